This is an optimization exercise on Yosys and OpenROAD, whose aim is small area, not a production implementation.
Function was checked by simulation only, so behaviour that the tests miss may differ from the original.
The runs stand in the order in which they began. Some may have run side by side, so a run need not build on the results above it, and the first need not be the original design.
The series may have gaps, and a smaller design here may also do less where the tests do not look.

==> design/flow/design.v <==
module mux
(input[15:0] A, B, C, D,
 input[1:0] CHAVE,
 output reg[15:0] outMux);
always @(*)
begin
	case(CHAVE)
		2'b00 : outMux <= A;
		2'b01 : outMux <= B;
		2'b10 : outMux <= C;
		2'b11 : outMux <= D;
	endcase
end
endmodule
module somador
(input [15:0] IN1,IN2,
 input [0:0] H,
 output reg [15:0] outSum);
always @(*)
begin
	case(H)
		1'b0 : outSum <= IN1 + IN2;
		1'b1 : outSum <= IN1 * IN2;
	endcase
end
endmodule
module display 
(input [9:0] res, 
output reg[6:0] display0, display1, display2, display3);
wire[15:0] dif, dif2, dif3, dif4;
wire[15:0] div, div2, div3, div4;
assign div = res/10;  
assign dif = div*10;  
wire[3:0] numeroDisplay0 = res-dif;  
assign div2 = div/10;  
assign dif2 = div2*10;  
wire[3:0] numeroDisplay1 = div-dif2;  
assign div3 = div2/10;  
assign dif3 = div3*10;  
wire[3:0] numeroDisplay2 = div2-dif3;  
wire[3:0] numeroDisplay3 = div3;  
always @(*)
begin
	case(numeroDisplay0) 
		4'b0000 : display0 <= 7'b1000000; 
		4'b0001 : display0 <= 7'b1111001; 
		4'b0010 : display0 <= 7'b0100100; 
		4'b0011 : display0 <= 7'b0110000; 
		4'b0100 : display0 <= 7'b0011001; 
		4'b0101 : display0 <= 7'b0010010; 
		4'b0110 : display0 <= 7'b0000010; 
		4'b0111 : display0 <= 7'b1011000; 
		4'b1000 : display0 <= 7'b0000000;
		4'b1001 : display0 <= 7'b0010000; 
		default : display0 <= 7'b0111111;
	endcase
	case(numeroDisplay1) 
		4'b0000 : display1 <= 7'b1000000; 
		4'b0001 : display1 <= 7'b1111001; 
		4'b0010 : display1 <= 7'b0100100; 
		4'b0011 : display1 <= 7'b0110000; 
		4'b0100 : display1 <= 7'b0011001; 
		4'b0101 : display1 <= 7'b0010010; 
		4'b0110 : display1 <= 7'b0000010; 
		4'b0111 : display1 <= 7'b1011000; 
		4'b1000 : display1 <= 7'b0000000;
		4'b1001 : display1 <= 7'b0010000; 
		default : display1 <= 7'b0111111;
	endcase
	case(numeroDisplay2) 
		4'b0000 : display2 <= 7'b1000000; 
		4'b0001 : display2 <= 7'b1111001; 
		4'b0010 : display2 <= 7'b0100100; 
		4'b0011 : display2 <= 7'b0110000; 
		4'b0100 : display2 <= 7'b0011001; 
		4'b0101 : display2 <= 7'b0010010; 
		4'b0110 : display2 <= 7'b0000010; 
		4'b0111 : display2 <= 7'b1011000; 
		4'b1000 : display2 <= 7'b0000000;
		4'b1001 : display2 <= 7'b0010000; 
		default : display2 <= 7'b0111111;
	endcase
	case(numeroDisplay3) 
		4'b0000 : display3 <= 7'b1000000; 
		4'b0001 : display3 <= 7'b1111001; 
		4'b0010 : display3 <= 7'b0100100; 
		4'b0011 : display3 <= 7'b0110000; 
		4'b0100 : display3 <= 7'b0011001; 
		4'b0101 : display3 <= 7'b0010010; 
		4'b0110 : display3 <= 7'b0000010; 
		4'b0111 : display3 <= 7'b1011000; 
		4'b1000 : display3 <= 7'b0000000;
		4'b1001 : display3 <= 7'b0010000; 
		default : display3 <= 7'b0111111;
	endcase
end
endmodule
module bo
(output [6:0] d0, d1, d2, d3,
input flag,
input LX, LS, LH, _H,
input[1:0] _M0, _M1, _M2,
input clock,
input[9:0] X);
parameter A = 2;
parameter B = 2;
parameter C = 1;
wire[15:0] resultado;
wire[15:0] outM0, outM1, outM2;
reg[15:0] regX, regS, regH;
always @(posedge clock)
begin
	if(LX == 1)
		regX <= {6'b000000, X};
	if(LS == 1)
		regS[15:0] <= resultado;
	if(LH == 1)
		regH[15:0] <= resultado;
	if(flag == 1)
		regS <= 0;
end
mux M0(.A(0), .B(A) , .C(B), .D(C), .CHAVE(_M0), .outMux(outM0));  
mux M1(.A(outM0), .B(regX) , .C(regS), .D(regH), .CHAVE(_M1), .outMux(outM2));  
mux M2(.A(regX), .B(outM0) , .C(regS), .D(regH), .CHAVE(_M2), .outMux(outM1));  
somador sum(.IN1(outM2), .IN2(outM1), .H(_H), .outSum(resultado));
display dis(.res(regS), .display0(d0), .display1(d1), .display2(d2), .display3(d3));
endmodule
module bc
(input clock, start,  
 output reg flag,
 output reg LX, LS, LH, H,
 output reg[1:0] M0, M1, M2);
reg[3:0] state;
always @(posedge clock)
	begin
		if(start == 1) 
			begin
				state <= 1;
				flag <= 0;
			end
		if(start == 0) 
			begin
				state <= 0;
				flag <= 1;
				LX <= 0;
				LS <= 0;
				LH <= 0;
				H <= 0;
				M0 <= 2'b00;
				M1 <= 2'b00;
				M2 <= 2'b00;
			end
		else
		begin 
			case(state)
				3'd1 : begin
							LX <= 1;
							LS <= 0;
							LH <= 0;
							H <= 0;
							M0 <= 2'b00;
							M1 <= 2'b00;
							M2 <= 2'b00;
							flag <= 3'd0;
							state <= 2;
						end
				3'd2 : begin
							LX <= 0;
							LS <= 1;
							LH <= 0;
							H <= 1;
							M0 <= 2'b00;
							M1 <= 2'b01;
							M2 <= 2'b00;
							state <= 3;
						end
				3'd3 : begin
							LX <= 0;
							LS <= 0;
							LH <= 1;
							H <= 1;
							M0 <= 2'b01;
							M1 <= 2'b00;
							M2 <= 2'b10;
							state <= 4;
						end
				3'd4 : begin
							LX <= 0;
							LS <= 1;
							LH <= 0;
							H <= 1;
							M0 <= 2'b10;
							M1 <= 2'b00;
							M2 <= 2'b00;
							state <= 5;
						end
				3'd5 : begin
							LX <= 0;
							LS <= 1;
							LH <= 0;
							H <= 0;
							M0 <= 2'b10;
							M1 <= 2'b11;
							M2 <= 2'b10;
							state <= 6;
						end
				3'd6 : begin
							LX <= 0;
							LS <= 1;
							LH <= 0;
							H <= 0;
							M0 <= 2'b11;
							M1 <= 2'b00;
							M2 <= 2'b10;
							state <= 7;
						end		
				3'd7 : begin
							LX <= 0;
							LS <= 1;
							LH <= 0;
							H <= 0;
							M0 <= 2'b11;
							M1 <= 2'b00;
							M2 <= 2'b10;
							flag <= 3'd1;
							state <= 1;
						end
			endcase
		end
	end
endmodule
module main
(input clk,
input start,
input[9:0] x,
output flag,
output [6:0] hex0, hex1, hex2, hex3);
wire[1:0] m0, m1, m2;
wire lx, ls, lh, h, f;
assign flag = f;
bc comandBlock(.clock(clk), .start(start), .LX(lx), .LS(ls), .LH(lh), .H(h), .flag(f), .M0(m0), .M1(m1), .M2(m2));
bo operatorBlock(.d0(hex0), .d1(hex1), .d2(hex2),  .d3(hex3), .flag(f), .LX(lx), .LS(ls), .LH(lh), ._H(h), ._M0(m0), ._M1(m1), ._M2(m2),  .clock(clk), .X(x));
endmodule
==> design/flow/run.sh <==
#!/bin/bash
# synth_recipe.tcl (not shown) runs the flow's synth.tcl, then flattens the netlist and writes it again
# the make line also repeats each setting of config.mk as NAME=value (left out here)
make -C /OpenROAD-flow-scripts/flow DESIGN_CONFIG=/design/flow/config.mk WORK_HOME=/design/flow/orfs CLKGATE_MAP_FILE= SYNTH_SCRIPT=/design/flow/synth_recipe.tcl finish
==> design/flow/config.mk <==
export PLATFORM = sky130hd
export DESIGN_NAME = main
export DESIGN_NICKNAME = main
export VERILOG_FILES = /design/flow/design.v
export SDC_FILE = /design/flow/constraint.sdc
export NUM_CORES = 4
export LEC_CHECK = 0
export CAP_MARGIN = 20
export CORE_MARGIN = 2
export CORE_UTILIZATION = 40
export SLEW_MARGIN = 20
==> design/flow/constraint.sdc <==
create_clock -name core_clock -period 16.0 [get_ports {clk}]
set_input_delay 3.2000 -clock core_clock [delete_from_list [all_inputs] [get_ports {clk}]]
set_output_delay 3.2000 -clock core_clock [all_outputs]
set_load 0.01 [all_outputs]
==> impl_metrics.tcl, run 1 <==
set metrics [dict create \
    tns_ps 0 \
    hold_buffers 0 \
    maxCapViolations 0 \
    synth.avg_cell_area_sq_um 8.05 \
    num_io_pins 41 \
    holdPathStages 2 \
    busiest_layer "met2" \
    multiInputGateArea_sq_um 5090 \
    cp-startpoint "operatorBlock.regS[9]$_SDFFE_PP0P_" \
    worst_slew_pin_slew_ps 906 \
    min_period_ps 14970 \
    hpwl_um 12900 \
    grt_pass1_vias 5398 \
    core_area_sq_um 16600 \
    cp-endpoint "hex1[2]" \
    clkTransAtPathRegs_ps 60 \
    clock-sinks 43 \
    slew_violations 0 \
    yosys_register_bits 43 \
    critPathMaxStageDelay_ps 790 \
    grt_overflow 0 \
    yosys.cell_types.count 100 \
    ant_nets 0 \
    slew_headroom_pct 37.9 \
    outcome "timing/DRC/antenna clean" \
    place.gp.congestion 0.904 \
    clock_skew_ps 3.06 \
    dieArea_sq_um 18000 \
    gr-usage-met3_pct 1.74 \
    rr_endpoint "operatorBlock.regS[9]$_SDFFE_PP0P_" \
    io_buffers 37 \
    num_rows 47 \
    die_h_um 134 \
    cts_buffers 5 \
    synth_edf_count 20 \
    grtUsageMet1_pct 24.5 \
    vias 5882 \
    cp_max_fo 24 \
    start_kind "register" \
    timing.final.crit_share_pct 93.6 \
    rr_worst_depth 24 \
    crit_top_cell "ha_1" \
    grt_max_degree 26 \
    syn-cell-area_sq_um 6770 \
    hold_viol_final 0 \
    clock_path_buffers 2 \
    final_cell_mix "inv_1 (90), nor2_1 (83), nand2_1 (71), ha_1 (71), a21oi_1 (47)" \
    diodes 0 \
    grt_pass1_wl_um 27000 \
    clock_latency_ps 280 \
    cts_tree "yes" \
    arrival_ps 11770 \
    rsz0062_at_grt "no" \
    timing.rr.start "comandBlock.M1[1]$_SDFFE_PN0P_" \
    place_area_sq_um 7180 \
    final_common_cell "inv_1" \
    drive_gt1_share_pct 7.83 \
    ys_seq_area_share_pct 15.7 \
    fillers 1681 \
    route.detailed.drc 0 \
    ys.flop_type "dfxtp_1" \
    endpoint_kind "output pin" \
    area_growth_syn_to_layout_pct 8.44 \
    cts_max_level 2 \
    synth_cells 841 \
    viasPerCell 5.53 \
    root_buffer "clkbuf_16" \
    fmax_mhz 66.8 \
    crit_required_ps 12800 \
    dieWidth_um 134 \
    rrSetupSlack_ps 9550 \
    start_util_pct 40.8 \
    track_usage_pct 18.0 \
    critPathKind "reg -> out" \
    async_flop_share_pct 0 \
    routedWlPerCell_um 15.4 \
    drtIter0Drc 322 \
    ys_warn_count 10 \
    antenna_found_initial 0 \
    use_met2_pct 31.7 \
    seq_area_sq_um 1060 \
    finalSetupViolations 0 \
    nets 950 \
    hp-class "reg -> reg" \
    drtPass1Iterations 8 \
    drt-total-wl_um 16300 \
    design_area_sq_um 7350 \
    cpMaxStageDelayCell "dfxtp_1" \
]
Yosys cell counts (all sizes together) (23+ instances only):
master  count  area [sq um]
ha         71           888
xnor2      36           353
o21ai      55           275
a21oi      48           244
dfxtp      23           460
fa         25           500
inv        94           353
nand2      73           293
buf        31           203
nor2       86           340
mux2i      24           240
per-layer routing:
| metal | wire length, um | share of wire [%] | vias up |
|---|---|---|---|
| li1 | - | - | 2951 |
| met5 | 0 | 0 | - |
| met1 | 7650 | 47 | 2760 |
| met3 | 657 | 4.0 | 15 |
| met4 | 142 | 0.87 | 0 |
| met2 | 7890 | 48 | 156 |
flip-flops by register name (all words and copies together) (netlist names), 2 cells and up:
| register | count |
|---|---|
| operatorBlock.regS | 10 |
| comandBlock.M1 | 2 |
| operatorBlock.regH | 10 |
| comandBlock.state | 3 |
| operatorBlock.regX | 10 |
| comandBlock.M0 | 2 |
critical path, delay by kind of cell (launching register included):
family          cells  cell delay [ps]
flops               1              790
fa+ha+maj           6             2090
buf+inv             6             1050
simple gates       12             3510
compound gates     17             4070
final cells by class:
type / instances / area share (%)
multi-input combinational: 658 / 69.3
sequential: 43 / 14.5
timing repair buffer: 39 / 5.25
inverter: 95 / 5.02
tap: 220 / 3.75
clock buffer: 5 / 1.70
clock inverter: 3 / 0.528
what timing repair did:
| action | 4_1_cts | 5_1_grt |
|---|---|---|
| setup buffers | 0 | 0 |
| gates resized for setup | 0 | 2 |
| endpoints found under the setup margin | 0 | 5 |
how the worst min path moves through the flow:
stage	from	endpoint	slack (ps)
2_1_floorplan	comandBlock.M0[1]$_SDFFE_PN0P_	comandBlock.M0[1]$_SDFFE_PN0P_	470
3_3_place_gp	comandBlock.M0[1]$_SDFFE_PN0P_	comandBlock.M0[1]$_SDFFE_PN0P_	510
3_5_place_dp	comandBlock.M0[1]$_SDFFE_PN0P_	comandBlock.M0[1]$_SDFFE_PN0P_	520
4_1_cts	comandBlock.M0[1]$_SDFFE_PN0P_	comandBlock.M0[1]$_SDFFE_PN0P_	530
5_1_grt	comandBlock.M0[1]$_SDFFE_PN0P_	comandBlock.M0[1]$_SDFFE_PN0P_	580
6_report	comandBlock.M0[1]$_SDFFE_PN0P_	comandBlock.M0[1]$_SDFFE_PN0P_	520
through the flow:
stage               hold slack [ps]  utilization [%]  std cells  worst slack, ps
finish                          522             44.3       1063             1030
global route                    579             44.3       1063             79.3
CTS                             530             44.3       1063              994
detailed placement              520             43.3       1055             1320
global placement                514             43.3       1055             1620
floorplan                       473                -        842             3400
kinds of logic (layout without fill, tap and decap cells):
family	count (synthesis)	after routing	synth area share (%)
and+or+nand+nor	247	247	17.7
xor gates and xnor gates	43	43	6.22
buffers and inverters	141	142	9.27
adders and majority gates	99	99	21.0
AOI/OAI and AO/OA	228	228	24.2
muxes	38	38	5.87
DFF	43	43	15.7
other	2	3	0.111
Power of run 1 is not shown: default switching activity piles up to over one toggle a cycle in this logic, so the estimate is an artifact.
==> run 2, diff against run 1 <==
==> design/flow/design.v (replaced) <==
module mux
(input [9:0] q,
 input sh, b,
 output [9:0] out);
assign out = sh ? {q[8:0], b} : q;
endmodule
module somador
(input [8:0] X,
 input s, a,
 output [9:0] q);
wire w1 = (s & X[0]) ^ (a & X[0]);
wire w2 = (s & X[0]) & (a & X[0]);
wire w3 = (a & X[1]) ^ (w2);
wire w4 = (a & X[1]) & (w2);
wire w5 = (s & X[1] & ~X[0]) ^ (a & X[2]) ^ (w4);
wire w6 = ((s & X[1] & ~X[0]) & (a & X[2])) | ((w4) & ((s & X[1] & ~X[0]) ^ (a & X[2])));
wire w7 = (s & X[0] & X[1]) ^ (s & X[0] & X[2]) ^ (a & X[3]);
wire w8 = ((s & X[0] & X[1]) & (s & X[0] & X[2])) | ((a & X[3]) & ((s & X[0] & X[1]) ^ (s & X[0] & X[2])));
wire w9 = (w6) ^ (w7);
wire w10 = (w6) & (w7);
wire w11 = (s & X[2] & ~X[1]) ^ (s & X[0] & X[3]) ^ (a & X[4]);
wire w12 = ((s & X[2] & ~X[1]) & (s & X[0] & X[3])) | ((a & X[4]) & ((s & X[2] & ~X[1]) ^ (s & X[0] & X[3])));
wire w13 = (w8) ^ (w10) ^ (w11);
wire w14 = ((w8) & (w10)) | ((w11) & ((w8) ^ (w10)));
wire w15 = (s & X[1] & X[2]) ^ (s & X[0] & X[4]) ^ (s & X[1] & X[3]);
wire w16 = ((s & X[1] & X[2]) & (s & X[0] & X[4])) | ((s & X[1] & X[3]) & ((s & X[1] & X[2]) ^ (s & X[0] & X[4])));
wire w17 = (a & X[5]) ^ (w12) ^ (w14);
wire w18 = ((a & X[5]) & (w12)) | ((w14) & ((a & X[5]) ^ (w12)));
wire w19 = (w15) ^ (w17);
wire w20 = (w15) & (w17);
wire w21 = (s & X[3] & ~X[2]) ^ (s & X[0] & X[5]) ^ (s & X[1] & X[4]);
wire w22 = ((s & X[3] & ~X[2]) & (s & X[0] & X[5])) | ((s & X[1] & X[4]) & ((s & X[3] & ~X[2]) ^ (s & X[0] & X[5])));
wire w23 = (a & X[6]) ^ (w16) ^ (w18);
wire w24 = ((a & X[6]) & (w16)) | ((w18) & ((a & X[6]) ^ (w16)));
wire w25 = (w20) ^ (w21) ^ (w23);
wire w26 = ((w20) & (w21)) | ((w23) & ((w20) ^ (w21)));
wire w27 = (s & X[2] & X[3]) ^ (s & X[0] & X[6]) ^ (s & X[1] & X[5]);
wire w28 = ((s & X[2] & X[3]) & (s & X[0] & X[6])) | ((s & X[1] & X[5]) & ((s & X[2] & X[3]) ^ (s & X[0] & X[6])));
wire w29 = (s & X[2] & X[4]) ^ (a & X[7]) ^ (w22);
wire w30 = ((s & X[2] & X[4]) & (a & X[7])) | ((w22) & ((s & X[2] & X[4]) ^ (a & X[7])));
wire w31 = (w24) ^ (w26) ^ (w27);
wire w32 = ((w24) & (w26)) | ((w27) & ((w24) ^ (w26)));
wire w33 = (w29) ^ (w31);
wire w34 = (w29) & (w31);
wire w35 = (s & X[4] & ~X[3]) ^ (s & X[0] & X[7]) ^ (s & X[1] & X[6]);
wire w36 = ((s & X[4] & ~X[3]) & (s & X[0] & X[7])) | ((s & X[1] & X[6]) & ((s & X[4] & ~X[3]) ^ (s & X[0] & X[7])));
wire w37 = (s & X[2] & X[5]) ^ (a & X[8]) ^ (w28);
wire w38 = ((s & X[2] & X[5]) & (a & X[8])) | ((w28) & ((s & X[2] & X[5]) ^ (a & X[8])));
wire w39 = (w30) ^ (w32) ^ (w34);
wire w40 = ((w30) & (w32)) | ((w34) & ((w30) ^ (w32)));
wire w41 = (w35) ^ (w37) ^ (w39);
wire w42 = ((w35) & (w37)) | ((w39) & ((w35) ^ (w37)));
wire w43 = (s & X[3] & X[4]) ^ (s & X[0] & X[8]) ^ (s & X[1] & X[7]);
wire w44 = (s & X[2] & X[6]) ^ (s & X[3] & X[5]) ^ (w36);
wire w45 = (w38) ^ (w40) ^ (w42);
wire w46 = (w43) ^ (w44) ^ (w45);
assign q[0] = w1;
assign q[1] = w3;
assign q[2] = w5;
assign q[3] = w9;
assign q[4] = w13;
assign q[5] = w19;
assign q[6] = w25;
assign q[7] = w33;
assign q[8] = w41;
assign q[9] = w46;
endmodule
module display
(input [9:0] res,
output [6:0] display0, display1, display2, display3);
function [3:0] a3(input [3:0] d);
	case (d)
		4'd0: a3=4'd0; 4'd1: a3=4'd1; 4'd2: a3=4'd2; 4'd3: a3=4'd3; 4'd4: a3=4'd4;
		4'd5: a3=4'd8; 4'd6: a3=4'd9; 4'd7: a3=4'd10; 4'd8: a3=4'd11; 4'd9: a3=4'd12;
		default: a3=4'bxxxx;
	endcase
endfunction
wire [3:0] c1 = a3({1'b0,res[9:7]});
wire [3:0] c2 = a3({c1[2:0],res[6]});
wire [3:0] c3 = a3({c2[2:0],res[5]});
wire [3:0] c4 = a3({c3[2:0],res[4]});
wire [3:0] d1 = a3({1'b0,c1[3],c2[3],c3[3]});
wire [3:0] c5 = a3({c4[2:0],res[3]});
wire [3:0] d2 = a3({d1[2:0],c4[3]});
wire [3:0] c6 = a3({c5[2:0],res[2]});
wire [3:0] d3 = a3({d2[2:0],c5[3]});
wire [3:0] e1 = a3({1'b0,d1[3],d2[3],d3[3]});
wire [3:0] c7 = a3({c6[2:0],res[1]});
wire [3:0] d4 = a3({d3[2:0],c6[3]});
wire [3:0] ones = {c7[2:0],res[0]};
wire [3:0] tens = {d4[2:0],c7[3]};
wire [3:0] hund = {e1[2:0],d4[3]};
wire th = e1[3];
seg7 s0(ones, display0); seg7 s1(tens, display1); seg7 s2(hund, display2);
assign display3 = {1'b1, th, th, th, 2'b00, th};
endmodule
module seg7(input [3:0] d, output reg [6:0] s);
always @(*)
	case (d)
		4'd0: s = 7'b1000000;
		4'd1: s = 7'b1111001;
		4'd2: s = 7'b0100100;
		4'd3: s = 7'b0110000;
		4'd4: s = 7'b0011001;
		4'd5: s = 7'b0010010;
		4'd6: s = 7'b0000010;
		4'd7: s = 7'b1011000;
		4'd8: s = 7'b0000000;
		4'd9: s = 7'b0010000;
		default: s = 7'bxxxxxxx;
	endcase
endmodule
module bo
(output [6:0] d0, d1, d2, d3,
 input ldx,
 input s, a, sh, b,
 input clock,
 input [9:0] X);
reg [8:0] regX;
always @(posedge clock)
	if (ldx)
		regX <= X[8:0];
wire [9:0] q, v;
somador sum(.X(regX), .s(s), .a(a), .q(q));
mux m(.q(q), .sh(sh), .b(b), .out(v));
display dis(.res(v), .display0(d0), .display1(d1), .display2(d2), .display3(d3));
endmodule
module bc
(input clock, start,
 output flag,
 output ldx,             
 output s, a, sh, b);    
localparam R0  = 4'd0,  RX2 = 4'd1,  R2X = 4'd2,  RP  = 4'd3,
           RP1 = 4'd4,  A   = 4'd5,  B   = 4'd6,  S2  = 4'd7,
           S3  = 4'd8,  S4  = 4'd9,  S5  = 4'd10, S6  = 4'd11,
           S7  = 4'd12;
reg [3:0] state;
always @(posedge clock)
	if (start)
		case (state)
			A, B:    state <= S2;
			S2:      state <= S3;
			S3:      state <= S4;
			S4:      state <= S5;
			S5:      state <= S6;
			S6:      state <= S7;
			S7:      state <= B;
			default: state <= A;
		endcase
	else
		case (state)
			S3, S4:  state <= RX2;
			S5:      state <= R2X;
			S6:      state <= RP;
			S7:      state <= RP1;
			default: state <= R0;
		endcase
reg [3:0] c;
always @(*)
	case (state)
		RX2, S4, S5: c = 4'b1000;    
		R2X, S6:     c = 4'b0110;    
		RP, S7:      c = 4'b1110;    
		RP1, B:      c = 4'b1111;    
		default:     c = 4'b0000;    
	endcase
assign {s, a, sh, b} = c;
assign flag = (state == R0) | (state == RX2) | (state == R2X) |
              (state == RP) | (state == RP1) | (state == B);
assign ldx = !(state == S3 || state == S4 || state == S5 ||
               state == S6 || state == S7);
endmodule
module main
(input clk,
input start,
input[9:0] x,
output flag,
output [6:0] hex0, hex1, hex2, hex3);
wire ldx, s, a, sh, b;
bc comandBlock(.clock(clk), .start(start), .flag(flag), .ldx(ldx), .s(s), .a(a), .sh(sh), .b(b));
bo operatorBlock(.d0(hex0), .d1(hex1), .d2(hex2), .d3(hex3), .ldx(ldx), .s(s), .a(a), .sh(sh), .b(b), .clock(clk), .X(x));
endmodule
--- a/design/flow/config.mk
+++ b/design/flow/config.mk
@@ -7,2 +7,3 @@
 export LEC_CHECK = 0
+export ABC_AREA = 1
 export CAP_MARGIN = 20
==> run 2 against run 1 <==
Effect of this change:
- global-route usage decreased by 3.5 points
- utilization increased by 3.4 points
- count of clock-buffer cells in the layout decreased by 2
- setup slack improved by 2100 ps
- fmax is 16% higher
- highest routed layer unchanged
==> impl_metrics.tcl, run 2 <==
set metrics [dict create \
    timing.final.crit_share_pct 80.7 \
    outcome "timing/DRC/antenna clean" \
    ys_seq_area_share_pct 11.9 \
    route.detailed.drc 0 \
    root_buffer "clkbuf_8" \
    critPathMaxStageDelay_ps 540 \
    synth_area_leaders "nand2_1 (13%), fa_1 (11%), edfxtp_1 (9.9%), ha_1 (9.9%), inv_1 (9.8%)" \
    cp_max_fo 12 \
    diodes 0 \
    hold_viol_final 0 \
    worst_slew_pin_slew_ps 713 \
    antenna_found_initial 0 \
    clock-sinks 13 \
    routedWlPerCell_um 9.33 \
    ys.flop_type "edfxtp_1" \
    endpoint_kind "output pin" \
    final_common_cell "nand2_1" \
    core_area_sq_um 7290 \
    cpMaxStageDelayCell "fa_1" \
    fillers 789 \
    top_regs "operatorBlock.regX (9), comandBlock.state (4)" \
    drive_gt1_share_pct 16.3 \
    fmax_mhz 77.5 \
    start_util_pct 41.4 \
    dieWidth_um 90.9 \
    slew_violations 0 \
    holdPathStages 2 \
    grt_overflow 0 \
    synth.avg_cell_area_sq_um 6.45 \
    ys_warn_count 4 \
    finalNonFillerCells 597 \
    synth_most_common_cell "nand2_1" \
    drtPass1Iterations 4 \
    grt_max_degree 20 \
    arrival_ps 9710 \
    postCtsResizedCells 0 \
    drtIter0Drc 55 \
    rsz0062_at_grt "no" \
    hold_buffers 0 \
    num_io_pins 41 \
    crit_required_ps 12800 \
    synth_common_cells "nand2_1 (106), inv_1 (79), nor2_1 (56), nand3_1 (31), ha_1 (24)" \
    clock_path_buffers 2 \
    viasPerCell 4.62 \
    synth_edf_count 10 \
    setup_ws_ps 3090 \
    ant_nets 0 \
    yosys.cell_types.count 38 \
    cts_buffers 3 \
    largest_reg_flops 9 \
    holdPathEnd "comandBlock.state[2]$_DFF_P_" \
    nets 551 \
    start_kind "register" \
    cts_tree "yes" \
    regMostFlops "operatorBlock.regX" \
    final_cell_mix "nand2_1 (106), inv_1 (79), nor2_1 (56)" \
    clock_latency_ps 240 \
    yosys.area.top_type "nand2_1" \
    timing.rr.start "comandBlock.state[0]$_DFFE_PP_" \
    post-place-cells 593 \
    hpwl_um 4860 \
    cts_max_level 1 \
    maxCapViolations 0 \
    area_growth_syn_to_layout_pct 15.0 \
    hp-class "reg -> reg" \
    design_area_sq_um 3470 \
    clock_skew_ps 1.28 \
    synth_cells 468 \
    num_rows 31 \
    postCtsSetupRepairBufs 0 \
    async_flop_share_pct 0 \
    drt-total-wl_um 5570 \
    place.gp.congestion 0.828 \
    synth_top_area_share_pct 13.2 \
    vias 2758 \
    rrSetupSlack_ps 14260 \
    rr_endpoint "operatorBlock.regX[4]$_DFFE_PN_" \
    yosys_register_bits 13 \
    rr_worst_depth 3 \
    io_buffers 36 \
    tns_ps 0 \
    slew_headroom_pct 52.1 \
    hold_start "comandBlock.state[3]$_SDFF_PN0_" \
    min_period_ps 12910 \
    grt_pass1_vias 2705 \
    track_usage_pct 14.5 \
    finalSetupViolations 0 \
    dp_worst_setup_slack_ps 3320 \
    place_area_sq_um 3430 \
    clkTransAtPathRegs_ps 50 \
    syn-cell-area_sq_um 3020 \
    die_h_um 90.9 \
    dieArea_sq_um 8260 \
    critPathKind "reg -> out" \
    grt_pass1_wl_um 10700 \
]
[run 2: worst max-delay path, delay by kind of cell, from the launching register on]
family / cells / cell delay, ps
compound gates: 2 / 370
xor+xnor: 2 / 410
fa+ha+maj: 12 / 4310
buf+inv: 11 / 1290
flops: 1 / 430
simple gates: 23 / 2640
[run 2: per-stage QoR]
| step | utilization [%] | hold slack [ps] |
|---|---|---|
| floorplan | - | 570 |
| global placement | 47.0 | 619 |
| detailed placement | 47.0 | 630 |
| CTS | 47.6 | 645 |
| global route | 47.6 | 684 |
| finish | 47.6 | 642 |
[run 2: worst max-delay path by stage]
stage / cells past startpoint / from / to
final: 50 / comandBlock.state[0]$_DFFE_PP_ / hex2[4]
after global routing: 51 / comandBlock.state[0]$_DFFE_PP_ / hex2[3]
after CTS: 50 / comandBlock.state[0]$_DFFE_PP_ / hex2[4]
after detailed placement: 50 / comandBlock.state[0]$_DFFE_PP_ / hex2[4]
after global placement: 50 / comandBlock.state[0]$_DFFE_PP_ / hex2[4]
after floorplan: 50 / comandBlock.state[0]$_DFFE_PP_ / hex2[4]
[run 2: cells by family after synthesis]
family	after synthesis	synth area share [%]
adder cells (fa/ha/maj)	40	20.5
AND/OR/NAND/NOR	252	40.9
AO/OA/AOI/OAI	51	11.1
flip-flops	13	11.9
buffers and inverters	108	14.7
other	2	0.249
XOR/XNOR	2	0.580
[run 2: layer usage]
| metal | GRT usage, % | part of all wire [%] | vias to the layer above |
|---|---|---|---|
| li1 | - | - | 1492 |
| met1 | 17.6 | 47 | 1228 |
| met2 | 27.6 | 50 | 33 |
| met3 | 0.751 | 2.1 | 5 |
| met4 | 4.17 | 0.95 | 0 |
| met5 | 0 | 0 | - |
[run 2: final cells by class]
class	count	area (sq um)	area share (%)
clock buffers	3	41.3	1.19
clock inverters	1	5.00	0.144
inverters	97	364	10.5
multi-input cells	348	2220	63.9
flip-flops and latches	13	360	10.4
well taps	99	124	3.57
repair buffers	36	360	10.4
Power of run 2 is left out for the same reason.
==> run 3, diff against run 2 <==
==> design/flow/flow/run.sh (new file) <==
#!/bin/bash
# Standard layout with two changes: after the standard synthesis every
# combinational cell is set to its smallest drive strength (the flow's own
# repair steps size up whatever needs it), and the port buffers are buf_1.
set -euo pipefail
R=orfs/results/$FLOW_PLATFORM/main/base
bash standard.sh synth > synth.log 2>&1
cp $R/1_2_yosys.v 1_2_yosys.std.v
python3 flow/downsize.py $FLOW_HOME/platforms/$FLOW_PLATFORM/lib/sky130_fd_sc_hd__tt_025C_1v80.lib \
    1_2_yosys.std.v $R/1_2_yosys.v > downsize.log 2>&1
bash standard.sh 'BUFFER_PORTS_ARGS=-buffer_cell sky130_fd_sc_hd__buf_1' finish > layout.log 2>&1
==> design/flow/flow/downsize.py (new file) <==
# Rewrites a mapped netlist with each combinational cell X_N replaced by the
# smallest-area drive strength of X that has the same pins. Flip-flops keep
# their cell (their drive strength may change, but is left as is here).
import re, sys
lib, src, dst = sys.argv[1:4]
t = open(lib).read()
cells = {}
for m in re.finditer(r'\n\s*cell\s*\(\s*"?(\w+)"?\s*\)\s*\{', t):
    name = m.group(1)
    body = t[m.end():m.end() + 20000]
    nxt = re.search(r'\n\s*cell\s*\(', body)
    if nxt: body = body[:nxt.start()]
    area = float(re.search(r'area\s*:\s*([\d.]+)', body).group(1))
    pins = tuple(sorted(re.findall(r'\n\s*pin\s*\(\s*"?(\w+)"?\s*\)', body)))
    seq = bool(re.search(r'\bff\s*\(|\blatch\s*\(|statetable', body))
    cells[name] = (area, pins, seq)
dont = set()
def family(n):
    m = re.match(r'(sky130_fd_sc_hd__\w+?)_(\d+)$', n)
    return m.group(1) if m else None
best = {}
for n, (a, p, s) in cells.items():
    f = family(n)
    if f is None or s or 'lpflow' in n or 'probe' in n: continue
    k = (f, p)
    if k not in best or a < cells[best[k]][0]:
        best[k] = n
v = open(src).read()
count = {}
out = []
for line in v.split('\n'):
    m = re.match(r'^(\s*)(sky130_fd_sc_hd__\w+)(\s.*)$', line)
    if m:
        n = m.group(2)
        if n in cells and not cells[n][2]:
            f = family(n)
            if f and not f.endswith('conb'):
                b = best.get((f, cells[n][1]), n)
                if b != n:
                    count[(n, b)] = count.get((n, b), 0) + 1
                    line = m.group(1) + b + m.group(3)
    out.append(line)
open(dst, 'w').write('\n'.join(out))
for (a, b), c in sorted(count.items()):
    print(a, '->', b, c)
==> design/flow/standard.sh (new file) <==
#!/bin/bash
# synth_recipe.tcl (not shown) runs the flow's synth.tcl, then flattens the netlist and writes it again
# the make line also repeats each setting of config.mk as NAME=value (left out here)
make -C /OpenROAD-flow-scripts/flow DESIGN_CONFIG=/design/flow/config.mk WORK_HOME=/design/flow/orfs CLKGATE_MAP_FILE= SYNTH_SCRIPT=/design/flow/synth_recipe.tcl "${@:-finish}"
removed: design/flow/run.sh
==> run 3 against run 2 <==
Effect of this change:
- highest routed layer unchanged
- worst hold slack better by 6.3 ps
- synthesized area down 10%
- via count up 0.33%
- non-clock buffer count unchanged
==> impl_metrics.tcl, run 3 <==
set metrics [dict create \
    num_rows 30 \
    finalSetupViolations 0 \
    endpoint_kind "output pin" \
    rsz0062_at_grt "no" \
    final_core_util_pct 44.3 \
    drtIter0Drc 72 \
    post-place-cells 574 \
    synth_cells 468 \
    drt-total-wl_um 5250 \
    synth.avg_cell_area_sq_um 5.80 \
    clock-sinks 13 \
    hold_start "comandBlock.state[3]$_SDFF_PN0_" \
    grt_max_degree 20 \
    core_area_sq_um 6680 \
    crit_top_cell "inv_1" \
    grt_pass1_vias 2478 \
    grtUsageMet1_pct 18.0 \
    final_cell_mix "nand2_1 (128), inv_1 (96), nor2_1 (65)" \
    io_buffers 36 \
    timing.rr.start "comandBlock.state[0]$_DFFE_PP_" \
    antenna_found_initial 0 \
    ys_warn_count 4 \
    min_period_ps 13390 \
    drive_gt1_share_pct 0.803 \
    cpMaxStageDelayCell "fa_1" \
    dieArea_sq_um 7460 \
    track_usage_pct 15.0 \
    vias 2767 \
    slew_headroom_pct 54.2 \
    slew_violations 0 \
    cts_max_level 1 \
    cp_max_fo 12 \
    cp.buffers_inverters 11 \
    clock_latency_ps 240 \
    regMostFlops "operatorBlock.regX" \
    start_kind "register" \
    arrival_ps 10190 \
    area_growth_syn_to_layout_pct 8.99 \
    num_io_pins 41 \
    die_h_um 86.4 \
    start_util_pct 40.6 \
    busiest_layer "met2" \
    design_area_sq_um 2960 \
    cts_tree "yes" \
    diodes 0 \
    postCtsSetupRepairBufs 0 \
    routedWlPerCell_um 9.07 \
    clock_path_buffers 2 \
    hpwl_um 4470 \
    hold_buffers 0 \
    use_met2_pct 28.7 \
    top_regs "operatorBlock.regX (9), comandBlock.state (4)" \
    syn-cell-area_sq_um 2710 \
    worst_slew_pin_slew_ps 682 \
    place_area_sq_um 2910 \
    grt_overflow 0 \
    root_buffer "clkbuf_8" \
    cp-startpoint "comandBlock.state[0]$_DFFE_PP_" \
    hp-class "reg -> reg" \
    finalNonFillerCells 578 \
    final_common_cell "nand2_1" \
    critPathTopFamily "adder cells" \
    critPathMaxStageDelay_ps 540 \
    route.detailed.drc 0 \
    timing.final.crit_share_pct 83.7 \
    tns_ps 0 \
    crit_required_ps 12800 \
    place.gp.congestion 0.844 \
    clkTransAtPathRegs_ps 50 \
    fmax_mhz 74.7 \
    largest_reg_flops 9 \
    nets 551 \
    clock_skew_ps 0.840 \
    postCtsResizedCells 0 \
    ant_nets 0 \
    grt_pass1_wl_um 9650 \
    dieWidth_um 86.4 \
    outcome "timing/DRC/antenna clean" \
    viasPerCell 4.79 \
    critPathKind "reg -> out" \
    maxCapViolations 0 \
    gr-usage-met3_pct 0.571 \
    drtPass1Iterations 5 \
    cts_buffers 3 \
    hold_viol_final 0 \
]
==> run 3: routing by layer <==
metal / vias to the layer above / part of all wire [%]
met5: - / 0
met1: 1228 / 47
met3: 5 / 1.9
li1: 1495 / -
met4: 0 / 1.2
met2: 39 / 50
==> run 3: final timing paths <==
check / depth (start not counted) / to / slack [ps]
max reg2reg: 3 / operatorBlock.regX[7]$_DFFE_PN_ / 14300
min: 3 / comandBlock.state[3]$_SDFF_PN0_ / 650
max: 47 / hex2[3] / 2610
min reg2reg: 3 / comandBlock.state[3]$_SDFF_PN0_ / 650
==> run 3: worst reg2reg max path, stage by stage, from the launching register on <==
cell and delay [ps]:
edfxtp_1 390, inv_1 120, ha_1 260, o21ai_1 570
==> run 3: layout make-up <==
class	instances	area, sq um
fillers	730	3720
multi-input cells	348	1950
inverters	97	364
flip-flops and latches	13	360
repair buffers	36	135
well taps	80	100
clock buffers	3	41.3
clock inverters	1	5.00
==> run 3: through the flow <==
stage | setup WS, ps | hold slack (ps)
2_1_floorplan | 3940 | 572
3_3_place_gp | 2970 | 629
3_5_place_dp | 2860 | 638
4_1_cts | 2540 | 656
5_1_grt | 1540 | 705
6_report | 2610 | 649
Power of run 3 is left out for the same reason.
==> run 4, diff against run 3 <==
==> design/flow/design.v (replaced) <==
module mux
(input [3:0] st, input [8:0] X, input start,
 output [3:0] nst, output ldx, flag,
 output [6:0] display0, display1, display2, display3);
comb_core core(
  .st(st), .X(X), .start(start), .nst(nst), .ldx(ldx), .flag(flag),
  .display0(display0), .display1(display1), .display2(display2), .display3(display3));
endmodule
module comb_core
(input [3:0] st, input [8:0] X, input start, output [3:0] nst, output ldx, flag, output [6:0] display0, display1, display2, display3);
wire n0;
wire n1;
wire n2;
wire n3;
wire n4;
wire n5;
wire n6;
wire n7;
wire n8;
wire n9;
wire n10;
wire n11;
wire n12;
wire n13;
wire n14;
wire n15;
wire n16;
wire n17;
wire n18;
wire n19;
wire n20;
wire n21;
wire n22;
wire n23;
wire n24;
wire n25;
wire n26;
wire n27;
wire n28;
wire n29;
wire n30;
wire n31;
wire n32;
wire n33;
wire n34;
wire n35;
wire n36;
wire n37;
wire n38;
wire n39;
wire n40;
wire n41;
wire n42;
wire n43;
wire n44;
wire n45;
wire n46;
wire n47;
wire n48;
wire n49;
wire n50;
wire n51;
wire n52;
wire n53;
wire n54;
wire n55;
wire n56;
wire n57;
wire n58;
wire n59;
wire n60;
wire n61;
wire n62;
wire n63;
wire n64;
wire n65;
wire n66;
wire n67;
wire n68;
wire n69;
wire n70;
wire n71;
wire n72;
wire n73;
wire n74;
wire n75;
wire n76;
wire n77;
wire n78;
wire n79;
wire n80;
wire n81;
wire n82;
wire n83;
wire n84;
wire n85;
wire n86;
wire n87;
wire n88;
wire n89;
wire n90;
wire n91;
wire n92;
wire n93;
wire n94;
wire n95;
wire n96;
wire n97;
wire n98;
wire n99;
wire n100;
wire n101;
wire n102;
wire n103;
wire n104;
wire n105;
wire n106;
wire n107;
wire n108;
wire n109;
wire n110;
wire n111;
wire n112;
wire n113;
wire n114;
wire n115;
wire n116;
wire n117;
wire n118;
wire n119;
wire n120;
wire n121;
wire n122;
wire n123;
wire n124;
wire n125;
wire n126;
wire n127;
wire n128;
wire n129;
wire n130;
wire n131;
wire n132;
wire n133;
wire n134;
wire n135;
wire n136;
wire n137;
wire n138;
wire n139;
wire n140;
wire n141;
wire n142;
wire n143;
wire n144;
wire n145;
wire n146;
wire n147;
wire n148;
wire n149;
wire n150;
wire n151;
wire n152;
wire n153;
wire n154;
wire n155;
wire n156;
wire n157;
wire n158;
wire n159;
wire n160;
wire n161;
wire n162;
wire n163;
wire n164;
wire n165;
wire n166;
wire n167;
wire n168;
wire n169;
wire n170;
wire n171;
wire n172;
wire n173;
wire n174;
wire n175;
wire n176;
wire n177;
wire n178;
wire n179;
wire n180;
wire n181;
wire n182;
wire n183;
wire n184;
wire n185;
wire n186;
wire n187;
wire n188;
wire n189;
wire n190;
wire n191;
wire n192;
wire n193;
wire n194;
wire n195;
wire n196;
wire n197;
wire n198;
wire n199;
wire n200;
wire n201;
wire n202;
wire n203;
wire n204;
wire n205;
wire n206;
wire n207;
wire n208;
wire n209;
wire n210;
wire n211;
wire n212;
wire n213;
wire n214;
wire n215;
wire n216;
wire n217;
wire n218;
wire n219;
wire n220;
wire n221;
wire n222;
wire n223;
wire n224;
wire n225;
wire n226;
wire n227;
wire n228;
wire n229;
wire n230;
wire n231;
wire n232;
wire n233;
wire n234;
wire n235;
wire n236;
wire n237;
wire n238;
wire n239;
wire n240;
wire n241;
wire n242;
wire n243;
wire n244;
wire n245;
wire n246;
wire n247;
wire n248;
wire n249;
wire n250;
wire n251;
wire n252;
wire n253;
wire n254;
wire n255;
wire n256;
wire n257;
wire n258;
wire n259;
wire n260;
wire n261;
wire n262;
wire n263;
wire n264;
wire n265;
wire n266;
wire n267;
wire n268;
wire n269;
wire n270;
wire n271;
wire n272;
wire n273;
wire n274;
wire n275;
wire n276;
wire n277;
wire n278;
wire n279;
wire n280;
wire n281;
wire n282;
wire n283;
wire n284;
wire n285;
wire n286;
wire n287;
wire n288;
wire n289;
wire n290;
wire n291;
wire n292;
wire n293;
wire n294;
wire n295;
wire n296;
wire n297;
wire n298;
wire n299;
wire n300;
wire n301;
wire n302;
wire n303;
wire n304;
wire n305;
wire n306;
wire n307;
wire n308;
wire n309;
wire n310;
wire n311;
wire n312;
wire n313;
wire n314;
wire n315;
wire n316;
wire n317;
wire n318;
wire n319;
wire n320;
wire n321;
wire n322;
wire n323;
wire n324;
wire n325;
wire n326;
wire n327;
wire n328;
wire n329;
wire n330;
wire n331;
wire n332;
wire n333;
wire n334;
wire n335;
wire n336;
wire n337;
wire n338;
wire n339;
wire n340;
wire n341;
wire n342;
wire n343;
wire n344;
wire n345;
wire n346;
wire n347;
wire n348;
wire n349;
wire n350;
wire n351;
wire n352;
wire n353;
wire n354;
wire n355;
wire n356;
wire n357;
wire n358;
wire n359;
wire n360;
wire n361;
wire n362;
wire n363;
wire n364;
wire n365;
wire n366;
wire n367;
wire n368;
assign n0 = ~st[0] & st[1];
assign n1 = st[0] & ~st[1];
assign n2 = ~n0 & ~n1;
assign n3 = st[2] & ~st[3];
assign n4 = ~n2 & n3;
assign n5 = start & ~n4;
assign n6 = st[0] & st[2];
assign flag = ~st[3] & ~n6;
assign n7 = n5 & ~flag;
assign n8 = ~n0 & ~n6;
assign n9 = st[2] & st[3];
assign n10 = n8 & n9;
assign n11 = ~st[0] & ~st[2];
assign n12 = ~n9 & ~n11;
assign n13 = ~n10 & ~n12;
assign n14 = n7 & ~n13;
assign n15 = ~st[2] & st[3];
assign n16 = ~n0 & n15;
assign n17 = ~start & ~n16;
assign nst[0] = ~n14 & ~n17;
assign n18 = st[1] & n15;
assign n19 = ~start & ~n18;
assign ldx = ~n10 & ~n15;
assign n20 = n2 & ~n10;
assign n21 = ~ldx & ~n20;
assign n22 = n5 & ~n21;
assign nst[1] = ~n19 & ~n22;
assign nst[3] = n7 & ~n9;
assign n23 = ~flag & ~n8;
assign n24 = ~st[1] & ~st[2];
assign n25 = ~n23 & ~n24;
assign n26 = nst[3] & ~n25;
assign n27 = ~start & ~n10;
assign nst[2] = ~n26 & ~n27;
assign n28 = flag & ~n11;
assign n29 = ~n21 & ~n28;
assign n30 = X[0] & ~n29;
assign n31 = X[1] & n30;
assign n32 = X[1] & ~n29;
assign n33 = ~n25 & ~n32;
assign n34 = ~X[1] & ~n30;
assign n35 = ~n33 & ~n34;
assign n36 = ~n31 & n35;
assign n37 = X[2] & ~n29;
assign n38 = X[6] & n37;
assign n39 = X[3] & n30;
assign n40 = n38 & n39;
assign n41 = X[6] & n30;
assign n42 = X[3] & ~n29;
assign n43 = X[2] & n42;
assign n44 = ~n41 & ~n43;
assign n45 = ~n40 & ~n44;
assign n46 = X[5] & n32;
assign n47 = n45 & n46;
assign n48 = ~n40 & ~n47;
assign n49 = X[5] & n37;
assign n50 = ~n48 & n49;
assign n51 = X[7] & n30;
assign n52 = ~X[3] & X[4];
assign n53 = n51 & n52;
assign n54 = X[6] & n32;
assign n55 = ~n29 & n52;
assign n56 = ~n51 & ~n55;
assign n57 = ~n53 & ~n56;
assign n58 = n54 & n57;
assign n59 = ~n53 & ~n58;
assign n60 = n50 & ~n59;
assign n61 = ~n50 & n59;
assign n62 = ~n60 & ~n61;
assign n63 = X[4] & ~X[5];
assign n64 = ~X[4] & X[5];
assign n65 = ~n63 & ~n64;
assign n66 = n42 & ~n65;
assign n67 = ~n45 & ~n46;
assign n68 = ~n47 & ~n67;
assign n69 = X[6] & n25;
assign n70 = X[4] & n30;
assign n71 = X[3] & n32;
assign n72 = ~n70 & ~n71;
assign n73 = X[4] & n32;
assign n74 = n39 & n73;
assign n75 = ~n72 & ~n74;
assign n76 = X[2] & n32;
assign n77 = n75 & ~n76;
assign n78 = ~n72 & ~n77;
assign n79 = n69 & n78;
assign n80 = ~n69 & ~n78;
assign n81 = ~n79 & ~n80;
assign n82 = X[5] & n25;
assign n83 = ~X[1] & n37;
assign n84 = X[4] & n25;
assign n85 = ~n83 & ~n84;
assign n86 = n83 & n84;
assign n87 = ~n85 & ~n86;
assign n88 = ~n39 & n87;
assign n89 = ~n85 & ~n88;
assign n90 = n82 & n89;
assign n91 = X[3] & n25;
assign n92 = X[0] & n76;
assign n93 = n91 & n92;
assign n94 = n39 & ~n87;
assign n95 = ~n88 & ~n94;
assign n96 = ~n91 & ~n92;
assign n97 = ~X[2] & ~n32;
assign n98 = ~n30 & ~n76;
assign n99 = ~n97 & ~n98;
assign n100 = ~n93 & n99;
assign n101 = ~n96 & n100;
assign n102 = ~n95 & n101;
assign n103 = ~n93 & ~n102;
assign n104 = ~n82 & ~n89;
assign n105 = ~n90 & ~n104;
assign n106 = ~n103 & n105;
assign n107 = ~n90 & ~n106;
assign n108 = n81 & ~n107;
assign n109 = ~n79 & ~n108;
assign n110 = n68 & ~n109;
assign n111 = ~n68 & n109;
assign n112 = ~n110 & ~n111;
assign n113 = n103 & ~n105;
assign n114 = ~n106 & ~n113;
assign n115 = ~n75 & n76;
assign n116 = ~n77 & ~n115;
assign n117 = n114 & ~n116;
assign n118 = X[5] & n30;
assign n119 = ~X[2] & n42;
assign n120 = n73 & n119;
assign n121 = ~n73 & ~n119;
assign n122 = ~n120 & ~n121;
assign n123 = n118 & ~n122;
assign n124 = ~n118 & n122;
assign n125 = ~n123 & ~n124;
assign n126 = ~n117 & n125;
assign n127 = ~n81 & n107;
assign n128 = ~n108 & ~n127;
assign n129 = n117 & ~n125;
assign n130 = ~n126 & ~n129;
assign n131 = ~n128 & n130;
assign n132 = ~n126 & ~n131;
assign n133 = n112 & n132;
assign n134 = ~n110 & ~n133;
assign n135 = X[4] & n37;
assign n136 = X[7] & n25;
assign n137 = n135 & n136;
assign n138 = ~n135 & ~n136;
assign n139 = ~n137 & ~n138;
assign n140 = ~n121 & ~n124;
assign n141 = n139 & n140;
assign n142 = ~n137 & ~n141;
assign n143 = ~n134 & ~n142;
assign n144 = X[8] & n30;
assign n145 = n38 & ~n144;
assign n146 = ~n38 & n144;
assign n147 = ~n145 & ~n146;
assign n148 = n143 & ~n147;
assign n149 = ~n143 & n147;
assign n150 = ~n148 & ~n149;
assign n151 = n66 & n150;
assign n152 = ~n66 & ~n150;
assign n153 = ~n151 & ~n152;
assign n154 = ~n54 & ~n57;
assign n155 = ~n58 & ~n154;
assign n156 = X[8] & n25;
assign n157 = n48 & ~n49;
assign n158 = ~n50 & ~n157;
assign n159 = n156 & n158;
assign n160 = ~n156 & ~n158;
assign n161 = ~n159 & ~n160;
assign n162 = n155 & n161;
assign n163 = ~n112 & ~n132;
assign n164 = ~n133 & ~n163;
assign n165 = ~n139 & ~n140;
assign n166 = ~n141 & ~n165;
assign n167 = n164 & n166;
assign n168 = n134 & n142;
assign n169 = ~n143 & ~n168;
assign n170 = n167 & ~n169;
assign n171 = ~n167 & n169;
assign n172 = ~n170 & ~n171;
assign n173 = ~n155 & ~n161;
assign n174 = ~n162 & ~n173;
assign n175 = ~n172 & n174;
assign n176 = ~n162 & ~n175;
assign n177 = X[7] & n32;
assign n178 = n176 & ~n177;
assign n179 = ~n176 & n177;
assign n180 = ~n178 & ~n179;
assign n181 = ~n153 & n180;
assign n182 = n153 & ~n180;
assign n183 = ~n181 & ~n182;
assign n184 = n62 & n183;
assign n185 = ~n62 & ~n183;
assign n186 = ~n184 & ~n185;
assign n187 = ~n25 & ~n186;
assign n188 = n172 & ~n174;
assign n189 = ~n175 & ~n188;
assign n190 = n25 & n189;
assign n191 = ~n187 & ~n190;
assign n192 = ~n164 & ~n166;
assign n193 = ~n167 & ~n192;
assign n194 = ~n25 & ~n193;
assign n195 = n128 & ~n130;
assign n196 = ~n131 & ~n195;
assign n197 = n25 & n196;
assign n198 = ~n194 & ~n197;
assign n199 = n191 & n198;
assign n200 = ~n191 & ~n198;
assign n201 = ~n25 & n189;
assign n202 = n25 & n193;
assign n203 = ~n201 & ~n202;
assign n204 = ~n200 & ~n203;
assign n205 = ~n114 & n116;
assign n206 = ~n117 & ~n205;
assign n207 = n25 & ~n206;
assign n208 = ~n25 & n196;
assign n209 = ~n207 & ~n208;
assign n210 = n204 & ~n209;
assign n211 = ~n199 & n210;
assign n212 = n200 & n203;
assign n213 = n209 & n212;
assign n214 = ~n211 & ~n213;
assign n215 = ~n199 & ~n200;
assign n216 = ~n210 & ~n215;
assign n217 = ~n25 & n206;
assign n218 = n95 & ~n101;
assign n219 = ~n102 & ~n218;
assign n220 = n25 & n219;
assign n221 = ~n217 & ~n220;
assign n222 = n216 & n221;
assign n223 = ~n204 & n209;
assign n224 = ~n210 & ~n212;
assign n225 = ~n223 & n224;
assign n226 = ~n222 & ~n225;
assign n227 = n214 & ~n226;
assign n228 = ~X[3] & ~n99;
assign n229 = X[3] & n99;
assign n230 = ~n228 & ~n229;
assign n231 = n25 & ~n230;
assign n232 = ~n25 & ~n219;
assign n233 = ~n231 & ~n232;
assign n234 = ~n227 & ~n233;
assign n235 = ~n216 & ~n221;
assign n236 = n214 & ~n235;
assign n237 = n234 & n236;
assign n238 = ~n214 & ~n221;
assign n239 = n221 & n225;
assign n240 = n216 & n239;
assign n241 = ~n238 & ~n240;
assign n242 = n233 & ~n241;
assign n243 = ~n237 & ~n242;
assign n244 = ~n25 & ~n30;
assign n245 = ~n76 & ~n97;
assign n246 = ~n244 & n245;
assign n247 = ~n243 & n246;
assign n248 = ~n222 & n236;
assign n249 = ~n234 & ~n248;
assign n250 = n241 & ~n249;
assign n251 = ~n246 & ~n250;
assign n252 = n227 & n233;
assign n253 = ~n234 & n241;
assign n254 = ~n252 & n253;
assign n255 = n251 & n254;
assign n256 = ~n247 & ~n255;
assign n257 = ~n251 & ~n254;
assign n258 = n243 & ~n257;
assign n259 = n256 & ~n258;
assign n260 = ~n36 & ~n259;
assign n261 = n36 & n256;
assign n262 = ~n260 & ~n261;
assign n263 = n246 & n250;
assign n264 = n243 & ~n251;
assign n265 = ~n263 & n264;
assign n266 = ~n262 & ~n265;
assign n267 = X[0] & n25;
assign n268 = n29 & n267;
assign n269 = n266 & ~n268;
assign n270 = n256 & ~n265;
assign n271 = n262 & ~n270;
assign n272 = ~n258 & ~n271;
assign n273 = n256 & ~n272;
assign n274 = n36 & ~n273;
assign n275 = ~n36 & n273;
assign n276 = ~n274 & ~n275;
assign n277 = n269 & n276;
assign n278 = ~n266 & n268;
assign n279 = ~n271 & ~n278;
assign n280 = ~n277 & n279;
assign n281 = ~n269 & n276;
assign n282 = ~n268 & n271;
assign n283 = ~n281 & ~n282;
assign n284 = ~n280 & n283;
assign n285 = n269 & ~n276;
assign n286 = ~n284 & ~n285;
assign n287 = ~st[0] & n3;
assign n288 = ~n25 & n30;
assign n289 = ~n287 & ~n288;
assign n290 = n268 & n271;
assign n291 = ~n280 & ~n290;
assign n292 = n289 & ~n291;
assign n293 = ~n289 & n291;
assign n294 = ~n283 & ~n293;
assign display0[1] = ~n292 & n294;
assign n295 = n283 & n289;
assign n296 = ~display0[1] & ~n295;
assign display0[3] = n286 & n296;
assign display0[0] = n280 & display0[3];
assign display0[2] = n291 & n295;
assign display0[4] = ~(n289 & ~n296);
assign n297 = n283 & ~n285;
assign display0[5] = ~n292 & n297;
assign display0[6] = n286 & ~n294;
assign n298 = ~n250 & ~n255;
assign n299 = ~n237 & ~n298;
assign n300 = n216 & ~n239;
assign n301 = n214 & ~n300;
assign n302 = ~n227 & ~n237;
assign n303 = n241 & ~n302;
assign n304 = ~n191 & ~n212;
assign n305 = ~n203 & ~n211;
assign n306 = n191 & ~n305;
assign n307 = ~n304 & ~n306;
assign n308 = n303 & n307;
assign n309 = n301 & n308;
assign n310 = n301 & n304;
assign n311 = ~n204 & n310;
assign n312 = ~n303 & n311;
assign n313 = ~n309 & ~n312;
assign n314 = ~n299 & ~n313;
assign n315 = ~n301 & ~n304;
assign n316 = ~n310 & ~n315;
assign n317 = ~n308 & ~n316;
assign n318 = n299 & n317;
assign n319 = ~n303 & ~n307;
assign n320 = ~n311 & ~n319;
assign n321 = n318 & n320;
assign n322 = ~n314 & ~n321;
assign n323 = ~n273 & ~n322;
assign n324 = ~n308 & n320;
assign n325 = ~n318 & ~n324;
assign n326 = n313 & ~n325;
assign n327 = n273 & ~n326;
assign n328 = ~n299 & ~n317;
assign n329 = ~n309 & ~n318;
assign n330 = ~n328 & n329;
assign n331 = ~n327 & ~n330;
assign n332 = n322 & ~n331;
assign n333 = ~n323 & ~n332;
assign n334 = ~n314 & n327;
assign n335 = ~n330 & n334;
assign n336 = ~n273 & n326;
assign n337 = n322 & ~n336;
assign n338 = ~n335 & n337;
assign n339 = ~n323 & ~n338;
assign n340 = n266 & ~n285;
assign n341 = ~n271 & ~n340;
assign n342 = ~n339 & n341;
assign n343 = n330 & n334;
assign n344 = n332 & ~n343;
assign display1[5] = ~n342 & n344;
assign n345 = n338 & display1[5];
assign n346 = ~n333 & ~n345;
assign n347 = n333 & ~n342;
assign display1[0] = ~n346 & ~n347;
assign n348 = n339 & ~n341;
assign display1[1] = n347 & ~n348;
assign n349 = n332 & ~n338;
assign display1[2] = n341 & n349;
assign display1[3] = ~n346 & ~display1[1];
assign display1[4] = ~(n341 & ~display1[0]);
assign n350 = ~n344 & ~n348;
assign display1[6] = ~n349 & ~n350;
assign n351 = n317 & ~n321;
assign n352 = n313 & ~n351;
assign n353 = ~n204 & n301;
assign n354 = n304 & ~n353;
assign n355 = ~n352 & ~n354;
assign n356 = ~n326 & ~n343;
assign n357 = ~n321 & ~n356;
assign n358 = ~n355 & n357;
assign n359 = n307 & ~n309;
assign n360 = ~n311 & ~n359;
assign n361 = ~n355 & ~n360;
assign n362 = n357 & ~n360;
assign n363 = ~n361 & ~n362;
assign display2[1] = ~n358 & ~n363;
assign display2[4] = ~(n357 & ~n361);
assign n364 = n355 & n360;
assign n365 = n304 & n352;
assign n366 = ~n364 & ~n365;
assign n367 = display2[4] & n366;
assign display2[3] = ~display2[1] & n367;
assign display2[0] = ~n355 & display2[3];
assign display2[2] = n357 & n364;
assign n368 = n360 & ~n365;
assign display2[5] = ~n358 & n368;
assign display2[6] = n363 & n366;
assign display3[0] = ~n352 & n354;
assign display3[1] = 1'b0;
assign display3[2] = 1'b0;
assign display3[6] = 1'b1;
assign display3[3] = display3[0];
assign display3[4] = display3[0];
assign display3[5] = display3[0];
endmodule
module bo
(input clock, ldx,
 input [8:0] X,
 output reg [8:0] regX);
always @(posedge clock)
	if (ldx)
		regX <= X;
endmodule
module bc
(input clock,
 input [3:0] nst,
 output reg [3:0] state);
always @(posedge clock)
	state <= nst;
endmodule
module main
(input clk,
input start,
input[9:0] x,
output flag,
output [6:0] hex0, hex1, hex2, hex3);
wire [3:0] state, nst;
wire [8:0] regX;
wire ldx;
bc comandBlock(.clock(clk), .nst(nst), .state(state));
bo operatorBlock(.clock(clk), .ldx(ldx), .X(x[8:0]), .regX(regX));
mux comb(.st(state), .X(regX), .start(start), .nst(nst), .ldx(ldx), .flag(flag),
          .display0(hex0), .display1(hex1), .display2(hex2), .display3(hex3));
endmodule
==> run 4 against run 3 <==
Effect of this change:
- still clean on timing, DRC and antenna
- via count decreased by 7.3%
- synthesized area decreased by 13%
- register-to-register slack improved by 240 ps
- critical path type unchanged
- highest routed layer unchanged
==> impl_metrics.tcl, run 4 <==
set metrics [dict create \
    num_io_pins 41 \
    drt-total-wl_um 5170 \
    clock_latency_ps 240 \
    slew_violations 0 \
    postCtsSetupRepairBufs 0 \
    ys_warn_count 2 \
    timing.final.crit_share_pct 77.8 \
    outcome "timing/DRC/antenna clean" \
    start_kind "register" \
    rr_worst_depth 6 \
    num_rows 28 \
    viasPerCell 4.76 \
    dieWidth_um 81.0 \
    top_regs "operatorBlock.regX (9), comandBlock.state (4)" \
    grt_overflow 0 \
    cpMaxStageDelayCell "fa_1" \
    routedWlPerCell_um 9.59 \
    dp_worst_setup_slack_ps 3780 \
    syn-cell-area_sq_um 2370 \
    maxCapViolations 0 \
    min_period_ps 12450 \
    seq_area_sq_um 350 \
    arrival_ps 9250 \
    clock-sinks 13 \
    hold_buffers 0 \
    postCtsResizedCells 0 \
    drtIter0Drc 100 \
    synth_cells 431 \
    io_buffers 36 \
    route.detailed.drc 0 \
    cts_buffers 3 \
    final_cell_mix "nand2_1 (142), inv_1 (100), nand3_1 (59)" \
    tns_ps 0 \
    setup_ws_ps 3550 \
    hold_ws_ps 624 \
    die_h_um 81.0 \
    cp_max_fo 15 \
    critPathKind "reg -> out" \
    grt_pass1_vias 2352 \
    fmax_mhz 80.3 \
    cts_tree "yes" \
    crit_top_cell "nand2_1" \
    hp-class "reg -> reg" \
    largest_reg_flops 9 \
    grt_pass1_wl_um 9230 \
    drive_gt1_share_pct 0.862 \
    vias 2565 \
    critPathMaxStageDelay_ps 570 \
    rsz0062_at_grt "no" \
    endpoint_kind "output pin" \
    hold_start "comandBlock.state[1]$_DFF_P_" \
    worst_slew_pin_slew_ps 568 \
    final_common_cell "nand2_1" \
    core_area_sq_um 5820 \
    antenna_found_initial 0 \
    timing.rr.start "comandBlock.state[0]$_DFF_P_" \
    multiInputGateArea_sq_um 1610 \
    grt_max_degree 18 \
    root_buffer "clkbuf_8" \
    fillers 691 \
    finalSetupViolations 0 \
    regMostFlops "operatorBlock.regX" \
    drtPass1Iterations 4 \
    diodes 0 \
    track_usage_pct 17.2 \
    ant_nets 0 \
    cts_max_level 1 \
    clkTransAtPathRegs_ps 50 \
    hold_viol_final 0 \
    slew_headroom_pct 62.0 \
    area_growth_syn_to_layout_pct 10.5 \
    dieArea_sq_um 6560 \
    clock_path_buffers 2 \
    synth.avg_cell_area_sq_um 5.50 \
    clock_skew_ps 2.62 \
    holdPathStages 3 \
    hpwl_um 4420 \
    nets 499 \
    crit_required_ps 12800 \
    place.gp.congestion 0.828 \
    start_util_pct 40.7 \
    cp-startpoint "comandBlock.state[0]$_DFF_P_" \
]
-- run 4: critical path, delay by kind of cell, from the launching register on --
| family | cells | cell delay, ps |
|---|---|---|
| adders and majority gates | 10 | 3300 |
| AOI/OAI and AO/OA | 4 | 740 |
| and+or+nand+nor | 26 | 3180 |
| DFF | 1 | 360 |
| xor gates and xnor gates | 1 | 150 |
| buffers and inverters | 16 | 1280 |
-- run 4: layout make-up --
| type | instances | share of cell area (%) |
|---|---|---|
| clock buffer | 3 | 1.58 |
| clock inverter | 1 | 0.191 |
| inverter | 101 | 14.5 |
| multi-input combinational | 310 | 61.6 |
| sequential | 13 | 13.4 |
| tap | 75 | 3.58 |
| timing repair buffer | 36 | 5.16 |
-- run 4: worst paths after layout --
path | to | slack (ps)
worst max-delay path | hex1[3] | 3550
worst min-delay path | comandBlock.state[1]$_DFF_P_ | 620
worst max register to register | comandBlock.state[2]$_DFF_P_ | 14540
worst min register to register | comandBlock.state[1]$_DFF_P_ | 620
-- run 4: stage by stage --
stage,instance area [sq um],std cells,utilization [%]
CTS,2620,539,45.0
global placement,2570,535,44.2
global route,2620,539,45.0
detailed placement,2570,535,44.2
finish,2620,539,45.0
floorplan,2370,432,-
-- run 4: per-layer routing --
layer  GRT usage [%]  wire (um)  vias to the layer above
met3            2.22        180                       13
met1            21.9       2610                     1117
met2            30.2       2300                       41
met4            4.75         78                        0
met5               0          0                        -
li1                -          -                     1394
Power of run 4 is left out for the same reason.
==> run 5, diff against run 4 <==
==> design/flow/flow/run.sh (replaced) <==
#!/bin/bash
# Standard layout with these changes:
#  - synthesis is the standard one except that ABC maps for area with amap
#    (flow/map.abc) and Yosys's full-adder extraction is skipped;
#  - then every combinational cell is set to its smallest drive strength
#    (the flow's own repair steps size up whatever needs it);
#  - the port buffers are buf_1.
set -euo pipefail
R=orfs/results/$FLOW_PLATFORM/main/base
bash flow/mksynth.sh . flow/map.abc synth_recipe.tcl > mksynth.log 2>&1
bash standard.sh SYNTH_SCRIPT=$PWD/my_synth_recipe.tcl ADDER_MAP_FILE= synth > synth.log 2>&1
cp $R/1_2_yosys.v 1_2_yosys.amap.v
python3 flow/downsize.py $FLOW_HOME/platforms/$FLOW_PLATFORM/lib/sky130_fd_sc_hd__tt_025C_1v80.lib \
    1_2_yosys.amap.v $R/1_2_yosys.v > downsize.log 2>&1
bash standard.sh 'BUFFER_PORTS_ARGS=-buffer_cell sky130_fd_sc_hd__buf_1' finish > layout.log 2>&1
==> design/flow/flow/map.abc (new file) <==
strash
dc2
dch -f
amap
topo
==> design/flow/flow/mksynth.sh (new file) <==
#!/bin/bash
# mksynth.sh DIR ABC_SCRIPT FLOW_SYNTH_TCL: writes DIR/my_synth.tcl (ORFS's synth.tcl
# with the ABC mapping script replaced) and DIR/my_synth_recipe.tcl (the standard flow's
# synthesis script, sourcing my_synth.tcl instead of ORFS's synth.tcl).
set -euo pipefail
D=$(cd "$1" && pwd); A=$(cd "$(dirname "$2")" && pwd)/$(basename "$2")
sed "s#^\(\s*\)log_cmd abc {\*}\$abc_args#\1log_cmd abc {*}[lreplace \$abc_args 1 1 $A]#" \
    $FLOW_HOME/scripts/synth.tcl > $D/my_synth.tcl
grep -q "lreplace" $D/my_synth.tcl
sed "s#^source \$::env(SCRIPTS_DIR)/synth.tcl#source $D/my_synth.tcl#" "$3" > $D/my_synth_recipe.tcl
grep -q "my_synth.tcl" $D/my_synth_recipe.tcl
==> run 5 against run 4 <==
Effect of this change:
- still clean on timing, DRC and antenna
- utilization increased by 2.3 points
- cell count down 22%
- die area fell by 21%
- first-iteration DRC count shrank 8.0%
- synthesized cell count fell by 23%
==> impl_metrics.tcl, run 5 <==
set metrics [dict create \
    endpoint_kind "output pin" \
    grt_pass1_vias 1851 \
    cpMaxStageDelayCell "dfxtp_1" \
    fmax_mhz 80.6 \
    cp_max_fo 8 \
    area_growth_syn_to_layout_pct 12.8 \
    maxCapViolations 0 \
    viasPerCell 5.12 \
    min_period_ps 12400 \
    postCtsSetupRepairBufs 0 \
    finalSetupViolations 0 \
    crit_required_ps 12800 \
    hold_viol_final 0 \
    clock_latency_ps 240 \
    timing.final.crit_share_pct 77.5 \
    tns_ps 0 \
    grt_max_degree 15 \
    top_regs "operatorBlock.regX (9), comandBlock.state (4)" \
    outcome "timing/DRC/antenna clean" \
    final_cell_mix "nor2_1 (84), clkinv_1 (45), o21ai_0 (42)" \
    route.detailed.drc 0 \
    die_h_um 71.8 \
    hpwl_um 3500 \
    drive_gt1_share_pct 1.37 \
    core_area_sq_um 4380 \
    num_rows 24 \
    rsz0062_at_grt "no" \
    start_util_pct 41.9 \
    cts_max_level 1 \
    antenna_found_initial 0 \
    clock-sinks 13 \
    crit_top_cell "nor2_1" \
    cts_buffers 3 \
    critPathKind "reg -> out" \
    drt-total-wl_um 4130 \
    slew_violations 0 \
    track_usage_pct 17.0 \
    hp-class "reg -> reg" \
    grt_overflow 0 \
    num_io_pins 41 \
    worst_slew_pin_slew_ps 678 \
    clock_skew_ps 0.770 \
    dieWidth_um 71.8 \
    nets 379 \
    dieArea_sq_um 5150 \
    routedWlPerCell_um 9.89 \
    grt_pass1_wl_um 7370 \
    clkTransAtPathRegs_ps 50 \
    vias 2140 \
    synth_cells 330 \
    cts_tree "yes" \
    drtPass1Iterations 4 \
    regMostFlops "operatorBlock.regX" \
    root_buffer "clkbuf_8" \
    ys_warn_count 2 \
    io_buffers 36 \
    start_kind "register" \
    postCtsResizedCells 0 \
    largest_reg_flops 9 \
    hold_ws_ps 590 \
    arrival_ps 9200 \
    drtIter0Drc 92 \
    place.gp.congestion 0.851 \
    clock_path_buffers 2 \
    hold_buffers 0 \
    critPathMaxStageDelay_ps 400 \
    diodes 0 \
    slew_headroom_pct 54.6 \
    final_common_cell "nor2_1" \
    ant_nets 0 \
    synth.avg_cell_area_sq_um 5.57 \
    syn-cell-area_sq_um 1840 \
]
==> run 5: layer usage <==
metal / wire length, um / vias to the layer above / GRT usage (%)
li1: - / 1200 / -
met1: 2100 / 895 / 22.7
met2: 1850 / 41 / 29.4
met3: 132 / 4 / 0.563
met4: 48 / 0 / 5.87
met5: 0 / - / 0
==> run 5: worst paths after layout <==
check / startpoint / end / slack [ps] / cells past startpoint
max reg2reg: comandBlock.state[0]$_DFF_P_ / comandBlock.state[0]$_DFF_P_ / 14450 / 5
min: comandBlock.state[3]$_DFF_P_ / comandBlock.state[3]$_DFF_P_ / 590 / 3
max: comandBlock.state[2]$_DFF_P_ / hex1[4] / 3600 / 54
min reg2reg: comandBlock.state[3]$_DFF_P_ / comandBlock.state[3]$_DFF_P_ / 590 / 3
==> run 5: final cells by class <==
class	count	area (sq um)
fill	480	2310
multi-input combinational	267	1300
sequential	13	350
inverter	45	169
timing repair buffer	37	143
tap	52	65.1
clock buffer	3	41.3
clock inverter	1	5.00
==> run 5: critical path, delay by kind of cell, from the launching register on <==
family	cells	cell delay [ps]
AO/OA/AOI/OAI	23	4620
AND/OR/NAND/NOR	20	2510
buffers and inverters	11	1440
flip-flops	1	400
==> run 5: per-stage QoR <==
| step | setup WS, ps | utilization, % | std cells | area [sq um] |
|---|---|---|---|---|
| finish | 3600 | 47.3 | 418 | 2070 |
| global route | 1780 | 47.3 | 418 | 2070 |
| CTS | 3580 | 47.3 | 418 | 2070 |
| detailed placement | 3910 | 46.2 | 414 | 2030 |
| global placement | 3990 | 46.2 | 414 | 2030 |
| floorplan | 5000 | - | 331 | 1840 |
Power of run 5 is left out for the same reason.
==> run 6, diff against run 5 <==
--- a/design/flow/config.mk
+++ b/design/flow/config.mk
@@ -11,2 +11,4 @@
 export CORE_UTILIZATION = 40
+export CTS_BUF_LIST = sky130_fd_sc_hd__clkbuf_2
+export CTS_CLUSTER_SIZE = 20
 export SLEW_MARGIN = 20
==> run 6 against run 5 <==
Effect of this change:
- non-clock buffer count unchanged
- synthesized area stayed put
- cell count is the same
- flip-flop and latch count did not move
- still clean
- clock skew increased by 4.0 ps
==> impl_metrics.tcl, run 6 <==
set metrics [dict create \
    clock_skew_ps 4.74 \
    vias 2156 \
    critPathKind "reg -> out" \
    diodes 0 \
    cts_buffers 3 \
    place.gp.congestion 0.851 \
    drtPass1Iterations 4 \
    drive_gt1_share_pct 1.37 \
    antenna_found_initial 0 \
    clock_path_buffers 2 \
    hpwl_um 3500 \
    worst_slew_pin_slew_ps 687 \
    grt_overflow 0 \
    ys_warn_count 2 \
    arrival_ps 9310 \
    hold_buffers 0 \
    postCtsSetupRepairBufs 0 \
    min_period_ps 12510 \
    route.detailed.drc 0 \
    grt_max_degree 15 \
    final_common_cell "nor2_1" \
    final_cell_mix "nor2_1 (84), clkinv_1 (45), o21ai_0 (42)" \
    synth.avg_cell_area_sq_um 5.57 \
    outcome "timing/DRC/antenna clean" \
    area_growth_syn_to_layout_pct 11.4 \
    clock-sinks 13 \
    maxCapViolations 0 \
    slew_headroom_pct 54.0 \
    dieWidth_um 71.8 \
    clkTransAtPathRegs_ps 120 \
    cts_max_level 1 \
    syn-cell-area_sq_um 1840 \
    start_kind "register" \
    fillers 484 \
    num_io_pins 41 \
    cp_max_fo 8 \
    synth_cells 330 \
    fmax_mhz 79.9 \
    slew_violations 0 \
    critPathMaxStageDelay_ps 420 \
    die_h_um 71.8 \
    clock_latency_ps 260 \
    crit_top_cell "nor2_1" \
    dieArea_sq_um 5150 \
    io_buffers 36 \
    drt-total-wl_um 4150 \
    finalSetupViolations 0 \
    crit_required_ps 12800 \
    grt_pass1_vias 1856 \
    routedWlPerCell_um 9.92 \
    hp-class "reg -> reg" \
    track_usage_pct 16.9 \
    num_rows 24 \
    cpMaxStageDelayCell "dfxtp_1" \
    hold_viol_final 0 \
    nets 379 \
    rsz0062_at_grt "no" \
    postCtsResizedCells 0 \
    viasPerCell 5.16 \
    largest_reg_flops 9 \
    critPathTopFamily "compound AO/OA/AOI/OAI gates" \
    root_buffer "clkbuf_2" \
    tns_ps 0 \
    cts_tree "yes" \
    regMostFlops "operatorBlock.regX" \
    core_area_sq_um 4380 \
    cp.buffers_inverters 11 \
    endpoint_kind "output pin" \
    top_regs "operatorBlock.regX (9), comandBlock.state (4)" \
    drtIter0Drc 90 \
    start_util_pct 41.9 \
    grt_pass1_wl_um 7380 \
    timing.final.crit_share_pct 78.2 \
    ant_nets 0 \
]
## run 6: metal layers
layer / GRT usage [%] / up-vias / part of all wire, %
met4: 4.61 / 0 / 0.55
met5: 0 / - / 0
met2: 29.7 / 43 / 46
li1: - / 1203 / -
met3: 0.985 / 2 / 3.4
met1: 22.5 / 908 / 50
## run 6: path summary, 6_finish.rpt
check	from	endpoint	slack [ps]	cells past startpoint
max	comandBlock.state[2]$_DFF_P_	hex1[4]	3490	54
min reg2reg	comandBlock.state[3]$_DFF_P_	comandBlock.state[3]$_DFF_P_	620	3
max reg2reg	comandBlock.state[0]$_DFF_P_	comandBlock.state[0]$_DFF_P_	14440	5
min	comandBlock.state[3]$_DFF_P_	comandBlock.state[3]$_DFF_P_	620	3
## run 6: stage by stage
stage | hold WS [ps] | setup slack [ps] | cells | cell area (sq um) | util [%]
after floorplan | 542 | 5000 | 331 | 1840 | -
after global placement | 589 | 3990 | 414 | 2030 | 46.2
after detailed placement | 586 | 3910 | 414 | 2030 | 46.2
after CTS | 613 | 3480 | 418 | 2050 | 46.7
after global routing | 658 | 1680 | 418 | 2050 | 46.7
final | 616 | 3490 | 418 | 2050 | 46.7
## run 6: worst reg2reg max path, cell delays in order (launching register included)
cell and delay (ps):
dfxtp_1 400, clkinv_1 140, o21ai_0 230, o21ai_0 150, or2_0 250, o32a_1 300
## run 6: layout make-up
cell class	count	area [sq um]	share of cell area [%]
Clock buffer	3	15.0	0.733
Inverter	45	169	8.25
Tap cell	52	65.1	3.18
Sequential cell	13	350	17.1
Timing Repair Buffer	37	143	6.97
Clock inverter	1	5.00	0.244
Multi-Input combinational cell	267	1300	63.5
Power of run 6 is left out for the same reason.
==> run 7, diff against run 6 <==
--- a/design/flow/config.mk
+++ b/design/flow/config.mk
@@ -11,3 +11,3 @@
 export CORE_UTILIZATION = 40
-export CTS_BUF_LIST = sky130_fd_sc_hd__clkbuf_2
+export CTS_BUF_LIST = sky130_fd_sc_hd__clkbuf_4
 export CTS_CLUSTER_SIZE = 20
==> run 7 against run 6 <==
Effect of this change:
- still clean
- global-route usage unchanged
- synthesized area unchanged
- count of clock-buffer cells in the layout stayed put
- critical endpoint unchanged
- highest routed layer unchanged
==> impl_metrics.tcl, run 7 <==
set metrics [dict create \
    critPathKind "reg -> out" \
    route.detailed.drc 0 \
    drtIter0Drc 89 \
    setup_ws_ps 3500 \
    fmax_mhz 80.0 \
    postCtsResizedCells 0 \
    cts_buffers 3 \
    rr_endpoint "comandBlock.state[0]$_DFF_P_" \
    largest_reg_flops 9 \
    worst_slew_pin_slew_ps 690 \
    fillers 483 \
    num_io_pins 41 \
    diodes 0 \
    rsz0062_at_grt "no" \
    track_usage_pct 16.9 \
    cts_tree "yes" \
    holdPathEnd "comandBlock.state[3]$_DFF_P_" \
    clkTransAtPathRegs_ps 80 \
    root_buffer "clkbuf_4" \
    num_rows 24 \
    syn-cell-area_sq_um 1840 \
    clock-sinks 13 \
    core_area_sq_um 4380 \
    grt_pass1_vias 1856 \
    start_kind "register" \
    routedWlPerCell_um 9.92 \
    min_period_ps 12500 \
    synth.avg_cell_area_sq_um 5.57 \
    dp_worst_setup_slack_ps 3910 \
    drtPass1Iterations 4 \
    final_common_cell "nor2_1" \
    grt_pass1_wl_um 7380 \
    drt-total-wl_um 4150 \
    rrSetupSlack_ps 14440 \
    hold_start "comandBlock.state[3]$_DFF_P_" \
    io_buffers 36 \
    viasPerCell 5.14 \
    vias 2149 \
    cp_max_fo 8 \
    crit_required_ps 12800 \
    crit_top_cell "nor2_1" \
    seq_area_sq_um 350 \
    drive_gt1_share_pct 1.37 \
    grt_max_degree 15 \
    arrival_ps 9300 \
    ant_nets 0 \
    holdPathStages 3 \
    hpwl_um 3500 \
    maxCapViolations 0 \
    tns_ps 0 \
    multiInputGateArea_sq_um 1300 \
    slew_violations 0 \
    design_area_sq_um 2050 \
    grt_overflow 0 \
    place.gp.congestion 0.851 \
    clock_latency_ps 270 \
    synth_cells 330 \
    hold_viol_final 0 \
    timing.rr.start "comandBlock.state[0]$_DFF_P_" \
    nets 379 \
    regMostFlops "operatorBlock.regX" \
    area_growth_syn_to_layout_pct 11.8 \
    cpMaxStageDelayCell "dfxtp_1" \
    finalSetupViolations 0 \
    critPathMaxStageDelay_ps 400 \
    outcome "timing/DRC/antenna clean" \
    dieArea_sq_um 5150 \
    hp-class "reg -> reg" \
    start_util_pct 41.9 \
    timing.final.crit_share_pct 78.1 \
    place_area_sq_um 2030 \
    dieWidth_um 71.8 \
    clock_path_buffers 2 \
    endpoint_kind "output pin" \
    cts_max_level 1 \
    final_cell_mix "nor2_1 (84), clkinv_1 (45), o21ai_0 (42)" \
    clock_skew_ps 2.32 \
    hold_buffers 0 \
    slew_headroom_pct 53.8 \
    top_regs "operatorBlock.regX (9), comandBlock.state (4)" \
    ys_warn_count 2 \
    antenna_found_initial 0 \
    die_h_um 71.8 \
    rr_worst_depth 5 \
    postCtsSetupRepairBufs 0 \
]
==> run 7: cell count changes in the layout (fill, tap and decap cells not counted) <==
cell,before,now
clkbuf_4,0,3
clkbuf_2,3,0
==> run 7: worst max path at each step <==
stage | start | slack, ps | cells past startpoint | endpoint
6_report | comandBlock.state[2]$_DFF_P_ | 3500 | 54 | hex1[4]
5_1_grt | comandBlock.state[2]$_DFF_P_ | 1700 | 54 | hex1[4]
4_1_cts | comandBlock.state[2]$_DFF_P_ | 3490 | 54 | hex1[4]
3_5_place_dp | comandBlock.state[0]$_DFF_P_ | 3910 | 50 | hex1[4]
3_3_place_gp | comandBlock.state[2]$_DFF_P_ | 3990 | 54 | hex1[4]
2_1_floorplan | comandBlock.state[2]$_DFF_P_ | 5000 | 53 | hex0[0]
==> run 7: critical path, delay by kind of cell (launching register included) <==
kind | cells | cell delay (ps)
and+or+nand+nor | 20 | 2510
buffers and inverters | 11 | 1450
AOI/OAI and AO/OA | 23 | 4650
DFF | 1 | 400
==> run 7: routing by layer <==
| metal | up-vias | GRT usage, % | share of wire (%) |
|---|---|---|---|
| met5 | - | 0 | 0 |
| met4 | 0 | 4.61 | 0.55 |
| met3 | 2 | 0.985 | 3.4 |
| met2 | 43 | 29.7 | 46 |
| met1 | 903 | 22.5 | 50 |
| li1 | 1201 | - | - |
==> run 7: layout make-up <==
type | count | share of cell area (%)
Tap cell | 52 | 3.17
Clock inverter | 1 | 0.244
Sequential cell | 13 | 17.1
Multi-Input combinational cell | 267 | 63.3
Inverter | 45 | 8.22
Timing Repair Buffer | 37 | 6.94
Clock buffer | 3 | 1.10
==> run 7: through the flow <==
step	util (%)	hold WS, ps	instances
after global routing	46.9	647	418
after CTS	46.9	603	418
after detailed placement	46.2	586	414
after floorplan	-	542	331
after global placement	46.2	589	414
final	46.9	604	418
Power of run 7 is left out for the same reason.
==> run 8, diff against run 7 <==
--- a/design/flow/config.mk
+++ b/design/flow/config.mk
@@ -11,4 +11,5 @@
 export CORE_UTILIZATION = 40
-export CTS_BUF_LIST = sky130_fd_sc_hd__clkbuf_4
-export CTS_CLUSTER_SIZE = 20
+export CTS_BUF_LIST = sky130_fd_sc_hd__clkbuf_2
+export CTS_CLUSTER_DIAMETER = 200
+export CTS_CLUSTER_SIZE = 30
 export SLEW_MARGIN = 20
==> run 8 against run 7 <==
Effect of this change:
- setup slack got worse by 15 ps
- largest cell class unchanged
- register-to-register slack about the same
- cell count did not move
==> impl_metrics.tcl, run 8 <==
set metrics [dict create \
    crit_required_ps 12800 \
    finalSetupViolations 0 \
    clock_path_buffers 2 \
    root_buffer "clkbuf_2" \
    io_buffers 36 \
    routedWlPerCell_um 9.92 \
    start_kind "register" \
    clock-sinks 13 \
    outcome "timing/DRC/antenna clean" \
    cpMaxStageDelayCell "dfxtp_1" \
    diodes 0 \
    grt_max_degree 15 \
    hold_ws_ps 616 \
    cp-startpoint "comandBlock.state[2]$_DFF_P_" \
    cts_tree "yes" \
    slew_violations 0 \
    largest_reg_flops 9 \
    arrival_ps 9310 \
    nets 379 \
    clock_skew_ps 4.74 \
    route.detailed.drc 0 \
    fillers 484 \
    viasPerCell 5.16 \
    hpwl_um 3500 \
    ys_warn_count 2 \
    timing.final.crit_share_pct 78.2 \
    final_common_cell "nor2_1" \
    dieArea_sq_um 5150 \
    min_period_ps 12510 \
    worst_slew_pin_slew_ps 687 \
    die_h_um 71.8 \
    timing.rr.start "comandBlock.state[0]$_DFF_P_" \
    slew_headroom_pct 54.0 \
    synth.avg_cell_area_sq_um 5.57 \
    endpoint_kind "output pin" \
    cts_max_level 1 \
    rsz0062_at_grt "no" \
    fmax_mhz 79.9 \
    final_cell_mix "nor2_1 (84), clkinv_1 (45), o21ai_0 (42)" \
    hold_start "comandBlock.state[3]$_DFF_P_" \
    cp_max_fo 8 \
    tns_ps 0 \
    critPathMaxStageDelay_ps 420 \
    start_util_pct 41.9 \
    vias 2156 \
    num_rows 24 \
    hp-class "reg -> reg" \
    core_area_sq_um 4380 \
    drt-total-wl_um 4150 \
    area_growth_syn_to_layout_pct 11.4 \
    maxCapViolations 0 \
    grt_pass1_wl_um 7380 \
    top_regs "operatorBlock.regX (9), comandBlock.state (4)" \
    crit_top_cell "nor2_1" \
    clkTransAtPathRegs_ps 120 \
    num_io_pins 41 \
    grt_pass1_vias 1856 \
    dieWidth_um 71.8 \
    drtIter0Drc 90 \
    grt_overflow 0 \
    critPathKind "reg -> out" \
    postCtsSetupRepairBufs 0 \
    antenna_found_initial 0 \
    synth_cells 330 \
    cts_buffers 3 \
    syn-cell-area_sq_um 1840 \
    drtPass1Iterations 4 \
    ant_nets 0 \
    hold_buffers 0 \
    post-place-cells 414 \
    postCtsResizedCells 0 \
    finalNonFillerCells 418 \
    hold_viol_final 0 \
    regMostFlops "operatorBlock.regX" \
    place.gp.congestion 0.851 \
    drive_gt1_share_pct 1.37 \
    clock_latency_ps 260 \
    track_usage_pct 16.9 \
]
## run 8: metal layers
| layer | vias to the layer above | global-route usage [%] | wire length, um |
|---|---|---|---|
| li1 | 1203 | - | - |
| met1 | 908 | 22.5 | 2090 |
| met4 | 0 | 4.61 | 23 |
| met5 | - | 0 | 0 |
| met3 | 2 | 0.985 | 141 |
| met2 | 43 | 29.7 | 1900 |
## run 8: worst max-delay path: cells and delay by family (launching register included)
kind            cells  cell delay, ps
compound gates     23            4660
buf+inv            11            1450
flops               1             420
simple gates       20            2530
## run 8: worst paths after layout
check,to,slack (ps),cells past startpoint
max,hex1[4],3490,54
min,comandBlock.state[3]$_DFF_P_,620,3
min reg2reg,comandBlock.state[3]$_DFF_P_,620,3
max reg2reg,comandBlock.state[0]$_DFF_P_,14440,5
## run 8: stage by stage
| step | setup WS, ps | area [sq um] | utilization, % |
|---|---|---|---|
| floorplan | 5000 | 1840 | - |
| global placement | 3990 | 2030 | 46.2 |
| detailed placement | 3910 | 2030 | 46.2 |
| CTS | 3480 | 2050 | 46.7 |
| global route | 1680 | 2050 | 46.7 |
| finish | 3490 | 2050 | 46.7 |
## run 8: cell type report
type / count / area [sq um] / area share [%]
Inverter: 45 / 169 / 8.25
Sequential cell: 13 / 350 / 17.1
Clock buffer: 3 / 15.0 / 0.733
Tap cell: 52 / 65.1 / 3.18
Clock inverter: 1 / 5.00 / 0.244
Multi-Input combinational cell: 267 / 1300 / 63.5
Timing Repair Buffer: 37 / 143 / 6.97
Power of run 8 is left out for the same reason.
==> run 9, diff against run 8 <==
==> design/flow/design.v (replaced) <==
module mux
(input [3:0] st, input [8:0] X, input start,
 output [3:0] nst, output ldx, flag,
 output [6:0] display0, display1, display2, display3);
comb_core core(
  .st(st), .X(X), .start(start), .nst(nst), .ldx(ldx), .flag(flag),
  .display0(display0), .display1(display1), .display2(display2), .display3(display3));
endmodule
module comb_core
(input [3:0] st, input [8:0] X, input start, output [3:0] nst, output ldx, flag, output [6:0] display0, display1, display2, display3);
wire n0;
wire n1;
wire n2;
wire n3;
wire n4;
wire n5;
wire n6;
wire n7;
wire n8;
wire n9;
wire n10;
wire n11;
wire n12;
wire n13;
wire n14;
wire n15;
wire n16;
wire n17;
wire n18;
wire n19;
wire n20;
wire n21;
wire n22;
wire n23;
wire n24;
wire n25;
wire n26;
wire n27;
wire n28;
wire n29;
wire n30;
wire n31;
wire n32;
wire n33;
wire n34;
wire n35;
wire n36;
wire n37;
wire n38;
wire n39;
wire n40;
wire n41;
wire n42;
wire n43;
wire n44;
wire n45;
wire n46;
wire n47;
wire n48;
wire n49;
wire n50;
wire n51;
wire n52;
wire n53;
wire n54;
wire n55;
wire n56;
wire n57;
wire n58;
wire n59;
wire n60;
wire n61;
wire n62;
wire n63;
wire n64;
wire n65;
wire n66;
wire n67;
wire n68;
wire n69;
wire n70;
wire n71;
wire n72;
wire n73;
wire n74;
wire n75;
wire n76;
wire n77;
wire n78;
wire n79;
wire n80;
wire n81;
wire n82;
wire n83;
wire n84;
wire n85;
wire n86;
wire n87;
wire n88;
wire n89;
wire n90;
wire n91;
wire n92;
wire n93;
wire n94;
wire n95;
wire n96;
wire n97;
wire n98;
wire n99;
wire n100;
wire n101;
wire n102;
wire n103;
wire n104;
wire n105;
wire n106;
wire n107;
wire n108;
wire n109;
wire n110;
wire n111;
wire n112;
wire n113;
wire n114;
wire n115;
wire n116;
wire n117;
wire n118;
wire n119;
wire n120;
wire n121;
wire n122;
wire n123;
wire n124;
wire n125;
wire n126;
wire n127;
wire n128;
wire n129;
wire n130;
wire n131;
wire n132;
wire n133;
wire n134;
wire n135;
wire n136;
wire n137;
wire n138;
wire n139;
wire n140;
wire n141;
wire n142;
wire n143;
wire n144;
wire n145;
wire n146;
wire n147;
wire n148;
wire n149;
wire n150;
wire n151;
wire n152;
wire n153;
wire n154;
wire n155;
wire n156;
wire n157;
wire n158;
wire n159;
wire n160;
wire n161;
wire n162;
wire n163;
wire n164;
wire n165;
wire n166;
wire n167;
wire n168;
wire n169;
wire n170;
wire n171;
wire n172;
wire n173;
wire n174;
wire n175;
wire n176;
wire n177;
wire n178;
wire n179;
wire n180;
wire n181;
wire n182;
wire n183;
wire n184;
wire n185;
wire n186;
wire n187;
wire n188;
wire n189;
wire n190;
wire n191;
wire n192;
wire n193;
wire n194;
wire n195;
wire n196;
wire n197;
wire n198;
wire n199;
wire n200;
wire n201;
wire n202;
wire n203;
wire n204;
wire n205;
wire n206;
wire n207;
wire n208;
wire n209;
wire n210;
wire n211;
wire n212;
wire n213;
wire n214;
wire n215;
wire n216;
wire n217;
wire n218;
wire n219;
wire n220;
wire n221;
wire n222;
wire n223;
wire n224;
wire n225;
wire n226;
wire n227;
wire n228;
wire n229;
wire n230;
wire n231;
wire n232;
wire n233;
wire n234;
wire n235;
wire n236;
wire n237;
wire n238;
wire n239;
wire n240;
wire n241;
wire n242;
wire n243;
wire n244;
wire n245;
wire n246;
wire n247;
wire n248;
wire n249;
wire n250;
wire n251;
wire n252;
wire n253;
wire n254;
wire n255;
wire n256;
wire n257;
wire n258;
wire n259;
wire n260;
wire n261;
wire n262;
wire n263;
wire n264;
wire n265;
wire n266;
wire n267;
wire n268;
wire n269;
wire n270;
wire n271;
wire n272;
wire n273;
wire n274;
wire n275;
wire n276;
wire n277;
wire n278;
wire n279;
wire n280;
wire n281;
wire n282;
wire n283;
wire n284;
wire n285;
wire n286;
wire n287;
wire n288;
wire n289;
wire n290;
wire n291;
wire n292;
wire n293;
wire n294;
wire n295;
wire n296;
wire n297;
wire n298;
wire n299;
wire n300;
wire n301;
wire n302;
wire n303;
wire n304;
wire n305;
wire n306;
wire n307;
wire n308;
wire n309;
wire n310;
wire n311;
wire n312;
wire n313;
wire n314;
wire n315;
wire n316;
wire n317;
wire n318;
wire n319;
wire n320;
wire n321;
wire n322;
wire n323;
wire n324;
wire n325;
wire n326;
wire n327;
wire n328;
wire n329;
wire n330;
wire n331;
wire n332;
wire n333;
wire n334;
wire n335;
wire n336;
wire n337;
wire n338;
wire n339;
wire n340;
wire n341;
wire n342;
wire n343;
wire n344;
wire n345;
wire n346;
wire n347;
wire n348;
wire n349;
wire n350;
wire n351;
wire n352;
assign n0 = st[0] & ~st[3];
assign n1 = ~st[0] & st[3];
assign n2 = ~n0 & ~n1;
assign n3 = st[1] & ~n2;
assign n4 = ~st[2] & n3;
assign n5 = ~st[0] & ~st[2];
assign n6 = ~st[1] & ~n5;
assign nst[2] = n2 & n6;
assign n7 = ~st[1] & n5;
assign ldx = ~n4 & ~nst[2];
assign n8 = ~n7 & ldx;
assign flag = ~n0 & n8;
assign n9 = st[2] & ~n0;
assign n10 = ~nst[2] & n9;
assign n11 = start & ~flag;
assign n12 = ~st[2] & n11;
assign n13 = ~n10 & ~n12;
assign n14 = st[0] & ~n13;
assign n15 = ~start & ~n4;
assign nst[0] = ~n14 & ~n15;
assign n16 = ~st[1] & st[2];
assign n17 = n2 & n16;
assign nst[3] = ~(~n4 & ~n17);
assign n18 = ~st[3] & nst[3];
assign n19 = ~start & ~n18;
assign n20 = ~st[3] & n7;
assign n21 = st[0] & nst[3];
assign n22 = ~n20 & ~n21;
assign nst[1] = ~(~n19 & n22);
assign n23 = ~st[2] & ~X[0];
assign n24 = st[3] & ~n23;
assign n25 = ~n16 & n24;
assign n26 = ~n7 & n25;
assign n27 = X[2] & X[3];
assign n28 = X[3] & ~n9;
assign n29 = ~X[2] & ~n28;
assign n30 = st[3] & ~n7;
assign n31 = X[0] & n30;
assign n32 = ~X[1] & X[2];
assign n33 = n23 & n30;
assign n34 = n32 & n33;
assign n35 = X[1] & n30;
assign n36 = X[1] & n31;
assign n37 = X[2] & n35;
assign n38 = ~n36 & ~n37;
assign n39 = ~X[3] & n38;
assign n40 = X[2] & n31;
assign n41 = n38 & ~n40;
assign n42 = X[3] & ~n41;
assign n43 = n9 & ~n39;
assign n44 = ~n42 & n43;
assign n45 = ~n29 & n31;
assign n46 = ~n27 & n45;
assign n47 = ~n44 & ~n46;
assign n48 = ~n34 & n47;
assign n49 = X[1] & X[4];
assign n50 = X[3] & n49;
assign n51 = X[0] & X[5];
assign n52 = ~X[3] & ~n49;
assign n53 = n51 & ~n52;
assign n54 = ~X[0] & n50;
assign n55 = X[0] & X[1];
assign n56 = ~X[5] & ~n27;
assign n57 = n55 & n56;
assign n58 = ~n54 & ~n57;
assign n59 = n50 & ~n58;
assign n60 = n27 & ~n49;
assign n61 = ~n59 & ~n60;
assign n62 = ~n50 & n53;
assign n63 = n61 & ~n62;
assign n64 = X[2] & X[4];
assign n65 = X[0] & X[6];
assign n66 = X[1] & X[5];
assign n67 = ~n65 & ~n66;
assign n68 = n65 & n66;
assign n69 = ~n67 & ~n68;
assign n70 = ~n64 & n69;
assign n71 = n64 & ~n69;
assign n72 = ~n70 & ~n71;
assign n73 = ~X[1] & ~X[4];
assign n74 = ~n58 & n64;
assign n75 = n51 & ~n73;
assign n76 = n27 & n75;
assign n77 = ~n74 & ~n76;
assign n78 = ~n72 & ~n77;
assign n79 = n72 & n77;
assign n80 = ~n78 & ~n79;
assign n81 = n63 & ~n80;
assign n82 = n30 & ~n81;
assign n83 = ~n63 & n80;
assign n84 = n82 & ~n83;
assign n85 = X[7] & n84;
assign n86 = ~X[4] & ~X[5];
assign n87 = X[4] & X[5];
assign n88 = ~n86 & ~n87;
assign n89 = X[3] & n88;
assign n90 = X[0] & n89;
assign n91 = ~n32 & ~n52;
assign n92 = ~n90 & ~n91;
assign n93 = ~n51 & n92;
assign n94 = ~X[2] & n53;
assign n95 = n30 & ~n94;
assign n96 = ~n54 & n77;
assign n97 = ~n93 & n96;
assign n98 = n95 & n97;
assign n99 = X[6] & n98;
assign n100 = ~X[2] & ~X[3];
assign n101 = X[1] & ~n100;
assign n102 = ~n27 & n101;
assign n103 = X[4] & n27;
assign n104 = ~X[4] & ~n27;
assign n105 = ~n103 & ~n104;
assign n106 = X[0] & n105;
assign n107 = ~n102 & ~n106;
assign n108 = n30 & ~n107;
assign n109 = n102 & n106;
assign n110 = n108 & ~n109;
assign n111 = X[5] & n110;
assign n112 = ~X[1] & X[3];
assign n113 = ~X[2] & ~n112;
assign n114 = ~X[0] & ~n32;
assign n115 = ~n113 & ~n114;
assign n116 = ~n27 & ~n115;
assign n117 = n30 & ~n116;
assign n118 = X[4] & n117;
assign n119 = n42 & ~n117;
assign n120 = ~n118 & ~n119;
assign n121 = ~X[5] & ~n110;
assign n122 = ~n111 & ~n121;
assign n123 = ~n120 & n122;
assign n124 = ~X[6] & ~n98;
assign n125 = ~n99 & ~n124;
assign n126 = ~n111 & ~n123;
assign n127 = n125 & ~n126;
assign n128 = ~X[7] & ~n84;
assign n129 = ~n85 & ~n128;
assign n130 = ~n99 & ~n127;
assign n131 = n129 & ~n130;
assign n132 = ~n78 & ~n83;
assign n133 = X[4] & n61;
assign n134 = ~n112 & n133;
assign n135 = ~n132 & n134;
assign n136 = n132 & ~n134;
assign n137 = ~n135 & ~n136;
assign n138 = X[2] & X[5];
assign n139 = X[1] & X[6];
assign n140 = X[0] & X[7];
assign n141 = ~n139 & ~n140;
assign n142 = n139 & n140;
assign n143 = ~n141 & ~n142;
assign n144 = n138 & n143;
assign n145 = ~n138 & ~n143;
assign n146 = ~n144 & ~n145;
assign n147 = ~n67 & ~n70;
assign n148 = n146 & n147;
assign n149 = ~n146 & ~n147;
assign n150 = ~n148 & ~n149;
assign n151 = n137 & n150;
assign n152 = ~n137 & ~n150;
assign n153 = ~n151 & ~n152;
assign n154 = n30 & n153;
assign n155 = X[8] & n154;
assign n156 = ~X[8] & ~n154;
assign n157 = ~n155 & ~n156;
assign n158 = ~n85 & ~n131;
assign n159 = ~n157 & n158;
assign n160 = n157 & ~n158;
assign n161 = ~st[2] & n30;
assign n162 = ~n135 & n148;
assign n163 = n135 & ~n148;
assign n164 = ~n151 & ~n163;
assign n165 = ~n162 & n164;
assign n166 = X[2] & X[6];
assign n167 = X[0] & X[8];
assign n168 = ~n166 & ~n167;
assign n169 = n166 & n167;
assign n170 = ~n168 & ~n169;
assign n171 = X[1] & ~n65;
assign n172 = X[7] & n171;
assign n173 = n170 & n172;
assign n174 = ~n170 & ~n172;
assign n175 = ~n173 & ~n174;
assign n176 = n89 & n144;
assign n177 = ~n89 & ~n144;
assign n178 = ~n176 & ~n177;
assign n179 = n175 & n178;
assign n180 = ~n175 & ~n178;
assign n181 = ~n179 & ~n180;
assign n182 = n165 & n181;
assign n183 = ~n165 & ~n181;
assign n184 = ~n182 & ~n183;
assign n185 = n161 & ~n184;
assign n186 = ~n159 & ~n160;
assign n187 = n9 & n186;
assign n188 = ~n185 & ~n187;
assign n189 = ~n125 & n126;
assign n190 = ~n9 & n84;
assign n191 = n9 & ~n189;
assign n192 = ~n127 & n191;
assign n193 = ~n190 & ~n192;
assign n194 = ~n188 & n193;
assign n195 = ~n129 & n130;
assign n196 = ~n9 & n154;
assign n197 = n9 & ~n195;
assign n198 = ~n131 & n197;
assign n199 = ~n196 & ~n198;
assign n200 = ~n194 & ~n199;
assign n201 = n120 & ~n122;
assign n202 = ~n123 & ~n201;
assign n203 = n9 & n202;
assign n204 = ~n9 & n98;
assign n205 = ~n203 & ~n204;
assign n206 = n200 & n205;
assign n207 = n188 & ~n193;
assign n208 = ~n194 & ~n207;
assign n209 = ~n206 & ~n208;
assign n210 = ~X[4] & ~n117;
assign n211 = ~n118 & ~n210;
assign n212 = n9 & n211;
assign n213 = ~n9 & n110;
assign n214 = ~n212 & ~n213;
assign n215 = n194 & n199;
assign n216 = ~n206 & ~n215;
assign n217 = n205 & ~n208;
assign n218 = ~n216 & ~n217;
assign n219 = ~n200 & ~n205;
assign n220 = ~n215 & ~n219;
assign n221 = ~n206 & n220;
assign n222 = n214 & ~n218;
assign n223 = n209 & n222;
assign n224 = ~n221 & ~n223;
assign n225 = n209 & n214;
assign n226 = ~n218 & ~n225;
assign n227 = n214 & ~n221;
assign n228 = ~n226 & ~n227;
assign n229 = n48 & n224;
assign n230 = ~n48 & ~n224;
assign n231 = ~n229 & ~n230;
assign n232 = ~n228 & n231;
assign n233 = ~n209 & ~n214;
assign n234 = n226 & ~n233;
assign n235 = ~n228 & n229;
assign n236 = ~n234 & ~n235;
assign n237 = ~X[2] & ~n35;
assign n238 = ~n9 & ~n31;
assign n239 = ~n37 & ~n238;
assign n240 = ~n237 & n239;
assign n241 = n236 & ~n240;
assign n242 = ~n48 & n228;
assign n243 = ~n232 & ~n241;
assign n244 = ~n242 & ~n243;
assign n245 = ~X[1] & ~n31;
assign n246 = ~n36 & ~n245;
assign n247 = ~n9 & ~n35;
assign n248 = n246 & ~n247;
assign n249 = ~n244 & ~n248;
assign n250 = n229 & n234;
assign n251 = ~n242 & ~n250;
assign n252 = ~n236 & n240;
assign n253 = n251 & ~n252;
assign n254 = n249 & n253;
assign n255 = n240 & ~n251;
assign n256 = n232 & n241;
assign n257 = ~n255 & ~n256;
assign n258 = n248 & ~n257;
assign n259 = ~st[3] & X[0];
assign n260 = n9 & n259;
assign n261 = ~n241 & n253;
assign n262 = ~n249 & ~n261;
assign n263 = ~n255 & ~n262;
assign n264 = ~n254 & n263;
assign n265 = ~n244 & ~n254;
assign n266 = n257 & ~n265;
assign n267 = n248 & ~n266;
assign n268 = ~n248 & n266;
assign n269 = ~n267 & ~n268;
assign n270 = n260 & n264;
assign n271 = ~n264 & n269;
assign n272 = ~n260 & n271;
assign n273 = ~n270 & ~n272;
assign n274 = ~n254 & ~n258;
assign n275 = n273 & n274;
assign n276 = ~n259 & ~n263;
assign n277 = n269 & ~n276;
assign n278 = n275 & n277;
assign display0[4] = ~(~n26 & ~n278);
assign n279 = n26 & n278;
assign n280 = display0[4] & ~n279;
assign n281 = ~n259 & ~n274;
assign n282 = ~n277 & ~n281;
assign n283 = n275 & ~n276;
assign n284 = n282 & ~n283;
assign display0[3] = n280 & ~n284;
assign display0[0] = n275 & display0[3];
assign display0[1] = ~n280 & ~n282;
assign n285 = n273 & ~display0[3];
assign display0[5] = n282 & ~n285;
assign display0[2] = ~n25 & display0[5];
assign n286 = ~n278 & ~display0[1];
assign display0[6] = ~n284 & n286;
assign n287 = n209 & ~n228;
assign n288 = ~n218 & ~n287;
assign n289 = n224 & ~n250;
assign n290 = ~n228 & ~n289;
assign n291 = ~n199 & ~n218;
assign n292 = n188 & n291;
assign n293 = ~n215 & ~n292;
assign n294 = n290 & ~n293;
assign n295 = ~n188 & ~n215;
assign n296 = ~n294 & ~n295;
assign n297 = n288 & ~n296;
assign n298 = ~n288 & n296;
assign n299 = ~n297 & ~n298;
assign n300 = n236 & ~n256;
assign n301 = n251 & ~n300;
assign n302 = ~n299 & n301;
assign n303 = ~n290 & n293;
assign n304 = ~n200 & n288;
assign n305 = n295 & n304;
assign n306 = ~n303 & ~n305;
assign n307 = n303 & n305;
assign n308 = ~n294 & ~n307;
assign n309 = ~n302 & ~n306;
assign n310 = n308 & ~n309;
assign n311 = n302 & n306;
assign n312 = n310 & ~n311;
assign n313 = ~n266 & n312;
assign n314 = n266 & ~n312;
assign n315 = ~n313 & ~n314;
assign n316 = n275 & n276;
assign n317 = ~n264 & ~n316;
assign n318 = ~n299 & ~n308;
assign n319 = n299 & ~n301;
assign n320 = ~n302 & ~n319;
assign n321 = ~n318 & n320;
assign n322 = ~n294 & n311;
assign n323 = n266 & ~n322;
assign n324 = ~n301 & n318;
assign n325 = n323 & ~n324;
assign n326 = ~n315 & ~n325;
assign n327 = ~n321 & n326;
assign n328 = n317 & n327;
assign n329 = n315 & n321;
assign display1[6] = ~(~n328 & ~n329);
assign n330 = n315 & ~n320;
assign n331 = ~n322 & n330;
assign display1[4] = ~(~n317 & ~n331);
assign n332 = n317 & ~display1[6];
assign display1[3] = display1[4] & ~n332;
assign display1[0] = n315 & display1[3];
assign n333 = ~n327 & ~n331;
assign display1[1] = ~display1[3] & ~n333;
assign n334 = ~n313 & ~display1[3];
assign n335 = n321 & n323;
assign n336 = ~n312 & ~n335;
assign n337 = n325 & n336;
assign n338 = n321 & ~n334;
assign display1[5] = ~(~n337 & ~n338);
assign display1[2] = ~n317 & display1[5];
assign n339 = ~n299 & ~n322;
assign n340 = n295 & ~n304;
assign n341 = n339 & ~n340;
assign n342 = ~n293 & ~n297;
assign n343 = ~n305 & ~n342;
assign n344 = ~n341 & ~n343;
assign display2[4] = ~(~n336 & ~n344);
assign n345 = n336 & n344;
assign n346 = display2[4] & ~n345;
assign n347 = ~n340 & n346;
assign display2[0] = ~n339 & n347;
assign display2[1] = ~n343 & ~n346;
assign n348 = n341 & n343;
assign display2[2] = ~n336 & n348;
assign display2[3] = n347 & ~n348;
assign n349 = n336 & display2[0];
assign display2[5] = ~(~n348 & ~n349);
assign n350 = ~n339 & n340;
assign n351 = ~display2[1] & ~n350;
assign n352 = ~n348 & n351;
assign display2[6] = ~n344 & n352;
assign display3[0] = n339 & n340;
assign display3[1] = 1'b0;
assign display3[2] = 1'b0;
assign display3[6] = 1'b1;
assign display3[3] = display3[0];
assign display3[4] = display3[0];
assign display3[5] = display3[0];
endmodule
module bo
(input clock, ldx,
 input [8:0] X,
 output reg [8:0] regX);
always @(posedge clock)
	if (ldx)
		regX <= X;
endmodule
module bc
(input clock, start,
 input [3:0] nst,
 output reg [3:0] state);
always @(posedge clock)
	if (start)
		state <= nst;
	else
		case (state)
			4'd3, 4'd10: state <= 4'd11;
			4'd9: state <= 4'd6;
			4'd4: state <= 4'd12;
			4'd13: state <= 4'd14;
			default: state <= 4'd2;
		endcase
endmodule
module main
(input clk,
input start,
input[9:0] x,
output flag,
output [6:0] hex0, hex1, hex2, hex3);
wire [3:0] state, nst;
wire [8:0] regX;
wire ldx;
bc comandBlock(.clock(clk), .start(start), .nst(nst), .state(state));
bo operatorBlock(.clock(clk), .ldx(ldx), .X(x[8:0]), .regX(regX));
mux comb(.st(state), .X(regX), .start(start), .nst(nst), .ldx(ldx), .flag(flag),
          .display0(hex0), .display1(hex1), .display2(hex2), .display3(hex3));
endmodule
--- a/design/flow/config.mk
+++ b/design/flow/config.mk
@@ -11,5 +11,4 @@
 export CORE_UTILIZATION = 40
-export CTS_BUF_LIST = sky130_fd_sc_hd__clkbuf_2
-export CTS_CLUSTER_DIAMETER = 200
-export CTS_CLUSTER_SIZE = 30
+export CTS_BUF_LIST = sky130_fd_sc_hd__clkbuf_4
+export CTS_CLUSTER_SIZE = 20
 export SLEW_MARGIN = 20
==> run 9 against run 8 <==
Effect of this change:
- utilization increased by 0.52 points
- largest cell class unchanged
- count of clock-buffer cells in the layout increased by 1
- highest routed layer unchanged
- via count decreased by 6.6%
==> impl_metrics.tcl, run 9 <==
set metrics [dict create \
    regMostFlops "operatorBlock.regX" \
    critPathMaxStageDelay_ps 490 \
    clkTransAtPathRegs_ps 80 \
    syn-cell-area_sq_um 1710 \
    num_rows 23 \
    drive_gt1_share_pct 1.21 \
    drt-total-wl_um 3910 \
    cpMaxStageDelayCell "a2111oi_0" \
    timing.final.crit_share_pct 72.5 \
    finalSetupViolations 0 \
    hold_buffers 0 \
    io_buffers 36 \
    m1WireLength_um 1880 \
    dieArea_sq_um 4810 \
    largest_reg_flops 9 \
    fmax_mhz 86.2 \
    num_io_pins 41 \
    slew_headroom_pct 55.5 \
    cp.buffers_inverters 10 \
    arrival_ps 8400 \
    critPathKind "reg -> out" \
    routedWlPerCell_um 10.3 \
    start_kind "register" \
    core_area_sq_um 4060 \
    endpoint_kind "output pin" \
    die_h_um 69.3 \
    synth.avg_cell_area_sq_um 5.79 \
    area_growth_syn_to_layout_pct 12.2 \
    grt_overflow 0 \
    cts_tree "yes" \
    met2_length_um 1870 \
    min_period_ps 11600 \
    maxCapViolations 0 \
    top_regs "operatorBlock.regX (9), comandBlock.state (4)" \
    crit_required_ps 12800 \
    place.gp.congestion 0.920 \
    timing.rr.start "comandBlock.state[3]$_DFF_P_" \
    cts_max_level 1 \
    tns_ps 0 \
    root_buffer "clkbuf_4" \
    drtPass1Iterations 4 \
    rr_worst_depth 4 \
    cts_buffers 3 \
    synth_cells 295 \
    diodes 0 \
    slew_violations 0 \
    clock_skew_ps 11.2 \
    hold_viol_final 0 \
    postCtsResizedCells 0 \
    grt_max_degree 10 \
    start_util_pct 42.1 \
    outcome "timing/DRC/antenna clean" \
    grt_pass1_wl_um 6960 \
    hp-class "reg -> reg" \
    postCtsSetupRepairBufs 0 \
    antenna_found_initial 0 \
    ant_nets 0 \
    final_common_cell "nor2_1" \
    track_usage_pct 16.7 \
    ys_warn_count 2 \
    drtIter0Drc 77 \
    final_cell_mix "nor2_1 (83), clkinv_1 (40), buf_1 (36)" \
    cp_max_fo 8 \
    holdPathEnd "comandBlock.state[2]$_DFF_P_" \
    route.detailed.drc 0 \
    worst_slew_pin_slew_ps 665 \
    met3WireLength_um 146 \
    vias 2013 \
    rrSetupSlack_ps 14220 \
    clock_path_buffers 2 \
    hold_start "comandBlock.state[0]$_DFF_P_" \
    dieWidth_um 69.3 \
    top_layer "met4" \
    critical_path_depth 40 \
    critPathTopFamily "compound AO/OA/AOI/OAI gates" \
    grt_pass1_vias 1770 \
    rsz0062_at_grt "no" \
    nets 343 \
    hpwl_um 3300 \
    viasPerCell 5.30 \
    clock-sinks 13 \
    rr_endpoint "operatorBlock.regX[8]$_DFFE_PP_" \
    clock_latency_ps 270 \
    holdPathStages 2 \
]
[run 9: final cells by class]
class                           count  area, sq um
Tap cell                           50         62.6
Inverter                           40          150
Fill cell                         441         2140
Timing Repair Buffer               36          135
Multi-Input combinational cell    237         1190
Clock buffer                        4         30.0
Sequential cell                    13          350
[run 9: worst max-delay path by stage]
| stage | slack (ps) | from | end |
|---|---|---|---|
| final | 4400 | operatorBlock.regX[2]$_DFFE_PP_ | hex1[5] |
| after global routing | 3210 | operatorBlock.regX[2]$_DFFE_PP_ | hex1[2] |
| after CTS | 4450 | operatorBlock.regX[2]$_DFFE_PP_ | hex1[5] |
| after detailed placement | 4770 | operatorBlock.regX[2]$_DFFE_PP_ | hex1[5] |
| after global placement | 4870 | operatorBlock.regX[2]$_DFFE_PP_ | hex1[5] |
| after floorplan | 5840 | operatorBlock.regX[2]$_DFFE_PP_ | hex1[5] |
[run 9: worst min-delay path: cells and delay by family, from the launching register on]
family | cells | cell delay (ps)
buf+inv | 1 | 100
compound gates | 1 | 110
flops | 1 | 340
[run 9: routing by layer]
metal | track usage (%) | vias up
li1 | - | 1097
met3 | 1.31 | 2
met5 | 0 | -
met2 | 29.8 | 49
met1 | 21.2 | 865
met4 | 5.01 | 0
[run 9: through the flow]
stage	area, sq um	utilization [%]	cells	setup slack, ps	hold WS [ps]
after CTS	1920	47.2	380	4450	592
after floorplan	1710	-	296	5840	535
after global routing	1920	47.2	380	3210	639
after global placement	1890	46.5	376	4870	590
after detailed placement	1890	46.5	376	4770	581
final	1920	47.2	380	4400	599
Power of run 9 is left out for the same reason.
==> run 10, diff against run 9 <==
==> design/flow/design.v (replaced) <==
module mux
(input [3:0] st, input [8:0] X,
 output [3:0] nst, output ldx, flag,
 output [6:0] display0, display1, display2, display3);
comb_core core(
  .st(st), .X(X), .nst(nst), .ldx(ldx), .flag(flag),
  .display0(display0), .display1(display1), .display2(display2), .display3(display3));
endmodule
module comb_core
(input [3:0] st, input [8:0] X, output [3:0] nst, output ldx, flag, output [6:0] display0, display1, display2, display3);
wire n0;
wire n1;
wire n2;
wire n3;
wire n4;
wire n5;
wire n6;
wire n7;
wire n8;
wire n9;
wire n10;
wire n11;
wire n12;
wire n13;
wire n14;
wire n15;
wire n16;
wire n17;
wire n18;
wire n19;
wire n20;
wire n21;
wire n22;
wire n23;
wire n24;
wire n25;
wire n26;
wire n27;
wire n28;
wire n29;
wire n30;
wire n31;
wire n32;
wire n33;
wire n34;
wire n35;
wire n36;
wire n37;
wire n38;
wire n39;
wire n40;
wire n41;
wire n42;
wire n43;
wire n44;
wire n45;
wire n46;
wire n47;
wire n48;
wire n49;
wire n50;
wire n51;
wire n52;
wire n53;
wire n54;
wire n55;
wire n56;
wire n57;
wire n58;
wire n59;
wire n60;
wire n61;
wire n62;
wire n63;
wire n64;
wire n65;
wire n66;
wire n67;
wire n68;
wire n69;
wire n70;
wire n71;
wire n72;
wire n73;
wire n74;
wire n75;
wire n76;
wire n77;
wire n78;
wire n79;
wire n80;
wire n81;
wire n82;
wire n83;
wire n84;
wire n85;
wire n86;
wire n87;
wire n88;
wire n89;
wire n90;
wire n91;
wire n92;
wire n93;
wire n94;
wire n95;
wire n96;
wire n97;
wire n98;
wire n99;
wire n100;
wire n101;
wire n102;
wire n103;
wire n104;
wire n105;
wire n106;
wire n107;
wire n108;
wire n109;
wire n110;
wire n111;
wire n112;
wire n113;
wire n114;
wire n115;
wire n116;
wire n117;
wire n118;
wire n119;
wire n120;
wire n121;
wire n122;
wire n123;
wire n124;
wire n125;
wire n126;
wire n127;
wire n128;
wire n129;
wire n130;
wire n131;
wire n132;
wire n133;
wire n134;
wire n135;
wire n136;
wire n137;
wire n138;
wire n139;
wire n140;
wire n141;
wire n142;
wire n143;
wire n144;
wire n145;
wire n146;
wire n147;
wire n148;
wire n149;
wire n150;
wire n151;
wire n152;
wire n153;
wire n154;
wire n155;
wire n156;
wire n157;
wire n158;
wire n159;
wire n160;
wire n161;
wire n162;
wire n163;
wire n164;
wire n165;
wire n166;
wire n167;
wire n168;
wire n169;
wire n170;
wire n171;
wire n172;
wire n173;
wire n174;
wire n175;
wire n176;
wire n177;
wire n178;
wire n179;
wire n180;
wire n181;
wire n182;
wire n183;
wire n184;
wire n185;
wire n186;
wire n187;
wire n188;
wire n189;
wire n190;
wire n191;
wire n192;
wire n193;
wire n194;
wire n195;
wire n196;
wire n197;
wire n198;
wire n199;
wire n200;
wire n201;
wire n202;
wire n203;
wire n204;
wire n205;
wire n206;
wire n207;
wire n208;
wire n209;
wire n210;
wire n211;
wire n212;
wire n213;
wire n214;
wire n215;
wire n216;
wire n217;
wire n218;
wire n219;
wire n220;
wire n221;
wire n222;
wire n223;
wire n224;
wire n225;
wire n226;
wire n227;
wire n228;
wire n229;
wire n230;
wire n231;
wire n232;
wire n233;
wire n234;
wire n235;
wire n236;
wire n237;
wire n238;
wire n239;
wire n240;
wire n241;
wire n242;
wire n243;
wire n244;
wire n245;
wire n246;
wire n247;
wire n248;
wire n249;
wire n250;
wire n251;
wire n252;
wire n253;
wire n254;
wire n255;
wire n256;
wire n257;
wire n258;
wire n259;
wire n260;
wire n261;
wire n262;
wire n263;
wire n264;
wire n265;
wire n266;
wire n267;
wire n268;
wire n269;
wire n270;
wire n271;
wire n272;
wire n273;
wire n274;
wire n275;
wire n276;
wire n277;
wire n278;
wire n279;
wire n280;
wire n281;
wire n282;
wire n283;
wire n284;
wire n285;
wire n286;
wire n287;
wire n288;
wire n289;
wire n290;
wire n291;
wire n292;
wire n293;
wire n294;
wire n295;
wire n296;
wire n297;
wire n298;
wire n299;
wire n300;
wire n301;
wire n302;
wire n303;
wire n304;
wire n305;
wire n306;
wire n307;
wire n308;
wire n309;
wire n310;
wire n311;
wire n312;
wire n313;
wire n314;
wire n315;
wire n316;
wire n317;
wire n318;
wire n319;
wire n320;
wire n321;
wire n322;
wire n323;
wire n324;
wire n325;
wire n326;
wire n327;
wire n328;
wire n329;
wire n330;
wire n331;
wire n332;
wire n333;
wire n334;
wire n335;
assign n0 = ~st[2] & ~st[3];
assign n1 = st[0] & n0;
assign n2 = ~st[0] & ~st[3];
assign n3 = st[0] & st[3];
assign n4 = ~n2 & ~n3;
assign n5 = st[1] & ~n0;
assign n6 = ~n4 & n5;
assign nst[0] = ~n1 & ~n6;
assign n7 = ~st[0] & st[1];
assign n8 = ~st[1] & ~n2;
assign n9 = ~n7 & ~n8;
assign n10 = ~st[2] & n9;
assign n11 = ~n0 & n7;
assign nst[1] = ~(~n10 & ~n11);
assign n12 = ~st[3] & n9;
assign n13 = st[2] & ~n12;
assign n14 = ~n3 & ~n13;
assign nst[2] = nst[1] & ~n14;
assign ldx = ~(st[1] & nst[1]);
assign nst[3] = ~n3 & ~ldx;
assign n15 = ~n7 & n14;
assign flag = ~nst[1] & ~n15;
assign n16 = X[0] & X[6];
assign n17 = X[2] & X[4];
assign n18 = X[1] & X[5];
assign n19 = ~n17 & ~n18;
assign n20 = n17 & n18;
assign n21 = ~n19 & ~n20;
assign n22 = ~n16 & n21;
assign n23 = n16 & ~n21;
assign n24 = ~n22 & ~n23;
assign n25 = X[1] & X[4];
assign n26 = ~X[2] & X[3];
assign n27 = X[2] & ~X[3];
assign n28 = ~X[5] & ~n27;
assign n29 = X[0] & ~n28;
assign n30 = n26 & n29;
assign n31 = ~n26 & ~n29;
assign n32 = ~n30 & ~n31;
assign n33 = n25 & n32;
assign n34 = X[3] & ~n25;
assign n35 = X[3] & X[4];
assign n36 = ~X[3] & X[4];
assign n37 = ~X[2] & ~X[4];
assign n38 = X[3] & ~n37;
assign n39 = ~n17 & n38;
assign n40 = ~n36 & ~n39;
assign n41 = X[0] & ~n40;
assign n42 = ~n26 & ~n27;
assign n43 = X[1] & ~n42;
assign n44 = n41 & n43;
assign n45 = X[1] & ~n36;
assign n46 = ~n34 & n45;
assign n47 = ~X[1] & ~n26;
assign n48 = ~n46 & ~n47;
assign n49 = ~n44 & n48;
assign n50 = ~n35 & ~n49;
assign n51 = n32 & ~n50;
assign n52 = n34 & ~n51;
assign n53 = ~n33 & ~n52;
assign n54 = n24 & n53;
assign n55 = ~n24 & ~n53;
assign n56 = st[3] & ~n15;
assign n57 = ~n55 & n56;
assign n58 = ~n54 & n57;
assign n59 = X[7] & n58;
assign n60 = X[0] & n56;
assign n61 = n48 & n56;
assign n62 = ~n60 & ~n61;
assign n63 = X[0] & X[5];
assign n64 = ~n50 & n63;
assign n65 = ~X[5] & n50;
assign n66 = ~n64 & ~n65;
assign n67 = ~n62 & n66;
assign n68 = X[6] & n67;
assign n69 = ~n41 & ~n43;
assign n70 = ~n44 & ~n69;
assign n71 = n56 & n70;
assign n72 = ~X[5] & ~n71;
assign n73 = X[1] & n56;
assign n74 = X[2] & n73;
assign n75 = ~n60 & ~n74;
assign n76 = ~X[3] & n75;
assign n77 = X[1] & ~X[3];
assign n78 = ~n75 & ~n77;
assign n79 = ~n76 & ~n78;
assign n80 = ~n13 & ~n79;
assign n81 = ~X[0] & ~n80;
assign n82 = st[2] & X[1];
assign n83 = ~n42 & ~n82;
assign n84 = n56 & n83;
assign n85 = ~n81 & n84;
assign n86 = ~X[2] & ~n85;
assign n87 = ~X[0] & n77;
assign n88 = n56 & ~n87;
assign n89 = ~n86 & n88;
assign n90 = X[4] & n89;
assign n91 = X[3] & ~n75;
assign n92 = ~n89 & n91;
assign n93 = ~n90 & ~n92;
assign n94 = X[5] & n71;
assign n95 = ~n72 & ~n94;
assign n96 = n93 & n95;
assign n97 = ~n72 & ~n96;
assign n98 = ~X[6] & ~n67;
assign n99 = ~n68 & ~n98;
assign n100 = n97 & n99;
assign n101 = ~n68 & ~n100;
assign n102 = ~X[7] & ~n58;
assign n103 = ~n59 & ~n102;
assign n104 = ~n101 & n103;
assign n105 = ~n59 & ~n104;
assign n106 = ~n19 & ~n22;
assign n107 = X[2] & X[5];
assign n108 = X[1] & X[6];
assign n109 = X[0] & X[7];
assign n110 = ~n108 & ~n109;
assign n111 = n108 & n109;
assign n112 = ~n110 & ~n111;
assign n113 = ~n107 & n112;
assign n114 = n107 & ~n112;
assign n115 = ~n113 & ~n114;
assign n116 = ~n106 & n115;
assign n117 = n106 & ~n115;
assign n118 = ~n116 & ~n117;
assign n119 = ~n36 & n118;
assign n120 = n36 & ~n118;
assign n121 = ~n119 & ~n120;
assign n122 = ~X[1] & ~X[5];
assign n123 = ~n19 & ~n122;
assign n124 = n38 & n123;
assign n125 = n121 & n124;
assign n126 = ~n121 & ~n124;
assign n127 = ~n125 & ~n126;
assign n128 = ~n55 & ~n127;
assign n129 = X[0] & n124;
assign n130 = n121 & ~n129;
assign n131 = ~n121 & n129;
assign n132 = ~n130 & ~n131;
assign n133 = n55 & ~n132;
assign n134 = ~n128 & ~n133;
assign n135 = n56 & ~n134;
assign n136 = ~X[8] & n135;
assign n137 = X[8] & ~n135;
assign n138 = ~n136 & ~n137;
assign n139 = ~n105 & ~n138;
assign n140 = n105 & n138;
assign n141 = n13 & ~n140;
assign n142 = ~n139 & n141;
assign n143 = ~n110 & ~n113;
assign n144 = ~n128 & ~n130;
assign n145 = ~n143 & n144;
assign n146 = n143 & ~n144;
assign n147 = ~n145 & ~n146;
assign n148 = X[2] & X[6];
assign n149 = X[0] & X[8];
assign n150 = ~n148 & n149;
assign n151 = n148 & ~n149;
assign n152 = ~n150 & ~n151;
assign n153 = X[1] & X[7];
assign n154 = ~n35 & ~n153;
assign n155 = n35 & n153;
assign n156 = ~n154 & ~n155;
assign n157 = ~n152 & n156;
assign n158 = n152 & ~n156;
assign n159 = ~n157 & ~n158;
assign n160 = X[3] & X[5];
assign n161 = ~n116 & ~n160;
assign n162 = ~n119 & n161;
assign n163 = ~n117 & n160;
assign n164 = ~n162 & ~n163;
assign n165 = n159 & n164;
assign n166 = ~n159 & ~n164;
assign n167 = ~n165 & ~n166;
assign n168 = n147 & n167;
assign n169 = ~n147 & ~n167;
assign n170 = ~st[2] & n56;
assign n171 = ~n169 & n170;
assign n172 = ~n168 & n171;
assign n173 = ~n142 & ~n172;
assign n174 = ~n13 & n58;
assign n175 = ~n97 & ~n99;
assign n176 = n13 & ~n100;
assign n177 = ~n175 & n176;
assign n178 = ~n174 & ~n177;
assign n179 = ~n173 & n178;
assign n180 = n173 & ~n178;
assign n181 = ~n179 & ~n180;
assign n182 = ~n13 & n135;
assign n183 = n101 & ~n103;
assign n184 = n13 & ~n104;
assign n185 = ~n183 & n184;
assign n186 = ~n182 & ~n185;
assign n187 = ~n179 & ~n186;
assign n188 = ~n13 & ~n67;
assign n189 = ~n93 & ~n95;
assign n190 = n13 & ~n96;
assign n191 = ~n189 & n190;
assign n192 = ~n188 & ~n191;
assign n193 = n187 & ~n192;
assign n194 = ~n181 & ~n193;
assign n195 = ~X[4] & ~n89;
assign n196 = ~n90 & ~n195;
assign n197 = n13 & ~n196;
assign n198 = ~n13 & ~n71;
assign n199 = ~n197 & ~n198;
assign n200 = n194 & ~n199;
assign n201 = ~n187 & n192;
assign n202 = n179 & n186;
assign n203 = ~n193 & ~n202;
assign n204 = ~n201 & n203;
assign n205 = n200 & n204;
assign n206 = ~n181 & ~n192;
assign n207 = ~n203 & ~n206;
assign n208 = n199 & n207;
assign n209 = ~n205 & ~n208;
assign n210 = ~n13 & ~n89;
assign n211 = n79 & ~n210;
assign n212 = ~n85 & ~n211;
assign n213 = ~n209 & ~n212;
assign n214 = n200 & ~n207;
assign n215 = ~n204 & ~n214;
assign n216 = n212 & n215;
assign n217 = n209 & n216;
assign n218 = ~n194 & n199;
assign n219 = ~n200 & ~n207;
assign n220 = ~n218 & n219;
assign n221 = ~n217 & ~n220;
assign n222 = ~n213 & n221;
assign n223 = ~n13 & ~n60;
assign n224 = ~X[2] & ~n73;
assign n225 = ~n74 & ~n224;
assign n226 = ~n223 & n225;
assign n227 = n222 & n226;
assign n228 = n216 & n220;
assign n229 = ~n221 & ~n228;
assign n230 = ~n226 & n229;
assign n231 = ~n227 & ~n230;
assign n232 = ~n212 & ~n215;
assign n233 = n209 & ~n216;
assign n234 = ~n232 & n233;
assign n235 = ~n222 & ~n234;
assign n236 = ~n220 & n234;
assign n237 = ~n235 & ~n236;
assign n238 = n231 & ~n237;
assign n239 = ~X[1] & ~n60;
assign n240 = X[1] & n60;
assign n241 = ~n13 & ~n73;
assign n242 = ~n240 & ~n241;
assign n243 = ~n239 & n242;
assign n244 = n238 & ~n243;
assign n245 = ~n226 & ~n234;
assign n246 = ~n229 & ~n245;
assign n247 = ~n230 & ~n246;
assign n248 = ~n244 & ~n247;
assign n249 = ~n234 & ~n243;
assign n250 = ~n231 & ~n249;
assign n251 = n248 & ~n250;
assign n252 = n244 & ~n246;
assign n253 = ~n248 & ~n252;
assign n254 = X[0] & n13;
assign n255 = ~n56 & n254;
assign n256 = n253 & ~n255;
assign n257 = ~n253 & n255;
assign n258 = ~n256 & ~n257;
assign n259 = ~n234 & n250;
assign n260 = ~n238 & ~n259;
assign n261 = n243 & n260;
assign n262 = ~n244 & ~n261;
assign n263 = ~n3 & ~n170;
assign n264 = ~n223 & ~n263;
assign n265 = n262 & n264;
assign n266 = ~n262 & ~n264;
assign n267 = ~n265 & ~n266;
assign display0[3] = n258 & ~n267;
assign display0[0] = ~n251 & display0[3];
assign n268 = ~n256 & ~n262;
assign n269 = n258 & ~n264;
assign n270 = ~n268 & ~n269;
assign n271 = ~n251 & ~n268;
assign n272 = ~n270 & ~n271;
assign display0[1] = ~display0[3] & n272;
assign display0[4] = ~(~n264 & ~display0[3]);
assign n273 = n256 & n262;
assign n274 = ~n269 & ~n273;
assign display0[5] = n271 & n274;
assign display0[2] = ~display0[4] & display0[5];
assign display0[6] = n258 & ~n272;
assign n275 = ~n226 & n234;
assign n276 = ~n229 & ~n275;
assign n277 = ~n194 & ~n207;
assign n278 = ~n205 & ~n277;
assign n279 = ~n173 & ~n202;
assign n280 = ~n278 & n279;
assign n281 = n278 & ~n279;
assign n282 = ~n280 & ~n281;
assign n283 = n215 & ~n228;
assign n284 = ~n205 & ~n283;
assign n285 = n173 & ~n186;
assign n286 = ~n207 & n285;
assign n287 = ~n202 & ~n286;
assign n288 = n284 & ~n287;
assign n289 = ~n282 & ~n288;
assign n290 = n282 & n288;
assign n291 = ~n289 & ~n290;
assign n292 = n276 & ~n291;
assign n293 = ~n187 & n280;
assign n294 = ~n284 & n293;
assign n295 = ~n288 & ~n294;
assign n296 = n292 & ~n295;
assign n297 = ~n276 & ~n282;
assign n298 = ~n284 & n287;
assign n299 = ~n293 & ~n298;
assign n300 = n297 & n299;
assign n301 = ~n288 & n300;
assign n302 = ~n296 & ~n301;
assign n303 = ~n297 & ~n299;
assign n304 = n295 & ~n303;
assign n305 = n260 & ~n304;
assign n306 = ~n260 & n304;
assign n307 = ~n305 & ~n306;
assign n308 = n302 & n307;
assign n309 = ~n250 & ~n252;
assign n310 = ~n273 & n309;
assign n311 = ~n291 & ~n300;
assign n312 = ~n276 & ~n311;
assign n313 = ~n292 & ~n312;
assign n314 = n308 & n313;
assign display1[4] = ~(~n310 & ~n314);
assign n315 = ~n305 & n313;
assign n316 = n260 & ~n302;
assign n317 = ~n315 & ~n316;
assign n318 = n310 & ~n317;
assign n319 = ~n308 & ~n318;
assign display1[6] = ~n314 & ~n319;
assign n320 = n310 & ~display1[6];
assign display1[3] = display1[4] & ~n320;
assign display1[0] = n308 & display1[3];
assign display1[1] = ~n317 & ~display1[3];
assign n321 = n307 & ~n310;
assign n322 = n305 & ~n313;
assign n323 = n302 & ~n315;
assign n324 = ~n322 & n323;
assign display1[5] = ~n321 & n324;
assign display1[2] = ~n310 & display1[5];
assign n325 = ~n304 & ~n322;
assign n326 = n302 & ~n325;
assign n327 = ~n287 & ~n311;
assign display2[4] = ~(n326 & ~n327);
assign n328 = ~n287 & ~n290;
assign n329 = ~n279 & ~n328;
assign n330 = n311 & n329;
assign n331 = ~n311 & ~n329;
assign n332 = ~n330 & ~n331;
assign n333 = ~n326 & ~n332;
assign display2[3] = display2[4] & ~n333;
assign display2[0] = ~n311 & display2[3];
assign n334 = ~n293 & ~n328;
assign display2[1] = ~display2[3] & ~n334;
assign display2[2] = n326 & n330;
assign n335 = ~n278 & n326;
assign display2[5] = n329 & ~n335;
assign display2[6] = n332 & ~display2[1];
assign display3[0] = n187 & n332;
assign display3[1] = 1'b0;
assign display3[2] = 1'b0;
assign display3[6] = 1'b1;
assign display3[3] = display3[0];
assign display3[4] = display3[0];
assign display3[5] = display3[0];
endmodule
module bo
(input clock, ldx,
 input [8:0] X,
 output reg [8:0] regX);
always @(posedge clock)
	if (ldx)
		regX <= X;
endmodule
module bc
(input clock, start,
 input [3:0] nst,
 output reg [3:0] state);
always @(posedge clock)
	if (start)
		state <= nst;
	else
		case (state)
			4'd3, 4'd10: state <= 4'd9;
			4'd11: state <= 4'd5;
			4'd6: state <= 4'd12;
			4'd14: state <= 4'd13;
			default: state <= 4'd2;
		endcase
endmodule
module main
(input clk,
input start,
input[9:0] x,
output flag,
output [6:0] hex0, hex1, hex2, hex3);
wire [3:0] state, nst;
wire [8:0] regX;
wire ldx;
bc comandBlock(.clock(clk), .start(start), .nst(nst), .state(state));
bo operatorBlock(.clock(clk), .ldx(ldx), .X(x[8:0]), .regX(regX));
mux comb(.st(state), .X(regX), .nst(nst), .ldx(ldx), .flag(flag),
          .display0(hex0), .display1(hex1), .display2(hex2), .display3(hex3));
endmodule
==> run 10 against run 9 <==
Effect of this change:
- global-route usage increased by 1.1 points
- clock skew decreased by 8.4 ps
- synthesized area increased by 0.59%
- non-clock buffer count increased by 1
- wire length increased by 5.2%
- design area increased by 0.78%
- fmax decreased by 4.6%
- register-to-register slack got worse by 230 ps
- utilization increased by 0.37 points
- critical path depth increased by 12
==> impl_metrics.tcl, run 10 <==
set metrics [dict create \
    hold_viol_final 0 \
    core_area_sq_um 4060 \
    min_period_ps 12160 \
    route.detailed.drc 0 \
    root_buffer "clkbuf_4" \
    postCtsSetupRepairBufs 0 \
    vias 2015 \
    finalSetupViolations 0 \
    synth_cells 298 \
    cpMaxStageDelayCell "a2111oi_0" \
    grt_overflow 0 \
    synth.avg_cell_area_sq_um 5.76 \
    ys_warn_count 2 \
    cts_max_level 1 \
    top_regs "operatorBlock.regX (9), comandBlock.state (4)" \
    nets 347 \
    slew_headroom_pct 61.7 \
    area_growth_syn_to_layout_pct 12.5 \
    diodes 0 \
    dieWidth_um 69.5 \
    hpwl_um 3480 \
    track_usage_pct 17.8 \
    clock-sinks 13 \
    postCtsResizedCells 0 \
    largest_reg_flops 9 \
    grt_pass1_wl_um 7340 \
    viasPerCell 5.25 \
    finalNonFillerCells 384 \
    clock_path_buffers 2 \
    maxCapViolations 0 \
    tns_ps 0 \
    crit_top_cell "nor2_1" \
    routedWlPerCell_um 10.7 \
    syn-cell-area_sq_um 1720 \
    crit_required_ps 12800 \
    cp_max_fo 11 \
    worst_slew_pin_slew_ps 560 \
    cp-startpoint "comandBlock.state[1]$_DFF_P_" \
    arrival_ps 8960 \
    slew_violations 0 \
    place.gp.congestion 0.820 \
    start_kind "register" \
    hold_start "comandBlock.state[1]$_DFF_P_" \
    endpoint_kind "output pin" \
    clkTransAtPathRegs_ps 80 \
    clock_latency_ps 280 \
    hold_buffers 0 \
    critPathMaxStageDelay_ps 440 \
    grt_max_degree 12 \
    grt_pass1_vias 1809 \
    fmax_mhz 82.3 \
    io_buffers 36 \
    cts_buffers 3 \
    outcome "timing/DRC/antenna clean" \
    drt-total-wl_um 4120 \
    antenna_found_initial 0 \
    dieArea_sq_um 4830 \
    cp.buffers_inverters 10 \
    final_cell_mix "nor2_1 (80), clkinv_1 (42), buf_1 (36)" \
    drtIter0Drc 91 \
    hp-class "reg -> reg" \
    critPathTopFamily "compound AO/OA/AOI/OAI gates" \
    drtPass1Iterations 5 \
    post-place-cells 380 \
    clock_skew_ps 2.75 \
    die_h_um 69.5 \
    num_rows 23 \
    rsz0062_at_grt "no" \
    critPathKind "reg -> out" \
    start_util_pct 42.3 \
    ant_nets 0 \
    regMostFlops "operatorBlock.regX" \
    drive_gt1_share_pct 1.50 \
    timing.final.crit_share_pct 76.0 \
    num_io_pins 41 \
    final_common_cell "nor2_1" \
    timing.rr.start "comandBlock.state[1]$_DFF_P_" \
    cts_tree "yes" \
]
run 10: final cells by class:
cell class,count,area [sq um]
clock buffers,3,22.5
clock inverters,1,5.00
fillers,439,2130
inverters,42,158
multi-input cells,238,1190
flip-flops and latches,13,350
well taps,50,62.6
repair buffers,37,143
run 10: worst reg2reg max path: stages (launching register included):
cell and delay [ps]:
dfxtp_1 340, clkinv_1 130, nor2_1 220, clkinv_1 110, o22ai_1 200, clkinv_1 110
nor2_1 140, clkinv_1 320, a221oi_1 370
run 10: per-stage QoR:
stage	hold WS (ps)	util [%]	worst slack, ps	area (sq um)
after detailed placement	522	46.9	4210	1900
after floorplan	483	-	4810	1720
final	526	47.6	3840	1930
after CTS	535	47.6	3880	1930
after global placement	517	46.9	4330	1900
after global routing	581	47.6	2500	1930
run 10: worst paths after layout:
check | to | slack, ps | cells after the start
worst max-delay path | hex1[1] | 3840 | 52
worst min-delay path | comandBlock.state[2]$_DFF_P_ | 530 | 2
worst max register to register | comandBlock.state[3]$_DFF_P_ | 13990 | 8
worst min register to register | comandBlock.state[2]$_DFF_P_ | 530 | 2
run 10: layer usage:
layer / global-route usage (%) / up-vias / part of all wire [%]
li1: - / 1113 / -
met1: 23.8 / 838 / 49
met3: 1.89 / 8 / 5.4
met4: 6.75 / 0 / 1.4
met5: 0 / - / 0
met2: 29.4 / 56 / 44
Power of run 10 is left out for the same reason.
==> run 11, diff against run 10 <==
--- a/design/flow/flow/run.sh
+++ b/design/flow/flow/run.sh
@@ -14,2 +14,4 @@
     1_2_yosys.amap.v $R/1_2_yosys.v > downsize.log 2>&1
-bash standard.sh 'BUFFER_PORTS_ARGS=-buffer_cell sky130_fd_sc_hd__buf_1' finish > layout.log 2>&1
+bash standard.sh 'BUFFER_PORTS_ARGS=-buffer_cell sky130_fd_sc_hd__buf_1' \
+    'CTS_ARGS=-sink_clustering_enable -repair_clock_nets -buf_list sky130_fd_sc_hd__clkbuf_4 -root_buf sky130_fd_sc_hd__clkbuf_4 -dont_use_dummy_load -sink_clustering_size 20 -sink_clustering_max_diameter 500' \
+    finish > layout.log 2>&1
==> run 11 against run 10 <==
Effect of this change:
- still clean
- cell count down 0.26%
- register-to-register slack about the same
- sequential share of layout area about the same
- highest routed layer unchanged
==> impl_metrics.tcl, run 11 <==
set metrics [dict create \
    outcome "timing/DRC/antenna clean" \
    critical_path_depth 52 \
    cpMaxStageDelayCell "a2111oi_0" \
    timing.final.crit_share_pct 75.8 \
    io_buffers 36 \
    slew_violations 0 \
    crit_required_ps 12800 \
    crit_top_cell "nor2_1" \
    cts_buffers 3 \
    num_rows 23 \
    die_h_um 69.5 \
    critPathKind "reg -> out" \
    final_common_cell "nor2_1" \
    postCtsResizedCells 0 \
    start_kind "register" \
    cp_max_fo 11 \
    core_area_sq_um 4060 \
    endpoint_kind "output pin" \
    hold_buffers 0 \
    seq_area_sq_um 350 \
    nets 347 \
    fmax_mhz 82.4 \
    min_period_ps 12130 \
    start_util_pct 42.3 \
    rsz0062_at_grt "no" \
    drt-total-wl_um 4110 \
    area_growth_syn_to_layout_pct 12.2 \
    hpwl_um 3480 \
    antenna_found_initial 0 \
    grt_max_degree 12 \
    postCtsSetupRepairBufs 0 \
    worst_slew_pin_slew_ps 556 \
    root_buffer "clkbuf_4" \
    place.gp.congestion 0.820 \
    grt_pass1_wl_um 7340 \
    finalSetupViolations 0 \
    top_regs "operatorBlock.regX (9), comandBlock.state (4)" \
    critPathTopFamily "compound AO/OA/AOI/OAI gates" \
    holdPathStages 2 \
    ant_nets 0 \
    slew_headroom_pct 62.0 \
    diodes 0 \
    track_usage_pct 17.8 \
    cts_tree "yes" \
    ys_warn_count 2 \
    drtIter0Drc 63 \
    grt_overflow 0 \
    clock-sinks 13 \
    maxCapViolations 0 \
    routedWlPerCell_um 10.7 \
    drive_gt1_share_pct 1.20 \
    grt_pass1_vias 1809 \
    largest_reg_flops 9 \
    clock_skew_ps 10.6 \
    arrival_ps 8930 \
    dieWidth_um 69.5 \
    clock_latency_ps 270 \
    dieArea_sq_um 4830 \
    vias 2024 \
    clock_path_buffers 2 \
    viasPerCell 5.28 \
    hp-class "reg -> reg" \
    route.detailed.drc 0 \
    final_core_util_pct 47.5 \
    multiInputGateArea_sq_um 1190 \
    regMostFlops "operatorBlock.regX" \
    synth_cells 298 \
    hold_viol_final 0 \
    rr_worst_depth 8 \
    cts_max_level 1 \
    tns_ps 0 \
    final_cell_mix "nor2_1 (80), clkinv_1 (42), buf_1 (36)" \
    clkTransAtPathRegs_ps 80 \
    num_io_pins 41 \
    drtPass1Iterations 4 \
    synth.avg_cell_area_sq_um 5.76 \
    cp.buffers_inverters 10 \
    critPathMaxStageDelay_ps 440 \
    syn-cell-area_sq_um 1720 \
    fillers 438 \
]
-- run 11: metal layers --
layer | track usage (%) | vias to the layer above | share of wire [%]
met5 | 0 | - | 0
li1 | - | 1114 | -
met4 | 6.75 | 0 | 1.9
met1 | 23.8 | 844 | 49
met3 | 1.89 | 11 | 5.0
met2 | 29.4 | 55 | 44
-- run 11: worst min-delay path, delay by kind of cell, from the launching register on --
family,cells,cell delay [ps]
DFF,1,330
and+or+nand+nor,1,90
AOI/OAI and AO/OA,1,60
-- run 11: final cells by class --
cell class,count,area share [%]
Tap cell,50,3.25
Clock buffer,3,1.17
Sequential cell,13,18.2
Inverter,42,8.19
Multi-Input combinational cell,238,61.8
Timing Repair Buffer,37,7.41
-- run 11: path summary, 6_finish.rpt --
| kind | startpoint | to | slack (ps) |
|---|---|---|---|
| worst max register to register | comandBlock.state[1]$_DFF_P_ | comandBlock.state[3]$_DFF_P_ | 13980 |
| worst min register to register | comandBlock.state[0]$_DFF_P_ | comandBlock.state[2]$_DFF_P_ | 530 |
| worst min-delay path | comandBlock.state[0]$_DFF_P_ | comandBlock.state[2]$_DFF_P_ | 530 |
| worst max-delay path | comandBlock.state[1]$_DFF_P_ | hex1[1] | 3870 |
-- run 11: through the flow --
| step | instance area [sq um] | hold WS, ps | setup WS, ps | cells |
|---|---|---|---|---|
| 2_1_floorplan | 1720 | 483 | 4810 | 299 |
| 3_3_place_gp | 1900 | 517 | 4330 | 380 |
| 3_5_place_dp | 1900 | 522 | 4210 | 380 |
| 4_1_cts | 1930 | 533 | 3880 | 383 |
| 5_1_grt | 1930 | 588 | 2500 | 383 |
| 6_report | 1930 | 528 | 3870 | 383 |
Power of run 11 is left out for the same reason.
==> run 12, diff against run 11 <==
==> design/flow/design.v (replaced) <==
module mux
(input [3:0] st, input [8:0] X,
 output [3:0] nst, output ldx, flag,
 output [6:0] display0, display1, display2, display3);
comb_core core(
  .st(st), .X(X), .nst(nst), .ldx(ldx), .flag(flag),
  .display0(display0), .display1(display1), .display2(display2), .display3(display3));
endmodule
module comb_core
(input [3:0] st, input [8:0] X, output [3:0] nst, output ldx, flag, output [6:0] display0, display1, display2, display3);
wire n0;
wire n1;
wire n2;
wire n3;
wire n4;
wire n5;
wire n6;
wire n7;
wire n8;
wire n9;
wire n10;
wire n11;
wire n12;
wire n13;
wire n14;
wire n15;
wire n16;
wire n17;
wire n18;
wire n19;
wire n20;
wire n21;
wire n22;
wire n23;
wire n24;
wire n25;
wire n26;
wire n27;
wire n28;
wire n29;
wire n30;
wire n31;
wire n32;
wire n33;
wire n34;
wire n35;
wire n36;
wire n37;
wire n38;
wire n39;
wire n40;
wire n41;
wire n42;
wire n43;
wire n44;
wire n45;
wire n46;
wire n47;
wire n48;
wire n49;
wire n50;
wire n51;
wire n52;
wire n53;
wire n54;
wire n55;
wire n56;
wire n57;
wire n58;
wire n59;
wire n60;
wire n61;
wire n62;
wire n63;
wire n64;
wire n65;
wire n66;
wire n67;
wire n68;
wire n69;
wire n70;
wire n71;
wire n72;
wire n73;
wire n74;
wire n75;
wire n76;
wire n77;
wire n78;
wire n79;
wire n80;
wire n81;
wire n82;
wire n83;
wire n84;
wire n85;
wire n86;
wire n87;
wire n88;
wire n89;
wire n90;
wire n91;
wire n92;
wire n93;
wire n94;
wire n95;
wire n96;
wire n97;
wire n98;
wire n99;
wire n100;
wire n101;
wire n102;
wire n103;
wire n104;
wire n105;
wire n106;
wire n107;
wire n108;
wire n109;
wire n110;
wire n111;
wire n112;
wire n113;
wire n114;
wire n115;
wire n116;
wire n117;
wire n118;
wire n119;
wire n120;
wire n121;
wire n122;
wire n123;
wire n124;
wire n125;
wire n126;
wire n127;
wire n128;
wire n129;
wire n130;
wire n131;
wire n132;
wire n133;
wire n134;
wire n135;
wire n136;
wire n137;
wire n138;
wire n139;
wire n140;
wire n141;
wire n142;
wire n143;
wire n144;
wire n145;
wire n146;
wire n147;
wire n148;
wire n149;
wire n150;
wire n151;
wire n152;
wire n153;
wire n154;
wire n155;
wire n156;
wire n157;
wire n158;
wire n159;
wire n160;
wire n161;
wire n162;
wire n163;
wire n164;
wire n165;
wire n166;
wire n167;
wire n168;
wire n169;
wire n170;
wire n171;
wire n172;
wire n173;
wire n174;
wire n175;
wire n176;
wire n177;
wire n178;
wire n179;
wire n180;
wire n181;
wire n182;
wire n183;
wire n184;
wire n185;
wire n186;
wire n187;
wire n188;
wire n189;
wire n190;
wire n191;
wire n192;
wire n193;
wire n194;
wire n195;
wire n196;
wire n197;
wire n198;
wire n199;
wire n200;
wire n201;
wire n202;
wire n203;
wire n204;
wire n205;
wire n206;
wire n207;
wire n208;
wire n209;
wire n210;
wire n211;
wire n212;
wire n213;
wire n214;
wire n215;
wire n216;
wire n217;
wire n218;
wire n219;
wire n220;
wire n221;
wire n222;
wire n223;
wire n224;
wire n225;
wire n226;
wire n227;
wire n228;
wire n229;
wire n230;
wire n231;
wire n232;
wire n233;
wire n234;
wire n235;
wire n236;
wire n237;
wire n238;
wire n239;
wire n240;
wire n241;
wire n242;
wire n243;
wire n244;
wire n245;
wire n246;
wire n247;
wire n248;
wire n249;
wire n250;
wire n251;
wire n252;
wire n253;
wire n254;
wire n255;
wire n256;
wire n257;
wire n258;
wire n259;
wire n260;
wire n261;
wire n262;
wire n263;
wire n264;
wire n265;
wire n266;
wire n267;
wire n268;
wire n269;
wire n270;
wire n271;
wire n272;
wire n273;
wire n274;
wire n275;
wire n276;
wire n277;
wire n278;
wire n279;
wire n280;
wire n281;
wire n282;
wire n283;
wire n284;
wire n285;
wire n286;
wire n287;
wire n288;
wire n289;
wire n290;
wire n291;
wire n292;
wire n293;
wire n294;
wire n295;
wire n296;
wire n297;
wire n298;
wire n299;
wire n300;
wire n301;
wire n302;
wire n303;
wire n304;
wire n305;
wire n306;
wire n307;
wire n308;
wire n309;
wire n310;
wire n311;
wire n312;
wire n313;
wire n314;
wire n315;
wire n316;
wire n317;
wire n318;
wire n319;
wire n320;
wire n321;
wire n322;
wire n323;
wire n324;
wire n325;
wire n326;
wire n327;
wire n328;
wire n329;
wire n330;
wire n331;
wire n332;
wire n333;
wire n334;
wire n335;
wire n336;
wire n337;
wire n338;
wire n339;
wire n340;
wire n341;
wire n342;
wire n343;
wire n344;
wire n345;
wire n346;
wire n347;
wire n348;
wire n349;
wire n350;
wire n351;
wire n352;
wire n353;
wire n354;
wire n355;
assign n0 = ~st[2] & ~st[3];
assign n1 = st[0] & st[3];
assign n2 = ~st[0] & ~st[3];
assign n3 = ~n1 & ~n2;
assign n4 = ~n0 & ~n3;
assign n5 = st[1] & n4;
assign n6 = st[0] & n0;
assign nst[0] = ~n5 & ~n6;
assign n7 = ~st[0] & st[1];
assign n8 = ~st[1] & ~n2;
assign n9 = ~n7 & ~n8;
assign n10 = ~st[2] & n9;
assign n11 = ~n0 & n7;
assign nst[1] = ~(~n10 & ~n11);
assign n12 = ~st[3] & ~n7;
assign n13 = ~n8 & n12;
assign n14 = st[2] & ~n13;
assign n15 = ~n1 & ~n14;
assign nst[2] = nst[1] & ~n15;
assign ldx = ~(st[1] & nst[1]);
assign nst[3] = ~n1 & ~ldx;
assign n16 = ~n1 & ~n7;
assign n17 = ~n14 & n16;
assign flag = ~nst[1] & ~n17;
assign n18 = ~st[1] & ~st[2];
assign n19 = ~st[0] & n18;
assign n20 = st[3] & ~n19;
assign n21 = ~X[2] & X[3];
assign n22 = X[2] & ~X[3];
assign n23 = ~n21 & ~n22;
assign n24 = st[2] & X[1];
assign n25 = ~n23 & ~n24;
assign n26 = X[1] & n20;
assign n27 = X[0] & n20;
assign n28 = X[2] & n26;
assign n29 = ~n27 & ~n28;
assign n30 = X[1] & ~X[3];
assign n31 = ~n29 & ~n30;
assign n32 = ~X[3] & n29;
assign n33 = ~n31 & ~n32;
assign n34 = ~n14 & ~n33;
assign n35 = ~X[0] & ~n34;
assign n36 = n20 & n25;
assign n37 = ~n35 & n36;
assign n38 = ~X[0] & n30;
assign n39 = n20 & ~n38;
assign n40 = ~X[2] & ~n37;
assign n41 = n39 & ~n40;
assign n42 = ~n14 & ~n41;
assign n43 = n33 & ~n42;
assign n44 = ~n37 & ~n43;
assign n45 = ~X[5] & ~n22;
assign n46 = X[0] & X[5];
assign n47 = n21 & ~n46;
assign n48 = ~n21 & ~n45;
assign n49 = X[0] & n48;
assign n50 = ~n47 & ~n49;
assign n51 = ~X[2] & ~X[4];
assign n52 = X[3] & ~n51;
assign n53 = X[2] & X[4];
assign n54 = n52 & ~n53;
assign n55 = ~X[3] & X[4];
assign n56 = ~n54 & ~n55;
assign n57 = X[0] & ~n56;
assign n58 = X[1] & n57;
assign n59 = ~n23 & n58;
assign n60 = X[1] & X[4];
assign n61 = X[3] & ~n60;
assign n62 = X[1] & ~n55;
assign n63 = ~n61 & n62;
assign n64 = ~X[1] & ~n21;
assign n65 = ~n63 & ~n64;
assign n66 = X[3] & X[4];
assign n67 = ~n59 & n65;
assign n68 = ~n66 & ~n67;
assign n69 = ~n50 & ~n68;
assign n70 = n61 & ~n69;
assign n71 = X[4] & ~n50;
assign n72 = X[1] & n71;
assign n73 = ~n70 & ~n72;
assign n74 = X[1] & X[5];
assign n75 = ~n53 & ~n74;
assign n76 = X[1] & n53;
assign n77 = X[5] & n76;
assign n78 = X[0] & X[6];
assign n79 = ~n75 & ~n77;
assign n80 = n78 & ~n79;
assign n81 = ~n75 & ~n78;
assign n82 = ~n77 & n81;
assign n83 = ~n80 & ~n82;
assign n84 = ~n73 & ~n83;
assign n85 = n20 & ~n84;
assign n86 = n73 & n83;
assign n87 = n85 & ~n86;
assign n88 = X[7] & n87;
assign n89 = ~X[7] & ~n87;
assign n90 = ~n88 & ~n89;
assign n91 = X[4] & n41;
assign n92 = ~n29 & ~n41;
assign n93 = X[3] & n92;
assign n94 = ~n91 & ~n93;
assign n95 = X[1] & ~n23;
assign n96 = ~n57 & ~n95;
assign n97 = n20 & ~n96;
assign n98 = ~n59 & n97;
assign n99 = ~X[5] & n98;
assign n100 = X[5] & ~n98;
assign n101 = ~n99 & ~n100;
assign n102 = n94 & ~n101;
assign n103 = ~X[5] & ~n98;
assign n104 = n46 & ~n68;
assign n105 = ~X[5] & n68;
assign n106 = ~X[0] & ~n65;
assign n107 = n20 & ~n106;
assign n108 = ~n104 & ~n105;
assign n109 = n107 & n108;
assign n110 = X[6] & n109;
assign n111 = ~X[6] & ~n109;
assign n112 = ~n110 & ~n111;
assign n113 = ~n103 & n112;
assign n114 = ~n102 & n113;
assign n115 = ~n110 & ~n114;
assign n116 = n90 & ~n115;
assign n117 = n14 & ~n116;
assign n118 = ~n90 & n115;
assign n119 = X[0] & X[7];
assign n120 = X[1] & X[6];
assign n121 = ~n119 & ~n120;
assign n122 = X[0] & X[1];
assign n123 = X[6] & n122;
assign n124 = X[7] & n123;
assign n125 = ~n121 & ~n124;
assign n126 = X[2] & ~n125;
assign n127 = X[5] & n126;
assign n128 = X[2] & X[5];
assign n129 = ~n121 & ~n128;
assign n130 = ~n124 & n129;
assign n131 = ~n127 & ~n130;
assign n132 = ~n75 & ~n82;
assign n133 = n131 & ~n132;
assign n134 = ~n131 & n132;
assign n135 = ~n55 & ~n133;
assign n136 = ~n134 & n135;
assign n137 = ~n133 & ~n134;
assign n138 = n55 & ~n137;
assign n139 = ~n136 & ~n138;
assign n140 = ~X[1] & ~X[5];
assign n141 = ~n75 & ~n140;
assign n142 = n52 & n141;
assign n143 = X[0] & n142;
assign n144 = n84 & n143;
assign n145 = ~n84 & ~n142;
assign n146 = ~n144 & ~n145;
assign n147 = n139 & ~n146;
assign n148 = n20 & ~n147;
assign n149 = ~n139 & n146;
assign n150 = n148 & ~n149;
assign n151 = ~n14 & n150;
assign n152 = n117 & ~n118;
assign n153 = ~n151 & ~n152;
assign n154 = ~n102 & ~n103;
assign n155 = ~n112 & ~n154;
assign n156 = n112 & n154;
assign n157 = n14 & ~n156;
assign n158 = ~n14 & n87;
assign n159 = ~n155 & n157;
assign n160 = ~n158 & ~n159;
assign n161 = ~X[8] & n150;
assign n162 = X[8] & ~n150;
assign n163 = ~n161 & ~n162;
assign n164 = ~n88 & ~n116;
assign n165 = n163 & n164;
assign n166 = n14 & ~n165;
assign n167 = ~n163 & ~n164;
assign n168 = n166 & ~n167;
assign n169 = ~n139 & ~n145;
assign n170 = ~n144 & ~n169;
assign n171 = ~n121 & ~n130;
assign n172 = X[1] & X[7];
assign n173 = X[2] & X[6];
assign n174 = ~n172 & n173;
assign n175 = n172 & ~n173;
assign n176 = ~n174 & ~n175;
assign n177 = X[0] & X[8];
assign n178 = ~n66 & ~n177;
assign n179 = n66 & n177;
assign n180 = ~n178 & ~n179;
assign n181 = ~n176 & n180;
assign n182 = n176 & ~n180;
assign n183 = ~n181 & ~n182;
assign n184 = ~n171 & n183;
assign n185 = n171 & ~n183;
assign n186 = ~n184 & ~n185;
assign n187 = X[3] & X[5];
assign n188 = ~n136 & ~n187;
assign n189 = ~n133 & n188;
assign n190 = X[3] & ~n134;
assign n191 = X[5] & n190;
assign n192 = ~n189 & ~n191;
assign n193 = ~n186 & n192;
assign n194 = n186 & ~n192;
assign n195 = ~n193 & ~n194;
assign n196 = ~st[2] & n20;
assign n197 = ~n170 & ~n195;
assign n198 = n196 & ~n197;
assign n199 = n170 & n195;
assign n200 = n198 & ~n199;
assign n201 = ~n168 & ~n200;
assign n202 = n160 & ~n201;
assign n203 = ~n153 & ~n202;
assign n204 = ~n94 & n101;
assign n205 = n14 & ~n102;
assign n206 = ~n14 & ~n109;
assign n207 = ~n204 & n205;
assign n208 = ~n206 & ~n207;
assign n209 = ~n160 & n201;
assign n210 = ~n202 & ~n209;
assign n211 = n203 & ~n208;
assign n212 = ~n210 & ~n211;
assign n213 = ~n14 & n98;
assign n214 = ~X[4] & ~n41;
assign n215 = n14 & ~n91;
assign n216 = ~n214 & n215;
assign n217 = ~n213 & ~n216;
assign n218 = n212 & n217;
assign n219 = n153 & n202;
assign n220 = ~n211 & ~n219;
assign n221 = ~n208 & ~n210;
assign n222 = ~n220 & ~n221;
assign n223 = ~n203 & n208;
assign n224 = n220 & ~n223;
assign n225 = n218 & ~n222;
assign n226 = ~n224 & ~n225;
assign n227 = ~n44 & ~n226;
assign n228 = n218 & n224;
assign n229 = ~n217 & n222;
assign n230 = ~n228 & ~n229;
assign n231 = n44 & n226;
assign n232 = n230 & ~n231;
assign n233 = ~n227 & n232;
assign n234 = X[1] & n27;
assign n235 = ~X[1] & ~n27;
assign n236 = ~n14 & ~n26;
assign n237 = ~n235 & ~n236;
assign n238 = ~n234 & n237;
assign n239 = ~n14 & ~n27;
assign n240 = ~X[2] & ~n26;
assign n241 = ~n239 & ~n240;
assign n242 = ~n28 & n241;
assign n243 = ~n218 & ~n222;
assign n244 = ~n212 & ~n217;
assign n245 = n243 & ~n244;
assign n246 = n231 & n245;
assign n247 = n230 & n231;
assign n248 = ~n245 & ~n247;
assign n249 = ~n246 & ~n248;
assign n250 = ~n233 & ~n242;
assign n251 = ~n249 & ~n250;
assign n252 = ~n242 & n249;
assign n253 = ~n233 & ~n238;
assign n254 = ~n251 & ~n252;
assign n255 = ~n253 & ~n254;
assign n256 = ~n44 & ~n230;
assign n257 = n248 & ~n256;
assign n258 = n233 & ~n242;
assign n259 = n233 & n245;
assign n260 = n257 & ~n258;
assign n261 = ~n259 & ~n260;
assign n262 = ~n252 & n261;
assign n263 = ~n238 & n262;
assign n264 = ~n254 & ~n263;
assign n265 = n255 & ~n262;
assign n266 = n264 & ~n265;
assign n267 = ~n233 & n255;
assign n268 = ~n262 & ~n267;
assign n269 = n238 & n268;
assign n270 = ~n263 & ~n269;
assign n271 = ~n1 & ~n196;
assign n272 = ~n239 & ~n271;
assign n273 = ~n270 & ~n272;
assign n274 = n270 & n272;
assign n275 = X[0] & ~n20;
assign n276 = n14 & n275;
assign n277 = ~n251 & n263;
assign n278 = ~n264 & ~n277;
assign n279 = ~n276 & n278;
assign n280 = n276 & ~n278;
assign n281 = ~n279 & ~n280;
assign n282 = ~n273 & ~n274;
assign display0[3] = n281 & ~n282;
assign display0[0] = ~n266 & display0[3];
assign n283 = ~n272 & n281;
assign n284 = ~n270 & ~n279;
assign n285 = n266 & n283;
assign n286 = ~n284 & ~n285;
assign display0[1] = ~display0[3] & ~n286;
assign n287 = n270 & n279;
assign n288 = ~n266 & ~n284;
assign display0[4] = ~(~n272 & ~display0[3]);
assign n289 = ~n287 & n288;
assign n290 = ~n283 & n289;
assign display0[2] = ~display0[4] & n290;
assign n291 = ~n283 & ~n287;
assign display0[5] = n288 & n291;
assign display0[6] = n281 & n286;
assign n292 = ~n153 & n201;
assign n293 = ~n222 & n292;
assign n294 = ~n219 & ~n293;
assign n295 = n226 & ~n246;
assign n296 = ~n228 & ~n295;
assign n297 = ~n294 & n296;
assign n298 = ~n201 & ~n219;
assign n299 = ~n212 & ~n222;
assign n300 = ~n228 & ~n299;
assign n301 = ~n298 & n300;
assign n302 = n298 & ~n300;
assign n303 = ~n301 & ~n302;
assign n304 = ~n249 & ~n258;
assign n305 = ~n303 & ~n304;
assign n306 = ~n203 & ~n300;
assign n307 = n298 & n306;
assign n308 = n294 & ~n296;
assign n309 = ~n307 & ~n308;
assign n310 = n305 & n309;
assign n311 = ~n297 & ~n303;
assign n312 = n297 & n303;
assign n313 = ~n311 & ~n312;
assign n314 = n304 & ~n313;
assign n315 = ~n296 & n307;
assign n316 = ~n297 & ~n315;
assign n317 = n314 & ~n316;
assign n318 = ~n297 & n310;
assign n319 = ~n317 & ~n318;
assign n320 = ~n305 & ~n309;
assign n321 = n316 & ~n320;
assign n322 = n268 & ~n321;
assign n323 = ~n268 & n321;
assign n324 = ~n322 & ~n323;
assign n325 = ~n310 & ~n313;
assign n326 = ~n304 & ~n325;
assign n327 = ~n314 & ~n326;
assign n328 = ~n322 & n327;
assign n329 = n319 & ~n328;
assign n330 = ~n268 & ~n328;
assign n331 = ~n329 & ~n330;
assign n332 = ~n265 & ~n277;
assign n333 = ~n287 & n332;
assign n334 = n319 & n324;
assign n335 = n331 & n333;
assign n336 = ~n334 & ~n335;
assign n337 = n327 & n334;
assign display1[6] = ~n336 & ~n337;
assign display1[4] = ~(~n333 & ~n337);
assign n338 = n333 & ~display1[6];
assign display1[3] = display1[4] & ~n338;
assign display1[0] = n334 & display1[3];
assign display1[1] = n331 & ~display1[3];
assign n339 = n322 & ~n327;
assign n340 = n324 & ~n333;
assign n341 = n329 & ~n333;
assign n342 = ~n339 & n341;
assign display1[2] = ~n340 & n342;
assign n343 = n329 & ~n339;
assign display1[5] = ~n340 & n343;
assign n344 = n268 & ~n327;
assign n345 = ~n321 & ~n344;
assign n346 = n319 & ~n345;
assign n347 = ~n294 & ~n312;
assign n348 = ~n298 & ~n347;
assign n349 = ~n325 & ~n348;
assign n350 = n325 & n348;
assign n351 = ~n349 & ~n350;
assign n352 = ~n294 & ~n325;
assign display2[4] = ~(n346 & ~n352);
assign n353 = ~n346 & ~n351;
assign display2[3] = display2[4] & ~n353;
assign display2[0] = ~n325 & display2[3];
assign n354 = ~n307 & ~n347;
assign display2[1] = ~display2[3] & ~n354;
assign display2[2] = n346 & n350;
assign n355 = ~n300 & n346;
assign display2[5] = n348 & ~n355;
assign display2[6] = n351 & ~display2[1];
assign display3[0] = n203 & n351;
assign display3[1] = 1'b0;
assign display3[2] = 1'b0;
assign display3[6] = 1'b1;
assign display3[3] = display3[0];
assign display3[4] = display3[0];
assign display3[5] = display3[0];
endmodule
module bo
(input clock, ldx,
 input [8:0] X,
 output reg [8:0] regX);
always @(posedge clock)
	if (ldx)
		regX <= X;
endmodule
module bc
(input clock, start,
 input [3:0] nst,
 output reg [3:0] state);
always @(posedge clock)
	if (start)
		state <= nst;
	else
		case (state)
			4'd3, 4'd10: state <= 4'd9;
			4'd11: state <= 4'd5;
			4'd6: state <= 4'd12;
			4'd14: state <= 4'd13;
			default: state <= 4'd2;
		endcase
endmodule
module main
(input clk,
input start,
input[9:0] x,
output flag,
output [6:0] hex0, hex1, hex2, hex3);
wire [3:0] state, nst;
wire [8:0] regX;
wire ldx;
bc comandBlock(.clock(clk), .start(start), .nst(nst), .state(state));
bo operatorBlock(.clock(clk), .ldx(ldx), .X(x[8:0]), .regX(regX));
mux comb(.st(state), .X(regX), .nst(nst), .ldx(ldx), .flag(flag),
          .display0(hex0), .display1(hex1), .display2(hex2), .display3(hex3));
endmodule
--- a/design/flow/flow/run.sh
+++ b/design/flow/flow/run.sh
@@ -6,3 +6,5 @@
 #    (the flow's own repair steps size up whatever needs it);
-#  - the port buffers are buf_1.
+#  - the port buffers are buf_1;
+#  - clock tree synthesis uses clkbuf_4 and adds no dummy loads.
+# Each step's output goes to its own log file here.
 set -euo pipefail
--- a/design/flow/config.mk
+++ b/design/flow/config.mk
@@ -11,4 +11,2 @@
 export CORE_UTILIZATION = 40
-export CTS_BUF_LIST = sky130_fd_sc_hd__clkbuf_4
-export CTS_CLUSTER_SIZE = 20
 export SLEW_MARGIN = 20
==> run 12 against run 11 <==
Effect of this change:
- wire length decreased by 0.27%
- critical path depth decreased by 7
- largest cell class unchanged
- critical endpoint unchanged
- still clean on timing, DRC and antenna
- design area decreased by 1.0%
==> impl_metrics.tcl, run 12 <==
set metrics [dict create \
    num_io_pins 41 \
    dieArea_sq_um 4780 \
    grt_pass1_vias 1715 \
    maxCapViolations 0 \
    finalSetupViolations 0 \
    rr_worst_depth 6 \
    clock-sinks 13 \
    endpoint_kind "output pin" \
    hold_viol_final 0 \
    hold_buffers 0 \
    grt_pass1_wl_um 7220 \
    clock_latency_ps 270 \
    timing.final.crit_share_pct 73.1 \
    vias 2026 \
    hp-class "reg -> reg" \
    critPathKind "reg -> out" \
    ant_nets 0 \
    rrSetupSlack_ps 14080 \
    hpwl_um 3370 \
    design_area_sq_um 1910 \
    clock_path_buffers 2 \
    place.gp.congestion 0.823 \
    slew_violations 0 \
    cts_buffers 3 \
    start_util_pct 42.1 \
    min_period_ps 11700 \
    postCtsResizedCells 0 \
    drive_gt1_share_pct 1.21 \
    crit_required_ps 12800 \
    multiInputGateArea_sq_um 1180 \
    dieWidth_um 69.1 \
    final_common_cell "nor2_1" \
    rr_endpoint "comandBlock.state[1]$_DFF_P_" \
    largest_reg_flops 9 \
    cts_max_level 1 \
    cp-endpoint "hex1[1]" \
    synth.avg_cell_area_sq_um 5.73 \
    num_rows 23 \
    routedWlPerCell_um 10.8 \
    cp-startpoint "comandBlock.state[2]$_DFF_P_" \
    clkTransAtPathRegs_ps 60 \
    track_usage_pct 17.4 \
    start_kind "register" \
    regMostFlops "operatorBlock.regX" \
    nets 345 \
    cpMaxStageDelayCell "a31oi_1" \
    tns_ps 0 \
    syn-cell-area_sq_um 1700 \
    route.detailed.drc 0 \
    slew_headroom_pct 59.2 \
    synth_cells 296 \
    antenna_found_initial 0 \
    outcome "timing/DRC/antenna clean" \
    io_buffers 36 \
    seq_area_sq_um 350 \
    rsz0062_at_grt "no" \
    die_h_um 69.1 \
    critPathMaxStageDelay_ps 550 \
    timing.rr.start "comandBlock.state[1]$_DFF_P_" \
    final_cell_mix "nor2_1 (77), clkinv_1 (39), buf_1 (36)" \
    place_area_sq_um 1880 \
    drtIter0Drc 65 \
    fillers 451 \
    fmax_mhz 85.4 \
    viasPerCell 5.32 \
    postCtsSetupRepairBufs 0 \
    arrival_ps 8500 \
    drt-total-wl_um 4100 \
    top_regs "operatorBlock.regX (9), comandBlock.state (4)" \
    drtPass1Iterations 4 \
    grt_max_degree 12 \
    cts_tree "yes" \
    cp_max_fo 8 \
    worst_slew_pin_slew_ps 597 \
    area_growth_syn_to_layout_pct 12.3 \
    ys_warn_count 2 \
    core_area_sq_um 4030 \
    clock_skew_ps 12.1 \
    diodes 0 \
    root_buffer "clkbuf_4" \
    grt_overflow 0 \
]
## run 12: how the worst min path moves through the flow
stage | slack (ps) | cells after the start | endpoint | from
CTS | 570 | 3 | comandBlock.state[3]$_DFF_P_ | comandBlock.state[0]$_DFF_P_
finish | 570 | 3 | comandBlock.state[3]$_DFF_P_ | comandBlock.state[0]$_DFF_P_
global placement | 550 | 3 | comandBlock.state[3]$_DFF_P_ | comandBlock.state[0]$_DFF_P_
global route | 620 | 3 | comandBlock.state[3]$_DFF_P_ | comandBlock.state[0]$_DFF_P_
detailed placement | 560 | 3 | comandBlock.state[3]$_DFF_P_ | comandBlock.state[0]$_DFF_P_
floorplan | 520 | 2 | comandBlock.state[2]$_DFF_P_ | comandBlock.state[1]$_DFF_P_
## run 12: cell type report
cell class	count	area share [%]
Multi-Input combinational cell	239	62.0
Sequential cell	13	18.4
Inverter	39	7.68
Timing Repair Buffer	37	7.49
Tap cell	50	3.28
Clock buffer	3	1.18
## run 12: per-stage QoR
stage / hold WS (ps) / utilization, % / worst slack [ps] / std cells
global placement: 550 / 46.7 / 4760 / 378
CTS: 572 / 47.3 / 4440 / 381
global route: 619 / 47.3 / 3230 / 381
detailed placement: 557 / 46.7 / 4740 / 378
finish: 568 / 47.3 / 4300 / 381
floorplan: 515 / - / 5850 / 297
## run 12: worst max-delay path: cells and delay by family (launching register included)
kind | cells | cell delay [ps]
AOI/OAI and AO/OA | 18 | 4240
and+or+nand+nor | 16 | 1920
buffers and inverters | 11 | 1610
DFF | 1 | 470
## run 12: metal layers
| metal | global-route usage (%) | vias to the layer above | part of all wire [%] |
|---|---|---|---|
| li1 | - | 1109 | - |
| met1 | 24.5 | 858 | 51 |
| met2 | 29.0 | 52 | 43 |
| met3 | 0.439 | 7 | 4.2 |
| met4 | 5.23 | 0 | 1.3 |
| met5 | 0 | - | 0 |
Power of run 12 is left out for the same reason.
==> run 13, diff against run 12 <==
--- a/design/flow/flow/run.sh
+++ b/design/flow/flow/run.sh
@@ -17,3 +17,3 @@
 bash standard.sh 'BUFFER_PORTS_ARGS=-buffer_cell sky130_fd_sc_hd__buf_1' \
-    'CTS_ARGS=-sink_clustering_enable -repair_clock_nets -buf_list sky130_fd_sc_hd__clkbuf_4 -root_buf sky130_fd_sc_hd__clkbuf_4 -dont_use_dummy_load -sink_clustering_size 20 -sink_clustering_max_diameter 500' \
+    'CTS_ARGS=-sink_clustering_enable -repair_clock_nets -buf_list sky130_fd_sc_hd__clkbuf_8 -root_buf sky130_fd_sc_hd__clkbuf_8 -dont_use_dummy_load -sink_clustering_size 50 -sink_clustering_max_diameter 2000 -sink_clustering_levels 1' \
     finish > layout.log 2>&1
==> run 13 against run 12 <==
Effect of this change:
- count of clock-buffer cells in the layout stayed put
- clock skew is 2.3 ps lower
- first-iteration DRC count is 31% higher
- synthesized area stayed put
- critical endpoint unchanged
- register-to-register slack worse by 20 ps
- fmax is 0.97% higher
- highest routed layer unchanged
- cell count stayed put
==> impl_metrics.tcl, run 13 <==
set metrics [dict create \
    outcome "timing/DRC/antenna clean" \
    drt-total-wl_um 4100 \
    final_common_cell "nor2_1" \
    clkTransAtPathRegs_ps 50 \
    syn-cell-area_sq_um 1700 \
    viasPerCell 5.34 \
    seq_area_sq_um 350 \
    core_area_sq_um 4030 \
    grt_pass1_wl_um 7240 \
    grt_overflow 0 \
    grt_pass1_vias 1725 \
    cp_max_fo 8 \
    postCtsSetupRepairBufs 0 \
    nets 345 \
    tns_ps 0 \
    slew_violations 0 \
    finalNonFillerCells 381 \
    routedWlPerCell_um 10.8 \
    hold_buffers 0 \
    start_kind "register" \
    drive_gt1_share_pct 1.21 \
    fillers 449 \
    ant_nets 0 \
    ys_warn_count 2 \
    endpoint_kind "output pin" \
    drtIter0Drc 85 \
    postCtsResizedCells 0 \
    timing.final.crit_share_pct 72.4 \
    clock_path_buffers 2 \
    start_util_pct 42.1 \
    route.detailed.drc 0 \
    final_cell_mix "nor2_1 (77), clkinv_1 (39), buf_1 (36)" \
    root_buffer "clkbuf_8" \
    top_regs "operatorBlock.regX (9), comandBlock.state (4)" \
    cts_max_level 1 \
    critPathMaxStageDelay_ps 540 \
    clock_skew_ps 9.77 \
    synth.avg_cell_area_sq_um 5.73 \
    drtPass1Iterations 4 \
    design_area_sq_um 1920 \
    antenna_found_initial 0 \
    dieArea_sq_um 4780 \
    place_area_sq_um 1880 \
    fmax_mhz 86.3 \
    track_usage_pct 17.4 \
    crit_required_ps 12800 \
    clock_latency_ps 240 \
    largest_reg_flops 9 \
    arrival_ps 8390 \
    vias 2033 \
    finalSetupViolations 0 \
    synth_cells 296 \
    critPathKind "reg -> out" \
    hold_viol_final 0 \
    diodes 0 \
    hpwl_um 3370 \
    cts_buffers 3 \
    num_io_pins 41 \
    final_core_util_pct 47.8 \
    multiInputGateArea_sq_um 1180 \
    die_h_um 69.1 \
    maxCapViolations 0 \
    grt_max_degree 12 \
    regMostFlops "operatorBlock.regX" \
    num_rows 23 \
    io_buffers 36 \
    cts_tree "yes" \
    hp-class "reg -> reg" \
    worst_slew_pin_slew_ps 601 \
    slew_headroom_pct 59.8 \
    clock-sinks 13 \
    cpMaxStageDelayCell "a31oi_1" \
    rsz0062_at_grt "no" \
    post-place-cells 378 \
    area_growth_syn_to_layout_pct 13.4 \
    dieWidth_um 69.1 \
    min_period_ps 11590 \
    place.gp.congestion 0.823 \
]
==> run 13: stage by stage <==
stage / worst slack, ps / hold WS [ps]
2_1_floorplan: 5850 / 515
3_3_place_gp: 4760 / 550
3_5_place_dp: 4740 / 557
4_1_cts: 4470 / 568
5_1_grt: 3270 / 615
6_report: 4410 / 563
==> run 13: worst paths after layout <==
check	from	slack, ps	depth (start not counted)	end
worst max-delay path	comandBlock.state[2]$_DFF_P_	4410	45	hex1[1]
worst min-delay path	comandBlock.state[0]$_DFF_P_	560	3	comandBlock.state[3]$_DFF_P_
worst max register to register	comandBlock.state[1]$_DFF_P_	14060	6	comandBlock.state[1]$_DFF_P_
worst min register to register	comandBlock.state[0]$_DFF_P_	560	3	comandBlock.state[3]$_DFF_P_
==> run 13: layout make-up <==
| type | instances | share of cell area (%) |
|---|---|---|
| timing repair buffer | 37 | 7.41 |
| tap | 50 | 3.25 |
| sequential | 13 | 18.2 |
| inverter | 39 | 7.61 |
| multi-input combinational | 239 | 61.4 |
| clock buffer | 3 | 2.15 |
==> run 13: critical path: cells and delay by family, from the launching register on <==
| family | cells | cell delay [ps] |
|---|---|---|
| compound gates | 18 | 4180 |
| buf+inv | 11 | 1610 |
| flops | 1 | 460 |
| simple gates | 16 | 1910 |
==> run 13: routing by layer <==
metal	up-vias	track usage, %	wire, um
met2	47	29.1	1820
met1	871	24.5	2080
li1	1109	-	-
met5	-	0	0
met3	6	0.439	161
met4	0	5.23	43
Power of run 13 is left out for the same reason.
==> run 14, diff against run 13 <==
--- a/design/flow/flow/run.sh
+++ b/design/flow/flow/run.sh
@@ -17,3 +17,3 @@
 bash standard.sh 'BUFFER_PORTS_ARGS=-buffer_cell sky130_fd_sc_hd__buf_1' \
-    'CTS_ARGS=-sink_clustering_enable -repair_clock_nets -buf_list sky130_fd_sc_hd__clkbuf_8 -root_buf sky130_fd_sc_hd__clkbuf_8 -dont_use_dummy_load -sink_clustering_size 50 -sink_clustering_max_diameter 2000 -sink_clustering_levels 1' \
+    'CTS_ARGS=-repair_clock_nets -buf_list sky130_fd_sc_hd__clkbuf_4 -root_buf sky130_fd_sc_hd__clkbuf_4 -dont_use_dummy_load' \
     finish > layout.log 2>&1
==> run 14 against run 13 <==
Effect of this change:
- largest cell class unchanged
- register-to-register slack improved by 20 ps
- via count shrank 0.34%
- cell count unchanged
- flip-flop and latch count is the same
- count of clock-buffer cells in the layout did not move
- die area stayed put
- wire length about the same
- critical path depth did not move
- non-clock buffer count stayed put
==> impl_metrics.tcl, run 14 <==
set metrics [dict create \
    rr_worst_depth 6 \
    grt_pass1_wl_um 7220 \
    worst_slew_pin_slew_ps 597 \
    hold_viol_final 0 \
    critical_path_depth 45 \
    postCtsResizedCells 0 \
    hp-class "reg -> reg" \
    num_rows 23 \
    start_kind "register" \
    dieWidth_um 69.1 \
    largest_reg_flops 9 \
    synth.avg_cell_area_sq_um 5.73 \
    cp_max_fo 8 \
    cpMaxStageDelayCell "a31oi_1" \
    timing.rr.start "comandBlock.state[1]$_DFF_P_" \
    viasPerCell 5.32 \
    dieArea_sq_um 4780 \
    critPathKind "reg -> out" \
    hold_buffers 0 \
    rsz0062_at_grt "no" \
    area_growth_syn_to_layout_pct 12.3 \
    final_common_cell "nor2_1" \
    grt_max_degree 12 \
    final_cell_mix "nor2_1 (77), clkinv_1 (39), buf_1 (36)" \
    cts_tree "yes" \
    clock_latency_ps 270 \
    hpwl_um 3370 \
    clock_skew_ps 12.1 \
    cp-endpoint "hex1[1]" \
    arrival_ps 8500 \
    gr-usage-met3_pct 0.439 \
    grt_pass1_vias 1715 \
    track_usage_pct 17.4 \
    nets 345 \
    antenna_found_initial 0 \
    die_h_um 69.1 \
    slew_headroom_pct 59.2 \
    drt-total-wl_um 4100 \
    finalSetupViolations 0 \
    drive_gt1_share_pct 1.21 \
    grt_overflow 0 \
    critPathTopFamily "compound AO/OA/AOI/OAI gates" \
    clock-sinks 13 \
    outcome "timing/DRC/antenna clean" \
    fmax_mhz 85.4 \
    cts_max_level 1 \
    cp.buffers_inverters 11 \
    tns_ps 0 \
    timing.final.crit_share_pct 73.1 \
    ant_nets 0 \
    postCtsSetupRepairBufs 0 \
    cts_buffers 3 \
    rrSetupSlack_ps 14080 \
    cp-startpoint "comandBlock.state[2]$_DFF_P_" \
    clock_path_buffers 2 \
    maxCapViolations 0 \
    top_regs "operatorBlock.regX (9), comandBlock.state (4)" \
    crit_required_ps 12800 \
    drtIter0Drc 65 \
    clkTransAtPathRegs_ps 60 \
    place.gp.congestion 0.823 \
    grtUsageMet1_pct 24.5 \
    regMostFlops "operatorBlock.regX" \
    drtPass1Iterations 4 \
    use_met2_pct 29.0 \
    busiest_layer "met2" \
    endpoint_kind "output pin" \
    vias 2026 \
    start_util_pct 42.1 \
    slew_violations 0 \
    synth_cells 296 \
    core_area_sq_um 4030 \
    rr_endpoint "comandBlock.state[1]$_DFF_P_" \
    route.detailed.drc 0 \
    critPathMaxStageDelay_ps 550 \
    root_buffer "clkbuf_4" \
    syn-cell-area_sq_um 1700 \
    min_period_ps 11700 \
    num_io_pins 41 \
    routedWlPerCell_um 10.8 \
    diodes 0 \
    io_buffers 36 \
    ys_warn_count 2 \
]
[run 14: changes by cell type in the layout (fill, tap and decap cells not counted)]
cell      before  now
clkbuf_4       0    3
clkbuf_8       3    0
[run 14: layer usage]
metal | vias to the layer above | wire (um)
met4 | 0 | 55
li1 | 1109 | -
met3 | 7 | 171
met2 | 52 | 1780
met5 | - | 0
met1 | 858 | 2090
[run 14: worst min path at each step]
stage | depth (start not counted) | from | end | slack (ps)
after CTS | 3 | comandBlock.state[0]$_DFF_P_ | comandBlock.state[3]$_DFF_P_ | 570
after floorplan | 2 | comandBlock.state[1]$_DFF_P_ | comandBlock.state[2]$_DFF_P_ | 520
after detailed placement | 3 | comandBlock.state[0]$_DFF_P_ | comandBlock.state[3]$_DFF_P_ | 560
after global placement | 3 | comandBlock.state[0]$_DFF_P_ | comandBlock.state[3]$_DFF_P_ | 550
after global routing | 3 | comandBlock.state[0]$_DFF_P_ | comandBlock.state[3]$_DFF_P_ | 620
final | 3 | comandBlock.state[0]$_DFF_P_ | comandBlock.state[3]$_DFF_P_ | 570
[run 14: worst reg2reg max path, cell delays in order (launching register included)]
cell,delay [ps]
dfxtp_1,350
clkinv_1,150
nor2_1,230
clkinv_1,160
o32ai_1,240
nand2_1,380
a22o_1,300
[run 14: final cells by class]
class,count,area (sq um)
Multi-Input combinational cell,239,1180
Fill cell,451,2120
Inverter,39,146
Tap cell,50,62.6
Clock buffer,3,22.5
Timing Repair Buffer,37,143
Sequential cell,13,350
[run 14: stage by stage]
stage               worst slack (ps)  util, %  instances  instance area, sq um  hold WS [ps]
detailed placement              4740     46.7        378                  1880           557
global route                    3230     47.3        381                  1910           619
finish                          4300     47.3        381                  1910           568
global placement                4760     46.7        378                  1880           550
floorplan                       5850        -        297                  1700           515
CTS                             4440     47.3        381                  1910           572
Power of run 14 is left out for the same reason.
==> run 15, diff against run 14 <==
==> design/flow/design.v (replaced) <==
module mux
(input [2:0] st, input r, input [8:0] X,
 output [2:0] nst, output ldx, flag,
 output [6:0] display0, display1, display2, display3);
comb_core core(.st(st), .r(r), .X(X), .nst(nst), .ldx(ldx), .flag(flag),
  .display0(display0), .display1(display1), .display2(display2), .display3(display3));
endmodule
module comb_core
(input [2:0] st, input r, input [8:0] X, output [2:0] nst, output ldx, flag, output [6:0] display0, display1, display2, display3);
wire n0;
wire n1;
wire n2;
wire n3;
wire n4;
wire n5;
wire n6;
wire n7;
wire n8;
wire n9;
wire n10;
wire n11;
wire n12;
wire n13;
wire n14;
wire n15;
wire n16;
wire n17;
wire n18;
wire n19;
wire n20;
wire n21;
wire n22;
wire n23;
wire n24;
wire n25;
wire n26;
wire n27;
wire n28;
wire n29;
wire n30;
wire n31;
wire n32;
wire n33;
wire n34;
wire n35;
wire n36;
wire n37;
wire n38;
wire n39;
wire n40;
wire n41;
wire n42;
wire n43;
wire n44;
wire n45;
wire n46;
wire n47;
wire n48;
wire n49;
wire n50;
wire n51;
wire n52;
wire n53;
wire n54;
wire n55;
wire n56;
wire n57;
wire n58;
wire n59;
wire n60;
wire n61;
wire n62;
wire n63;
wire n64;
wire n65;
wire n66;
wire n67;
wire n68;
wire n69;
wire n70;
wire n71;
wire n72;
wire n73;
wire n74;
wire n75;
wire n76;
wire n77;
wire n78;
wire n79;
wire n80;
wire n81;
wire n82;
wire n83;
wire n84;
wire n85;
wire n86;
wire n87;
wire n88;
wire n89;
wire n90;
wire n91;
wire n92;
wire n93;
wire n94;
wire n95;
wire n96;
wire n97;
wire n98;
wire n99;
wire n100;
wire n101;
wire n102;
wire n103;
wire n104;
wire n105;
wire n106;
wire n107;
wire n108;
wire n109;
wire n110;
wire n111;
wire n112;
wire n113;
wire n114;
wire n115;
wire n116;
wire n117;
wire n118;
wire n119;
wire n120;
wire n121;
wire n122;
wire n123;
wire n124;
wire n125;
wire n126;
wire n127;
wire n128;
wire n129;
wire n130;
wire n131;
wire n132;
wire n133;
wire n134;
wire n135;
wire n136;
wire n137;
wire n138;
wire n139;
wire n140;
wire n141;
wire n142;
wire n143;
wire n144;
wire n145;
wire n146;
wire n147;
wire n148;
wire n149;
wire n150;
wire n151;
wire n152;
wire n153;
wire n154;
wire n155;
wire n156;
wire n157;
wire n158;
wire n159;
wire n160;
wire n161;
wire n162;
wire n163;
wire n164;
wire n165;
wire n166;
wire n167;
wire n168;
wire n169;
wire n170;
wire n171;
wire n172;
wire n173;
wire n174;
wire n175;
wire n176;
wire n177;
wire n178;
wire n179;
wire n180;
wire n181;
wire n182;
wire n183;
wire n184;
wire n185;
wire n186;
wire n187;
wire n188;
wire n189;
wire n190;
wire n191;
wire n192;
wire n193;
wire n194;
wire n195;
wire n196;
wire n197;
wire n198;
wire n199;
wire n200;
wire n201;
wire n202;
wire n203;
wire n204;
wire n205;
wire n206;
wire n207;
wire n208;
wire n209;
wire n210;
wire n211;
wire n212;
wire n213;
wire n214;
wire n215;
wire n216;
wire n217;
wire n218;
wire n219;
wire n220;
wire n221;
wire n222;
wire n223;
wire n224;
wire n225;
wire n226;
wire n227;
wire n228;
wire n229;
wire n230;
wire n231;
wire n232;
wire n233;
wire n234;
wire n235;
wire n236;
wire n237;
wire n238;
wire n239;
wire n240;
wire n241;
wire n242;
wire n243;
wire n244;
wire n245;
wire n246;
wire n247;
wire n248;
wire n249;
wire n250;
wire n251;
wire n252;
wire n253;
wire n254;
wire n255;
wire n256;
wire n257;
wire n258;
wire n259;
wire n260;
wire n261;
wire n262;
wire n263;
wire n264;
wire n265;
wire n266;
wire n267;
wire n268;
wire n269;
wire n270;
wire n271;
wire n272;
wire n273;
wire n274;
wire n275;
wire n276;
wire n277;
wire n278;
wire n279;
wire n280;
wire n281;
wire n282;
wire n283;
wire n284;
wire n285;
wire n286;
wire n287;
wire n288;
wire n289;
wire n290;
wire n291;
wire n292;
wire n293;
wire n294;
wire n295;
wire n296;
wire n297;
wire n298;
wire n299;
wire n300;
wire n301;
wire n302;
wire n303;
wire n304;
wire n305;
wire n306;
wire n307;
wire n308;
wire n309;
wire n310;
wire n311;
wire n312;
wire n313;
wire n314;
wire n315;
wire n316;
wire n317;
wire n318;
wire n319;
wire n320;
wire n321;
wire n322;
wire n323;
wire n324;
wire n325;
wire n326;
wire n327;
wire n328;
wire n329;
wire n330;
wire n331;
wire n332;
wire n333;
wire n334;
wire n335;
wire n336;
wire n337;
assign n0 = ~st[0] & ~st[1];
assign n1 = st[0] & st[1];
assign nst[0] = ~n0 & ~n1;
assign n2 = ~st[1] & ~st[2];
assign n3 = st[1] & st[2];
assign n4 = ~st[2] & n0;
assign n5 = ~n3 & ~n4;
assign n6 = ~st[0] & n5;
assign nst[1] = ~(~n2 & ~n6);
assign n7 = st[0] & ~st[1];
assign nst[2] = ~st[2] & ~n7;
assign ldx = nst[0] & ~nst[2];
assign n8 = ~st[0] & n3;
assign flag = ~(~r & ~n8);
assign n9 = X[1] & X[4];
assign n10 = X[0] & X[5];
assign n11 = ~n9 & ~n10;
assign n12 = X[3] & ~n11;
assign n13 = ~X[2] & ~n12;
assign n14 = X[1] & ~X[3];
assign n15 = X[2] & n14;
assign n16 = X[0] & X[4];
assign n17 = ~X[1] & X[3];
assign n18 = n16 & ~n17;
assign n19 = ~n15 & n18;
assign n20 = ~X[1] & X[2];
assign n21 = X[3] & ~n20;
assign n22 = ~n16 & ~n21;
assign n23 = ~n19 & ~n22;
assign n24 = X[1] & X[5];
assign n25 = n16 & n24;
assign n26 = ~n11 & ~n25;
assign n27 = n23 & n26;
assign n28 = X[2] & X[4];
assign n29 = ~n24 & ~n28;
assign n30 = X[2] & n10;
assign n31 = n29 & n30;
assign n32 = X[3] & ~n31;
assign n33 = ~n27 & ~n32;
assign n34 = ~n13 & ~n33;
assign n35 = X[2] & X[3];
assign n36 = ~n11 & n35;
assign n37 = ~n25 & ~n36;
assign n38 = n34 & ~n37;
assign n39 = n25 & n35;
assign n40 = ~n34 & n37;
assign n41 = n38 & ~n39;
assign n42 = ~n40 & ~n41;
assign n43 = X[2] & X[5];
assign n44 = n9 & n43;
assign n45 = ~n29 & ~n44;
assign n46 = X[0] & X[6];
assign n47 = ~n45 & n46;
assign n48 = n45 & ~n46;
assign n49 = ~n47 & ~n48;
assign n50 = n42 & ~n49;
assign n51 = ~n39 & ~n50;
assign n52 = ~n38 & n51;
assign n53 = ~X[3] & X[4];
assign n54 = ~n29 & ~n48;
assign n55 = X[0] & X[7];
assign n56 = ~n43 & ~n55;
assign n57 = X[7] & n30;
assign n58 = ~n56 & ~n57;
assign n59 = X[1] & X[6];
assign n60 = ~n58 & n59;
assign n61 = n58 & ~n59;
assign n62 = ~n60 & ~n61;
assign n63 = n54 & ~n62;
assign n64 = ~n54 & n62;
assign n65 = ~n63 & ~n64;
assign n66 = n53 & n65;
assign n67 = ~n53 & ~n65;
assign n68 = ~n66 & ~n67;
assign n69 = ~n52 & n68;
assign n70 = n39 & n55;
assign n71 = ~n69 & ~n70;
assign n72 = ~n63 & ~n66;
assign n73 = X[4] & ~X[5];
assign n74 = ~X[4] & X[5];
assign n75 = ~n73 & ~n74;
assign n76 = X[3] & ~n75;
assign n77 = n72 & ~n76;
assign n78 = ~n72 & n76;
assign n79 = ~n77 & ~n78;
assign n80 = n71 & ~n79;
assign n81 = ~n71 & n79;
assign n82 = ~n80 & ~n81;
assign n83 = X[1] & X[7];
assign n84 = X[2] & X[6];
assign n85 = ~n83 & n84;
assign n86 = n83 & ~n84;
assign n87 = ~n85 & ~n86;
assign n88 = X[0] & X[8];
assign n89 = ~n87 & ~n88;
assign n90 = n87 & n88;
assign n91 = ~n89 & ~n90;
assign n92 = ~n56 & ~n61;
assign n93 = ~n91 & n92;
assign n94 = n91 & ~n92;
assign n95 = ~n93 & ~n94;
assign n96 = ~n82 & ~n95;
assign n97 = n82 & n95;
assign n98 = ~n96 & ~n97;
assign n99 = n6 & n98;
assign n100 = ~n42 & n49;
assign n101 = ~n50 & ~n100;
assign n102 = ~st[0] & n101;
assign n103 = X[7] & n102;
assign n104 = ~n23 & ~n26;
assign n105 = ~n27 & ~n104;
assign n106 = ~st[0] & n105;
assign n107 = ~X[6] & ~n106;
assign n108 = ~X[2] & ~n17;
assign n109 = X[0] & ~n108;
assign n110 = X[2] & ~n14;
assign n111 = ~n109 & ~n110;
assign n112 = ~st[0] & ~n111;
assign n113 = ~st[0] & X[0];
assign n114 = X[2] & n113;
assign n115 = ~st[0] & X[1];
assign n116 = ~X[2] & n115;
assign n117 = ~n114 & ~n116;
assign n118 = X[3] & ~n117;
assign n119 = X[0] & n118;
assign n120 = ~n112 & ~n119;
assign n121 = ~X[4] & n112;
assign n122 = ~n120 & ~n121;
assign n123 = ~n15 & ~n118;
assign n124 = ~n16 & n123;
assign n125 = n16 & ~n123;
assign n126 = ~n124 & ~n125;
assign n127 = ~st[0] & n126;
assign n128 = ~n122 & ~n127;
assign n129 = n122 & n127;
assign n130 = ~n128 & ~n129;
assign n131 = ~X[5] & n130;
assign n132 = ~n128 & ~n131;
assign n133 = X[6] & n106;
assign n134 = ~n107 & ~n133;
assign n135 = ~n132 & n134;
assign n136 = ~n107 & ~n135;
assign n137 = ~X[7] & ~n102;
assign n138 = ~n103 & ~n137;
assign n139 = n136 & n138;
assign n140 = ~n103 & ~n139;
assign n141 = ~n39 & n69;
assign n142 = ~n70 & ~n141;
assign n143 = n52 & ~n68;
assign n144 = ~st[0] & ~n143;
assign n145 = n142 & n144;
assign n146 = ~X[8] & n145;
assign n147 = X[8] & ~n145;
assign n148 = ~n146 & ~n147;
assign n149 = ~n140 & ~n148;
assign n150 = n140 & n148;
assign n151 = ~n149 & ~n150;
assign n152 = ~n5 & n151;
assign n153 = ~n99 & ~n152;
assign n154 = ~n5 & ~n135;
assign n155 = n132 & ~n134;
assign n156 = n154 & ~n155;
assign n157 = n5 & ~n102;
assign n158 = ~n156 & ~n157;
assign n159 = ~n153 & ~n158;
assign n160 = ~n136 & ~n138;
assign n161 = ~n5 & ~n139;
assign n162 = ~n160 & n161;
assign n163 = n5 & n145;
assign n164 = ~n162 & ~n163;
assign n165 = n159 & n164;
assign n166 = X[5] & ~n130;
assign n167 = ~n5 & ~n131;
assign n168 = ~n166 & n167;
assign n169 = n5 & ~n106;
assign n170 = ~n168 & ~n169;
assign n171 = n165 & n170;
assign n172 = ~n159 & ~n164;
assign n173 = ~n170 & n172;
assign n174 = ~n171 & ~n173;
assign n175 = n153 & n158;
assign n176 = ~n159 & ~n175;
assign n177 = n174 & ~n176;
assign n178 = X[4] & ~n112;
assign n179 = ~n121 & ~n178;
assign n180 = ~n5 & ~n179;
assign n181 = n5 & n127;
assign n182 = ~n180 & ~n181;
assign n183 = ~n177 & ~n182;
assign n184 = n177 & n182;
assign n185 = ~n183 & ~n184;
assign n186 = ~n174 & ~n175;
assign n187 = n170 & ~n172;
assign n188 = ~n173 & ~n187;
assign n189 = ~n165 & n188;
assign n190 = n182 & n189;
assign n191 = ~n186 & ~n190;
assign n192 = ~n185 & ~n191;
assign n193 = ~n184 & ~n189;
assign n194 = X[1] & n113;
assign n195 = X[2] & n115;
assign n196 = ~n194 & ~n195;
assign n197 = ~n6 & ~n196;
assign n198 = ~n114 & ~n197;
assign n199 = ~X[3] & ~n198;
assign n200 = ~X[1] & ~n113;
assign n201 = n5 & ~n115;
assign n202 = ~n194 & ~n201;
assign n203 = ~n200 & n202;
assign n204 = ~n120 & ~n203;
assign n205 = n5 & n204;
assign n206 = X[3] & ~n5;
assign n207 = ~n205 & ~n206;
assign n208 = n198 & ~n207;
assign n209 = ~n199 & ~n208;
assign n210 = n193 & n209;
assign n211 = n185 & ~n186;
assign n212 = ~n210 & ~n211;
assign n213 = ~n192 & ~n212;
assign n214 = ~X[2] & ~n115;
assign n215 = n5 & ~n113;
assign n216 = ~n195 & ~n215;
assign n217 = ~n214 & n216;
assign n218 = n213 & n217;
assign n219 = ~n193 & ~n209;
assign n220 = ~n192 & ~n210;
assign n221 = ~n219 & n220;
assign n222 = ~n211 & n221;
assign n223 = ~n217 & n222;
assign n224 = ~n213 & ~n217;
assign n225 = ~n221 & ~n224;
assign n226 = ~n203 & ~n218;
assign n227 = n225 & ~n226;
assign n228 = n209 & ~n211;
assign n229 = ~n220 & ~n228;
assign n230 = ~n227 & ~n229;
assign n231 = ~n223 & n230;
assign n232 = ~n203 & ~n231;
assign n233 = n218 & ~n232;
assign n234 = ~n224 & ~n229;
assign n235 = ~n233 & n234;
assign n236 = n203 & ~n222;
assign n237 = n217 & n229;
assign n238 = n236 & ~n237;
assign n239 = ~n217 & n229;
assign n240 = ~n203 & ~n239;
assign n241 = ~n238 & ~n240;
assign n242 = ~n235 & ~n241;
assign n243 = st[2] & X[0];
assign n244 = n1 & n243;
assign n245 = n242 & ~n244;
assign n246 = ~n242 & n244;
assign n247 = ~n245 & ~n246;
assign n248 = n203 & n231;
assign n249 = ~n232 & ~n248;
assign n250 = ~n244 & n249;
assign n251 = ~n247 & ~n250;
assign n252 = n241 & n249;
assign n253 = n225 & n231;
assign n254 = ~n252 & ~n253;
assign n255 = n251 & n254;
assign n256 = ~n244 & ~n254;
assign n257 = ~n255 & ~n256;
assign n258 = ~n245 & ~n249;
assign n259 = ~n256 & ~n258;
assign n260 = ~n2 & n113;
assign n261 = ~n8 & ~n260;
assign n262 = ~n257 & ~n261;
assign n263 = ~n259 & ~n262;
assign n264 = n247 & ~n261;
assign n265 = n257 & ~n264;
assign display0[1] = n263 & ~n265;
assign n266 = n259 & ~n264;
assign display0[3] = ~display0[1] & ~n266;
assign display0[0] = n257 & display0[3];
assign display0[5] = n259 & ~n265;
assign display0[2] = n261 & display0[5];
assign display0[4] = ~(n261 & ~display0[3]);
assign display0[6] = n247 & ~n263;
assign n267 = n193 & ~n229;
assign n268 = ~n192 & ~n267;
assign n269 = ~n164 & ~n186;
assign n270 = n153 & n269;
assign n271 = ~n165 & ~n270;
assign n272 = n268 & ~n271;
assign n273 = ~n268 & n271;
assign n274 = ~n272 & ~n273;
assign n275 = n177 & ~n190;
assign n276 = ~n186 & ~n275;
assign n277 = ~n274 & n276;
assign n278 = ~n172 & n276;
assign n279 = ~n153 & ~n165;
assign n280 = n278 & n279;
assign n281 = n271 & ~n280;
assign n282 = n277 & ~n281;
assign n283 = n213 & ~n229;
assign n284 = ~n223 & ~n283;
assign n285 = n282 & n284;
assign n286 = n276 & ~n279;
assign n287 = ~n276 & n279;
assign n288 = ~n286 & ~n287;
assign n289 = ~n272 & n288;
assign n290 = ~n284 & n289;
assign n291 = n274 & ~n280;
assign n292 = n290 & n291;
assign n293 = ~n285 & ~n292;
assign n294 = n231 & ~n293;
assign n295 = ~n282 & n290;
assign n296 = ~n291 & ~n295;
assign n297 = ~n285 & n296;
assign n298 = n231 & n297;
assign n299 = ~n231 & ~n297;
assign n300 = ~n298 & ~n299;
assign n301 = ~n294 & n300;
assign n302 = n293 & ~n298;
assign n303 = n284 & ~n289;
assign n304 = ~n282 & ~n290;
assign n305 = ~n303 & n304;
assign n306 = n302 & ~n305;
assign n307 = ~n294 & ~n306;
assign n308 = n242 & ~n250;
assign n309 = n254 & ~n308;
assign n310 = ~n301 & ~n309;
assign n311 = ~n307 & ~n310;
assign n312 = n301 & n309;
assign display1[1] = n311 & ~n312;
assign n313 = ~n299 & n306;
assign display1[4] = ~(n309 & ~n313);
assign n314 = ~display1[1] & display1[4];
assign display1[0] = n301 & n314;
assign n315 = n231 & n305;
assign n316 = n296 & n315;
assign n317 = ~n312 & ~n316;
assign n318 = n293 & ~n306;
assign display1[5] = n317 & n318;
assign display1[2] = n309 & display1[5];
assign n319 = ~n300 & ~n306;
assign display1[3] = n314 & ~n319;
assign display1[6] = ~n311 & ~n319;
assign n320 = n289 & ~n292;
assign n321 = ~n282 & ~n320;
assign n322 = ~n278 & n279;
assign n323 = ~n321 & ~n322;
assign n324 = n277 & ~n280;
assign n325 = ~n281 & ~n324;
assign n326 = n296 & ~n315;
assign n327 = n293 & ~n326;
assign n328 = ~n323 & ~n327;
assign n329 = ~n325 & ~n328;
assign n330 = n323 & n327;
assign n331 = ~n328 & ~n330;
assign display2[1] = n325 & ~n331;
assign n332 = ~n329 & ~display2[1];
assign n333 = n321 & n322;
assign display2[3] = n332 & ~n333;
assign display2[0] = ~n323 & display2[3];
assign display2[2] = ~n325 & n330;
assign display2[4] = ~(n327 & ~display2[3]);
assign n334 = ~n323 & ~display2[3];
assign display2[5] = ~n325 & ~n334;
assign n335 = n323 & ~n332;
assign n336 = ~n333 & ~n335;
assign n337 = ~n323 & n325;
assign display2[6] = n336 & ~n337;
assign display3[0] = ~n321 & n322;
assign display3[1] = 1'b0;
assign display3[2] = 1'b0;
assign display3[6] = 1'b1;
assign display3[3] = display3[0];
assign display3[4] = display3[0];
assign display3[5] = display3[0];
endmodule
module bo
(input clock, ldx,
 input [8:0] X,
 output reg [8:0] regX);
always @(posedge clock)
	if (ldx)
		regX <= X;
endmodule
module bc
(input clock, start,
 input [2:0] nst,
 output reg [2:0] state,
 output reg r);
always @(posedge clock) begin
	r <= !start;
	if (r)
		state <= 3'd5;
	else
		state <= nst;
end
endmodule
module main
(input clk,
input start,
input[9:0] x,
output flag,
output [6:0] hex0, hex1, hex2, hex3);
wire [2:0] state, nst;
wire r, ldx;
wire [8:0] regX;
bc comandBlock(.clock(clk), .start(start), .nst(nst), .state(state), .r(r));
bo operatorBlock(.clock(clk), .ldx(ldx), .X(x[8:0]), .regX(regX));
mux comb(.st(state), .r(r), .X(regX), .nst(nst), .ldx(ldx), .flag(flag),
         .display0(hex0), .display1(hex1), .display2(hex2), .display3(hex3));
endmodule
--- a/design/flow/flow/run.sh
+++ b/design/flow/flow/run.sh
@@ -17,3 +17,3 @@
 bash standard.sh 'BUFFER_PORTS_ARGS=-buffer_cell sky130_fd_sc_hd__buf_1' \
-    'CTS_ARGS=-repair_clock_nets -buf_list sky130_fd_sc_hd__clkbuf_4 -root_buf sky130_fd_sc_hd__clkbuf_4 -dont_use_dummy_load' \
+    'CTS_ARGS=-sink_clustering_enable -repair_clock_nets -buf_list sky130_fd_sc_hd__clkbuf_4 -root_buf sky130_fd_sc_hd__clkbuf_4 -dont_use_dummy_load -sink_clustering_size 20 -sink_clustering_max_diameter 500' \
     finish > layout.log 2>&1
==> run 15 against run 14 <==
Effect of this change:
- still clean on timing, DRC and antenna
- setup slack gained 660 ps
- wire length down 10%
- design area fell by 2.0%
- register-to-register slack better by 150 ps
- first-iteration DRC count rose by 7.7%
- utilization down 0.60 points
- flip-flop and latch count is the same
- synthesized cell count is 3.0% lower
==> impl_metrics.tcl, run 15 <==
set metrics [dict create \
    track_usage_pct 16.2 \
    final_cell_mix "nor2_1 (74), o21ai_0 (36), buf_1 (36)" \
    fillers 430 \
    io_buffers 36 \
    dieWidth_um 68.6 \
    critPathKind "reg -> out" \
    synth_cells 287 \
    grt_overflow 0 \
    cp_max_fo 9 \
    rsz0062_at_grt "no" \
    fmax_mhz 90.5 \
    clock_latency_ps 260 \
    die_h_um 68.6 \
    seq_area_sq_um 350 \
    num_rows 23 \
    slew_violations 0 \
    finalSetupViolations 0 \
    nets 335 \
    routedWlPerCell_um 9.95 \
    worst_slew_pin_slew_ps 709 \
    min_period_ps 11050 \
    grt_pass1_wl_um 6030 \
    postCtsSetupRepairBufs 0 \
    ant_nets 0 \
    arrival_ps 7850 \
    clock_skew_ps 9.17 \
    multiInputGateArea_sq_um 1180 \
    postCtsResizedCells 0 \
    syn-cell-area_sq_um 1670 \
    tns_ps 0 \
    m1WireLength_um 1740 \
    diodes 0 \
    synth.avg_cell_area_sq_um 5.81 \
    vias 1947 \
    met3WireLength_um 100 \
    ys_warn_count 2 \
    dieArea_sq_um 4700 \
    top_regs "operatorBlock.regX (9), comandBlock.state (3), comandBlock.r (1)" \
    clock_path_buffers 2 \
    slew_headroom_pct 52.4 \
    place.gp.congestion 0.831 \
    outcome "timing/DRC/antenna clean" \
    cts_max_level 1 \
    critPathTopFamily "compound AO/OA/AOI/OAI gates" \
    regMostFlops "operatorBlock.regX" \
    drive_gt1_share_pct 0.935 \
    start_kind "register" \
    grt_max_degree 11 \
    hold_viol_final 0 \
    maxCapViolations 0 \
    cpMaxStageDelayCell "o221ai_1" \
    met2_length_um 1820 \
    core_area_sq_um 4000 \
    route.detailed.drc 0 \
    largest_reg_flops 9 \
    drtIter0Drc 70 \
    endpoint_kind "output pin" \
    final_common_cell "nor2_1" \
    cp.buffers_inverters 5 \
    viasPerCell 5.25 \
    cts_tree "yes" \
    drt-total-wl_um 3690 \
    antenna_found_initial 0 \
    critPathMaxStageDelay_ps 530 \
    drtPass1Iterations 4 \
    hp-class "reg -> reg" \
    clkTransAtPathRegs_ps 70 \
    top_layer "met4" \
    cts_buffers 3 \
    crit_required_ps 12800 \
    area_growth_syn_to_layout_pct 12.1 \
    root_buffer "clkbuf_4" \
    timing.final.crit_share_pct 69.0 \
    hpwl_um 3090 \
    grt_pass1_vias 1537 \
    hold_buffers 0 \
    start_util_pct 41.7 \
    num_io_pins 41 \
    clock-sinks 13 \
]
==> run 15: cell type report <==
type	count	share of cell area, %
clock buffers	3	1.21
inverters	31	6.23
multi-input cells	238	63.2
flip-flops and latches	13	18.8
well taps	50	3.35
repair buffers	36	7.23
==> run 15: per-stage QoR <==
step | area [sq um] | std cells | hold slack (ps) | setup slack, ps | utilization (%)
6_report | 1870 | 371 | 435 | 4950 | 46.7
5_1_grt | 1870 | 371 | 439 | 3750 | 46.7
4_1_cts | 1870 | 371 | 438 | 5010 | 46.7
2_1_floorplan | 1670 | 288 | 400 | 6490 | -
3_5_place_dp | 1850 | 368 | 412 | 5350 | 46.1
3_3_place_gp | 1850 | 368 | 413 | 5480 | 46.1
==> run 15: layer usage <==
metal	vias up	global-route usage (%)
met1	824	19.1
met2	41	30.9
met5	-	0
met4	0	5.00
li1	1078	-
met3	4	0.974
==> run 15: worst register-to-register path: cells and delay by family (launching register included) <==
family / cells / cell delay, ps
compound gates: 1 / 630
flops: 1 / 510
buf+inv: 1 / 250
==> run 15: worst paths after layout <==
kind | from | endpoint | slack [ps] | cells after the start
setup / recovery | operatorBlock.regX[0]$_DFFE_PP_ | hex0[0] | 4950 | 39
hold / removal | comandBlock.r$_DFF_P_ | comandBlock.state[1]$_SDFF_PP0_ | 440 | 1
hold reg to reg | comandBlock.r$_DFF_P_ | comandBlock.state[1]$_SDFF_PP0_ | 440 | 1
setup reg to reg | comandBlock.state[0]$_SDFF_PP1_ | operatorBlock.regX[4]$_DFFE_PP_ | 14230 | 2
Power of run 15 is left out for the same reason.
==> run 16, diff against run 15 <==
==> design/flow/design.v (replaced) <==
module mux
(input [2:0] st, input r, input [8:0] X,
 output [2:0] nst, output ldx, flag,
 output [6:0] display0, display1, display2, display3);
comb_core core(.st(st), .r(r), .X(X), .nst(nst), .ldx(ldx), .flag(flag),
  .display0(display0), .display1(display1), .display2(display2), .display3(display3));
endmodule
module comb_core
(input [2:0] st, input r, input [8:0] X, output [2:0] nst, output ldx, flag, output [6:0] display0, display1, display2, display3);
wire n0;
wire n1;
wire n2;
wire n3;
wire n4;
wire n5;
wire n6;
wire n7;
wire n8;
wire n9;
wire n10;
wire n11;
wire n12;
wire n13;
wire n14;
wire n15;
wire n16;
wire n17;
wire n18;
wire n19;
wire n20;
wire n21;
wire n22;
wire n23;
wire n24;
wire n25;
wire n26;
wire n27;
wire n28;
wire n29;
wire n30;
wire n31;
wire n32;
wire n33;
wire n34;
wire n35;
wire n36;
wire n37;
wire n38;
wire n39;
wire n40;
wire n41;
wire n42;
wire n43;
wire n44;
wire n45;
wire n46;
wire n47;
wire n48;
wire n49;
wire n50;
wire n51;
wire n52;
wire n53;
wire n54;
wire n55;
wire n56;
wire n57;
wire n58;
wire n59;
wire n60;
wire n61;
wire n62;
wire n63;
wire n64;
wire n65;
wire n66;
wire n67;
wire n68;
wire n69;
wire n70;
wire n71;
wire n72;
wire n73;
wire n74;
wire n75;
wire n76;
wire n77;
wire n78;
wire n79;
wire n80;
wire n81;
wire n82;
wire n83;
wire n84;
wire n85;
wire n86;
wire n87;
wire n88;
wire n89;
wire n90;
wire n91;
wire n92;
wire n93;
wire n94;
wire n95;
wire n96;
wire n97;
wire n98;
wire n99;
wire n100;
wire n101;
wire n102;
wire n103;
wire n104;
wire n105;
wire n106;
wire n107;
wire n108;
wire n109;
wire n110;
wire n111;
wire n112;
wire n113;
wire n114;
wire n115;
wire n116;
wire n117;
wire n118;
wire n119;
wire n120;
wire n121;
wire n122;
wire n123;
wire n124;
wire n125;
wire n126;
wire n127;
wire n128;
wire n129;
wire n130;
wire n131;
wire n132;
wire n133;
wire n134;
wire n135;
wire n136;
wire n137;
wire n138;
wire n139;
wire n140;
wire n141;
wire n142;
wire n143;
wire n144;
wire n145;
wire n146;
wire n147;
wire n148;
wire n149;
wire n150;
wire n151;
wire n152;
wire n153;
wire n154;
wire n155;
wire n156;
wire n157;
wire n158;
wire n159;
wire n160;
wire n161;
wire n162;
wire n163;
wire n164;
wire n165;
wire n166;
wire n167;
wire n168;
wire n169;
wire n170;
wire n171;
wire n172;
wire n173;
wire n174;
wire n175;
wire n176;
wire n177;
wire n178;
wire n179;
wire n180;
wire n181;
wire n182;
wire n183;
wire n184;
wire n185;
wire n186;
wire n187;
wire n188;
wire n189;
wire n190;
wire n191;
wire n192;
wire n193;
wire n194;
wire n195;
wire n196;
wire n197;
wire n198;
wire n199;
wire n200;
wire n201;
wire n202;
wire n203;
wire n204;
wire n205;
wire n206;
wire n207;
wire n208;
wire n209;
wire n210;
wire n211;
wire n212;
wire n213;
wire n214;
wire n215;
wire n216;
wire n217;
wire n218;
wire n219;
wire n220;
wire n221;
wire n222;
wire n223;
wire n224;
wire n225;
wire n226;
wire n227;
wire n228;
wire n229;
wire n230;
wire n231;
wire n232;
wire n233;
wire n234;
wire n235;
wire n236;
wire n237;
wire n238;
wire n239;
wire n240;
wire n241;
wire n242;
wire n243;
wire n244;
wire n245;
wire n246;
wire n247;
wire n248;
wire n249;
wire n250;
wire n251;
wire n252;
wire n253;
wire n254;
wire n255;
wire n256;
wire n257;
wire n258;
wire n259;
wire n260;
wire n261;
wire n262;
wire n263;
wire n264;
wire n265;
wire n266;
wire n267;
wire n268;
wire n269;
wire n270;
wire n271;
wire n272;
wire n273;
wire n274;
wire n275;
wire n276;
wire n277;
wire n278;
wire n279;
wire n280;
wire n281;
wire n282;
wire n283;
wire n284;
wire n285;
wire n286;
wire n287;
wire n288;
wire n289;
wire n290;
wire n291;
wire n292;
wire n293;
wire n294;
wire n295;
wire n296;
wire n297;
wire n298;
wire n299;
wire n300;
wire n301;
wire n302;
wire n303;
wire n304;
wire n305;
wire n306;
wire n307;
wire n308;
wire n309;
wire n310;
wire n311;
wire n312;
wire n313;
wire n314;
wire n315;
wire n316;
wire n317;
wire n318;
wire n319;
wire n320;
wire n321;
wire n322;
wire n323;
wire n324;
wire n325;
wire n326;
wire n327;
wire n328;
wire n329;
wire n330;
wire n331;
wire n332;
assign n0 = st[0] & ~st[1];
assign n1 = ~st[0] & st[1];
assign nst[0] = ~(~n0 & ~n1);
assign n2 = ~st[1] & ~st[2];
assign n3 = st[1] & st[2];
assign n4 = ~n2 & ~n3;
assign n5 = ~st[0] & n4;
assign nst[1] = ~(~n2 & ~n5);
assign nst[2] = ~st[2] & ~n0;
assign n6 = st[2] & n1;
assign ldx = ~(~n0 & ~n6);
assign flag = ~(~r & ~n6);
assign n7 = st[0] & X[0];
assign n8 = n3 & n7;
assign n9 = ~st[0] & ~X[0];
assign n10 = ~n0 & ~n4;
assign n11 = ~st[0] & X[1];
assign n12 = n10 & ~n11;
assign n13 = ~n9 & ~n12;
assign n14 = ~st[0] & X[0];
assign n15 = ~X[1] & ~n14;
assign n16 = ~n13 & ~n15;
assign n17 = ~X[3] & X[4];
assign n18 = X[1] & X[6];
assign n19 = X[0] & X[5];
assign n20 = n18 & n19;
assign n21 = X[2] & X[4];
assign n22 = X[1] & X[5];
assign n23 = X[0] & X[6];
assign n24 = ~n22 & ~n23;
assign n25 = ~n20 & ~n24;
assign n26 = n21 & n25;
assign n27 = ~n20 & ~n26;
assign n28 = n17 & ~n27;
assign n29 = ~n17 & n27;
assign n30 = ~n28 & ~n29;
assign n31 = X[0] & X[7];
assign n32 = X[2] & X[5];
assign n33 = ~n18 & n32;
assign n34 = n18 & ~n32;
assign n35 = ~n33 & ~n34;
assign n36 = n31 & ~n35;
assign n37 = ~n31 & n35;
assign n38 = ~n36 & ~n37;
assign n39 = n30 & n38;
assign n40 = ~n28 & ~n39;
assign n41 = X[0] & X[8];
assign n42 = n40 & ~n41;
assign n43 = ~n40 & n41;
assign n44 = ~n42 & ~n43;
assign n45 = X[2] & X[6];
assign n46 = n36 & ~n45;
assign n47 = ~n22 & ~n36;
assign n48 = n45 & n47;
assign n49 = ~n46 & ~n48;
assign n50 = n44 & ~n49;
assign n51 = ~n44 & n49;
assign n52 = ~n50 & ~n51;
assign n53 = X[4] & ~X[5];
assign n54 = ~X[4] & X[5];
assign n55 = ~n53 & ~n54;
assign n56 = X[3] & ~n55;
assign n57 = n52 & n56;
assign n58 = ~n52 & ~n56;
assign n59 = ~n57 & ~n58;
assign n60 = X[1] & X[7];
assign n61 = ~n30 & ~n38;
assign n62 = ~n39 & ~n61;
assign n63 = ~n21 & ~n25;
assign n64 = ~n26 & ~n63;
assign n65 = X[2] & X[3];
assign n66 = n19 & n65;
assign n67 = ~n19 & ~n65;
assign n68 = X[1] & X[4];
assign n69 = ~n67 & n68;
assign n70 = ~n66 & ~n69;
assign n71 = ~n64 & n70;
assign n72 = n64 & ~n70;
assign n73 = n67 & ~n68;
assign n74 = X[2] & ~X[3];
assign n75 = ~X[1] & X[2];
assign n76 = ~X[3] & ~n68;
assign n77 = ~n75 & ~n76;
assign n78 = ~n21 & ~n77;
assign n79 = ~n74 & ~n78;
assign n80 = n19 & ~n79;
assign n81 = X[0] & X[2];
assign n82 = ~X[3] & ~n81;
assign n83 = ~n80 & ~n82;
assign n84 = ~n73 & n83;
assign n85 = ~n72 & ~n84;
assign n86 = ~n71 & ~n85;
assign n87 = n62 & n86;
assign n88 = ~n60 & n87;
assign n89 = n66 & n68;
assign n90 = ~n87 & ~n89;
assign n91 = n60 & n90;
assign n92 = ~n88 & ~n91;
assign n93 = ~n59 & n92;
assign n94 = n59 & ~n92;
assign n95 = ~n93 & ~n94;
assign n96 = n5 & n95;
assign n97 = n84 & ~n89;
assign n98 = ~n71 & ~n72;
assign n99 = n97 & n98;
assign n100 = ~n97 & ~n98;
assign n101 = ~n99 & ~n100;
assign n102 = ~st[0] & n101;
assign n103 = X[7] & n102;
assign n104 = X[5] & ~n79;
assign n105 = ~X[5] & n79;
assign n106 = ~n104 & ~n105;
assign n107 = n14 & ~n106;
assign n108 = X[3] & n68;
assign n109 = n77 & ~n108;
assign n110 = n9 & n109;
assign n111 = ~n107 & ~n110;
assign n112 = ~X[6] & n111;
assign n113 = X[6] & ~n111;
assign n114 = ~n112 & ~n113;
assign n115 = ~X[2] & ~X[3];
assign n116 = ~n65 & ~n115;
assign n117 = n11 & n116;
assign n118 = X[3] & n21;
assign n119 = ~X[4] & ~n65;
assign n120 = n14 & ~n119;
assign n121 = ~n118 & n120;
assign n122 = n117 & ~n121;
assign n123 = ~n117 & n121;
assign n124 = ~n122 & ~n123;
assign n125 = X[5] & ~n124;
assign n126 = ~X[0] & ~n75;
assign n127 = ~n115 & ~n126;
assign n128 = ~n65 & ~n127;
assign n129 = ~st[0] & ~n128;
assign n130 = ~X[2] & n11;
assign n131 = n129 & ~n130;
assign n132 = ~X[4] & n131;
assign n133 = n129 & ~n132;
assign n134 = ~X[5] & n124;
assign n135 = ~n125 & ~n134;
assign n136 = n133 & n135;
assign n137 = ~n125 & ~n136;
assign n138 = n114 & n137;
assign n139 = ~n112 & ~n138;
assign n140 = ~X[7] & ~n102;
assign n141 = ~n103 & ~n140;
assign n142 = n139 & n141;
assign n143 = ~n103 & ~n142;
assign n144 = ~n62 & ~n86;
assign n145 = ~X[7] & n89;
assign n146 = ~n90 & ~n145;
assign n147 = ~st[0] & ~n146;
assign n148 = ~n144 & n147;
assign n149 = X[8] & ~n148;
assign n150 = ~X[8] & n148;
assign n151 = ~n149 & ~n150;
assign n152 = n143 & n151;
assign n153 = ~n143 & ~n151;
assign n154 = ~n152 & ~n153;
assign n155 = n10 & n154;
assign n156 = ~n96 & ~n155;
assign n157 = ~n114 & ~n137;
assign n158 = ~n138 & ~n157;
assign n159 = n10 & ~n158;
assign n160 = n4 & n102;
assign n161 = ~n159 & ~n160;
assign n162 = ~n156 & n161;
assign n163 = ~n10 & n148;
assign n164 = ~n139 & ~n141;
assign n165 = n10 & ~n164;
assign n166 = ~n142 & n165;
assign n167 = ~n163 & ~n166;
assign n168 = n162 & n167;
assign n169 = ~n10 & ~n111;
assign n170 = ~n133 & ~n135;
assign n171 = n10 & ~n170;
assign n172 = ~n136 & n171;
assign n173 = ~n169 & ~n172;
assign n174 = ~n168 & ~n173;
assign n175 = ~n162 & ~n167;
assign n176 = n173 & ~n175;
assign n177 = ~n174 & ~n176;
assign n178 = n156 & ~n161;
assign n179 = n177 & ~n178;
assign n180 = ~n173 & n175;
assign n181 = ~n176 & ~n180;
assign n182 = ~n168 & ~n181;
assign n183 = ~n10 & n124;
assign n184 = X[4] & ~n131;
assign n185 = n10 & ~n184;
assign n186 = ~n132 & n185;
assign n187 = ~n183 & ~n186;
assign n188 = n182 & ~n187;
assign n189 = ~n179 & ~n188;
assign n190 = ~n162 & ~n178;
assign n191 = ~n177 & ~n190;
assign n192 = ~n187 & n191;
assign n193 = n187 & ~n191;
assign n194 = ~n192 & ~n193;
assign n195 = ~n189 & ~n194;
assign n196 = ~n182 & ~n192;
assign n197 = ~X[0] & ~X[2];
assign n198 = ~n4 & ~n197;
assign n199 = X[1] & n198;
assign n200 = ~n81 & ~n199;
assign n201 = ~st[0] & ~n200;
assign n202 = X[3] & n10;
assign n203 = n5 & n127;
assign n204 = ~n202 & ~n203;
assign n205 = ~n201 & ~n204;
assign n206 = ~X[3] & n201;
assign n207 = ~n205 & ~n206;
assign n208 = n196 & n207;
assign n209 = ~n195 & ~n208;
assign n210 = ~n179 & n194;
assign n211 = n207 & ~n210;
assign n212 = ~n209 & ~n211;
assign n213 = ~n195 & n208;
assign n214 = ~n210 & ~n213;
assign n215 = ~n212 & ~n214;
assign n216 = ~n196 & ~n207;
assign n217 = n209 & ~n216;
assign n218 = ~n10 & ~n14;
assign n219 = X[2] & ~n11;
assign n220 = ~n130 & ~n219;
assign n221 = ~n218 & ~n220;
assign n222 = n217 & ~n221;
assign n223 = ~n215 & n222;
assign n224 = ~n16 & ~n221;
assign n225 = n16 & n221;
assign n226 = n214 & ~n225;
assign n227 = ~n224 & ~n226;
assign n228 = ~n212 & ~n227;
assign n229 = ~n217 & ~n228;
assign n230 = ~n223 & ~n229;
assign n231 = ~n16 & ~n230;
assign n232 = n16 & n230;
assign n233 = ~n231 & ~n232;
assign n234 = ~n8 & n233;
assign n235 = ~n16 & n212;
assign n236 = n16 & ~n212;
assign n237 = ~n217 & ~n236;
assign n238 = ~n214 & ~n237;
assign n239 = ~n235 & ~n238;
assign n240 = ~n221 & ~n239;
assign n241 = ~n215 & ~n222;
assign n242 = ~n231 & ~n241;
assign n243 = ~n221 & ~n242;
assign n244 = n239 & ~n243;
assign n245 = ~n240 & ~n244;
assign n246 = ~n234 & n245;
assign n247 = ~n238 & n242;
assign n248 = ~n215 & n221;
assign n249 = n237 & n248;
assign n250 = ~n247 & ~n249;
assign n251 = ~n246 & n250;
assign n252 = ~n8 & ~n251;
assign n253 = n8 & ~n245;
assign n254 = n250 & n253;
assign n255 = ~n252 & ~n254;
assign n256 = ~st[0] & ~n218;
assign n257 = ~n2 & n256;
assign n258 = ~n245 & n257;
assign n259 = ~n233 & n255;
assign n260 = ~n258 & ~n259;
assign n261 = n258 & n259;
assign display0[3] = ~n260 & ~n261;
assign display0[0] = n255 & display0[3];
assign n262 = n233 & ~n252;
assign n263 = ~n8 & n245;
assign n264 = ~n262 & ~n263;
assign display0[1] = ~display0[3] & n264;
assign n265 = n255 & ~n258;
assign display0[5] = ~n264 & ~n265;
assign display0[2] = ~n257 & display0[5];
assign display0[4] = ~(~n257 & ~n259);
assign n266 = ~n253 & ~display0[1];
assign n267 = ~n259 & ~n263;
assign display0[6] = n266 & n267;
assign n268 = ~n188 & n191;
assign n269 = ~n179 & ~n268;
assign n270 = n196 & ~n212;
assign n271 = ~n195 & ~n270;
assign n272 = ~n167 & ~n179;
assign n273 = n156 & n272;
assign n274 = ~n168 & ~n273;
assign n275 = n271 & ~n274;
assign n276 = ~n271 & n274;
assign n277 = ~n275 & ~n276;
assign n278 = n269 & ~n277;
assign n279 = ~n156 & ~n168;
assign n280 = n269 & n279;
assign n281 = ~n175 & n280;
assign n282 = n274 & ~n281;
assign n283 = n278 & ~n282;
assign n284 = n241 & n283;
assign n285 = n277 & ~n281;
assign n286 = ~n269 & ~n279;
assign n287 = ~n280 & ~n286;
assign n288 = ~n275 & ~n287;
assign n289 = ~n241 & n288;
assign n290 = ~n283 & n289;
assign n291 = ~n285 & ~n290;
assign n292 = ~n284 & n291;
assign n293 = n230 & n292;
assign n294 = ~n230 & ~n292;
assign n295 = ~n293 & ~n294;
assign n296 = n285 & n289;
assign n297 = ~n284 & ~n296;
assign n298 = n230 & ~n297;
assign n299 = n295 & ~n298;
assign n300 = ~n251 & ~n299;
assign n301 = n241 & ~n288;
assign n302 = ~n283 & ~n289;
assign n303 = ~n301 & n302;
assign n304 = ~n293 & n297;
assign n305 = ~n303 & n304;
assign n306 = ~n298 & ~n305;
assign n307 = ~n300 & ~n306;
assign n308 = n251 & n299;
assign display1[1] = n307 & ~n308;
assign n309 = ~n294 & n305;
assign display1[4] = ~(n251 & ~n309);
assign n310 = ~display1[1] & display1[4];
assign display1[0] = n299 & n310;
assign n311 = n297 & ~n305;
assign n312 = n230 & n303;
assign n313 = n291 & n312;
assign n314 = ~n308 & ~n313;
assign display1[5] = n311 & n314;
assign display1[2] = n251 & display1[5];
assign n315 = ~n295 & ~n305;
assign display1[3] = n310 & ~n315;
assign display1[6] = ~n307 & ~n315;
assign n316 = n288 & ~n296;
assign n317 = ~n283 & ~n316;
assign n318 = n279 & ~n281;
assign n319 = ~n317 & ~n318;
assign n320 = n291 & ~n312;
assign n321 = n297 & ~n320;
assign n322 = ~n319 & n321;
assign n323 = n319 & ~n321;
assign n324 = ~n322 & ~n323;
assign n325 = n278 & ~n281;
assign n326 = ~n282 & ~n325;
assign n327 = ~n324 & n326;
assign display2[4] = ~(n321 & ~n327);
assign n328 = n279 & n317;
assign n329 = ~n326 & ~n328;
assign n330 = ~n319 & n329;
assign n331 = ~n327 & ~n330;
assign display2[3] = display2[4] & ~n331;
assign display2[0] = ~n319 & display2[3];
assign display2[1] = n324 & n326;
assign display2[5] = ~n322 & n329;
assign display2[2] = n321 & display2[5];
assign n332 = n323 & n326;
assign display2[6] = ~(~n330 & ~n332);
assign display3[0] = ~n317 & n318;
assign display3[1] = 1'b0;
assign display3[2] = 1'b0;
assign display3[6] = 1'b1;
assign display3[3] = display3[0];
assign display3[4] = display3[0];
assign display3[5] = display3[0];
endmodule
module bo
(input clock, ldx,
 input [8:0] X,
 output reg [8:0] regX);
always @(posedge clock)
	if (ldx)
		regX <= X;
endmodule
module bc
(input clock, start,
 input [2:0] nst,
 output reg [2:0] state,
 output reg r);
always @(posedge clock) begin
	r <= !start;
	if (r)
		state <= 3'd5;
	else
		state <= nst;
end
endmodule
module main
(input clk,
input start,
input[9:0] x,
output flag,
output [6:0] hex0, hex1, hex2, hex3);
wire [2:0] state, nst;
wire r, ldx;
wire [8:0] regX;
bc comandBlock(.clock(clk), .start(start), .nst(nst), .state(state), .r(r));
bo operatorBlock(.clock(clk), .ldx(ldx), .X(x[8:0]), .regX(regX));
mux comb(.st(state), .r(r), .X(regX), .nst(nst), .ldx(ldx), .flag(flag),
         .display0(hex0), .display1(hex1), .display2(hex2), .display3(hex3));
endmodule
==> run 16 against run 15 <==
Effect of this change:
- register-to-register slack lost 130 ps
- worst hold slack gained 14 ps
- highest routed layer unchanged
- setup slack gained 400 ps
- die area shrank 0.71%
- synthesized area shrank 0.75%
- sequential share of layout area grew 0.13 points
- largest cell class unchanged
==> impl_metrics.tcl, run 16 <==
set metrics [dict create \
    outcome "timing/DRC/antenna clean" \
    cts_buffers 3 \
    rr_endpoint "operatorBlock.regX[5]$_DFFE_PN_" \
    viasPerCell 5.26 \
    final_core_util_pct 46.4 \
    drtPass1Iterations 4 \
    postCtsSetupRepairBufs 0 \
    cpMaxStageDelayCell "edfxtp_1" \
    critPathKind "reg -> out" \
    finalSetupViolations 0 \
    dp_worst_setup_slack_ps 5720 \
    grt_pass1_vias 1552 \
    final_cell_mix "nor2_1 (85), o21ai_0 (43), buf_1 (36)" \
    clock_latency_ps 260 \
    hpwl_um 3250 \
    final_common_cell "nor2_1" \
    drive_gt1_share_pct 0.920 \
    synth.avg_cell_area_sq_um 5.66 \
    route.detailed.drc 0 \
    hp-class "reg -> reg" \
    routedWlPerCell_um 10.4 \
    critPathMaxStageDelay_ps 470 \
    clkTransAtPathRegs_ps 70 \
    postCtsResizedCells 0 \
    io_buffers 36 \
    cp_max_fo 6 \
    crit_top_cell "nor2_1" \
    clock-sinks 13 \
    track_usage_pct 17.7 \
    grt_max_degree 11 \
    fmax_mhz 94.0 \
    holdPathStages 1 \
    holdPathEnd "comandBlock.state[1]$_SDFF_PP0_" \
    largest_reg_flops 9 \
    syn-cell-area_sq_um 1650 \
    slew_headroom_pct 47.2 \
    place.gp.congestion 0.854 \
    crit_required_ps 12800 \
    rsz0062_at_grt "no" \
    core_area_sq_um 4000 \
    num_io_pins 41 \
    drt-total-wl_um 3920 \
    diodes 0 \
    dieWidth_um 68.3 \
    hold_viol_final 0 \
    worst_slew_pin_slew_ps 792 \
    grt_overflow 0 \
    regMostFlops "operatorBlock.regX" \
    num_rows 23 \
    timing.final.crit_share_pct 66.5 \
    drtIter0Drc 96 \
    tns_ps 0 \
    ys_warn_count 2 \
    root_buffer "clkbuf_4" \
    nets 340 \
    cts_tree "yes" \
    area_growth_syn_to_layout_pct 12.2 \
    cts_max_level 1 \
    ant_nets 0 \
    timing.rr.start "comandBlock.state[0]$_SDFF_PP1_" \
    dieArea_sq_um 4670 \
    rrSetupSlack_ps 14100 \
    grt_pass1_wl_um 6470 \
    vias 1978 \
    min_period_ps 10640 \
    start_util_pct 41.4 \
    die_h_um 68.3 \
    maxCapViolations 0 \
    start_kind "register" \
    hold_buffers 0 \
    clock_path_buffers 2 \
    endpoint_kind "output pin" \
    setup_ws_ps 5360 \
    top_regs "operatorBlock.regX (9), comandBlock.state (3), comandBlock.r (1)" \
    antenna_found_initial 0 \
    clock_skew_ps 3.25 \
    arrival_ps 7440 \
    hold_start "comandBlock.r$_DFF_P_" \
    slew_violations 0 \
    synth_cells 292 \
    rr_worst_depth 2 \
]
==> run 16: worst max-delay path by stage <==
stage / startpoint / end / cells past startpoint
global placement: operatorBlock.regX[0]$_DFFE_PN_ / hex0[6] / 41
finish: operatorBlock.regX[0]$_DFFE_PN_ / hex0[6] / 41
global route: operatorBlock.regX[0]$_DFFE_PN_ / hex0[6] / 41
CTS: operatorBlock.regX[0]$_DFFE_PN_ / hex0[6] / 41
detailed placement: operatorBlock.regX[0]$_DFFE_PN_ / hex0[6] / 41
floorplan: operatorBlock.regX[0]$_DFFE_PN_ / hex0[6] / 37
==> run 16: final cells by class <==
class / count / area (sq um)
clock buffers: 3 / 22.5
fillers: 443 / 2140
inverters: 27 / 101
multi-input cells: 247 / 1180
flip-flops and latches: 13 / 350
well taps: 50 / 62.6
repair buffers: 36 / 135
==> run 16: critical path: cells and delay by family, from the launching register on <==
family                 cells  cell delay, ps
AOI/OAI and AO/OA         18            3090
buffers and inverters      4             680
DFF                        1             470
and+or+nand+nor           19            2950
==> run 16: stage by stage <==
stage / std cells / cell area, sq um / hold slack [ps]
3_5_place_dp: 373 / 1830 / 443
6_report: 376 / 1860 / 449
4_1_cts: 376 / 1860 / 456
3_3_place_gp: 373 / 1830 / 431
2_1_floorplan: 293 / 1660 / 417
5_1_grt: 376 / 1860 / 472
==> run 16: metal layers <==
| metal | GRT usage (%) | vias to the layer above | wire length (um) |
|---|---|---|---|
| li1 | - | 1087 | - |
| met4 | 4.75 | 0 | 31 |
| met3 | 1.32 | 4 | 179 |
| met2 | 28.9 | 48 | 1670 |
| met5 | 0 | - | 0 |
| met1 | 25.1 | 839 | 2040 |
Power of run 16 is not shown: the default activity estimate is doubtful for this run.

## re-timing with driven ports
How much do the figures lean on ideal ports? The routed layouts below were timed once more, with nothing changed but the port constraints. Step 1 assumes that a clkbuf_16 drives the clock port and a buf_2 every other input. Step 2 also shifts input and output timing later by t, the mid clock arrival at the registers, as if the neighbouring blocks saw the same clock. a / b / c = ideal ports / drivers / drivers and shift; a / b = the first two.
| run | shift t [ns] | setup WS [ns] | clock arrival spread, ns | worst register clock-pin slew, ns |
|---|---|---|---|---|
| run 1 | 0.309 | 1.025 / 0.995 / 1.304 | 0.003 / 0.003 | 0.06 / 0.06 |
| run 2 | 0.266 | 3.092 / 3.070 / 3.336 | 0.001 / 0.002 | 0.05 / 0.05 |
| run 3 | 0.264 | 2.610 / 2.587 / 2.851 | 0.001 / 0.000 | 0.05 / 0.05 |
| run 4 | 0.260 | 3.551 / 3.532 / 3.791 | 0.002 / 0.003 | 0.05 / 0.05 |
| run 5 | 0.263 | 3.598 / 3.578 / 3.840 | 0.001 / 0.001 | 0.05 / 0.05 |
| run 6 | 0.276 | 3.489 / 3.471 / 3.746 | 0.005 / 0.005 | 0.12 / 0.12 |
| run 7 | 0.286 | 3.504 / 3.486 / 3.772 | 0.003 / 0.002 | 0.08 / 0.08 |
| run 8 | 0.276 | 3.489 / 3.471 / 3.746 | 0.005 / 0.005 | 0.12 / 0.12 |
| run 9 | 0.282 | 4.401 / 4.382 / 4.665 | 0.011 / 0.011 | 0.08 / 0.08 |
| run 10 | 0.294 | 3.844 / 3.826 / 4.120 | 0.003 / 0.002 | 0.08 / 0.08 |
| run 11 | 0.286 | 3.867 / 3.849 / 4.136 | 0.010 / 0.011 | 0.08 / 0.08 |
| run 12 | 0.284 | 4.296 / 4.279 / 4.563 | 0.012 / 0.012 | 0.08 / 0.08 |
| run 13 | 0.257 | 4.409 / 4.389 / 4.645 | 0.010 / 0.009 | 0.06 / 0.06 |
| run 14 | 0.284 | 4.296 / 4.279 / 4.563 | 0.012 / 0.012 | 0.08 / 0.08 |
| run 15 | 0.272 | 4.954 / 4.938 / 5.209 | 0.009 / 0.009 | 0.07 / 0.07 |
| run 16 | 0.277 | 5.356 / 5.338 / 5.615 | 0.003 / 0.003 | 0.07 / 0.07 |
After both steps every run listed still meets setup and hold.
